Source: an optimization exercise on an open RTL-to-GDS flow (aim: small area). Production flows keep margins and buffers that such runs may drop. Where RTL was checked, it was by simulation tests only, not by an equivalence proof against the original. The runs stand in the order in which they began. Some may have run side by side, so a run need not build on the results above it, and the first need not be the original design. Some runs may be left out. An edit can pass the tests and still lose a function that they never use. The RTL of run 15 was laid out without a check of its function. The flow treats the clock pin as an ideal source, which a real chip does not have. Power figures rest on the tool's default switching activity, not on a simulated workload.

$ cat flow/run.sh
#!/bin/bash
# synth_recipe.tcl (not shown) runs the flow's synth.tcl, then flattens the netlist and writes it again
# the make line also repeats each setting of config.mk as NAME=value (left out here)
make -C /OpenROAD-flow-scripts/flow DESIGN_CONFIG=/design/flow/config.mk WORK_HOME=/design/flow/orfs CLKGATE_MAP_FILE= SYNTH_SCRIPT=/design/flow/synth_recipe.tcl finish
$ cat flow/config.mk
export PLATFORM = sky130hd
export DESIGN_NAME = project2
export DESIGN_NICKNAME = project2
export VERILOG_FILES = /design/flow/design.v
export SDC_FILE = /design/flow/constraint.sdc
export NUM_CORES = 4
export LEC_CHECK = 0
export CAP_MARGIN = 20
export CORE_MARGIN = 2
export CORE_UTILIZATION = 40
export PLACE_DENSITY = 0.6
export SLEW_MARGIN = 20
$ cat flow/constraint.sdc
create_clock -name core_clock -period 12.0 [get_ports {clk}]
set_input_delay 2.4000 -clock core_clock [delete_from_list [all_inputs] [get_ports {clk}]]
set_output_delay 2.4000 -clock core_clock [all_outputs]
set_load 0.01 [all_outputs]
$ cat flow/design.v
`timescale 1ns / 1ps
module project2(dip,btn,clk,rst,anodes,cathodes,leds);
input [4:0] dip;
input [3:0] btn;
input clk;
input rst;
output [3:0] anodes;
output [6:0] cathodes;
output [7:0] leds;
reg [3:0] anodes;
reg [6:0] cathodes;
reg [7:0] leds;
reg slow_clk1,slow_clk2;
reg tick1,tick2;  
integer d0,d1,d2,d3;  
integer pushcount, clk_count1, clk_count2;
integer segment, delay;  
reg [1:0] status;  
reg[3:0] flag;  
reg firstpress;  
integer entrycount;  
always @(posedge clk)
begin
	tick1 = 0;
	tick2 = 0;
	if(rst)
	begin
		d0 = 0; d1 = 0; d2 = 0; d3 = 0;
		pushcount = 0; clk_count1 = 0; clk_count2 = 0;
		segment = 0; delay = 0;
		status = 2'b00;
		flag = 0;
		firstpress = 0;
		entrycount = 0;
		slow_clk1 = 0;
		slow_clk2 = 0;
		leds = 0;
		anodes = 4'b1111;
		cathodes = 7'b1111111;
	end
	else
	begin
	if(clk_count1 > 8000)
	begin
		clk_count1 = 0;
		slow_clk1 = ~slow_clk1;  
		tick1 = slow_clk1;
	end
	else clk_count1 = clk_count1 + 1;
	if(clk_count2 > 100)
	begin
		clk_count2 = 0;
		slow_clk2 = ~slow_clk2;  
		tick2 = slow_clk2;
	end
	else clk_count2 = clk_count2 + 1;
if(tick1)
begin
	if(status == 2'b01)
		leds = ~leds;
	else
		leds = 0;
end
if(tick2)
begin
	segment = (segment + 1)%4;
	if(status == 2'b00)  
	begin
		if(entrycount <= 5000)
		begin
			if(dip[3:0]==4'b0001)  
			begin
				if(btn[0] == 1 && flag[0] == 0)
					begin 
						d0 = d0 + 1;
						flag[0] = 1; 
						pushcount = pushcount + 1;
						if(firstpress == 0)	firstpress = 1;
					end
				else if(btn[0] == 0)	flag[0] = 0;
				if(btn[1] == 1 && flag[1] == 0)
					begin 
						d0 = d0 + 2;
						flag[1] = 1; 
						pushcount = pushcount + 1;
						if(firstpress == 0)	firstpress = 1;
					end
				else if(btn[1] == 0)	flag[1] = 0;
				if(btn[2] == 1 && flag[2] == 0)
					begin 
						d0 = d0 + 4;
						flag[2] = 1; 
						pushcount = pushcount + 1;
						if(firstpress == 0)	firstpress = 1;
					end
				else if(btn[2] == 0)	flag[2] = 0;
				if(btn[3] == 1 && flag[3] == 0)
					begin 
						d0 = d0 + 8;
						flag[3] = 1; 
						pushcount = pushcount + 1;
						if(firstpress == 0)	firstpress = 1;
					end
				else if(btn[3] == 0)	flag[3] = 0;
			end
			else if(dip[3:0]==4'b0010)  
			begin
				if(btn[0] == 1 && flag[0] == 0)
					begin 
						d1 = d1 + 1;
						flag[0] = 1; 
						pushcount = pushcount + 1;
						if(firstpress == 0)	firstpress = 1;
					end
				else if(btn[0] == 0)	flag[0] = 0;
				if(btn[1] == 1 && flag[1] == 0)
					begin 
						d1 = d1 + 2;
						flag[1] = 1; 
						pushcount = pushcount + 1;
						if(firstpress == 0)	firstpress = 1;
					end
				else if(btn[1] == 0)	flag[1] = 0;
				if(btn[2] == 1 && flag[2] == 0)
					begin 
						d1 = d1 + 4;
						flag[2] = 1; 
						pushcount = pushcount + 1;
						if(firstpress == 0)	firstpress = 1;
					end
				else if(btn[2] == 0)	flag[2] = 0;
				if(btn[3] == 1 && flag[3] == 0)
					begin 
						d1 = d1 + 8;
						flag[3] = 1; 
						pushcount = pushcount + 1;
						if(firstpress == 0)	firstpress = 1;
					end
				else if(btn[3] == 0)	flag[3] = 0;
			end
			else if(dip[3:0]==4'b0100)  
			begin
				if(btn[0] == 1 && flag[0] == 0)
					begin 
						d2 = d2 + 1;
						flag[0] = 1; 
						pushcount = pushcount + 1;
						if(firstpress == 0)	firstpress = 1;  
					end
				else if(btn[0] == 0)	flag[0] = 0;
				if(btn[1] == 1 && flag[1] == 0)
					begin 
						d2 = d2 + 2;
						flag[1] = 1; 
						pushcount = pushcount + 1;
						if(firstpress == 0)	firstpress = 1;
					end
				else if(btn[1] == 0)	flag[1] = 0;
				if(btn[2] == 1 && flag[2] == 0)
					begin 
						d2 = d2 + 4;
						flag[2] = 1; 
						pushcount = pushcount + 1;
						if(firstpress == 0)	firstpress = 1;
					end
				else if(btn[2] == 0)	flag[2] = 0;
				if(btn[3] == 1 && flag[3] == 0)
					begin 
						d2 = d2 + 8;
						flag[3] = 1; 
						pushcount = pushcount + 1;
						if(firstpress == 0)	firstpress = 1;
					end
				else if(btn[3] == 0)	flag[3] = 0;
			end
			else if(dip[3:0]==4'b1000)  
			begin
				if(btn[0] == 1 && flag[0] == 0)
					begin
						d3 = d3 + 1;
						flag[0] = 1; 
						pushcount = pushcount + 1;
						if(firstpress == 0)	firstpress = 1;
					end
				else if(btn[0] == 0)	flag[0] = 0;
				if(btn[1] == 1 && flag[1] == 0)
					begin 
						d3 = d3 + 2;
						flag[1] = 1; 
						pushcount = pushcount + 1;
						if(firstpress == 0)	firstpress = 1;
					end
				else if(btn[1] == 0)	flag[1] = 0;
				if(btn[2] == 1 && flag[2] == 0)
					begin 
						d3 = d3 + 4;
						flag[2] = 1; 
						pushcount = pushcount + 1;
						if(firstpress == 0)	firstpress = 1;
					end
				else if(btn[2] == 0)	flag[2] = 0;
				if(btn[3] == 1 && flag[3] == 0)
					begin 
						d3 = d3 + 8;
						flag[3] = 1; 
						pushcount = pushcount + 1;
						if(firstpress == 0)	firstpress = 1;
					end
				else if(btn[3] == 0)	flag[3] = 0;
			end
			if(pushcount > 20)  
			begin
				status = 2'b10;
				pushcount = 0;
				firstpress = 0;
				entrycount = 0;
			end
			else if(d0 == 9 && d1 == 8 && d2 == 8 && d3 == 3)  
			begin
				status = 2'b01;  
				pushcount = 0;
				firstpress = 0;
				entrycount = 0;
				flag = 0;
				d0 = 0;d1 = 0;d2 = 0;d3 = 0;
			end
			else
			begin
				case(segment)
					0: begin anodes = 4'b1111; cathodes = 7'b1111111; end 
					1: begin anodes = 4'b1101; cathodes = 7'b1000110; end	 
					2: begin anodes = 4'b1011; cathodes = 7'b1000000; end	 
					3: begin anodes = 4'b0111; cathodes = 7'b1000111; end	 
				endcase
			end
			if(firstpress == 1)
				entrycount = entrycount + 1;  
		end
		else
		begin
			status = 2'b10;  
			entrycount = 0;
			pushcount = 0;
			firstpress = 0;
		end
	end
	else if(status == 2'b01)  
	begin
		if(dip[4] == 1)  
		begin
			status = 2'b00;  
			pushcount = 0;
			flag = 0;
			d0 = 0;d1 = 0;d2 = 0;d3 = 0;
		end
		else
		begin
			case(segment)
				0: begin anodes = 4'b1110; cathodes = 7'b1000110; end  
				1: begin anodes = 4'b1101; cathodes = 7'b1000111; end  
				2: begin anodes = 4'b1011; cathodes = 7'b0101011; end  
				3: begin anodes = 4'b0111; cathodes = 7'b1000001; end  
			endcase
		end
	end
	else if(status == 2'b10)  
	begin
		if(delay > 2500)  
		begin
			delay = 0;
			status = 2'b00;
			pushcount = 0;
			flag = 0;
			d0 = 0;d1 = 0;d2 = 0;d3 = 0;
		end
		else
			delay = delay + 1;
		case(segment)
			0: begin anodes = 4'b1110; cathodes = 7'b0010010;end  
			1: begin anodes = 4'b1101; cathodes = 7'b1000001;end  
			2: begin anodes = 4'b1011; cathodes = 7'b0001000;end  
			3: begin anodes = 4'b0111; cathodes = 7'b0001100;end  
		endcase
	end
end
	end
end
endmodule
==> run notes, run 1 <==
outcome=no timing/DRC/antenna violations; post-synthesis simple-gate area fraction=0.358; critical path's largest stage delay=roughly 0.72 ns; TNS Setup=0 ns; most frequent cells in the layout=nand2_1, nor2_1, xnor2_1; endpoints failing hold=0; Slew HR=0.233; Clock Latency Late Sink=0.60 ns; Yosys top cell area share=0.181; Starting DRT DRC Count=3778; clock skew=roughly 0.033 ns; Tcrit/Tclk final=0.956; Multi-input gate area=27400 um2; clock period minus worst slack=~11 ns; Least-Margin Pin Slew=1.15 ns; fmax=approximately 0.087 GHz; Starting Density=0.402; R2R depth=38; CTS sink cnt=about 320; ys flop type=dfxtp_1; cell taking the most area after synthesis=dfxtp_1; most frequent CP cell=and3_1; row cnt=~110; most common cell after layout, fill and taps aside=nand2_1; register area share after synthesis=0.181; H-Tree Depth=2; first-pass GRT wire length=around 200 mm; Startpoint Class=input pin; unrepaired setup endpoints after global routing=no; routed len/inst=approximately 21 um; Die X=301 um; GRT Util Overall=0.273; I/O Pins=30; Adder-Cell Fraction of Synth Area=0.0113; mean post-synth cell area=approximately 7.2 um2; final setup fails=0; Hold Path Class=flop to flop; vias in the first global route=35347; largest family of logic cells by synthesized area=simple AND/OR/NAND/NOR gates; clk buf depth=3; Worst Hold Depth=2; area grow syn2layout=9.07%; R2R Path End=entrycount[28]; first-pass detailed-route iteration total=6; Core Region=slightly below 90000 um2; root cell of the clock tree=clkbuf_16; R2R Path Start=d2[0]; Post-CTS Setup Bufs=0; Core Util, Final=0.438; Pwr Density=around 66 nW/um2; Reg area=~6400 um2; PortBufs=29; final WL=128 mm; Reg2Reg Setup Slack=about 2.1 ns; drt drc=0; gpl congestion=approximately 1.0; via count=~38000; complex-gate fraction of the synthesized area=0.239; post-synthesis mux area share=0.0191; CTS Hold Buffers Added=0; Final HPWL DP=98.5 mm; HP Start=slow_clk1; Post-Synthesis Cells=4912; peak supply drop=0.0888 mV; Leak=around 0.012 uW; nets@finish=4874; Distinct cells, synth=113; XOR/XNOR Fraction of Synth Area=0.145; die area=between 90000 and 100000 um2; Worst EP arrival=approximately 12 ns; Worst Hold End=slow_clk1; Post-Syn Area=~35000 um2; EDFF count, synth=0; Detail Route Antenna Nets=0; initial antenna violation count=1; Crit. End Element=flop; share of cells above drive strength 1=0.0782; Reg clk slew, reported paths=around 0.06 ns; Max Slew Vio Count=0; Seq cells post-synth=about 320; Worst EP required=between 10 and 15 ns; hold slack final=~0.47 ns; CTS Buf Count=40; Crit Path Max Fanout=18; Chip Height=about 300 um; pin count of the biggest net entering global routing=between 50 and 60; Synthesized Nets=about 5000; Synth Warn #=1; maxcap violations=0; crit path kind=input pin to flop; synth top area cells=dfxtp_1, xnor2_1, nand2_1; drt via density=roughly 6.3; CTS tree=done; fraction of registers with async set/reset=0; CP max-delay cell=or4b_2; Congestion Overflow GR=0; filler instances=9083
cell families after synthesis:
| group | after synthesis |
|---|---|
| XOR/XNOR | 576 |
| AO/OA/AOI/OAI | 1178 |
| flip-flops | 319 |
| AND/OR/NAND/NOR | 2335 |
| multiplexers | 66 |
| adder cells (fa/ha/maj) | 32 |
| buffers and inverters | 406 |
cells in the mapped netlist, types with 26 or more instances:
master and number:
xnor2_1 383, a21oi_1 183, nand2b_1 32, o21ai_0 199, nand4_1 161, o2111ai_1 29, nand3b_1 36, a22o_1 64
nor4b_1 29, or4_1 51, xor2_1 186, or2_2 38, buf_2 41, buf_1 31, a2111oi_0 27, clkbuf_1 219
nor3b_1 33, nor2b_1 48, nand4b_1 26, nor2_1 445, ha_1 32, nand3_1 242, a21o_1 38, a32o_1 27
dfxtp_1 319, and2_1 67, o31a_1 26, nor3_1 197, o31ai_1 43, o22ai_1 34, nor4_1 162, a22oi_1 36
a31oi_1 54, nand2_1 447, and4_1 50, or3_1 69, mux2i_1 55, inv_1 97, a211oi_1 44, o2bb2ai_1 29
o211ai_1 65, and3_1 102
registers in the layout, summed over array words and instances (netlist names), 32 cells and up:
| name | cells |
|---|---|
| clk_count1 | 32 |
| clk_count2 | 32 |
| d0 | 32 |
| d1 | 32 |
| d2 | 32 |
| d3 | 32 |
| delay | 32 |
| entrycount | 32 |
| pushcount | 32 |
critical path: cells and delay by family:
family	cells	cell delay, ns
AND/OR/NAND/NOR	24	6.24
buffers and inverters	4	1.22
XOR/XNOR	2	0.61
AO/OA/AOI/OAI	5	1.25
adder cells (fa/ha/maj)	1	0.22
layer usage:
metal  track usage  share of wire
met1         0.366           0.44
met2         0.451           0.46
met3        0.0302          0.066
met4        0.0959          0.037
met5             0        0.00010
area by class of cell:
| class | count | area share |
|---|---|---|
| clock inverter | 18 | 0.00769 |
| multi-input combinational | 4187 | 0.712 |
| clock buffer | 52 | 0.0295 |
| inverter | 99 | 0.00964 |
| antenna | 2 | 0.000130 |
| tap | 1165 | 0.0378 |
| sequential | 319 | 0.166 |
| timing repair buffer | 184 | 0.0379 |
where the power goes:
| group | internal [uW] | switching, uW |
|---|---|---|
| Sequential | 1060 | 2.11 |
| Combinational | 35.7 | 96.6 |
| Clock | 803 | 527 |
per-stage QoR:
| stage | instance area, um2 | setup WS (ns) | power (uW) | std cells |
|---|---|---|---|---|
| 6_report | 38500 | 0.525 | 2530 | 6026 |
| 5_1_grt | 38500 | 0.0170 | 2600 | 6024 |
| 4_1_cts | 38500 | 0.834 | 2550 | 6024 |
| 3_5_place_dp | 37100 | 0.220 | 1220 | 5954 |
| 3_3_place_gp | 37100 | 0.237 | 1220 | 5954 |
| 2_1_floorplan | 35300 | 0.813 | 1170 | 4912 |
worst max-delay path by stage:
stage	slack [ns]	startpoint	to	cells after the start
after floorplan	0.81	btn[0]	entrycount[28]	41
after global routing	0.02	btn[0]	entrycount[28]	40
after CTS	0.83	btn[0]	entrycount[28]	36
final	0.53	btn[0]	entrycount[28]	36
after detailed placement	0.22	btn[0]	entrycount[28]	36
after global placement	0.24	btn[0]	entrycount[28]	36
what timing repair did:
action                                 4_1_cts  5_1_grt
setup endpoints to repair                    0        2
resized for setup                            0        2
endpoints found under the hold margin        0        0
==> run 2, diff against run 1 <==
==> flow/design.v (replaced) <==
module project2(dip,btn,clk,rst,anodes,cathodes,leds);
input [4:0] dip;
input [3:0] btn;
input clk;
input rst;
output [3:0] anodes;
output [6:0] cathodes;
output [7:0] leds;
reg [1:0] p;
reg [11:0] x;
reg [5:0] y;
wire xt = x[11] & x[10] & x[9] & x[8] & x[7] & x[5];   
wire yt = y[5] & y[4] & y[1];                           
wire ph1 = ~p[1] & p[0];
wire ph3 = p[1] & p[0];
wire tick1 = ph1 & xt;    
wire tick2 = ph1 & yt;    
always @(posedge clk) begin
	if (rst) begin
		p <= 2'd0;
		x <= 12'd2000;
		y <= 6'd25;
	end else begin
		p <= p + 2'd1;
		if (ph3) begin
			x <= xt ? 12'd0 : x + 12'd1;
			y <= yt ? 6'd0 : y + 6'd1;
		end
	end
end
reg unl, pau;
reg [1:0] seg;          
reg [3:0] d0, d1, d2;   
reg [1:0] d3;
reg dead;               
reg [3:0] flag;         
reg [4:0] pc;           
reg [12:0] t;           
reg led;
reg [1:0] dm;           
reg [1:0] ds;           
wire loc = ~unl & ~pau;
wire [1:0] segn = seg + 2'd1;
wire texp = t[12] & t[9] & t[8] & t[7] & t[3] & t[0];    
wire pexp = t[11] & t[8] & t[7] & t[6] & t[2] & t[0];    
wire valid = (dip[3:0] == 4'b0001) | (dip[3:0] == 4'b0010) |
             (dip[3:0] == 4'b0100) | (dip[3:0] == 4'b1000);
wire [3:0] nw = valid ? (btn & ~flag) : 4'd0;
wire [4:0] pcn = pc + nw[0] + nw[1] + nw[2] + nw[3];
wire over = pcn > 5'd20;
wire [4:0] s0 = d0 + nw;
wire [4:0] s1 = d1 + nw;
wire [4:0] s2 = d2 + nw;
wire [4:0] s3 = d3 + nw;
wire [3:0] d0n = dip[0] ? s0[3:0] : d0;
wire [3:0] d1n = dip[1] ? s1[3:0] : d1;
wire [3:0] d2n = dip[2] ? s2[3:0] : d2;
wire [1:0] d3n = dip[3] ? s3[1:0] : d3;
wire deadn = dead | (dip[0] & (s0 > 5'd9)) | (dip[1] & (s1 > 5'd8)) |
                    (dip[2] & (s2 > 5'd8)) | (dip[3] & (s3 > 5'd3));
wire unlock = ~deadn & (d0n == 4'd9) & (d1n == 4'd8) & (d2n == 4'd8) & (d3n == 2'd3);
wire fpn = (t != 13'd0) | (nw != 4'd0);
wire clr = rst | ~loc;
always @(posedge clk) begin
	if (clr) begin
		d0 <= 4'd0; d1 <= 4'd0; d2 <= 4'd0; d3 <= 2'd0;
		dead <= 1'b0;
		flag <= 4'd0;
		pc <= 5'd0;
	end else if (tick2) begin
		if (valid) begin
			d0 <= d0n; d1 <= d1n; d2 <= d2n; d3 <= d3n;
			dead <= deadn;
			flag <= btn;
			pc <= pcn;
		end
	end
end
always @(posedge clk) begin
	if (rst) begin
		unl <= 1'b0; pau <= 1'b0;
		seg <= 2'd0;
		t <= 13'd0;
		led <= 1'b0;
		dm <= 2'd0; ds <= 2'd0;
	end else begin
		if (tick1)
			led <= unl & ~led;
		if (tick2) begin
			seg <= segn;
			if (loc) begin
				if (texp) begin
					pau <= 1'b1; t <= 13'd0;
				end else if (over) begin
					pau <= 1'b1; t <= 13'd0;
				end else if (unlock) begin
					unl <= 1'b1; t <= 13'd0;
				end else begin
					dm <= 2'd0; ds <= segn;
					if (fpn) t <= t + 13'd1;
				end
			end else if (unl) begin
				if (dip[4]) unl <= 1'b0;
				else begin dm <= 2'd1; ds <= segn; end
			end else begin
				dm <= 2'd2; ds <= segn;
				if (pexp) begin
					pau <= 1'b0; t <= 13'd0;
				end else
					t <= t + 13'd1;
			end
		end
	end
end
reg [3:0] an;
reg [6:0] ca;
always @* begin
	case ({dm, ds})
	4'b00_00: begin an = 4'b1111; ca = 7'b1111111; end
	4'b00_01: begin an = 4'b1101; ca = 7'b1000110; end  
	4'b00_10: begin an = 4'b1011; ca = 7'b1000000; end  
	4'b00_11: begin an = 4'b0111; ca = 7'b1000111; end  
	4'b01_00: begin an = 4'b1110; ca = 7'b1000110; end  
	4'b01_01: begin an = 4'b1101; ca = 7'b1000111; end  
	4'b01_10: begin an = 4'b1011; ca = 7'b0101011; end  
	4'b01_11: begin an = 4'b0111; ca = 7'b1000001; end  
	4'b10_00: begin an = 4'b1110; ca = 7'b0010010; end  
	4'b10_01: begin an = 4'b1101; ca = 7'b1000001; end  
	4'b10_10: begin an = 4'b1011; ca = 7'b0001000; end  
	4'b10_11: begin an = 4'b0111; ca = 7'b0001100; end  
	default:  begin an = 4'b1111; ca = 7'b1111111; end
	endcase
end
assign anodes = an;
assign cathodes = ca;
assign leds = {8{led}};
endmodule
--- a/flow/config.mk
+++ b/flow/config.mk
@@ -8,5 +8,5 @@
 export CAP_MARGIN = 20
 export CORE_MARGIN = 2
-export CORE_UTILIZATION = 40
-export PLACE_DENSITY = 0.6
+export CORE_UTILIZATION = 70
+export PLACE_DENSITY = 0.8
 export SLEW_MARGIN = 20
==> run 2 against run 1 <==
Effect of this change:
- still clean
- via count is 89% lower
- global-route usage up 2.4 points
- power decreased by 81%
- clock power decreased by 87%
- cell area is 86% lower
- non-clock buffer count is 152 lower
- fmax up 31%
- critical path type unchanged
- critical endpoint is now cathodes[2]
- highest routed layer is now met4
==> run notes, run 2 <==
outcome=no timing/DRC/antenna violations; Detail Route Antenna Nets=0 (unchanged); post-synthesis mux area share=0.0159 (-0.00319); Tcrit/Tclk final=0.729 (-0.227); Worst EP arrival=9.01 ns (-2.96 ns); initial antenna violation count=0 (-1); Biggest register=t; Yosys top cell area share=0.316 (+0.135); Distinct cells, synth=73 (-35%); switching power=129 uW (-79%); Multi-input gate area=3010 um2 (-89%); pin count of the biggest net entering global routing=28 (-46%); Core Util, Final=0.780 (+0.342); Adder-Cell Fraction of Synth Area=0.0851 (+0.0738); Clock Latency Late Sink=0.35 ns (-0.25 ns); unrepaired setup endpoints after global routing=no; Top Family by Delay on Critical Path=compound AO/OA/AOI/OAI gates; post-synthesis simple-gate area fraction=0.276 (-0.0821); most frequent CP cell=inv_1; Worst EP required=12.25 ns (-0.25 ns); Startpoint Class=input pin; CP max-delay cell=clkdlybuf4s50_1; maxcap violations=0 (unchanged); most common cell after layout, fill and taps aside=dfxtp_1; CTS Buf Count=9 (-78%); Ant. Diodes=0 (-2); Crit. End Element=flop; fraction of registers with async set/reset=0 (unchanged); cells along the critical path=clkdlybuf4s50_1, xor2_1, a22oi_4, nor3b_1, inv_1, fa_1, inv_1, fa_1, inv_1, fa_1, nand2b_1, a21oi_1, o221ai_1, a22oi_1, o21ai_0, a221o_1, a21oi_2, mux2i_1, and2_1, inv_1, ha_1, nor3b_1, a221oi_1; die area=7660 um2 (-92%); Sequential Power Share=0.533 (+0.112); via count=4296 (-89%); hold slack final=0.445 ns (-0.0240 ns); TNS Setup=0 ns (unchanged); area grow syn2layout=7.92%; PortBufs=29 (unchanged); Max Slew Vio Count=0 (unchanged); Buf+Inv Stages, Crit Path=5 (+1); ys flop type=dfxtp_1; Post-Syn Area=4880 um2 (-86%); Switching Share=0.266 (+0.0185); crit path kind=input pin to flop; Seq cells post-synth=77 (-76%); clk buf depth=2 (-1); endpoints failing hold=0 (unchanged); H-Tree Depth=3 (+1); GRT Util Overall=0.296 (+0.0239); Internal=355 uW (-81%); largest family of logic cells by synthesized area=simple AND/OR/NAND/NOR gates; register area share after synthesis=0.316 (+0.135); Reg area=1540 um2 (-76%); first-pass detailed-route iteration total=5 (-1); clock period minus worst slack=8.75 ns (-2.72 ns); Post-CTS Setup Bufs=0 (unchanged); Reg clk slew, reported paths=0.08 ns (+0.02 ns); critical path's largest stage delay=0.84 ns (+0.12 ns); vias in the first global route=4009 (-89%); post-CTS resize count=0 (unchanged); Core Region=6760 um2 (-92%); most frequent cells in the layout=dfxtp_1, nor2_1, nand2_1; drt via density=6.23 (-1.9%); Hold Path Class=flop to flop; mean post-synth cell area=8.14 um2 (+13%); routed len/inst=15.6 um (-27%); final setup fails=0 (unchanged); most numerous cell in the Yosys netlist=dfxtp_1; CTS Hold Buffers Added=0 (unchanged); Starting DRT DRC Count=423 (-89%); share of cells above drive strength 1=0.0590 (-0.0192); gpl congestion=0.929 (-7.0%); Congestion Overflow GR=0 (unchanged); Leak=0.00192 uW (-84%); Final HPWL DP=7.81 mm (-92%); clock skew=0.00997 ns (-0.0234 ns); Least-Margin Pin Slew=0.899 ns (-0.248 ns); root cell of the clock tree=clkbuf_8; most frequent cells after synthesis=dfxtp_1, nor2_1, nand2_1; Starting Density=0.723 (+0.321); Largest register FFs=13; drt drc=0 (unchanged); row cnt=30 (-72%); complex-gate fraction of the synthesized area=0.174 (-0.0653); Slew HR=0.399 (+0.166); Post-Synthesis Cells=600 (-88%); final WL=10.8 mm (-92%); filler instances=498 (-95%); first-pass GRT wire length=18.2 mm (-91%); Crit Path Max Fanout=18 (unchanged); cell taking the most area after synthesis=dfxtp_1; fmax=0.114 GHz (+31%); Die X=87.5 um (-71%); Synthesized Nets=640 (-87%); CTS sink cnt=77 (-76%); I/O Pins=30 (unchanged); Synth Warn #=1 (unchanged); Chip Height=87.5 um (-71%); CTS tree=done; Comb pwr share=0.104 (+0.052); peak supply drop=0.0725 mV (-18%); XOR/XNOR Fraction of Synth Area=0.0661 (-0.0792); Pwr Density=91.7 nW/um2 (+40%); Clock Power Share=0.363 (-0.164); EDFF count, synth=0 (unchanged); nets@finish=646 (-87%); synth top area cells=dfxtp_1, ha_1, nor2_1
-- run 2: cell types whose count changed in the layout (fill, tap and decap cells not counted), moves of 171 or more --
cell     delta
nor2_1    -385
xor2_1    -172
nand3_1   -214
o21ai_0   -171
dfxtp_1   -241
nand2_1   -392
nor3_1    -185
xnor2_1   -362
-- run 2: logic make-up after synthesis --
kind of cell | Yosys count
AOI/OAI and AO/OA | 128
xor gates and xnor gates | 36
adders and majority gates | 29
buffers and inverters | 71
DFF | 77
muxes | 7
and+or+nand+nor | 252
-- run 2: path summary, 6_finish.rpt --
| kind | from | cells after the start | slack [ns] | endpoint |
|---|---|---|---|---|
| max | dip[1] | 23 | 3.25 | cathodes[2] |
| min | p[0] | 1 | 0.44 | p[0] |
| max reg2reg | flag[2] | 21 | 6.38 | cathodes[2] |
| min reg2reg | p[0] | 1 | 0.44 | p[0] |
-- run 2: final cells by class --
| type | count | share of cell area |
|---|---|---|
| multi-input combinational | 452 | 0.572 |
| clock inverter | 5 | 0.00665 |
| tap | 80 | 0.0190 |
| clock buffer | 10 | 0.0261 |
| inverter | 34 | 0.0245 |
| sequential | 77 | 0.293 |
| timing repair buffer | 32 | 0.0594 |
-- run 2: metrics by stage --
step | instances | power (uW) | setup WS (ns) | cell area [um2]
after global placement | 675 | 311 | 3.33 | 5100
after detailed placement | 675 | 312 | 2.97 | 5100
final | 690 | 483 | 3.25 | 5270
after global routing | 690 | 503 | 2.70 | 5270
after floorplan | 600 | 301 | 4.60 | 4880
after CTS | 690 | 486 | 3.28 | 5270
-- run 2: layer usage --
metal | track usage | wire length (um) | vias up
li1 | - | - | 2125
met1 | 0.395 | 4720 | 2007
met2 | 0.490 | 5250 | 131
met3 | 0.0398 | 561 | 33
met4 | 0.113 | 227 | 0
met5 | 0 | 0 | -
-- run 2: power groups by stage --
stage	Clock (uW)	Combinational (uW)	Sequential, uW
global route	191	55.0	258
CTS	179	49.1	258
detailed placement	0	48.5	264
global placement	0	47.2	264
floorplan	0	37.4	263
finish	176	50.1	258
==> run 3, diff against run 2 <==
==> flow/design.v (replaced) <==
module project2(dip,btn,clk,rst,anodes,cathodes,leds);
input [4:0] dip;
input [3:0] btn;
input clk;
input rst;
output [3:0] anodes;
output [6:0] cathodes;
output [7:0] leds;
reg [12:0] c1;
reg [6:0] c2;
reg sc1, sc2;
wire w1 = (c1 == 13'd1354);
wire w2 = (c2 == 7'd45);
wire tick1 = w1 & ~sc1;   
wire tick2 = w2 & ~sc2;   
always @(posedge clk) begin
	if (rst | w1) c1 <= 13'd0;
	else c1 <= {c1[11:0], ~(c1[12] ^ c1[11] ^ c1[10])};
	if (rst | w2) c2 <= 7'd0;
	else c2 <= {c2[5:0], ~(c2[6] ^ c2[5])};
	if (rst) begin
		sc1 <= 1'b0; sc2 <= 1'b0;
	end else begin
		if (w1) sc1 <= ~sc1;
		if (w2) sc2 <= ~sc2;
	end
end
reg unl, pau;
reg [1:0] seg;               
reg [3:0] r0, r1, r2;        
reg [1:0] r3;
reg dead;                    
reg [3:0] flag;              
reg [4:0] rem;               
reg [12:0] t;                
reg led;
reg [1:0] dm;                
reg [1:0] ds;                
wire loc = ~unl & ~pau;
wire [1:0] segn = seg + 2'd1;
wire texp = t[12] & t[9] & t[8] & t[7] & t[3] & t[0];    
wire pexp = t[11] & t[8] & t[7] & t[6] & t[2] & t[0];    
wire valid = (dip[3:0] == 4'b0001) | (dip[3:0] == 4'b0010) |
             (dip[3:0] == 4'b0100) | (dip[3:0] == 4'b1000);
wire [3:0] nw = valid ? (btn & ~flag) : 4'd0;
wire [2:0] np = nw[0] + nw[1] + nw[2] + nw[3];
wire [5:0] remd = {1'b0, rem} - {3'b000, np};
wire over = remd[5];
wire [3:0] rsel = ({4{dip[0]}} & r0) | ({4{dip[1]}} & r1) |
                  ({4{dip[2]}} & r2) | ({4{dip[3]}} & {2'b00, r3});
wire [4:0] diff = {1'b0, rsel} - {1'b0, nw};
wire deadn = dead | diff[4];
wire unlock = ~deadn & (diff[3:0] == 4'd0) &
              (dip[0] | (r0 == 4'd0)) & (dip[1] | (r1 == 4'd0)) &
              (dip[2] | (r2 == 4'd0)) & (dip[3] | (r3 == 2'd0));
wire fpn = (t != 13'd0) | (nw != 4'd0);
always @(posedge clk) begin
	if (rst | ~loc) begin
		r0 <= 4'd9; r1 <= 4'd8; r2 <= 4'd8; r3 <= 2'd3;
		dead <= 1'b0;
		flag <= 4'd0;
		rem <= 5'd20;
	end else if (tick2 & valid) begin
		if (dip[0]) r0 <= diff[3:0];
		if (dip[1]) r1 <= diff[3:0];
		if (dip[2]) r2 <= diff[3:0];
		if (dip[3]) r3 <= diff[1:0];
		dead <= deadn;
		flag <= btn;
		rem <= remd[4:0];
	end
end
always @(posedge clk) begin
	if (rst) begin
		unl <= 1'b0; pau <= 1'b0;
		seg <= 2'd0;
		t <= 13'd0;
		led <= 1'b0;
		dm <= 2'd0; ds <= 2'd0;
	end else begin
		if (tick1)
			led <= unl & ~led;
		if (tick2) begin
			seg <= segn;
			if (loc) begin
				if (texp | over) begin
					pau <= 1'b1; t <= 13'd0;
				end else if (unlock) begin
					unl <= 1'b1; t <= 13'd0;
				end else begin
					dm <= 2'd0; ds <= segn;
					if (fpn) t <= t + 13'd1;
				end
			end else if (unl) begin
				if (dip[4]) unl <= 1'b0;
				else begin dm <= 2'd1; ds <= segn; end
			end else begin
				dm <= 2'd2; ds <= segn;
				if (pexp) begin
					pau <= 1'b0; t <= 13'd0;
				end else
					t <= t + 13'd1;
			end
		end
	end
end
wire [3:0] dc = {dm, ds};
wire [10:0] disp =
	(dc == 4'b00_01) ? {4'b1101, 7'b1000110} :  
	(dc == 4'b00_10) ? {4'b1011, 7'b1000000} :  
	(dc == 4'b00_11) ? {4'b0111, 7'b1000111} :  
	(dc == 4'b01_00) ? {4'b1110, 7'b1000110} :  
	(dc == 4'b01_01) ? {4'b1101, 7'b1000111} :  
	(dc == 4'b01_10) ? {4'b1011, 7'b0101011} :  
	(dc == 4'b01_11) ? {4'b0111, 7'b1000001} :  
	(dc == 4'b10_00) ? {4'b1110, 7'b0010010} :  
	(dc == 4'b10_01) ? {4'b1101, 7'b1000001} :  
	(dc == 4'b10_10) ? {4'b1011, 7'b0001000} :  
	(dc == 4'b10_11) ? {4'b0111, 7'b0001100} :  
	                   {4'b1111, 7'b1111111};   
assign anodes = disp[10:7];
assign cathodes = disp[6:0];
assign leds = {8{led}};
endmodule
==> run 3 against run 2 <==
Effect of this change:
- largest cell class unchanged
- highest routed layer unchanged
- worst hold slack improved by 0.017 ns
- area after synthesis is 25% lower
- core utilization up 3.4 points
- critical path type unchanged
- routed wire length decreased by 25%
- fmax increased by 25%
- die area shrank 24%
==> run notes, run 3 <==
outcome=no timing/DRC/antenna violations; Least-Margin Pin Slew=0.839 ns (-0.0606 ns); maxcap violations=0 (unchanged); Clock Power Share=0.409 (+0.046); fmax=0.143 GHz (+25%); Post-Synthesis Cells=428 (-29%); Finished Cell Area=4130 um2 (-22%); Starting DRT DRC Count=191 (-55%); Reg clk slew, reported paths=0.08 ns (about the same); Clock Latency Late Sink=0.36 ns (about the same); ys flop type=dfxtp_1; fraction of registers with async set/reset=0 (unchanged); TNS Setup=0 ns (unchanged); Reg2Reg Setup Slack=7.98 ns (+1.60 ns); Crit Path Max Fanout=12 (-6); Slew HR=0.436 (+0.0374); Seq cells post-synth=68 (-12%); Distinct cells, synth=62 (-15%); Starting Density=0.724 (+0.00152); share of cells above drive strength 1=0.0850 (+0.0260); Post-Syn Area=3670 um2 (-25%); CTS Buf Count=9 (unchanged); EDFF count, synth=0 (unchanged); critical path's largest stage delay=0.72 ns (-0.12 ns); Synth Warn #=1 (unchanged); first-pass detailed-route iteration total=6 (+1); nets@finish=466 (-28%); CTS Hold Buffers Added=0 (unchanged); drt via density=6.03 (-3.2%); vias in the first global route=2983 (-26%); Adder-Cell Fraction of Synth Area=0.0565 (-0.0286); clock period minus worst slack=6.98 ns (-1.77 ns); filler instances=367 (-26%); synth top area cells=dfxtp_1, nand2_1, nor2_1; Core Util, Final=0.814 (+0.0340); root cell of the clock tree=clkbuf_8; I/O Pins=30 (unchanged); Max Slew Vio Count=0 (unchanged); Final Worst Setup Slack=5.02 ns (+1.77 ns); Pwr Density=125 nW/um2 (+36%); Hold Path Class=flop to flop; Tcrit/Tclk final=0.582 (-0.147); drt drc=0 (unchanged); final setup fails=0 (unchanged); unrepaired setup endpoints after global routing=no; initial antenna violation count=0 (unchanged); number of placed instances, taps included=501 (-26%); post-synthesis mux area share=0.0191 (+0.00318); XOR/XNOR Fraction of Synth Area=0.0334 (-0.0328); Chip Height=76.5 um (-13%); gpl congestion=0.895 (-3.7%); register area share after synthesis=0.370 (+0.0547); clock skew=0.00589 ns (-0.00408 ns); cell taking the most area after synthesis=dfxtp_1; clk buf depth=2 (unchanged); Congestion Overflow GR=0 (unchanged); Leak=0.00158 uW (-17%); largest family of logic cells by synthesized area=simple AND/OR/NAND/NOR gates; Startpoint Class=input pin; most frequent cells after synthesis=dfxtp_1, nand2_1, nor2_1; most frequent cells in the layout=dfxtp_1, nand2_1, nor2_1; mean post-synth cell area=8.59 um2 (+5.5%); cells along the critical path=clkdlybuf4s50_1, o31ai_1, nand3_1, inv_1, fa_1, fa_1, fa_1, inv_1, ha_1, nand2_1, and4b_1, o21ai_0, o2111a_1, nand4_1, o211ai_2; Internal=377 uW (+6.2%); most frequent CP cell=fa_1; Yosys top cell area share=0.370 (+0.0547); dpl cell area=3910 um2 (-23%); Post-CTS Setup Bufs=0 (unchanged); Worst EP arrival=7.27 ns (-1.74 ns); Ant. Diodes=0 (unchanged); routed len/inst=15.6 um (about the same); most common cell after layout, fill and taps aside=dfxtp_1; CTS sink cnt=68 (-12%); Finished Layout Cells=517 (-25%); peak supply drop=0.137 mV (+89%); complex-gate fraction of the synthesized area=0.156 (-0.0178); Crit. End Element=flop; pre-CTS setup slack=4.66 ns (+1.70 ns); Worst EP required=12.29 ns (+0.04 ns); post-synthesis simple-gate area fraction=0.287 (+0.0108); GRT Util Overall=0.300 (+0.00329); most numerous cell in the Yosys netlist=dfxtp_1; Sequential Power Share=0.475 (-0.058); CP max-delay cell=o31ai_1; final WL=8.06 mm (-25%); Comb pwr share=0.116 (+0.012); endpoints failing hold=0 (unchanged); switching power=138 uW (+7.1%); Switching Share=0.268 (+0.00169); H-Tree Depth=3 (unchanged); area grow syn2layout=12.4%; Detail Route Antenna Nets=0 (unchanged); Die X=76.5 um (-13%); pin count of the biggest net entering global routing=30 (+7.1%); first-pass GRT wire length=14.1 mm (-22%); post-CTS resize count=0 (unchanged); die area=5850 um2 (-24%); CTS tree=done; via count=3117 (-27%); row cnt=26 (-13%); Core Region=5070 um2 (-25%); crit path kind=input pin to flop; Synthesized Nets=452 (-29%); Final HPWL DP=5.62 mm (-28%); PortBufs=29 (unchanged)
==> run 3: cell count changes after synthesis, moves of 10 or more <==
cell	before	now
xor2_1	14	4
o211ai_2	0	10
nor2_1	58	36
a21oi_1	37	19
xnor2_1	21	10
o21ai_0	28	7
nand2b_1	13	2
ha_1	22	7
==> run 3: path summary, 6_finish.rpt <==
path                              start  endpoint  depth (start not counted)
worst max-delay path             dip[2]      t[9]                         15
worst min-delay path              c1[2]     c1[3]                          1
worst max register to register  flag[1]      t[9]                         14
worst min register to register    c1[2]     c1[3]                          1
==> run 3: stage by stage <==
stage          hold slack (ns)  power, uW
4_1_cts                  0.461        516
3_3_place_gp             0.435        305
6_report                 0.461        515
3_5_place_dp             0.441        308
5_1_grt                  0.482        534
2_1_floorplan            0.421        293
==> run 3: worst max-delay path, delay by kind of cell <==
family / cells / cell delay, ns
AOI/OAI and AO/OA: 4 / 1.73
adders and majority gates: 4 / 1.66
buffers and inverters: 3 / 0.80
and+or+nand+nor: 4 / 0.67
==> run 3: final cells by class <==
class,count,area [um2],area share
Clock inverter,7,98.8,0.0239
Tap cell,70,87.6,0.0212
Clock buffer,9,124,0.0300
Multi-Input combinational cell,300,2030,0.492
Inverter,32,120,0.0291
Sequential cell,68,1360,0.330
Timing Repair Buffer,31,305,0.0739
==> run 3: cells by family after synthesis <==
| logic type | after synthesis |
|---|---|
| DFF | 68 |
| and+or+nand+nor | 195 |
| adders and majority gates | 13 |
| xor gates and xnor gates | 14 |
| buffers and inverters | 60 |
| AOI/OAI and AO/OA | 71 |
| muxes | 7 |
==> run 3: layer usage <==
layer,wire length (um),vias up,global-route usage
li1,-,1537,-
met1,3460,1461,0.372
met2,3990,103,0.499
met3,426,16,0.0640
met4,182,0,0.138
met5,0,-,0
==> run 3: power by group through the flow <==
stage,Clock [uW],Sequential [uW],Combinational (uW)
after floorplan,0,246,46.8
after global placement,0,249,56.5
after detailed placement,0,249,59.0
after CTS,213,244,59.5
after global routing,221,246,66.8
final,211,244,59.6
==> run 4, diff against run 3 <==
==> flow/flow/run.sh (new file) <==
#!/bin/bash
# Own layout flow: the standard ORFS flow (standard.sh) with
#  - an area-oriented ABC script in synthesis (flow/area.abc) and no
#    separate full/half-adder cell mapping; registers are mapped by the
#    standard synthesis exactly as before, only the logic between them changes;
#  - minimum-size buffers on the input and output ports;
#  - a clock tree without dummy balancing loads.
# Each tool's output goes to the ORFS logs under orfs/logs; make's own output
# goes to flow_make.log here.
set -euo pipefail
here=$(pwd)
flowdir=$here/flow
cat > "$here/own_synth.tcl" <<EOT
proc abc {args} {
  set i [lsearch \$args -script]
  if {\$i >= 0} { set args [lreplace \$args \$i [expr {\$i+1}] -script $flowdir/area.abc] }
  set j [lsearch \$args -D]
  if {\$j >= 0} { set args [lreplace \$args \$j [expr {\$j+1}]] }
  yosys abc {*}\$args
}
source $here/synth_recipe.tcl
EOT
sed "s#SYNTH_SCRIPT=[^ ]*#SYNTH_SCRIPT=$here/own_synth.tcl#" standard.sh > own_standard.sh
bash own_standard.sh ADDER_MAP_FILE= \
  "BUFFER_PORTS_ARGS=-buffer_cell sky130_fd_sc_hd__buf_1" \
  "CTS_ARGS=-sink_clustering_enable -repair_clock_nets -dont_use_dummy_load -buf_list {sky130_fd_sc_hd__clkbuf_4 sky130_fd_sc_hd__clkbuf_8}" \
  finish > flow_make.log 2>&1
mkdir -p logs_copy
cp -r orfs/logs/* logs_copy/ 2>/dev/null || true
==> flow/flow/area.abc (new file) <==
strash
dc2
dch -f
amap
topo
==> flow/standard.sh (new file) <==
#!/bin/bash
# synth_recipe.tcl (not shown) runs the flow's synth.tcl, then flattens the netlist and writes it again
# the make line also repeats each setting of config.mk as NAME=value (left out here)
make -C /OpenROAD-flow-scripts/flow DESIGN_CONFIG=/design/flow/config.mk WORK_HOME=/design/flow/orfs CLKGATE_MAP_FILE= SYNTH_SCRIPT=/design/flow/synth_recipe.tcl "${@:-finish}"
removed: flow/run.sh
==> run 4 against run 3 <==
Effect of this change:
- largest power group unchanged
- combinational power fell by 46%
- critical path depth rose by 18
- synthesized cell count fell by 9.1%
- final cell count fell by 9.1%
- critical path type unchanged
==> run notes, run 4 <==
outcome=no timing/DRC/antenna violations; peak supply drop=0.0831 mV (-39%); most numerous cell in the Yosys netlist=nor2_1; Clock Latency Late Sink=0.34 ns (-0.02 ns); Final HPWL DP=4.64 mm (-17%); Switching Share=0.236 (-0.0316); Congestion Overflow GR=0 (unchanged); filler instances=309 (-16%); Startpoint Class=input pin; PortBufs=29 (unchanged); Crit Path Max Fanout=8 (-4); Synthesized Nets=400 (-12%); Worst EP arrival=7.87 ns (+0.60 ns); root cell of the clock tree=clkbuf_8; GRT Util Overall=0.287 (-0.0127); Crit. End Element=flop; via count=2810 (-9.8%); Die X=69.5 um (-9.1%); most frequent cells after synthesis=nor2_1, dfxtp_1, clkinv_1; drt via density=5.98 (-0.83%); Yosys top cell area share=0.453 (+0.0827); CTS tree=done; mean post-synth cell area=7.72 um2 (-10%); Distinct cells, synth=31 (-50%); die area=4830 um2 (-17%); register area share after synthesis=0.453 (+0.0827); row cnt=23 (-12%); area grow syn2layout=8.08%; post-CTS resize count=0 (unchanged); CTS Hold Buffers Added=0 (unchanged); first-pass detailed-route iteration total=6 (unchanged); unrepaired setup endpoints after global routing=no; CTS Buf Count=9 (unchanged); Leak=0.00116 uW (-27%); Worst EP required=12.25 ns (-0.04 ns); first-pass GRT wire length=11.2 mm (-20%); most common cell after layout, fill and taps aside=nor2_1; nets@finish=433 (-7.1%); endpoints failing hold=0 (unchanged); Hold Path Class=flop to flop; H-Tree Depth=3 (unchanged); Slew HR=0.485 (+0.0483); pre-CTS setup slack=4.30 ns (-0.363 ns); clock skew=0.0207 ns (+0.0148 ns); most frequent cells in the layout=nor2_1, dfxtp_1, clkinv_1; crit path kind=input pin to flop; drt drc=0 (unchanged); Chip Height=69.5 um (-9.1%); Reg clk slew, reported paths=0.06 ns (-0.02 ns); Reg2Reg Setup Slack=6.84 ns (-1.14 ns); maxcap violations=0 (unchanged); Post-Synthesis Cells=389 (-9.1%); Seq cells post-synth=68 (unchanged); hold slack final=0.424 ns (-0.0376 ns); CP max-delay cell=nor3b_1; gpl congestion=0.922 (+3.0%); Internal=303 uW (-20%); Post-CTS Setup Bufs=0 (unchanged); share of cells above drive strength 1=0.0238 (-0.0612); clk buf depth=2 (unchanged); final setup fails=0 (unchanged); Core Region=4060 um2 (-20%); overall power=397 uW (-23%); Comb pwr share=0.081 (-0.035); initial antenna violation count=0 (unchanged); EDFF count, synth=0 (unchanged); cell taking the most area after synthesis=dfxtp_1; switching power=93.8 uW (-32%); Sequential Power Share=0.574 (+0.099); fraction of registers with async set/reset=0 (unchanged); Final Worst Setup Slack=4.38 ns (-0.642 ns); Tcrit/Tclk final=0.635 (+0.0535); Synth Warn #=1 (unchanged); fmax=0.131 GHz (-8.4%); Ant. Diodes=0 (unchanged); CTS sink cnt=68 (unchanged); clock period minus worst slack=7.62 ns (+0.642 ns); I/O Pins=30 (unchanged); Clock Power Share=0.345 (-0.064); critical path's largest stage delay=0.49 ns (-0.23 ns); vias in the first global route=2599 (-13%); Post-Syn Area=3000 um2 (-18%); routed len/inst=13.9 um (-11%); TNS Setup=0 ns (unchanged); Starting Density=0.740 (+0.0163); final WL=6.52 mm (-19%); ys flop type=dfxtp_1; Pwr Density=122 nW/um2 (-1.9%); Max Slew Vio Count=0 (unchanged); Detail Route Antenna Nets=0 (unchanged); Starting DRT DRC Count=257 (+35%); pin count of the biggest net entering global routing=18 (-40%); synth top area cells=dfxtp_1, nor2_1, clkinv_1; Least-Margin Pin Slew=0.770 ns (-0.0688 ns)
-- run 4: cell types whose count changed after synthesis, sizes merged, moves of 12 or more --
cell and delta:
nand3 -15, o21ai +15, and2 -12, clkinv +56, nand2 -21, clkbuf -13
nor2 +43, o211ai -15, inv -32, nor2b -13, a21oi +12
-- run 4: per-stage QoR --
| step | area [um2] | utilization | instances |
|---|---|---|---|
| 2_1_floorplan | 3000 | - | 389 |
| 3_3_place_gp | 3120 | 0.770 | 461 |
| 3_5_place_dp | 3120 | 0.770 | 461 |
| 4_1_cts | 3250 | 0.800 | 470 |
| 5_1_grt | 3250 | 0.800 | 470 |
| 6_report | 3250 | 0.800 | 470 |
-- run 4: logic make-up after synthesis --
logic type	count (synthesis)	share of synthesized area
DFF	68	0.453
and+or+nand+nor	154	0.228
buffers and inverters	64	0.0900
AOI/OAI and AO/OA	103	0.229
-- run 4: layout make-up --
type / instances / area [um2] / share of cell area
clock buffers: 9 / 124 / 0.0382
flip-flops and latches: 68 / 1360 / 0.419
multi-input cells: 257 / 1370 / 0.423
inverters: 56 / 210 / 0.0647
well taps: 50 / 62.6 / 0.0193
repair buffers: 30 / 116 / 0.0358
-- run 4: power groups by stage --
| stage | registers [uW] | clock network [uW] | logic (uW) |
|---|---|---|---|
| global route | 228 | 149 | 35.1 |
| floorplan | 233 | 0 | 21.4 |
| CTS | 228 | 139 | 31.1 |
| detailed placement | 233 | 0 | 30.4 |
| global placement | 233 | 0 | 29.5 |
| finish | 228 | 137 | 32.0 |
-- run 4: worst max-delay path: cells and delay by family --
family	cells	cell delay [ns]
and+or+nand+nor	18	2.83
buffers and inverters	2	0.45
AOI/OAI and AO/OA	13	2.17
-- run 4: worst paths after layout --
path,start,endpoint,cells past startpoint
setup / recovery,dip[2],t[11],33
hold / removal,c1[8],c1[9],2
setup reg to reg,flag[1],t[11],29
hold reg to reg,c1[8],c1[9],2
-- run 4: layer usage --
| metal | global-route usage | up-vias | share of wire |
|---|---|---|---|
| met1 | 0.376 | 1261 | 0.45 |
| met3 | 0.0741 | 20 | 0.058 |
| met4 | 0.107 | 0 | 0.019 |
| li1 | - | 1431 | - |
| met5 | 0 | - | 0 |
| met2 | 0.457 | 98 | 0.47 |
==> run 5, diff against run 4 <==
--- a/flow/flow/run.sh
+++ b/flow/flow/run.sh
@@ -24,5 +24,5 @@
 bash own_standard.sh ADDER_MAP_FILE= \
   "BUFFER_PORTS_ARGS=-buffer_cell sky130_fd_sc_hd__buf_1" \
-  "CTS_ARGS=-sink_clustering_enable -repair_clock_nets -dont_use_dummy_load -buf_list {sky130_fd_sc_hd__clkbuf_4 sky130_fd_sc_hd__clkbuf_8}" \
+  "CTS_ARGS=-sink_clustering_enable -repair_clock_nets -dont_use_dummy_load -buf_list {sky130_fd_sc_hd__clkbuf_4}" \
   finish > flow_make.log 2>&1
 mkdir -p logs_copy
==> run 5 against run 4 <==
Effect of this change:
- final cell count unchanged
- routed wire length down 3.2%
- area after synthesis unchanged
- sequential cell count unchanged
- register-to-register slack better by 0.05 ns
- sequential share of layout area up 0.74 points
- clock power down 26%
- combinational power down 2%
- power down 9.2%
- core utilization down 1.4 points
- non-clock buffer count unchanged
- critical path depth unchanged
- largest cell class unchanged
- largest power group unchanged
==> run notes, run 5 <==
pre-CTS setup slack=4.30 ns (unchanged); root cell of the clock tree=clkbuf_4; row cnt=23 (unchanged); post-CTS resize count=0 (unchanged); die area=4830 um2 (unchanged); highest routed layer=met4; Ant. Diodes=0 (unchanged); register area share after synthesis=0.453 (unchanged); Crit. End Element=flop; crit path kind=input pin to flop; most frequent cells in the layout=nor2_1, dfxtp_1, clkinv_1; drt via density=5.95 (-0.50%); CTS sink cnt=68 (unchanged); Chip Height=69.5 um (unchanged); R2R Path Start=flag[1]; Post-Syn Area=3000 um2 (unchanged); clock period minus worst slack=7.44 ns (-0.180 ns); Clock Latency Late Sink=0.41 ns (+0.07 ns); CTS Hold Buffers Added=0 (unchanged); Least-Margin Pin Slew=0.760 ns (-0.0104 ns); Distinct cells, synth=31 (unchanged); GRT Util Overall=0.281 (-0.00617); CTS Buf Count=9 (unchanged); CP startpoint=dip[2]; outcome=no timing/DRC/antenna violations; area grow syn2layout=6.21%; final WL=6.31 mm (-3.2%); Seq cells post-synth=68 (unchanged); clk buf depth=2 (unchanged); Worst EP arrival=7.78 ns (-0.09 ns); most frequent CP cell=nor2_1; Final Worst Setup Slack=4.56 ns (+0.180 ns); initial antenna violation count=0 (unchanged); Reg clk slew, reported paths=0.10 ns (+0.04 ns); Synth Warn #=1 (unchanged); maxcap violations=0 (unchanged); routed len/inst=13.4 um (-3.2%); ys flop type=dfxtp_1; drt drc=0 (unchanged); first-pass GRT wire length=11.0 mm (-2.0%); pin count of the biggest net entering global routing=18 (unchanged); peak supply drop=0.0688 mV (-17%); CP max-delay cell=nor3b_1; Final HPWL DP=4.64 mm (unchanged); Congestion Overflow GR=0 (unchanged); I/O Pins=30 (unchanged); Synthesized Nets=400 (unchanged); gpl congestion=0.922 (unchanged); unrepaired setup endpoints after global routing=no; Hold Path Class=flop to flop; Yosys top cell area share=0.453 (unchanged); metal2 WL=2.89 mm (-5.9%); overall power=360 uW (-9.2%); Detail Route Antenna Nets=0 (unchanged); filler instances=329 (+6.5%); Reg2Reg Setup Slack=6.89 ns (+0.05 ns); EDFF count, synth=0 (unchanged); met3 WL=382 um (+1.9%); most common cell after layout, fill and taps aside=nor2_1; Die X=69.5 um (unchanged); synth top area cells=dfxtp_1, nor2_1, clkinv_1; Post-Synthesis Cells=389 (unchanged); Worst EP required=12.34 ns (+0.09 ns); Pwr Density=113 nW/um2 (-7.6%); final setup fails=0 (unchanged); Core Util, Final=0.786 (-0.0139); most frequent cells after synthesis=nor2_1, dfxtp_1, clkinv_1; Tcrit/Tclk final=0.620 (-0.0150); CTS tree=done; Multi-input gate area=1370 um2 (unchanged); H-Tree Depth=3 (unchanged); nets@finish=433 (unchanged); Core Region=4060 um2 (unchanged); TNS Setup=0 ns (unchanged); met1 wire length=2.93 mm (-0.51%); critical path's largest stage delay=0.47 ns (-0.02 ns); Starting DRT DRC Count=241 (-6.2%); PortBufs=29 (unchanged); Slew HR=0.492 (+0.00699); vias in the first global route=2560 (-1.5%); fraction of registers with async set/reset=0 (unchanged); HP Start=c2[1]; Post-CTS Setup Bufs=0 (unchanged); cell taking the most area after synthesis=dfxtp_1; endpoints failing hold=0 (unchanged); Leak=0.00114 uW (-2.0%); Crit Path Max Fanout=8 (unchanged); mean post-synth cell area=7.72 um2 (unchanged); most numerous cell in the Yosys netlist=nor2_1; Starting Density=0.740 (unchanged); clock skew=0.0355 ns (+0.0147 ns); via count=2796 (-0.50%); Max Slew Vio Count=0 (unchanged); fmax=0.134 GHz (+2.4%); Reg area=1360 um2 (unchanged); first-pass detailed-route iteration total=4 (-2); share of cells above drive strength 1=0.0238 (unchanged); Startpoint Class=input pin
[run 5: cell counts after synthesis]
Identical to the previous run, type by type.
[run 5: cells by family after synthesis]
logic type      synth area share
simple gates               0.228
buf+inv                   0.0900
compound gates             0.229
flops                      0.453
[run 5: stage by stage]
stage	hold slack [ns]	instances	instance area, um2
after floorplan	0.400	389	3000
after global placement	0.411	461	3120
after detailed placement	0.418	461	3120
after CTS	0.418	470	3190
after global routing	0.442	470	3190
final	0.415	470	3190
[run 5: worst paths after layout]
path	to	cells after the start
max	t[12]	33
min	c2[2]	2
max reg2reg	t[12]	29
min reg2reg	c2[2]	2
[run 5: layout make-up]
type                    instances  share of cell area
clock buffers                   9              0.0212
multi-input cells             257               0.430
well taps                      50              0.0196
repair buffers                 30              0.0365
flip-flops and latches         68               0.427
inverters                      56              0.0659
[run 5: metal layers]
metal	vias up	track usage
met2	80	0.443
met1	1271	0.375
li1	1434	-
met5	-	0
met3	11	0.0669
met4	0	0.105
[run 5: critical path: cells and delay by family]
| family | cells | cell delay (ns) |
|---|---|---|
| simple gates | 19 | 2.87 |
| buf+inv | 2 | 0.45 |
| compound gates | 12 | 2.05 |
[run 5: power by group]
part / leakage, uW / total (uW) / internal [uW] / switching, uW
combinational: 0.000546 / 31.3 / 9.40 / 21.9
sequential: 0.000550 / 227 / 227 / 0.562
clock: 0.0000414 / 102 / 34.8 / 66.8
total: 0.00114 / 360 / 271 / 89.2
==> run 6, diff against run 5 <==
--- a/flow/design.v
+++ b/flow/design.v
@@ -10,13 +10,13 @@
 reg [6:0] c2;
 reg sc1, sc2;
-wire w1 = (c1 == 13'd1354);
-wire w2 = (c2 == 7'd45);
+wire w1 = ((c1 & 13'b1111011111111) == (13'd3083 & 13'b1111011111111));
+wire w2 = ((c2 & 7'b1011110) == (7'd116 & 7'b1011110));
 wire tick1 = w1 & ~sc1;   
 wire tick2 = w2 & ~sc2;   
+wire clr1 = rst | w1;
+wire clr2 = rst | w2;
 always @(posedge clk) begin
-	if (rst | w1) c1 <= 13'd0;
-	else c1 <= {c1[11:0], ~(c1[12] ^ c1[11] ^ c1[10])};
-	if (rst | w2) c2 <= 7'd0;
-	else c2 <= {c2[5:0], ~(c2[6] ^ c2[5])};
+	c1 <= ~({13{clr1}} | {c1[11:0], ~(c1[12] ^ c1[7] ^ c1[6])});
+	c2 <= ~({7{clr2}} | {c2[5:0], c2[6] ^ c2[0]});
 	if (rst) begin
 		sc1 <= 1'b0; sc2 <= 1'b0;
==> flow/flow/area.abc (replaced) <==
strash
&get -n
&deepsyn -T 60
&put
dc2
dch -f
amap
topo
==> run 6 against run 5 <==
Effect of this change:
- fmax rose by 33%
- highest routed layer unchanged
- count of clock-buffer cells in the layout did not move
- still clean
- register-to-register slack improved by 1.1 ns
- synthesized cell count fell by 2.8%
- clock skew fell by 0.0078 ns
- final cell count fell by 2.3%
- largest cell class is now flip-flops and latches
- worst hold slack got worse by 0.033 ns
==> run notes, run 6 <==
outcome=no timing/DRC/antenna violations; Ant. Diodes=0 (unchanged); Core Region=3970 um2 (-2.1%); CTS sink cnt=68 (unchanged); most numerous cell in the Yosys netlist=nor2_1; TNS Setup=0 ns (unchanged); root cell of the clock tree=clkbuf_4; synth top area cells=dfxtp_1, nor2_1, clkinv_1; area grow syn2layout=6.50%; Detail Route Antenna Nets=0 (unchanged); filler instances=307 (-6.7%); Core Util, Final=0.769 (-0.0169); most frequent cells in the layout=nor2_1, dfxtp_1, clkinv_1; Finished Layout Cells=459 (-2.3%); Crit Path Max Fanout=13 (+5); number of placed instances, taps included=450 (-2.4%); fmax=0.178 GHz (+33%); drt drc=0 (unchanged); Reg clk slew, reported paths=0.10 ns (about the same); fraction of registers with async set/reset=0 (unchanged); CTS Buf Count=9 (unchanged); maxcap violations=0 (unchanged); Die X=68.0 um (-2.1%); most frequent cells after synthesis=nor2_1, dfxtp_1, clkinv_1; Yosys top cell area share=0.474 (+0.0213); Starting Density=0.722 (-0.0179); CTS tree=done; Worst EP required=12.27 ns (-0.07 ns); Distinct cells, synth=35 (+13%); endpoints failing hold=0 (unchanged); Least-Margin Pin Slew=0.754 ns (-0.00559 ns); Tcrit/Tclk final=0.468 (-0.152); peak supply drop=0.107 mV (+55%); final WL=5.98 mm (-5.2%); Chip Height=68.0 um (-2.1%); mean post-synth cell area=7.59 um2 (-1.7%); GRT Util Overall=0.286 (+0.00494); pin count of the biggest net entering global routing=18 (unchanged); Clock Latency Late Sink=0.42 ns (about the same); initial antenna violation count=0 (unchanged); die area=4630 um2 (-4.2%); ys flop type=dfxtp_1; Crit. End Element=flop; clock period minus worst slack=5.62 ns (-1.83 ns); crit path kind=input pin to flop; share of cells above drive strength 1=0.0244 (+0.000640); clk buf depth=2 (unchanged); most common cell after layout, fill and taps aside=nor2_1; I/O Pins=30 (unchanged); first-pass GRT wire length=9.72 mm (-12%); row cnt=23 (unchanged); nets@finish=422 (-2.5%); Startpoint Class=input pin; vias in the first global route=2285 (-11%); first-pass detailed-route iteration total=5 (+1); Final HPWL DP=4.44 mm (-4.3%); EDFF count, synth=0 (unchanged); Synth Warn #=1 (unchanged); clock skew=0.0277 ns (-0.00778 ns); CTS Hold Buffers Added=0 (unchanged); Slew HR=0.495 (+0.00374); Seq cells post-synth=68 (unchanged); dpl cell area=2990 um2 (-4.3%); Worst EP arrival=5.89 ns (-1.89 ns); Post-CTS Setup Bufs=0 (unchanged); unrepaired setup endpoints after global routing=no; routed len/inst=13.0 um (-2.9%); register area share after synthesis=0.474 (+0.0213); gpl congestion=0.964 (+4.6%); Leak=0.00112 uW (-1.7%); Synthesized Nets=389 (-2.8%); Max Slew Vio Count=0 (unchanged); Finished Cell Area=3060 um2 (-4.2%); post-CTS resize count=0 (unchanged); Post-Synthesis Cells=378 (-2.8%); via count=2577 (-7.8%); Pwr Density=120 nW/um2 (+6.5%); Congestion Overflow GR=0 (unchanged); hold slack final=0.382 ns (-0.0331 ns); PortBufs=29 (unchanged); drt via density=5.61 (-5.6%); cell taking the most area after synthesis=dfxtp_1; final setup fails=0 (unchanged); Post-Syn Area=2870 um2 (-4.5%); H-Tree Depth=3 (unchanged); Hold Path Class=flop to flop; Starting DRT DRC Count=156 (-35%)
run 6: power breakdown:
part	internal [uW]	switching, uW	total (uW)
clock network	34.8	68.6	103
registers	231	3.19	235
logic	9.08	20.3	29.4
total	275	92.2	367
run 6: per-stage QoR:
stage	power (uW)	worst slack, ns
2_1_floorplan	259	6.85
3_3_place_gp	267	6.32
3_5_place_dp	269	6.05
4_1_cts	368	6.46
5_1_grt	381	5.81
6_report	367	6.38
run 6: cell type report:
cell class	instances	area, um2	area share
clock buffer	9	67.6	0.0221
inverter	61	229	0.0749
multi-input combinational	241	1220	0.399
sequential	68	1360	0.446
tap	50	62.6	0.0205
timing repair buffer	30	116	0.0381
run 6: metal layers:
layer	up-vias	global-route usage	wire, um
met5	-	0	0
met1	1140	0.349	2780
met3	16	0.0740	263
li1	1350	-	-
met2	71	0.470	2800
met4	0	0.135	131
run 6: cells by family after synthesis:
logic type | count (synthesis) | synth area share
flip-flops | 68 | 0.474
AND/OR/NAND/NOR | 150 | 0.218
AO/OA/AOI/OAI | 91 | 0.206
buffers and inverters | 69 | 0.101
run 6: path summary, 6_finish.rpt:
check	slack (ns)	depth (start not counted)	to	startpoint
worst min register to register	0.38	1	c2[6]	c2[5]
worst max-delay path	6.38	22	t[3]	dip[0]
worst min-delay path	0.38	1	c2[6]	c2[5]
worst max register to register	8.02	25	t[11]	c2[3]
run 6: critical path: stages:
cell	delay, ns
buf_1	0.18
clkinv_1	0.18
o21ai_0	0.19
nor2_1	0.05
a21oi_1	0.39
nor3_1	0.14
nor2_1	0.14
a21oi_1	0.08
nand2_1	0.11
o21ai_0	0.11
nand2_1	0.12
o21ai_0	0.11
nand2_1	0.12
o21ai_0	0.12
nor2_1	0.16
a21oi_1	0.10
nor3_1	0.26
nor2_1	0.10
a31oi_1	0.24
o21ai_0	0.14
nand2_1	0.37
a211oi_1	0.10
==> run 7, diff against run 6 <==
==> flow/design.v (replaced) <==
module project2(dip,btn,clk,rst,anodes,cathodes,leds);
input [4:0] dip;
input [3:0] btn;
input clk;
input rst;
output [3:0] anodes;
output [6:0] cathodes;
output [7:0] leds;
localparam [12:0] P_C1 = 13'd0;
reg [12:0] s_c1;
wire [12:0] c1 = s_c1 ^ P_C1;
wire [12:0] c1_d;
localparam [6:0] P_C2 = 7'd0;
reg [6:0] s_c2;
wire [6:0] c2 = s_c2 ^ P_C2;
wire [6:0] c2_d;
localparam [0:0] P_SC1 = 1'd0;
reg [0:0] s_sc1;
wire [0:0] sc1 = s_sc1 ^ P_SC1;
wire [0:0] sc1_d;
localparam [0:0] P_SC2 = 1'd0;
reg [0:0] s_sc2;
wire [0:0] sc2 = s_sc2 ^ P_SC2;
wire [0:0] sc2_d;
localparam [0:0] P_UNL = 1'd0;
reg [0:0] s_unl;
wire [0:0] unl = s_unl ^ P_UNL;
wire [0:0] unl_d;
localparam [0:0] P_PAU = 1'd0;
reg [0:0] s_pau;
wire [0:0] pau = s_pau ^ P_PAU;
wire [0:0] pau_d;
localparam [1:0] P_SEG = 2'd0;
reg [1:0] s_seg;
wire [1:0] seg = s_seg ^ P_SEG;
wire [1:0] seg_d;
localparam [3:0] P_R0 = 4'd0;
reg [3:0] s_r0;
wire [3:0] r0 = s_r0 ^ P_R0;
wire [3:0] r0_d;
localparam [3:0] P_R1 = 4'd0;
reg [3:0] s_r1;
wire [3:0] r1 = s_r1 ^ P_R1;
wire [3:0] r1_d;
localparam [3:0] P_R2 = 4'd0;
reg [3:0] s_r2;
wire [3:0] r2 = s_r2 ^ P_R2;
wire [3:0] r2_d;
localparam [1:0] P_R3 = 2'd0;
reg [1:0] s_r3;
wire [1:0] r3 = s_r3 ^ P_R3;
wire [1:0] r3_d;
localparam [0:0] P_DEAD = 1'd0;
reg [0:0] s_dead;
wire [0:0] dead = s_dead ^ P_DEAD;
wire [0:0] dead_d;
localparam [3:0] P_FLAG = 4'd0;
reg [3:0] s_flag;
wire [3:0] flag = s_flag ^ P_FLAG;
wire [3:0] flag_d;
localparam [4:0] P_REM = 5'd0;
reg [4:0] s_rem;
wire [4:0] rem = s_rem ^ P_REM;
wire [4:0] rem_d;
localparam [12:0] P_T = 13'd0;
reg [12:0] s_t;
wire [12:0] t = s_t ^ P_T;
wire [12:0] t_d;
localparam [0:0] P_LED = 1'd0;
reg [0:0] s_led;
wire [0:0] led = s_led ^ P_LED;
wire [0:0] led_d;
localparam [1:0] P_DM = 2'd0;
reg [1:0] s_dm;
wire [1:0] dm = s_dm ^ P_DM;
wire [1:0] dm_d;
localparam [1:0] P_DS = 2'd0;
reg [1:0] s_ds;
wire [1:0] ds = s_ds ^ P_DS;
wire [1:0] ds_d;
always @(posedge clk) begin
	s_c1 <= c1_d ^ P_C1;
	s_c2 <= c2_d ^ P_C2;
	s_sc1 <= sc1_d ^ P_SC1;
	s_sc2 <= sc2_d ^ P_SC2;
	s_unl <= unl_d ^ P_UNL;
	s_pau <= pau_d ^ P_PAU;
	s_seg <= seg_d ^ P_SEG;
	s_r0 <= r0_d ^ P_R0;
	s_r1 <= r1_d ^ P_R1;
	s_r2 <= r2_d ^ P_R2;
	s_r3 <= r3_d ^ P_R3;
	s_dead <= dead_d ^ P_DEAD;
	s_flag <= flag_d ^ P_FLAG;
	s_rem <= rem_d ^ P_REM;
	s_t <= t_d ^ P_T;
	s_led <= led_d ^ P_LED;
	s_dm <= dm_d ^ P_DM;
	s_ds <= ds_d ^ P_DS;
end
wire w1 = ((c1 & 13'b1111011111111) == (13'd3083 & 13'b1111011111111));
wire w2 = ((c2 & 7'b1011110) == (7'd116 & 7'b1011110));
wire tick1 = w1 & ~sc1;   
wire tick2 = w2 & ~sc2;   
wire clr1 = rst | w1;
wire clr2 = rst | w2;
assign c1_d = ~({13{clr1}} | {c1[11:0], ~(c1[12] ^ c1[7] ^ c1[6])});
assign c2_d = ~({7{clr2}} | {c2[5:0], c2[6] ^ c2[0]});
assign sc1_d = ~rst & (sc1 ^ w1);
assign sc2_d = ~rst & (sc2 ^ w2);
wire loc = ~unl & ~pau;
wire [1:0] segn = seg + 2'd1;
wire texp = t[12] & t[9] & t[8] & t[7] & t[3] & t[0];    
wire pexp = t[11] & t[8] & t[7] & t[6] & t[2] & t[0];    
wire valid = (dip[3:0] == 4'b0001) | (dip[3:0] == 4'b0010) |
             (dip[3:0] == 4'b0100) | (dip[3:0] == 4'b1000);
wire [3:0] nw = valid ? (btn & ~flag) : 4'd0;
wire [2:0] np = nw[0] + nw[1] + nw[2] + nw[3];
wire [5:0] remd = {1'b0, rem} - {3'b000, np};
wire over = remd[5];
wire [3:0] rsel = ({4{dip[0]}} & r0) | ({4{dip[1]}} & r1) |
                  ({4{dip[2]}} & r2) | ({4{dip[3]}} & {2'b00, r3});
wire [4:0] diff = {1'b0, rsel} - {1'b0, nw};
wire deadn = dead | diff[4];
wire unlock = ~deadn & (diff[3:0] == 4'd0) &
              (dip[0] | (r0 == 4'd0)) & (dip[1] | (r1 == 4'd0)) &
              (dip[2] | (r2 == 4'd0)) & (dip[3] | (r3 == 2'd0));
wire fpn = (t != 13'd0) | (nw != 4'd0);
wire lt = tick2 & loc;
wire lstay = lt & ~texp & ~over & ~unlock;
wire uu = tick2 & unl;
wire pt = tick2 & pau;
wire clrd = rst | ~loc;
wire upd = tick2 & valid;
assign r0_d = clrd ? 4'd9 : (upd & dip[0]) ? diff[3:0] : r0;
assign r1_d = clrd ? 4'd8 : (upd & dip[1]) ? diff[3:0] : r1;
assign r2_d = clrd ? 4'd8 : (upd & dip[2]) ? diff[3:0] : r2;
assign r3_d = clrd ? 2'd3 : (upd & dip[3]) ? diff[1:0] : r3;
assign dead_d = clrd ? 1'b0 : upd ? deadn : dead;
assign flag_d = clrd ? 4'd0 : upd ? btn : flag;
assign rem_d = clrd ? 5'd20 : upd ? remd[4:0] : rem;
assign unl_d = ~rst & ((unl & ~(uu & dip[4])) | (lt & ~texp & ~over & unlock));
assign pau_d = ~rst & ((pau & ~(pt & pexp)) | (lt & (texp | over)));
assign seg_d = rst ? 2'd0 : tick2 ? segn : seg;
assign t_d = rst ? 13'd0 :
             lt ? ((texp | over | unlock) ? 13'd0 : fpn ? t + 13'd1 : t) :
             pt ? (pexp ? 13'd0 : t + 13'd1) : t;
assign led_d = rst ? 1'b0 : tick1 ? (unl & ~led) : led;
assign dm_d = rst ? 2'd0 : lstay ? 2'd0 : (uu & ~dip[4]) ? 2'd1 : pt ? 2'd2 : dm;
assign ds_d = rst ? 2'd0 : (lstay | (uu & ~dip[4]) | pt) ? segn : ds;
wire [10:0] dl = (ds == 2'd0) ? {4'b1111, 7'b1111111} :   
                 (ds == 2'd1) ? {4'b1101, 7'b1000110} :   
                 (ds == 2'd2) ? {4'b1011, 7'b1000000} :   
                                {4'b0111, 7'b1000111};    
wire [10:0] du = (ds == 2'd0) ? {4'b1110, 7'b1000110} :   
                 (ds == 2'd1) ? {4'b1101, 7'b1000111} :   
                 (ds == 2'd2) ? {4'b1011, 7'b0101011} :   
                                {4'b0111, 7'b1000001};    
wire [10:0] dp = (ds == 2'd0) ? {4'b1110, 7'b0010010} :   
                 (ds == 2'd1) ? {4'b1101, 7'b1000001} :   
                 (ds == 2'd2) ? {4'b1011, 7'b0001000} :   
                                {4'b0111, 7'b0001100};    
wire [10:0] disp = dm[1] ? dp : dm[0] ? du : dl;
assign anodes = disp[10:7];
assign cathodes = disp[6:0];
assign leds = {8{led}};
endmodule
==> flow/flow/run.sh (replaced) <==
#!/bin/bash
# Own layout flow: the standard ORFS flow (standard.sh) with
#  - the logic between the registers mapped by area-oriented ABC scripts
#    (flow/area*.abc, the smallest result kept, flow/own_abc.tcl) and no
#    separate full/half-adder cell mapping; the registers come out of the
#    standard synthesis unchanged;
#  - minimum-size buffers on the input and output ports;
#  - a clock tree of clkbuf_4 cells without dummy balancing loads, with any
#    leaf that drives its flip-flops too slowly made a clkbuf_8
#    (flow/post_cts.tcl).
# The ORFS logs stay under orfs/logs; make's own output goes to flow_make.log.
set -euo pipefail
here=$(pwd)
flowdir=$here/flow
export OWN_ABC_SCRIPTS="$(ls "$flowdir"/area*.abc | tr '\n' ' ')"
export OWN_LOG_DIR="$here"
cat > "$here/own_synth.tcl" <<EOT
source $flowdir/own_abc.tcl
source $here/synth_recipe.tcl
EOT
sed "s#SYNTH_SCRIPT=[^ ]*#SYNTH_SCRIPT=$here/own_synth.tcl#" standard.sh > own_standard.sh
bash own_standard.sh ADDER_MAP_FILE= \
  "BUFFER_PORTS_ARGS=-buffer_cell sky130_fd_sc_hd__buf_1" \
  "CTS_ARGS=-sink_clustering_enable -repair_clock_nets -dont_use_dummy_load -buf_list {sky130_fd_sc_hd__clkbuf_4}" \
  "POST_CTS_TCL=$flowdir/post_cts.tcl" \
  finish > flow_make.log 2>&1
==> flow/flow/area0.abc (new file) <==
strash
&get -n
&deepsyn -T 60 -S 0
&put
dc2
dch -f
amap
topo
==> flow/flow/area1.abc (new file) <==
strash
&get -n
&deepsyn -T 60 -S 1
&put
dc2
dch -f
amap
topo
==> flow/flow/area2.abc (new file) <==
strash
&get -n
&deepsyn -T 60 -S 2
&put
dc2
dch -f
amap
topo
==> flow/flow/area3.abc (new file) <==
strash
&get -n
&deepsyn -T 60 -S 3
&put
dc2
dch -f
amap
topo
==> flow/flow/area4.abc (new file) <==
strash
&get -n
&deepsyn -T 60 -S 4
&put
dc2
dch -f
amap
topo
==> flow/flow/area5.abc (new file) <==
strash
&get -n
&deepsyn -T 60 -S 5
&put
dc2
dch -f
amap
topo
==> flow/flow/own_abc.tcl (new file) <==
# Loaded before synth_recipe.tcl: replaces Yosys's abc command so that the
# logic between the registers (which synthesis has already mapped) is mapped
# by each of the area-oriented ABC scripts in OWN_ABC_SCRIPTS, keeping the
# result with the smallest cell area.
proc abc {args} {
  set rest {}
  set skip 0
  foreach a $args {
    if {$skip} { set skip 0; continue }
    if {$a eq "-script" || $a eq "-D"} { set skip 1; continue }
    lappend rest $a
  }
  set lib [lindex $args [expr {[lsearch $args -liberty] + 1}]]
  yosys design -save own_abc_in
  set best_area 1e18
  set best ""
  set k 0
  foreach s $::env(OWN_ABC_SCRIPTS) {
    yosys design -load own_abc_in
    yosys abc -script $s {*}$rest
    set f $::env(OWN_LOG_DIR)/own_abc_stat_$k.txt
    yosys tee -q -o $f stat -liberty $lib
    set fh [open $f r]; set txt [read $fh]; close $fh
    if {[regexp {Chip area for module[^:]*:\s*([0-9.]+)} $txt -> a]} {
      puts "own abc: $s area $a"
      if {$a < $best_area} {
        set best_area $a
        set best $s
        yosys design -save own_abc_best
      }
    }
    incr k
  }
  yosys design -load own_abc_best
  puts "own abc: kept $best area $best_area"
}
==> flow/flow/post_cts.tcl (new file) <==
# POST_CTS_TCL hook: clkbuf_4 leaves of the clock tree that drive their
# flip-flops too slowly become clkbuf_8.
source [file dirname [info script]]/upsize_clk.tcl
own_upsize_clock_buffers 0.095
==> flow/flow/upsize_clk.tcl (new file) <==
# Upsize any clock tree buffer whose flip-flop clock pins see a slew above
# OWN_CLK_SLEW (ns, placement parasitics) to clkbuf_8, then re-legalize.
proc own_upsize_clock_buffers { limit } {
  set_propagated_clock [all_clocks]
  estimate_parasitics -placement
  set worst [dict create]
  foreach p [get_pins -hierarchical */CLK] {
    set s [get_property $p slew_max]
    set net [get_nets -of_objects $p]
    foreach d [get_pins -of_objects $net -filter "direction == output"] {
      set inst [get_cells -of_objects $d]
      set n [get_full_name $inst]
      if {![dict exists $worst $n] || [dict get $worst $n] < $s} { dict set worst $n $s }
    }
  }
  set changed 0
  dict for {n s} $worst {
    set inst [get_cells $n]
    set m [get_property $inst ref_name]
    puts "clock driver $n ($m): worst clock pin slew $s"
    if {$s > $limit && $m eq "sky130_fd_sc_hd__clkbuf_4"} {
      replace_cell $inst sky130_fd_sc_hd__clkbuf_8
      puts "  upsized to clkbuf_8"
      incr changed
    }
  }
  if {$changed} { detailed_placement }
  estimate_parasitics -placement
}
removed: flow/flow/area.abc
==> run 7 against run 6 <==
Effect of this change:
- synthesized cell count down 9.3%
- clock skew down 0.011 ns
- worst hold slack better by 0.0082 ns
- largest power group unchanged
- routed wire length up 2.9%
- first-iteration DRC count up 39%
- clock power up 5%
- sequential cell count unchanged
- still clean
- global-route usage up 2.0 points
- sequential power about the same
- area after synthesis down 3.5%
==> run notes, run 7 <==
Startpoint Class=input pin; Reg clk slew, reported paths=0.09 ns (about the same); Slew HR=0.530 (+0.0343); most frequent cells in the layout=nor2_1, dfxtp_1, clkinv_1; crit path kind=input pin to flop; Clock Latency Late Sink=0.41 ns (about the same); Post-Synthesis Cells=343 (-9.3%); Worst EP required=12.29 ns (+0.02 ns); row cnt=22 (-4.3%); mean post-synth cell area=8.07 um2 (+6.4%); Worst EP arrival=6.60 ns (+0.71 ns); unrepaired setup endpoints after global routing=no; initial antenna violation count=0 (unchanged); cell taking the most area after synthesis=dfxtp_1; R2R depth=21 (-16%); Top Family by Delay on Critical Path=simple AND/OR/NAND/NOR gates; Crit. End Element=flop; nets@finish=388 (-8.1%); Core Region=3740 um2 (-5.7%); GRT Util Overall=0.306 (+0.0201); share of cells above drive strength 1=0.0293 (+0.00488); Hold Path Class=flop to flop; HP Start=s_c1[8]; Least-Margin Pin Slew=0.705 ns (-0.0486 ns); first-pass GRT wire length=10.1 mm (+3.5%); via count=2533 (-1.7%); CTS tree=done; peak supply drop=0.105 mV (-1.1%); Congestion Overflow GR=0 (unchanged); Tcrit/Tclk final=0.525 (+0.0574); CTS sink cnt=68 (unchanged); PortBufs=29 (unchanged); Seq cells post-synth=68 (unchanged); Starting Density=0.740 (+0.0172); fmax=0.159 GHz (-11%); Reg2Reg Setup Slack=8.09 ns (+0.07 ns); Chip Height=66.9 um (-1.7%); Leak=0.00104 uW (-7.3%); vias in the first global route=2302 (+0.74%); gpl congestion=0.881 (-8.6%); Worst Hold Depth=1 (unchanged); CP startpoint=dip[1]; critical path's largest stage delay=0.55 ns (+0.16 ns); Max Slew Vio Count=0 (unchanged); Die X=66.9 um (-1.7%); most frequent CP cell=nor2_1; final WL=6.15 mm (+2.9%); most common cell after layout, fill and taps aside=nor2_1; pre-CTS setup slack=5.43 ns (-0.618 ns); Synthesized Nets=354 (-9.0%); ys flop type=dfxtp_1; overall power=375 uW (+2.0%); Ant. Diodes=0 (unchanged); Final HPWL DP=4.42 mm (-0.56%); TNS Setup=0 ns (unchanged); Crit Path Max Fanout=8 (-5); routed len/inst=14.5 um (+12%); area grow syn2layout=7.14%; Detail Route Antenna Nets=0 (unchanged); Post-Syn Area=2770 um2 (-3.5%); EDFF count, synth=0 (unchanged); synth top area cells=dfxtp_1, nor2_1, clkinv_1; die area=4470 um2 (-3.3%); drt drc=0 (unchanged); Final Worst Setup Slack=5.69 ns (-0.688 ns); clock period minus worst slack=6.31 ns (+0.688 ns); clock skew=0.0171 ns (-0.0106 ns); first-pass detailed-route iteration total=5 (unchanged); CP max-delay cell=nor3b_1; fraction of registers with async set/reset=0 (unchanged); outcome=no timing/DRC/antenna violations; most numerous cell in the Yosys netlist=nor2_1; hold slack final=0.390 ns (+0.00816 ns); register area share after synthesis=0.492 (+0.0172); endpoints failing hold=0 (unchanged); Buf+Inv Stages, Crit Path=1 (-1); final setup fails=0 (unchanged); drt via density=5.99 (+6.7%); Worst Hold End=s_c1[9]; Synth Warn #=1 (unchanged); I/O Pins=30 (unchanged); Pwr Density=126 nW/um2 (+5.0%); pin count of the biggest net entering global routing=17 (-1); Distinct cells, synth=32 (-8.6%); R2R Path Start=s_flag[1]; Starting DRT DRC Count=217 (+39%); maxcap violations=0 (unchanged); Yosys top cell area share=0.492 (+0.0172); most frequent cells after synthesis=nor2_1, dfxtp_1, clkinv_1; R2R Path End=s_t[12]
==> run 7: worst max-delay path by stage <==
stage / endpoint / slack (ns) / cells after the start
finish: s_t[12] / 5.69 / 25
global route: s_t[12] / 5.16 / 25
detailed placement: s_t[12] / 5.43 / 25
global placement: s_t[12] / 5.83 / 25
floorplan: s_t[1] / 6.31 / 20
==> run 7: kinds of logic after synthesis <==
family                 share of synthesized area
buffers and inverters                     0.0718
flip-flops                                 0.492
AND/OR/NAND/NOR                            0.228
AO/OA/AOI/OAI                              0.206
XOR/XNOR                                 0.00316
==> run 7: stage by stage <==
step                instances  instance area (um2)   util
floorplan                 343                 2770      -
global placement          414                 2890  0.773
detailed placement        414                 2890  0.773
global route              423                 2970  0.792
finish                    423                 2970  0.792
==> run 7: routing by layer <==
metal  up-vias  track usage  wire [um]
met1      1162        0.358       2640
met4         0        0.153        181
li1       1270            -          -
met2        80        0.498       2980
met5         -            0          0
met3        21        0.103        351
==> run 7: area by class of cell <==
cell class	count	area (um2)
well taps	48	60.1
inverters	37	139
repair buffers	31	124
flip-flops and latches	68	1360
clock buffers	9	73.8
fillers	274	777
multi-input cells	230	1210
==> run 7: where the power goes <==
part / switching (uW) / total (uW) / internal, uW
combinational: 21.6 / 31.5 / 9.84
clock: 69.9 / 108 / 38.4
sequential: 3.53 / 235 / 231
==> run 8, diff against run 7 <==
==> flow/design.v (replaced) <==
module project2(dip,btn,clk,rst,anodes,cathodes,leds);
input [4:0] dip;
input [3:0] btn;
input clk;
input rst;
output [3:0] anodes;
output [6:0] cathodes;
output [7:0] leds;
reg [12:0] c1;     
reg [6:0] c2;      
reg sc1, sc2;      
reg unl, pau;      
reg [1:0] seg;     
reg [3:0] r0, r1, r2;   
reg [1:0] r3;
reg [3:0] flag;    
reg [4:0] rem;     
reg [12:0] t;      
reg led;           
reg [1:0] dm;      
reg [1:0] ds;      
wire [12:0] c1_d, t_d;
wire [6:0] c2_d;
wire sc1_d, sc2_d, unl_d, pau_d, led_d;
wire [1:0] seg_d, r3_d, dm_d, ds_d;
wire [3:0] r0_d, r1_d, r2_d, flag_d;
wire [4:0] rem_d;
always @(posedge clk) begin
	c1 <= c1_d;
	c2 <= c2_d;
	sc1 <= sc1_d;
	sc2 <= sc2_d;
	unl <= unl_d;
	pau <= pau_d;
	seg <= seg_d;
	r0 <= r0_d;
	r1 <= r1_d;
	r2 <= r2_d;
	r3 <= r3_d;
	flag <= flag_d;
	rem <= rem_d;
	t <= t_d;
	led <= led_d;
	dm <= dm_d;
	ds <= ds_d;
end
wire w1 = ((c1 & 13'b1111011111111) == (13'd3083 & 13'b1111011111111));
wire w2 = ((c2 & 7'b1011110) == (7'd116 & 7'b1011110));
wire tick1 = w1 & ~sc1;   
wire tick2 = w2 & ~sc2;   
wire clr1 = rst | w1;
wire clr2 = rst | w2;
assign c1_d = ~({13{clr1}} | {c1[11:0], ~(c1[12] ^ c1[7] ^ c1[6])});
assign c2_d = ~({7{clr2}} | {c2[5:0], c2[6] ^ c2[0]});
assign sc1_d = ~rst & (sc1 ^ w1);
assign sc2_d = ~rst & (sc2 ^ w2);
wire loc = ~unl & ~pau;
wire [1:0] segn = seg + 2'd1;
wire texp = ((t & 13'b1101111011101) == (13'd2528 & 13'b1101111011101));
wire pexp = ((t & 13'b0001101111111) == (13'd3764 & 13'b0001101111111));
wire [12:0] tstep = ~{t[11:0], t[12] ^ t[5]};
wire valid = (dip[3:0] == 4'b0001) | (dip[3:0] == 4'b0010) |
             (dip[3:0] == 4'b0100) | (dip[3:0] == 4'b1000);
wire [3:0] nw = valid ? (btn & ~flag) : 4'd0;
wire [2:0] np = nw[0] + nw[1] + nw[2] + nw[3];
wire [5:0] remd = {1'b0, rem} - {3'b000, np};
wire over = remd[5];
wire [3:0] rsel = ({4{dip[0]}} & r0) | ({4{dip[1]}} & r1) |
                  ({4{dip[2]}} & r2) | ({4{dip[3]}} & {2'b00, r3});
wire [4:0] diff = {1'b0, rsel} - {1'b0, nw};
wire dead = r0[3] & (r0[2] | r0[1]);
wire deadn = dead | diff[4];
wire unlock = ~deadn & (diff[3:0] == 4'd0) &
              (dip[0] | (r0 == 4'd0)) & (dip[1] | (r1 == 4'd0)) &
              (dip[2] | (r2 == 4'd0)) & (dip[3] | (r3 == 2'd0));
wire fpn = (t != 13'd0) | (nw != 4'd0);
wire lt = tick2 & loc;
wire lstay = lt & ~texp & ~over & ~unlock;
wire uu = tick2 & unl;
wire pt = tick2 & pau;
wire clrd = rst | ~loc;
wire upd = tick2 & valid;
assign r0_d = clrd ? 4'd9 : (upd & deadn) ? 4'd15 : (upd & dip[0]) ? diff[3:0] : r0;
assign r1_d = clrd ? 4'd8 : (upd & dip[1]) ? diff[3:0] : r1;
assign r2_d = clrd ? 4'd8 : (upd & dip[2]) ? diff[3:0] : r2;
assign r3_d = clrd ? 2'd3 : (upd & dip[3]) ? diff[1:0] : r3;
assign flag_d = clrd ? 4'd0 : upd ? btn : flag;
assign rem_d = clrd ? 5'd20 : upd ? remd[4:0] : rem;
assign unl_d = ~rst & ((unl & ~(uu & dip[4])) | (lt & ~texp & ~over & unlock));
assign pau_d = ~rst & ((pau & ~(pt & pexp)) | (lt & (texp | over)));
assign seg_d = rst ? 2'd0 : tick2 ? segn : seg;
assign t_d = rst ? 13'd0 :
             lt ? ((texp | over | unlock) ? 13'd0 : fpn ? tstep : t) :
             pt ? (pexp ? 13'd0 : tstep) : t;
assign led_d = rst ? 1'b0 : tick1 ? (unl & ~led) : led;
assign dm_d = rst ? 2'd0 : lstay ? 2'd0 : (uu & ~dip[4]) ? 2'd1 : pt ? 2'd2 : dm;
assign ds_d = rst ? 2'd0 : (lstay | (uu & ~dip[4]) | pt) ? segn : ds;
wire [10:0] dl = (ds == 2'd0) ? {4'b1111, 7'b1111111} :   
                 (ds == 2'd1) ? {4'b1101, 7'b1000110} :   
                 (ds == 2'd2) ? {4'b1011, 7'b1000000} :   
                                {4'b0111, 7'b1000111};    
wire [10:0] du = (ds == 2'd0) ? {4'b1110, 7'b1000110} :   
                 (ds == 2'd1) ? {4'b1101, 7'b1000111} :   
                 (ds == 2'd2) ? {4'b1011, 7'b0101011} :   
                                {4'b0111, 7'b1000001};    
wire [10:0] dp = (ds == 2'd0) ? {4'b1110, 7'b0010010} :   
                 (ds == 2'd1) ? {4'b1101, 7'b1000001} :   
                 (ds == 2'd2) ? {4'b1011, 7'b0001000} :   
                                {4'b0111, 7'b0001100};    
wire [10:0] disp = dm[1] ? dp : dm[0] ? du : dl;
assign anodes = disp[10:7];
assign cathodes = disp[6:0];
assign leds = {8{led}};
endmodule
==> flow/flow/area6.abc (new file) <==
strash
&get -n
&deepsyn -T 60
&dch -f
&nf -a -R 1000
&put
topo
==> flow/flow/area7.abc (new file) <==
strash
&get -n
&deepsyn -T 60
&put
dc2
dch -f
amap
mfs -a -W 4
strash
dch -f
amap
topo
--- a/flow/flow/upsize_clk.tcl
+++ b/flow/flow/upsize_clk.tcl
@@ -1,4 +1,4 @@
 # Upsize any clock tree buffer whose flip-flop clock pins see a slew above
-# OWN_CLK_SLEW (ns, placement parasitics) to clkbuf_8, then re-legalize.
+# limit (ns, with placement parasitics) to clkbuf_8, then re-legalize.
 proc own_upsize_clock_buffers { limit } {
   set_propagated_clock [all_clocks]
==> run 8 against run 7 <==
Effect of this change:
- via count rose by 0.79%
- synthesized cell count increased by 2.9%
- still clean on timing, DRC and antenna
- core utilization up 0.12 points
- worst hold slack worse by 0.0025 ns
- area after synthesis fell by 0.59%
- register-to-register slack improved by 0.47 ns
- sequential power is essentially flat
- critical endpoint is now ds[1]
- cell area is 0.59% lower
- count of clock-buffer cells in the layout unchanged
- largest cell class unchanged
- clock power is essentially flat
==> run notes, run 8 <==
clock period minus worst slack=5.67 ns (-0.637 ns); Worst EP required=12.32 ns (+0.03 ns); first-pass GRT wire length=10.4 mm (+3.0%); drt drc=0 (unchanged); Synthesized Nets=364 (+2.8%); Detail Route Antenna Nets=0 (unchanged); CTS sink cnt=67 (-1.5%); nets@finish=397 (+2.3%); Comb pwr share=0.091 (+0.007); Hold Path Class=flop to flop; gpl congestion=0.982 (+11%); PortBufs=29 (unchanged); maxcap violations=0 (unchanged); Slew HR=0.538 (+0.00807); Post-Syn Area=2750 um2 (-0.59%); endpoints failing hold=0 (unchanged); switching power=95.1 uW (about the same); Final HPWL DP=4.46 mm (+0.91%); Core Region=3720 um2 (-0.74%); Clock Power Share=0.291 (+0.002); die area=4450 um2 (-0.55%); most frequent CP cell=nor2_1; Distinct cells, synth=32 (unchanged); Pwr Density=128 nW/um2 (+1.0%); GRT Util Overall=0.309 (+0.00279); crit path kind=input pin to flop; dpl cell area=2870 um2 (-0.82%); drt via density=5.91 (-1.3%); register area share after synthesis=0.487 (-0.00437); fraction of registers with async set/reset=0 (unchanged); unrepaired setup endpoints after global routing=no; Crit Path Max Fanout=9 (+1); Finished Cell Area=2950 um2 (-0.59%); Sequential Power Share=0.618 (-0.009); Switching Share=0.253 (-0.00127); clock skew=0.0309 ns (+0.0138 ns); vias in the first global route=2423 (+5.3%); Reg clk slew, reported paths=0.07 ns (-0.02 ns); Post-Synthesis Cells=353 (+2.9%); Yosys top cell area share=0.487 (-0.00437); ys flop type=dfxtp_1; Least-Margin Pin Slew=0.693 ns (-0.0121 ns); Buf+Inv Stages, Crit Path=1 (unchanged); critical path's largest stage delay=0.52 ns (-0.03 ns); outcome=no timing/DRC/antenna violations; Starting Density=0.741 (+0.00110); Multi-input gate area=1160 um2 (-4.3%); Synth Warn #=1 (unchanged); initial antenna violation count=0 (unchanged); final setup fails=0 (unchanged); mean post-synth cell area=7.80 um2 (-3.4%); most numerous cell in the Yosys netlist=nor2_1; hold slack final=0.387 ns (-0.00252 ns); peak supply drop=0.0952 mV (-9.7%); CTS tree=done; Tcrit/Tclk final=0.472 (-0.0531); share of cells above drive strength 1=0.0260 (-0.00329); Top Family by Delay on Critical Path=compound AO/OA/AOI/OAI gates; Final Worst Setup Slack=6.33 ns (+0.637 ns); Congestion Overflow GR=0 (unchanged); Max Slew Vio Count=0 (unchanged); synth top area cells=dfxtp_1, nor2_1, clkinv_1; Die X=66.7 um (-0.28%); routed len/inst=14.1 um (-2.9%); most frequent cells in the layout=nor2_1, dfxtp_1, clkinv_1; area grow syn2layout=7.14% (about the same); most common cell after layout, fill and taps aside=nor2_1; Chip Height=66.7 um (-0.28%); fmax=0.176 GHz (+11%); cells along the critical path=buf_1, nor2_1, o21ai_0, nor2_1, nand2_1, o21ai_0, o21ai_0, nor2_1, a21oi_1, nand2_1, o21ai_0, nor2_1, a21oi_1, a31oi_1, or2_0, a211oi_1, nor2_1, a21oi_1; EDFF count, synth=0 (unchanged); first-pass detailed-route iteration total=5 (unchanged); Crit. End Element=flop; Internal=281 uW (+0.62%); TNS Setup=0 ns (unchanged); pre-CTS setup slack=6.02 ns (+0.583 ns); Startpoint Class=input pin; Leak=0.00106 uW (+2.2%); via count=2553 (+0.79%); row cnt=22 (unchanged); Ant. Diodes=0 (unchanged); pin count of the biggest net entering global routing=17 (unchanged); final WL=6.10 mm (-0.81%); most frequent cells after synthesis=nor2_1, dfxtp_1, clkinv_1; Starting DRT DRC Count=305 (+41%); CP max-delay cell=o21ai_0; filler instances=288 (+5.1%); Clock Latency Late Sink=0.41 ns (about the same); cell taking the most area after synthesis=dfxtp_1; Worst EP arrival=5.99 ns (-0.61 ns); I/O Pins=30 (unchanged); Reg area=1340 um2 (-1.5%); Seq cells post-synth=67 (-1.5%)
==> run 8: changes by cell type after synthesis, sizes merged, moves of 3 or more <==
cell	previous run	this run
nand3	2	5
nor3	15	8
o22a	5	0
clkinv	37	52
a211oi	12	8
nand4	5	2
nor3b	5	0
a21oi	20	25
or2	1	4
o22ai	15	25
o21ai	13	18
and2	5	1
==> run 8: logic make-up (layout without fill, tap and decap cells) <==
logic type,after synthesis,after routing,synth area share
flip-flops,67,67,0.487
AO/OA/AOI/OAI,96,96,0.217
AND/OR/NAND/NOR,130,130,0.203
buffers and inverters,60,91,0.0927
==> run 8: metal layers <==
metal | wire [um] | up-vias | track usage
li1 | - | 1285 | -
met1 | 2640 | 1162 | 0.372
met2 | 3000 | 97 | 0.538
met3 | 395 | 9 | 0.0608
met4 | 70 | 0 | 0.122
met5 | 0 | - | 0
==> run 8: power groups by stage <==
stage	registers [uW]	logic, uW	clock network (uW)
after global placement	238	32.1	0
after global routing	233	38.7	118
final	233	34.2	109
after floorplan	237	23.0	0
after detailed placement	238	33.5	0
==> run 8: cell type report <==
cell class	count	share of cell area
Inverter	52	0.0662
Clock buffer	9	0.0272
Sequential cell	67	0.455
Multi-Input combinational cell	226	0.392
Tap cell	48	0.0204
Timing Repair Buffer	30	0.0395
==> run 8: per-stage QoR <==
stage	total power (uW)	utilization	instances
6_report	376	0.794	432
5_1_grt	390	0.794	432
3_5_place_dp	271	0.772	423
3_3_place_gp	270	0.772	423
2_1_floorplan	260	-	353
==> run 8: worst register-to-register path, delay by kind of cell (launching register included) <==
kind	cells	cell delay (ns)
AOI/OAI and AO/OA	10	2.28
DFF	1	0.33
and+or+nand+nor	6	0.77
==> run 8: path summary, 6_finish.rpt <==
path | slack, ns | endpoint | from | cells past startpoint
max reg2reg | 8.56 | ds[1] | r0[1] | 16
min reg2reg | 0.39 | c1[9] | c1[8] | 1
min | 0.39 | c1[9] | c1[8] | 1
max | 6.33 | ds[1] | dip[0] | 18
==> run 9, diff against run 8 <==
==> flow/flow/run.sh (replaced) <==
#!/bin/bash
# Own layout flow: the standard ORFS flow (standard.sh) with
#  - the logic between the registers mapped by area-oriented ABC scripts
#    (flow/area*.abc): four synthesis runs in parallel, each trying its share
#    of the scripts and keeping its smallest result (flow/own_abc.tcl); the
#    smallest of the four goes on to the layout. No separate full/half-adder
#    cell mapping. The registers come out of the standard synthesis unchanged;
#  - minimum-size buffers on the input and output ports;
#  - a clock tree of clkbuf_4 cells without dummy balancing loads, with any
#    leaf that drives its flip-flops too slowly made a clkbuf_8
#    (flow/post_cts.tcl).
# The ORFS logs stay under orfs/logs (and orfs_N/logs for the synthesis
# runs); make's own output goes to synth_N.log and flow_make.log.
set -euo pipefail
here=$(pwd)
flowdir=$here/flow
cat > "$here/own_synth.tcl" <<EOT
source $flowdir/own_abc.tcl
source $here/synth_recipe.tcl
EOT
sed "s#SYNTH_SCRIPT=[^ ]*#SYNTH_SCRIPT=$here/own_synth.tcl#" standard.sh > own_standard.sh
args=(ADDER_MAP_FILE=
  "BUFFER_PORTS_ARGS=-buffer_cell sky130_fd_sc_hd__buf_1"
  "CTS_ARGS=-sink_clustering_enable -repair_clock_nets -dont_use_dummy_load -buf_list {sky130_fd_sc_hd__clkbuf_4}"
  "POST_CTS_TCL=$flowdir/post_cts.tcl")
scripts=("$flowdir"/area*.abc)
pids=()
for k in 0 1 2 3; do
  mine=""
  for i in "${!scripts[@]}"; do
    if (( i % 4 == k )); then mine="$mine ${scripts[$i]}"; fi
  done
  mkdir -p "$here/synth_$k"
  sed "s#WORK_HOME=[^ ]*#WORK_HOME=$here/orfs_$k#" own_standard.sh > "own_standard_$k.sh"
  OWN_ABC_SCRIPTS="$mine" OWN_LOG_DIR="$here/synth_$k" \
    bash "own_standard_$k.sh" "${args[@]}" synth > "synth_$k.log" 2>&1 &
  pids+=($!)
done
for p in "${pids[@]}"; do wait "$p" || true; done
best=""; best_area=""
for k in 0 1 2 3; do
  f="$here/orfs_$k/reports/sky130hd/project2/base/synth_stat.txt"
  [[ -f $f ]] || continue
  a=$(sed -n 's/.*Chip area for module[^:]*: *\([0-9.]*\).*/\1/p' "$f" | head -1)
  echo "synthesis run $k: area $a"
  if [[ -z $best ]] || awk -v a="$a" -v b="$best_area" 'BEGIN{exit !(a < b)}'; then
    best=$k; best_area=$a
  fi
done
echo "using synthesis run $best (area $best_area)"
if [[ -n $best ]]; then
  mkdir -p orfs
  cp -a "orfs_$best"/. orfs/
fi
export OWN_ABC_SCRIPTS="${scripts[*]}"
export OWN_LOG_DIR="$here"
bash own_standard.sh "${args[@]}" finish > flow_make.log 2>&1
==> flow/flow/area10.abc (new file) <==
strash
&get -n
&deepsyn -T 60 -S 10
&put
dc2
dch -f
amap
topo
==> flow/flow/area11.abc (new file) <==
strash
&get -n
&deepsyn -T 60 -S 11
&put
dc2
dch -f
amap
topo
==> flow/flow/area12.abc (new file) <==
strash
&get -n
&deepsyn -T 60 -S 2
&dch -f
&nf -a -R 1000
&put
topo
==> flow/flow/area13.abc (new file) <==
strash
&get -n
&deepsyn -T 60 -S 2
&put
dc2
dch -f
amap
mfs -a -W 4
strash
dch -f
amap
topo
==> flow/flow/area6.abc (replaced) <==
strash
&get -n
&deepsyn -T 60 -S 6
&put
dc2
dch -f
amap
topo
==> flow/flow/area7.abc (replaced) <==
strash
&get -n
&deepsyn -T 60 -S 7
&put
dc2
dch -f
amap
topo
==> flow/flow/area8.abc (new file) <==
strash
&get -n
&deepsyn -T 60 -S 8
&put
dc2
dch -f
amap
topo
==> flow/flow/area9.abc (new file) <==
strash
&get -n
&deepsyn -T 60 -S 9
&put
dc2
dch -f
amap
topo
==> run 9 against run 8 <==
Effect of this change:
- fmax unchanged
- sequential power hardly changed
- clock skew is the same
- first-iteration DRC count unchanged
- synthesized cell count unchanged
- non-clock buffer count unchanged
- worst hold slack stayed put
==> run notes, run 9 <==
area grow syn2layout=7.14% (unchanged); peak supply drop=0.0952 mV (unchanged); vias in the first global route=2423 (unchanged); Pwr Density=128 nW/um2 (unchanged); Starting DRT DRC Count=305 (unchanged); CTS sink cnt=67 (unchanged); register area share after synthesis=0.487 (unchanged); Synthesized Nets=364 (unchanged); Congestion Overflow GR=0 (unchanged); Chip Height=66.7 um (unchanged); Worst EP required=12.32 ns (about the same); TNS Setup=0 ns (unchanged); maxcap violations=0 (unchanged); HP Start=c1[8]; Post-Syn Area=2750 um2 (unchanged); fraction of registers with async set/reset=0 (unchanged); highest routed layer=met4; GRT Util Overall=0.309 (unchanged); Synth Warn #=1 (unchanged); Tcrit/Tclk final=0.472 (unchanged); crit path kind=input pin to flop; Yosys top cell area share=0.487 (unchanged); mean post-synth cell area=7.80 um2 (unchanged); initial antenna violation count=0 (unchanged); fmax=0.176 GHz (unchanged); Crit Path Max Fanout=9 (unchanged); Hold Path Class=flop to flop; row cnt=22 (unchanged); Seq cells post-synth=67 (unchanged); first-pass detailed-route iteration total=5 (unchanged); pre-CTS setup slack=6.02 ns (unchanged); Die X=66.7 um (unchanged); critical path's largest stage delay=0.52 ns (about the same); number of placed instances, taps included=423 (unchanged); synth top area cells=dfxtp_1, nor2_1, clkinv_1; dpl cell area=2870 um2 (unchanged); outcome=no timing/DRC/antenna violations; met1 wire length=2.64 mm (unchanged); Buf+Inv Stages, Crit Path=1 (unchanged); Slew HR=0.538 (unchanged); cell taking the most area after synthesis=dfxtp_1; CP max-delay cell=o21ai_0; final setup fails=0 (unchanged); drt drc=0 (unchanged); Final HPWL DP=4.46 mm (unchanged); filler instances=288 (unchanged); Ant. Diodes=0 (unchanged); Leak=0.00106 uW (unchanged); Detail Route Antenna Nets=0 (unchanged); EDFF count, synth=0 (unchanged); metal2 WL=3.00 mm (unchanged); Max Slew Vio Count=0 (unchanged); via count=2553 (unchanged); Least-Margin Pin Slew=0.693 ns (unchanged); R2R Path End=ds[1]; Starting Density=0.741 (unchanged); Worst EP arrival=5.99 ns (about the same); share of cells above drive strength 1=0.0260 (unchanged); Worst Hold Depth=1 (unchanged); Reg clk slew, reported paths=0.07 ns (about the same); most frequent cells after synthesis=nor2_1, dfxtp_1, clkinv_1; R2R depth=16 (unchanged); final WL=6.10 mm (unchanged); Final Worst Setup Slack=6.33 ns (unchanged); most common cell after layout, fill and taps aside=nor2_1; die area=4450 um2 (unchanged); most frequent CP cell=nor2_1; Finished Cell Area=2950 um2 (unchanged); drt via density=5.91 (unchanged); unrepaired setup endpoints after global routing=no; most frequent cells in the layout=nor2_1, dfxtp_1, clkinv_1; Reg2Reg Setup Slack=8.56 ns (about the same); Crit. End Element=flop; Clock Latency Late Sink=0.41 ns (about the same); Distinct cells, synth=32 (unchanged); first-pass GRT wire length=10.4 mm (unchanged); nets@finish=397 (unchanged); clock period minus worst slack=5.67 ns (unchanged); endpoints failing hold=0 (unchanged); routed len/inst=14.1 um (unchanged); clock skew=0.0309 ns (unchanged); Top Family by Delay on Critical Path=compound AO/OA/AOI/OAI gates; cells along the critical path=buf_1, nor2_1, o21ai_0, nor2_1, nand2_1, o21ai_0, o21ai_0, nor2_1, a21oi_1, nand2_1, o21ai_0, nor2_1, a21oi_1, a31oi_1, or2_0, a211oi_1, nor2_1, a21oi_1; Worst Hold End=c1[9]; gpl congestion=0.982 (unchanged); Post-Synthesis Cells=353 (unchanged); overall power=376 uW (unchanged); Startpoint Class=input pin; Core Region=3720 um2 (unchanged); R2R Path Start=r0[1]; ys flop type=dfxtp_1; Finished Layout Cells=432 (unchanged); PortBufs=29 (unchanged); pin count of the biggest net entering global routing=17 (unchanged); CTS tree=done; met3 WL=395 um (unchanged); I/O Pins=30 (unchanged); most numerous cell in the Yosys netlist=nor2_1
==> run 9: cell counts after synthesis <==
Identical to the previous run, type by type.
==> run 9: worst max-delay path by stage <==
stage                       from    end  slack [ns]  depth (start not counted)
after detailed placement  dip[0]  ds[0]        6.02                         18
final                     dip[0]  ds[1]        6.33                         18
after floorplan           dip[2]  ds[0]        6.92                         17
after global placement    dip[0]  ds[0]        6.29                         18
after global routing      dip[0]  ds[1]        5.92                         18
==> run 9: layout make-up <==
class,instances,area (um2),share of cell area
clock buffers,9,80.1,0.0272
inverters,52,195,0.0662
multi-input cells,226,1160,0.392
flip-flops and latches,67,1340,0.455
well taps,48,60.1,0.0204
repair buffers,30,116,0.0395
==> run 9: routing by layer <==
layer | vias up | track usage
li1 | 1285 | -
met1 | 1162 | 0.372
met2 | 97 | 0.538
met3 | 9 | 0.0608
met4 | 0 | 0.122
met5 | - | 0
==> run 9: worst register-to-register path, delay by kind of cell (launching register included) <==
| family | cells | cell delay (ns) |
|---|---|---|
| simple gates | 6 | 0.77 |
| compound gates | 10 | 2.28 |
| flops | 1 | 0.33 |
==> run 9: power by group <==
group          switching [uW]  internal, uW
combinational            23.3          10.9
sequential               4.18           229
clock                    67.5          41.8
total                    95.1           281
==> run 9: cells by family (layout without fill, tap and decap cells) <==
group | Yosys count | in the layout | synth area share
buffers and inverters | 60 | 91 | 0.0927
flip-flops | 67 | 67 | 0.487
AO/OA/AOI/OAI | 96 | 96 | 0.217
AND/OR/NAND/NOR | 130 | 130 | 0.203
==> run 9: through the flow <==
stage / hold slack, ns / util
after global routing: 0.406 / 0.794
after floorplan: 0.368 / -
final: 0.387 / 0.794
after detailed placement: 0.383 / 0.772
after global placement: 0.369 / 0.772
==> run 10, diff against run 9 <==
--- a/flow/design.v
+++ b/flow/design.v
@@ -14,5 +14,5 @@
 reg [3:0] r0, r1, r2;   
 reg [1:0] r3;
-reg [3:0] flag;    
+reg [3:0] rel;     
 reg [4:0] rem;     
 reg [12:0] t;      
@@ -24,5 +24,5 @@
 wire sc1_d, sc2_d, unl_d, pau_d, led_d;
 wire [1:0] seg_d, r3_d, dm_d, ds_d;
-wire [3:0] r0_d, r1_d, r2_d, flag_d;
+wire [3:0] r0_d, r1_d, r2_d, rel_d;
 wire [4:0] rem_d;
 always @(posedge clk) begin
@@ -38,5 +38,5 @@
 	r2 <= r2_d;
 	r3 <= r3_d;
-	flag <= flag_d;
+	rel <= rel_d;
 	rem <= rem_d;
 	t <= t_d;
@@ -57,10 +57,10 @@
 wire loc = ~unl & ~pau;
 wire [1:0] segn = seg + 2'd1;
-wire texp = ((t & 13'b1101111011101) == (13'd2528 & 13'b1101111011101));
-wire pexp = ((t & 13'b0001101111111) == (13'd3764 & 13'b0001101111111));
-wire [12:0] tstep = ~{t[11:0], t[12] ^ t[5]};
+wire texp = ((t & 13'b1110111111001) == (13'd2367 & 13'b1110111111001));
+wire pexp = ((t & 13'b0011101101111) == (13'd1824 & 13'b0011101101111));
+wire [12:0] tstep = {t[11:0], ~(t[12] ^ t[8])};
 wire valid = (dip[3:0] == 4'b0001) | (dip[3:0] == 4'b0010) |
              (dip[3:0] == 4'b0100) | (dip[3:0] == 4'b1000);
-wire [3:0] nw = valid ? (btn & ~flag) : 4'd0;
+wire [3:0] nw = valid ? (btn & rel) : 4'd0;
 wire [2:0] np = nw[0] + nw[1] + nw[2] + nw[3];
 wire [5:0] remd = {1'b0, rem} - {3'b000, np};
@@ -85,5 +85,5 @@
 assign r2_d = clrd ? 4'd8 : (upd & dip[2]) ? diff[3:0] : r2;
 assign r3_d = clrd ? 2'd3 : (upd & dip[3]) ? diff[1:0] : r3;
-assign flag_d = clrd ? 4'd0 : upd ? btn : flag;
+assign rel_d = clrd ? 4'b1111 : upd ? ~btn : rel;
 assign rem_d = clrd ? 5'd20 : upd ? remd[4:0] : rem;
 assign unl_d = ~rst & ((unl & ~(uu & dip[4])) | (lt & ~texp & ~over & unlock));
--- a/flow/config.mk
+++ b/flow/config.mk
@@ -8,5 +8,5 @@
 export CAP_MARGIN = 20
 export CORE_MARGIN = 2
-export CORE_UTILIZATION = 70
-export PLACE_DENSITY = 0.8
+export CORE_UTILIZATION = 85
+export PLACE_DENSITY = 0.9
 export SLEW_MARGIN = 20
==> run 10 against run 9 <==
Effect of this change:
- synthesized cell count is 0.85% lower
- area after synthesis down 0.59%
- the run now fails in global placement without I/O
==> run notes, run 10 <==
register area share after synthesis=0.490 (+0.00290); EDFF count, synth=0 (unchanged); Post-Synthesis Cells=350 (-0.85%); Yosys top cell area share=0.490 (+0.00290); outcome=stopped before the end; cell taking the most area after synthesis=dfxtp_1; ys flop type=dfxtp_1; Distinct cells, synth=30 (-6.3%); Synth Warn #=1 (unchanged); Stop stage=global placement without I/O; Die X=60.7 um (-8.9%); stop err=[ERROR GPL-0301] Utilization 103.341 % exceeds 100%.; most frequent cells after synthesis=nor2_1, dfxtp_1, clkinv_1; synth top area cells=dfxtp_1, nor2_1, clkinv_1; Synthesized Nets=361 (-0.82%); Chip Height=60.7 um (-8.9%); Seq cells post-synth=67 (unchanged); row cnt=20 (-9.1%); mean post-synth cell area=7.82 um2 (+0.26%); most numerous cell in the Yosys netlist=nor2_1; Post-Syn Area=2740 um2 (-0.59%); Starting Density=0.896 (+0.156); fraction of registers with async set/reset=0 (unchanged)
## run 10: changes by cell type after synthesis, moves of 2 or more
cell,delta
nand2_1,+10
a21oi_1,-7
clkinv_1,-6
nor3_1,-6
nand4_1,+4
o21ai_0,+3
a221oi_1,+2
a32o_1,-2
o22a_1,+2
o22ai_1,-2
or2_0,-2
or3_1,+2
## run 10: cells by family after synthesis
| family | after synthesis | synth area share |
|---|---|---|
| flip-flops | 67 | 0.490 |
| AND/OR/NAND/NOR | 135 | 0.209 |
| buffers and inverters | 54 | 0.0851 |
| AO/OA/AOI/OAI | 94 | 0.216 |
==> run 11, diff against run 10 <==
--- a/flow/config.mk
+++ b/flow/config.mk
@@ -8,5 +8,5 @@
 export CAP_MARGIN = 20
 export CORE_MARGIN = 2
-export CORE_UTILIZATION = 85
-export PLACE_DENSITY = 0.9
+export CORE_UTILIZATION = 70
+export PLACE_DENSITY = 0.8
 export SLEW_MARGIN = 20
==> run 11 against run 10 <==
Effect of this change:
- the run now finishes clean
- area after synthesis unchanged
- synthesized cell count unchanged
==> run notes, run 11 <==
HP Start=c2[5]; CTS tree=done; gpl congestion=approximately 0.96; Distinct cells, synth=30 (unchanged); filler instances=approximately 280; Core Util, Final=0.789; register area share after synthesis=0.490 (unchanged); highest routed layer=met4; met1 wire length=between 2 and 3 mm; Die X=66.5 um (+9.5%); clock period minus worst slack=roughly 6.0 ns; Finished Layout Cells=~430; crit path kind=input pin to flop; most common cell after layout, fill and taps aside=nor2_1; Chip Height=66.5 um (+9.5%); ys flop type=dfxtp_1; R2R Path Start=rel[2]; cell taking the most area after synthesis=dfxtp_1; Ant. Diodes=0; Clock Latency Late Sink=around 0.4 ns; met3 WL=a little over 300 um; Detail Route Antenna Nets=0; I/O Pins=30; nets@finish=about 400; Pwr Density=126 nW/um2; Leak=between 0.001 and 0.0015 uW; Worst EP required=between 10 and 15 ns; fraction of registers with async set/reset=0 (unchanged); initial antenna violation count=0; hold slack final=0.388 ns; Synthesized Nets=361 (unchanged); routed len/inst=12.9 um; Synth Warn #=1 (unchanged); final WL=around 5.5 mm; Reg area=approximately 1300 um2; Starting Density=0.736 (-0.160); share of cells above drive strength 1=0.0237; TNS Setup=0 ns; Hold Path Class=flop to flop; Seq cells post-synth=67 (unchanged); number of placed instances, taps included=419; Reg clk slew, reported paths=approximately 0.080 ns; unrepaired setup endpoints after global routing=no; area grow syn2layout=7.13%; synth top area cells=dfxtp_1, nor2_1, clkinv_1; peak supply drop=0.124 mV; metal2 WL=roughly 2.6 mm; first-pass detailed-route iteration total=4; fmax=between 0.15 and 0.2 GHz; EDFF count, synth=0 (unchanged); row cnt=22 (+10%); R2R Path End=t[0]; drt via density=approximately 5.6; Final HPWL DP=slightly above 4 mm; Post-Synthesis Cells=350 (unchanged); die area=about 4400 um2; CTS sink cnt=67; Worst Hold End=c2[6]; Starting DRT DRC Count=roughly 270; final setup fails=0; Least-Margin Pin Slew=between 0.8 and 0.9 ns; most numerous cell in the Yosys netlist=nor2_1; most frequent cells after synthesis=nor2_1, dfxtp_1, clkinv_1; Worst Hold Depth=1; pin count of the biggest net entering global routing=17; most frequent cells in the layout=nor2_1, dfxtp_1, clkinv_1; Crit Path Max Fanout=13; Crit. End Element=flop; Tcrit/Tclk final=0.504; first-pass GRT wire length=~9.2 mm; GRT Util Overall=0.280; Post-Syn Area=2740 um2 (unchanged); endpoints failing hold=0; Multi-input gate area=1160 um2; outcome=no timing/DRC/antenna violations; PortBufs=29; drt drc=0; R2R depth=16; Slew HR=0.420; Yosys top cell area share=0.490 (unchanged); Max Slew Vio Count=0; clock skew=approximately 0.023 ns; Core Region=between 3000 and 4000 um2; Startpoint Class=input pin; mean post-synth cell area=7.82 um2 (unchanged); overall power=between 300 and 400 uW; Congestion Overflow GR=0; Reg2Reg Setup Slack=8.44 ns; vias in the first global route=around 2100; Worst EP arrival=6.27 ns; via count=between 2000 and 2500; maxcap violations=0
==> run 11: cell counts after synthesis <==
Identical to the previous run, type by type.
==> run 11: worst max path at each step <==
stage,start,to,cells after the start
final,dip[0],t[0],19
after global routing,dip[0],t[0],19
after detailed placement,dip[0],t[4],19
after global placement,dip[0],t[0],19
after floorplan,dip[0],t[0],18
==> run 11: layout make-up <==
class / count / share of cell area
Sequential cell: 67 / 0.458
Multi-Input combinational cell: 229 / 0.396
Inverter: 46 / 0.0589
Timing Repair Buffer: 29 / 0.0371
Clock buffer: 9 / 0.0294
Tap cell: 48 / 0.0205
==> run 11: metrics by stage <==
step	setup slack (ns)	area (um2)
floorplan	6.46	2740
global placement	5.86	2850
finish	5.96	2930
global route	5.63	2930
detailed placement	5.64	2850
==> run 11: where the power goes <==
part           internal [uW]  total (uW)  switching [uW]
clock network           45.2         111            65.5
logic                   8.57        27.7            19.1
registers                228         231            3.19
==> run 11: kinds of logic after synthesis <==
logic type / Yosys count / share of synthesized area
AO/OA/AOI/OAI: 94 / 0.216
AND/OR/NAND/NOR: 135 / 0.209
flip-flops: 67 / 0.490
buffers and inverters: 54 / 0.0851
==> run 11: metal layers <==
layer | track usage | vias to the layer above
met1 | 0.345 | 1041
met2 | 0.441 | 65
met3 | 0.0963 | 11
met5 | 0 | -
li1 | - | 1278
met4 | 0.125 | 0
==> run 11: critical path, cell delays in order <==
cell      delay, ns
buf_1          0.19
clkinv_1       0.16
o21ai_0        0.19
nor2_1         0.06
a21oi_1        0.33
nor2_1         0.17
nor2_1         0.17
a31oi_1        0.07
o21ai_0        0.28
and2_0         0.19
o22ai_1        0.09
nand2_1        0.10
nand2_1        0.09
or4_1          0.53
o21ai_0        0.13
or4_1          0.16
a21oi_1        0.06
o21bai_1       0.71
o22ai_1        0.18
==> run 12, diff against run 11 <==
--- a/flow/design.v
+++ b/flow/design.v
@@ -74,5 +74,5 @@
               (dip[0] | (r0 == 4'd0)) & (dip[1] | (r1 == 4'd0)) &
               (dip[2] | (r2 == 4'd0)) & (dip[3] | (r3 == 2'd0));
-wire fpn = (t != 13'd0) | (nw != 4'd0);
+wire fpn = ~(rem[4] & rem[2]) | (nw != 4'd0);
 wire lt = tick2 & loc;
 wire lstay = lt & ~texp & ~over & ~unlock;
==> flow/flow/post_cts.tcl (replaced) <==
# POST_CTS_TCL hook: clkbuf_4 leaves of the clock tree that drive their
# flip-flops too slowly become clkbuf_8.
source [file dirname [info script]]/upsize_clk.tcl
own_upsize_clock_buffers 0.11
==> run 12 against run 11 <==
Effect of this change:
- die area decreased by 0.51%
- largest power group unchanged
- worst setup slack improved by 0.18 ns
- power decreased by 2.1%
- critical endpoint is now t[11]
==> run notes, run 12 <==
Synth Warn #=1 (unchanged); Hold Path Class=flop to flop; first-pass detailed-route iteration total=5 (+1); share of cells above drive strength 1=0.0267 (+0.00298); maxcap violations=0 (unchanged); HP Start=c1[8]; die area=4400 um2 (-0.51%); register area share after synthesis=0.493 (+0.00270); Worst Hold Depth=1 (unchanged); first-pass GRT wire length=9.43 mm (+2.7%); Leak=0.00105 uW (-1.3%); Slew HR=0.571 (+0.152); CP startpoint=dip[2]; TNS Setup=0 ns (unchanged); row cnt=22 (unchanged); Post-Synthesis Cells=344 (-1.7%); I/O Pins=30 (unchanged); CTS sink cnt=67 (unchanged); pin count of the biggest net entering global routing=14 (-3); Worst EP required=12.29 ns (+0.07 ns); clock skew=0.0254 ns (+0.00209 ns); hold slack final=0.389 ns (+0.00119 ns); EDFF count, synth=0 (unchanged); Worst EP arrival=6.15 ns (-0.12 ns); Tcrit/Tclk final=0.488 (-0.0153); Detail Route Antenna Nets=0 (unchanged); cell taking the most area after synthesis=dfxtp_1; pre-CTS setup slack=5.86 ns (+0.222 ns); Finished Layout Cells=423 (-1.2%); drt drc=0 (unchanged); unrepaired setup endpoints after global routing=no; Die X=66.4 um (-0.26%); PortBufs=29 (unchanged); GRT Util Overall=0.284 (+0.00474); fraction of registers with async set/reset=0 (unchanged); endpoints failing hold=0 (unchanged); most frequent cells after synthesis=nor2_1, dfxtp_1, clkinv_1; mean post-synth cell area=7.91 um2 (+1.2%); Seq cells post-synth=67 (unchanged); routed len/inst=13.0 um (+0.76%); Starting Density=0.738 (+0.00142); final setup fails=0 (unchanged); Yosys top cell area share=0.493 (+0.00270); Startpoint Class=input pin; Final Worst Setup Slack=6.14 ns (+0.184 ns); via count=2443 (+2.0%); Final HPWL DP=4.17 mm (+1.6%); outcome=no timing/DRC/antenna violations; Least-Margin Pin Slew=0.635 ns (-0.234 ns); R2R Path Start=r2[1]; Reg clk slew, reported paths=0.10 ns (+0.02 ns); most frequent cells in the layout=nor2_1, dfxtp_1, clkinv_1; Pwr Density=125 nW/um2 (-1.2%); number of placed instances, taps included=414 (-1.2%); peak supply drop=0.120 mV (-3.5%); Ant. Diodes=0 (unchanged); area grow syn2layout=6.76%; ys flop type=dfxtp_1; gpl congestion=0.933 (-3.3%); most numerous cell in the Yosys netlist=nor2_1; R2R depth=15 (-1); Core Region=3690 um2 (-0.74%); Clock Latency Late Sink=0.39 ns (about the same); drt via density=5.78 (+3.2%); Congestion Overflow GR=0 (unchanged); crit path kind=input pin to flop; Chip Height=66.4 um (-0.26%); CTS tree=done; Synthesized Nets=355 (-1.7%); Distinct cells, synth=35 (+17%); clock period minus worst slack=5.86 ns (-0.184 ns); most common cell after layout, fill and taps aside=nor2_1; Crit Path Max Fanout=13 (unchanged); initial antenna violation count=0 (unchanged); Core Util, Final=0.788 (-0.00124); nets@finish=388 (-1.3%); Crit. End Element=flop; Starting DRT DRC Count=174 (-35%); vias in the first global route=2134 (+0.094%); synth top area cells=dfxtp_1, nor2_1, clkinv_1; fmax=0.171 GHz (+3.1%); final WL=5.49 mm (-0.42%); Post-Syn Area=2720 um2 (-0.55%); Max Slew Vio Count=0 (unchanged)
[run 12: cell types whose count changed after synthesis, moves of 3 or more]
cell      change
o21ai_0       -9
a21oi_1       -3
nor2_1        +6
nand2_1       -6
nor3_1        +4
clkinv_1      -3
[run 12: cell type report]
class	count	area [um2]
Sequential cell	67	1340
Multi-Input combinational cell	226	1160
Fill cell	275	783
Inverter	43	161
Timing Repair Buffer	30	116
Clock buffer	9	67.6
Tap cell	48	60.1
[run 12: report_power, final]
part	switching (uW)	total [uW]	internal, uW
Combinational	21.9	32.5	10.5
Sequential	4.21	233	228
Clock	62.0	96.8	34.8
Total	88.1	362	274
[run 12: metal layers]
| layer | up-vias | track usage | part of all wire |
|---|---|---|---|
| met5 | - | 0 | 0 |
| met1 | 1081 | 0.376 | 0.46 |
| li1 | 1269 | - | - |
| met3 | 9 | 0.0545 | 0.067 |
| met2 | 84 | 0.446 | 0.45 |
| met4 | 0 | 0.135 | 0.016 |
[run 12: worst paths after layout]
| check | endpoint | slack (ns) |
|---|---|---|
| min reg2reg | c1[9] | 0.39 |
| max reg2reg | t[11] | 8.57 |
| min | c1[9] | 0.39 |
| max | t[11] | 6.14 |
[run 12: logic make-up after synthesis]
family                 synth area share
AND/OR/NAND/NOR                   0.215
flip-flops                        0.493
buffers and inverters            0.0814
AO/OA/AOI/OAI                     0.211
[run 12: worst max-delay path, cell delays in order]
cell      delay [ns]
buf_1           0.22
clkinv_1        0.14
o21ai_0         0.18
nor2_1          0.05
a21oi_1         0.37
nor2_1          0.13
o21ai_0         0.34
o21ai_0         0.19
nor2_1          0.16
nor2_1          0.07
nand2_1         0.08
o21ai_0         0.19
o41ai_1         0.58
or4_1           0.20
o21ai_0         0.11
or3_1           0.53
o22ai_1         0.19
[run 12: through the flow]
step / area [um2] / power [uW]
5_1_grt: 2910 / 379
2_1_floorplan: 2720 / 259
3_5_place_dp: 2840 / 270
6_report: 2910 / 362
3_3_place_gp: 2840 / 268
==> run 13, diff against run 12 <==
--- a/flow/design.v
+++ b/flow/design.v
@@ -62,5 +62,6 @@
 wire valid = (dip[3:0] == 4'b0001) | (dip[3:0] == 4'b0010) |
              (dip[3:0] == 4'b0100) | (dip[3:0] == 4'b1000);
-wire [3:0] nw = valid ? (btn & rel) : 4'd0;
+wire upd = tick2 & valid;
+wire [3:0] nw = upd ? (btn & rel) : 4'd0;
 wire [2:0] np = nw[0] + nw[1] + nw[2] + nw[3];
 wire [5:0] remd = {1'b0, rem} - {3'b000, np};
@@ -80,11 +81,10 @@
 wire pt = tick2 & pau;
 wire clrd = rst | ~loc;
-wire upd = tick2 & valid;
-assign r0_d = clrd ? 4'd9 : (upd & deadn) ? 4'd15 : (upd & dip[0]) ? diff[3:0] : r0;
-assign r1_d = clrd ? 4'd8 : (upd & dip[1]) ? diff[3:0] : r1;
-assign r2_d = clrd ? 4'd8 : (upd & dip[2]) ? diff[3:0] : r2;
-assign r3_d = clrd ? 2'd3 : (upd & dip[3]) ? diff[1:0] : r3;
+assign r0_d = clrd ? 4'd9 : (valid & deadn) ? 4'd15 : (valid & dip[0]) ? diff[3:0] : r0;
+assign r1_d = clrd ? 4'd8 : (valid & dip[1]) ? diff[3:0] : r1;
+assign r2_d = clrd ? 4'd8 : (valid & dip[2]) ? diff[3:0] : r2;
+assign r3_d = clrd ? 2'd3 : (valid & dip[3]) ? diff[1:0] : r3;
 assign rel_d = clrd ? 4'b1111 : upd ? ~btn : rel;
-assign rem_d = clrd ? 5'd20 : upd ? remd[4:0] : rem;
+assign rem_d = clrd ? 5'd20 : remd[4:0];
 assign unl_d = ~rst & ((unl & ~(uu & dip[4])) | (lt & ~texp & ~over & unlock));
 assign pau_d = ~rst & ((pau & ~(pt & pexp)) | (lt & (texp | over)));
==> run 13 against run 12 <==
Effect of this change:
- critical endpoint is now t[0]
- count of clock-buffer cells in the layout is the same
- area after synthesis fell by 0.28%
- clock power up 7%
- worst setup slack got worse by 0.55 ns
- worst hold slack better by 0.013 ns
- sequential power about the same
- first-iteration DRC count stayed put
- largest cell class unchanged
- global-route usage fell by 0.94 points
- sequential share of layout area up 0.14 points
- die area down 0.26%
==> run notes, run 13 <==
Leak=0.00102 uW (-3.1%); routed len/inst=12.9 um (-0.95%); first-pass GRT wire length=9.07 mm (-3.8%); Post-Syn Area=2710 um2 (-0.28%); filler instances=286 (+4.0%); GRT Util Overall=0.275 (-0.00935); I/O Pins=30 (unchanged); vias in the first global route=2140 (+0.28%); number of placed instances, taps included=414 (unchanged); Max Slew Vio Count=0 (unchanged); die area=4390 um2 (-0.26%); share of cells above drive strength 1=0.0240 (-0.00267); ys flop type=dfxtp_1; Final HPWL DP=4.12 mm (-1.2%); initial antenna violation count=0 (unchanged); Congestion Overflow GR=0 (unchanged); Synth Warn #=1 (unchanged); row cnt=22 (unchanged); switching power=90.5 uW (+2.7%); Chip Height=66.3 um (-0.13%); most common cell after layout, fill and taps aside=nor2_1; Adder-Cell Fraction of Synth Area=0 (unchanged); CTS tree=done; Least-Margin Pin Slew=0.920 ns (+0.285 ns); register area share after synthesis=0.494 (+0.00136); Seq cells post-synth=67 (unchanged); PortBufs=29 (unchanged); XOR/XNOR Fraction of Synth Area=0 (unchanged); complex-gate fraction of the synthesized area=0.200 (-0.0114); CP max-delay cell=nor4_1; Crit. End Element=flop; fmax=0.156 GHz (-8.6%); Finished Layout Cells=423 (unchanged); clock skew=0.0200 ns (-0.00538 ns); Slew HR=0.384 (-0.187); Startpoint Class=input pin; Crit Path Max Fanout=13 (unchanged); Core Region=3690 um2 (unchanged); cell taking the most area after synthesis=dfxtp_1; drt drc=0 (unchanged); most frequent CP cell=nor2_1; nets@finish=388 (unchanged); final WL=5.44 mm (-0.95%); peak supply drop=0.0988 mV (-18%); Starting DRT DRC Count=174 (unchanged); area grow syn2layout=6.73% (about the same); Hold Path Class=flop to flop; critical path's largest stage delay=0.47 ns (-0.11 ns); hold slack final=0.402 ns (+0.0126 ns); unrepaired setup endpoints after global routing=no; Comb pwr share=0.083 (-0.007); Worst EP required=12.33 ns (+0.04 ns); post-synthesis simple-gate area fraction=0.219 (+0.00428); Die X=66.3 um (-0.13%); overall power=369 uW (+1.9%); most frequent cells in the layout=nor2_1, dfxtp_1, clkinv_1; outcome=no timing/DRC/antenna violations; fraction of registers with async set/reset=0 (unchanged); maxcap violations=0 (unchanged); clock period minus worst slack=6.41 ns (+0.549 ns); Clock Power Share=0.281 (+0.013); Pwr Density=127 nW/um2 (+2.2%); Post-Synthesis Cells=345 (+0.29%); Reg clk slew, reported paths=0.09 ns (about the same); Synthesized Nets=356 (+0.28%); Detail Route Antenna Nets=0 (unchanged); synth top area cells=dfxtp_1, nor2_1, clkinv_1; endpoints failing hold=0 (unchanged); mean post-synth cell area=7.87 um2 (-0.56%); TNS Setup=0 ns (unchanged); CTS sink cnt=67 (unchanged); post-synthesis mux area share=0 (unchanged); most frequent cells after synthesis=nor2_1, dfxtp_1, clkinv_1; crit path kind=input pin to flop; Sequential Power Share=0.636 (-0.007); Internal=278 uW (+1.6%); gpl congestion=1.00 (+7.3%); Starting Density=0.736 (-0.00204); drt via density=5.70 (-1.3%); Worst EP arrival=6.74 ns (+0.59 ns); most numerous cell in the Yosys netlist=nor2_1; Ant. Diodes=0 (unchanged); largest family of logic cells by synthesized area=simple AND/OR/NAND/NOR gates; Distinct cells, synth=30 (-14%); final setup fails=0 (unchanged); cells along the critical path=buf_1, clkinv_1, nand2_1, nor3_1, nor4_1, nor2_1, clkinv_1, nor2_1, o21ai_0, o21ai_0, nor2_1, a21oi_1, a21oi_1, nand2_1, o21a_1, o21ai_0, nor2_1, nor2_1, clkinv_1, o32a_1, or2_0, o22ai_1; Core Util, Final=0.785 (-0.00238); via count=2411 (-1.3%); Clock Latency Late Sink=0.41 ns (+0.02 ns); Yosys top cell area share=0.494 (+0.00136); pin count of the biggest net entering global routing=17 (+3); Switching Share=0.245 (+0.00195); first-pass detailed-route iteration total=4 (-1); Tcrit/Tclk final=0.534 (+0.0458); EDFF count, synth=0 (unchanged)
==> run 13: power by group through the flow <==
stage	clock network [uW]	logic (uW)	registers, uW
2_1_floorplan	0	20.9	238
3_3_place_gp	0	29.2	239
3_5_place_dp	0	30.1	239
5_1_grt	113	34.1	235
6_report	104	30.5	234
==> run 13: final timing paths <==
kind | startpoint | end | slack (ns) | cells after the start
setup / recovery | dip[0] | t[0] | 5.59 | 22
hold / removal | c2[4] | c2[5] | 0.40 | 1
setup reg to reg | c2[1] | t[0] | 7.36 | 22
hold reg to reg | c2[4] | c2[5] | 0.40 | 1
==> run 13: final cells by class <==
type	count	area [um2]	share of cell area
multi-input cells	223	1140	0.392
well taps	48	60.1	0.0207
flip-flops and latches	67	1340	0.463
inverters	47	176	0.0609
clock buffers	9	73.8	0.0255
repair buffers	29	109	0.0376
==> run 13: stage by stage <==
stage | area (um2) | setup slack (ns)
floorplan | 2710 | 6.16
global placement | 2820 | 5.46
detailed placement | 2820 | 5.31
global route | 2900 | 4.94
finish | 2900 | 5.59
==> run 13: kinds of logic (layout without fill, tap and decap cells) <==
family / count (synthesis) / after routing
AND/OR/NAND/NOR: 137 / 137
AO/OA/AOI/OAI: 86 / 86
flip-flops: 67 / 67
buffers and inverters: 55 / 85
==> run 13: layer usage <==
metal  GRT usage  wire length (um)  vias up
li1            -                 -     1250
met1       0.362              2530     1064
met2       0.414              2420       83
met3      0.0801               369       14
met4       0.133               126        0
met5           0                 0        -
==> run 13: critical path, delay by kind of cell <==
family,cells,cell delay (ns)
AOI/OAI and AO/OA,8,1.91
and+or+nand+nor,10,1.82
buffers and inverters,4,0.62
==> run 14, diff against run 13 <==
==> flow/flow/area14.abc (new file) <==
strash
&get -n
&deepsyn -T 60 -S 14
&put
dc2
dch -f
amap
topo
==> flow/flow/area15.abc (new file) <==
strash
&get -n
&deepsyn -T 60 -S 15
&put
dc2
dch -f
amap
topo
==> flow/flow/area16.abc (new file) <==
strash
&get -n
&deepsyn -T 60 -S 16
&put
dc2
dch -f
amap
topo
==> flow/flow/area17.abc (new file) <==
strash
&get -n
&deepsyn -T 60 -S 17
&put
dc2
dch -f
amap
topo
==> flow/flow/area18.abc (new file) <==
strash
&get -n
&deepsyn -T 60 -S 18
&put
dc2
dch -f
amap
topo
==> flow/flow/area19.abc (new file) <==
strash
&get -n
&deepsyn -T 60 -S 19
&put
dc2
dch -f
amap
topo
==> run 14 against run 13 <==
Effect of this change:
- largest cell class unchanged
- critical endpoint is now t[4]
- still clean
- first-iteration DRC count increased by 4.0%
- sequential cell count unchanged
- largest power group unchanged
- clock skew decreased by 0.0056 ns
==> run notes, run 14 <==
outcome=no timing/DRC/antenna violations; filler instances=272 (-4.9%); nets@finish=387 (-0.26%); fmax=0.157 GHz (+0.76%); most numerous cell in the Yosys netlist=nor2_1; critical path's largest stage delay=0.53 ns (+0.06 ns); Comb pwr share=0.084 (about the same); cells along the critical path=buf_1, clkinv_1, nor3_1, nor4_1, nor2_1, clkinv_1, nor3_1, nand2_1, o21ai_0, and2_0, nor2_1, or3_1, o22ai_1, clkinv_1, nand2_1, nor2_1, clkinv_1, o32ai_1, or3_1, o22ai_1; synth top area cells=dfxtp_1, nor2_1, clkinv_1; Final HPWL DP=4.00 mm (-2.9%); share of cells above drive strength 1=0.0267 (+0.00274); CTS sink cnt=67 (unchanged); Tcrit/Tclk final=0.530 (-0.00404); pin count of the biggest net entering global routing=15 (-2); Slew HR=0.602 (+0.218); Distinct cells, synth=30 (unchanged); Chip Height=66.1 um (-0.20%); first-pass detailed-route iteration total=4 (unchanged); Die X=66.1 um (-0.20%); GRT Util Overall=0.271 (-0.00388); Crit Path Max Fanout=13 (unchanged); Worst EP arrival=6.67 ns (-0.07 ns); number of placed instances, taps included=413 (-0.24%); vias in the first global route=2130 (-0.47%); I/O Pins=30 (unchanged); Yosys top cell area share=0.496 (+0.00206); most frequent cells in the layout=nor2_1, dfxtp_1, clkinv_1; cell taking the most area after synthesis=dfxtp_1; pre-CTS setup slack=5.29 ns (-0.0183 ns); endpoints failing hold=0 (unchanged); Reg clk slew, reported paths=0.09 ns (about the same); final setup fails=0 (unchanged); Synthesized Nets=354 (-0.56%); Multi-input gate area=1130 um2 (-0.33%); clock skew=0.0144 ns (-0.00563 ns); fraction of registers with async set/reset=0 (unchanged); Detail Route Antenna Nets=0 (unchanged); routed len/inst=12.7 um (-1.4%); register area share after synthesis=0.496 (+0.00206); Sequential Power Share=0.642 (+0.006); Starting Density=0.733 (-0.00305); via count=2397 (-0.58%); Finished Layout Cells=422 (-0.24%); EDFF count, synth=0 (unchanged); Starting DRT DRC Count=181 (+4.0%); Least-Margin Pin Slew=0.590 ns (-0.330 ns); peak supply drop=0.0980 mV (-0.81%); CP max-delay cell=or3_1; Buf+Inv Stages, Crit Path=5 (+1); initial antenna violation count=0 (unchanged); Seq cells post-synth=67 (unchanged); final WL=5.35 mm (-1.6%); unrepaired setup endpoints after global routing=no; clock period minus worst slack=6.36 ns (-0.0485 ns); Final Worst Setup Slack=5.64 ns (+0.0485 ns); gpl congestion=0.954 (-4.7%); Leak=0.00101 uW (-0.67%); most frequent cells after synthesis=nor2_1, dfxtp_1, clkinv_1; Post-Syn Area=2700 um2 (-0.41%); Max Slew Vio Count=0 (unchanged); crit path kind=input pin to flop; overall power=365 uW (-0.93%); Synth Warn #=1 (unchanged); Reg area=1340 um2 (unchanged); drt via density=5.68 (-0.35%); mean post-synth cell area=7.88 um2 (+0.17%); drt drc=0 (unchanged); most common cell after layout, fill and taps aside=nor2_1; Startpoint Class=input pin; ys flop type=dfxtp_1; most frequent CP cell=clkinv_1; Worst EP required=12.31 ns (-0.02 ns); CTS tree=done; switching power=90.4 uW (about the same); TNS Setup=0 ns (unchanged); area grow syn2layout=6.81% (about the same); Crit. End Element=flop; hold slack final=0.393 ns (-0.00894 ns); die area=4370 um2 (-0.39%); Clock Power Share=0.274 (-0.007); first-pass GRT wire length=9.00 mm (-0.76%); Post-Synthesis Cells=343 (-0.58%); Core Region=3690 um2 (unchanged); Congestion Overflow GR=0 (unchanged); Clock Latency Late Sink=0.39 ns (-0.02 ns); Hold Path Class=flop to flop; PortBufs=29 (unchanged); Pwr Density=127 nW/um2 (-0.59%); Top Family by Delay on Critical Path=simple AND/OR/NAND/NOR gates; maxcap violations=0 (unchanged); Ant. Diodes=0 (unchanged); row cnt=22 (unchanged); Switching Share=0.248 (+0.00210); Internal=275 uW (-1.2%)
[run 14: metal layers]
layer  global-route usage  share of wire  vias up
met5                    0              0        -
met2                0.425           0.44       70
li1                     -              -     1256
met1                0.344           0.48     1057
met4                0.153          0.026        0
met3               0.0613          0.060       14
[run 14: cells by family after synthesis]
group	after synthesis	share of synthesized area
AO/OA/AOI/OAI	81	0.190
AND/OR/NAND/NOR	142	0.229
buffers and inverters	53	0.0847
flip-flops	67	0.496
[run 14: worst register-to-register path, cell delays in order, from the launching register on]
cell	delay (ns)
dfxtp_1	0.32
nor2_1	0.09
nand4_1	0.14
nor2_1	0.25
clkinv_1	0.25
nor2_1	0.41
clkinv_1	0.22
nor3_1	0.35
nand2_1	0.11
o21ai_0	0.12
and2_0	0.19
nor2_1	0.08
or3_1	0.41
o22ai_1	0.24
clkinv_1	0.12
nand2_1	0.08
nor2_1	0.06
clkinv_1	0.08
o32ai_1	0.08
or3_1	0.53
o22ai_1	0.25
[run 14: worst paths after layout]
kind	startpoint	end	slack, ns	depth (start not counted)
max	dip[0]	t[4]	5.64	20
max reg2reg	c2[1]	t[4]	7.53	20
min	c1[3]	c1[4]	0.39	1
min reg2reg	c1[3]	c1[4]	0.39	1
[run 14: cell type report]
cell class                 count  share of cell area
timing repair buffer          30              0.0403
tap                           48              0.0208
inverter                      45              0.0585
clock buffer                   9              0.0234
sequential                    67               0.465
multi-input combinational    223               0.392
[run 14: per-stage QoR]
stage,utilization,instance area (um2)
floorplan,-,2700
global placement,0.764,2820
detailed placement,0.764,2820
global route,0.783,2890
finish,0.783,2890
[run 14: power by group through the flow]
stage | Combinational [uW] | Clock (uW) | Sequential, uW
2_1_floorplan | 20.8 | 0 | 238
3_3_place_gp | 29.3 | 0 | 239
3_5_place_dp | 30.1 | 0 | 240
5_1_grt | 34.5 | 109 | 235
6_report | 30.5 | 100 | 234
==> run 15, diff against run 14 <==
--- a/flow/design.v
+++ b/flow/design.v
@@ -57,7 +57,6 @@
 wire loc = ~unl & ~pau;
 wire [1:0] segn = seg + 2'd1;
-wire texp = ((t & 13'b1110111111001) == (13'd2367 & 13'b1110111111001));
-wire pexp = ((t & 13'b0011101101111) == (13'd1824 & 13'b0011101101111));
-wire [12:0] tstep = {t[11:0], ~(t[12] ^ t[8])};
+wire texp = t[12] & t[9] & t[8] & t[7] & t[3] & t[0];    
+wire pexp = t[11] & t[8] & t[7] & t[6] & t[2] & t[0];    
 wire valid = (dip[3:0] == 4'b0001) | (dip[3:0] == 4'b0010) |
              (dip[3:0] == 4'b0100) | (dip[3:0] == 4'b1000);
@@ -90,7 +89,7 @@
 assign pau_d = ~rst & ((pau & ~(pt & pexp)) | (lt & (texp | over)));
 assign seg_d = rst ? 2'd0 : tick2 ? segn : seg;
-assign t_d = rst ? 13'd0 :
-             lt ? ((texp | over | unlock) ? 13'd0 : fpn ? tstep : t) :
-             pt ? (pexp ? 13'd0 : tstep) : t;
+wire tclr = rst | (lt & (texp | over | unlock)) | (pt & pexp);
+wire tinc = (lt & fpn) | pt;
+assign t_d = tclr ? 13'd0 : t + {12'd0, tinc};
 assign led_d = rst ? 1'b0 : tick1 ? (unl & ~led) : led;
 assign dm_d = rst ? 2'd0 : lstay ? 2'd0 : (uu & ~dip[4]) ? 2'd1 : pt ? 2'd2 : dm;
==> run 15 against run 14 <==
Effect of this change:
- final cell count is 0.71% higher
- via count is 3.8% higher
- clock skew is 0.015 ns higher
- power is 1.9% higher
- critical path type unchanged
- critical endpoint is now ds[0]
==> run notes, run 15 <==
Reg2Reg Setup Slack=7.08 ns (-0.45 ns); register area share after synthesis=0.493 (-0.00365); R2R Path End=ds[0]; gr busiest metal=met2; filler instances=272 (unchanged); Seq cells post-synth=67 (unchanged); routed len/inst=13.7 um (+7.7%); clock period minus worst slack=6.59 ns (+0.231 ns); GR Util met2=0.498 (+0.0725); overall power=372 uW (+1.9%); Ant. Diodes=0 (unchanged); Chip Height=66.4 um (+0.35%); Yosys top cell area share=0.493 (-0.00365); pin count of the biggest net entering global routing=14 (-1); most frequent cells after synthesis=nor2_1, dfxtp_1, clkinv_1; mean post-synth cell area=7.85 um2 (-0.42%); largest family of logic cells by synthesized area=simple AND/OR/NAND/NOR gates; initial antenna violation count=0 (unchanged); R2R depth=24 (+20%); XOR/XNOR Fraction of Synth Area=0 (unchanged); cell taking the most area after synthesis=dfxtp_1; final WL=5.80 mm (+8.5%); Synthesized Nets=358 (+1.1%); EDFF count, synth=0 (unchanged); Starting DRT DRC Count=161 (-11%); first-pass detailed-route iteration total=7 (+3); Pwr Density=128 nW/um2 (+1.5%); Core Region=3690 um2 (unchanged); most frequent cells in the layout=nor2_1, dfxtp_1, clkinv_1; CTS tree=done; synth top area cells=dfxtp_1, nor2_1, clkinv_1; Post-Syn Area=2720 um2 (+0.74%); peak supply drop=0.0814 mV (-17%); PortBufs=29 (unchanged); I/O Pins=30 (unchanged); Max Slew Vio Count=0 (unchanged); final setup fails=0 (unchanged); nets@finish=390 (+0.78%); Final HPWL DP=4.34 mm (+8.4%); row cnt=22 (unchanged); gpl congestion=0.983 (+3.1%); clock skew=0.0294 ns (+0.0150 ns); Startpoint Class=input pin; complex-gate fraction of the synthesized area=0.187 (-0.00277); Reg clk slew, reported paths=0.09 ns (about the same); Tcrit/Tclk final=0.549 (+0.0193); Distinct cells, synth=33 (+10%); post-synthesis mux area share=0 (unchanged); met3 usage in global routing=0.0733 (+0.0119); GRT Util Overall=0.297 (+0.0254); Least-Margin Pin Slew=0.856 ns (+0.266 ns); Worst EP required=12.33 ns (+0.02 ns); die area=4400 um2 (+0.70%); Worst Hold Depth=1 (unchanged); maxcap violations=0 (unchanged); outcome=no timing/DRC/antenna violations; Detail Route Antenna Nets=0 (unchanged); Leak=0.00103 uW (+1.3%); ys flop type=dfxtp_1; most common cell after layout, fill and taps aside=nor2_1; endpoints failing hold=0 (unchanged); area grow syn2layout=6.48%; Worst Hold End=c1[9]; Adder-Cell Fraction of Synth Area=0 (unchanged); fmax=0.152 GHz (-3.5%); Worst EP arrival=6.92 ns (+0.25 ns); Crit Path Max Fanout=8 (-5); CTS sink cnt=67 (unchanged); drt via density=5.85 (+3.1%); vias in the first global route=2292 (+7.6%); crit path kind=input pin to flop; Hold Path Class=flop to flop; Congestion Overflow GR=0 (unchanged); first-pass GRT wire length=9.69 mm (+7.7%); unrepaired setup endpoints after global routing=no; post-synthesis simple-gate area fraction=0.246 (+0.0167); Starting Density=0.738 (+0.00543); share of cells above drive strength 1=0.0239 (-0.00287); Die X=66.4 um (+0.35%); R2R Path Start=c2[6]; drt drc=0 (unchanged); most numerous cell in the Yosys netlist=nor2_1; TNS Setup=0 ns (unchanged); Slew HR=0.425 (-0.177); fraction of registers with async set/reset=0 (unchanged); HP Start=c1[8]; GRT met1 Usage=0.343 (about the same); Post-Synthesis Cells=347 (+1.2%); Clock Latency Late Sink=0.41 ns (+0.02 ns); via count=2488 (+3.8%); Crit. End Element=flop; Synth Warn #=1 (unchanged)
[run 15: cell count changes after synthesis, sizes merged, moves of 4 or more]
cell | previous run | this run
o22ai | 24 | 9
nand2 | 32 | 28
nor2 | 69 | 86
a21oi | 17 | 21
a211oi | 4 | 11
nand4 | 5 | 1
clkinv | 45 | 38
[run 15: where the power goes]
group	internal [uW]	leakage (uW)	total (uW)	switching (uW)
Sequential	230	0.000548	236	5.64
Combinational	11.6	0.000438	35.3	23.7
Clock	34.8	0.0000414	101	66.2
[run 15: cell type report]
type                    count  area (um2)  share of cell area
clock buffers               9        67.6              0.0233
flip-flops and latches     67        1340               0.463
multi-input cells         234        1180               0.407
repair buffers             29         109              0.0375
inverters                  38         143              0.0492
well taps                  48        60.1              0.0207
[run 15: metrics by stage]
step / hold slack, ns / utilization / std cells / setup slack [ns] / area [um2]
2_1_floorplan: 0.368 / - / 347 / 6.18 / 2720
3_3_place_gp: 0.370 / 0.768 / 416 / 5.43 / 2830
3_5_place_dp: 0.377 / 0.768 / 416 / 5.17 / 2830
5_1_grt: 0.372 / 0.786 / 425 / 4.88 / 2900
6_report: 0.383 / 0.786 / 425 / 5.41 / 2900
[run 15: cell families (layout without fill, tap and decap cells)]
logic type,count (synthesis),in the layout
and+or+nand+nor,155,155
AOI/OAI and AO/OA,79,79
DFF,67,67
buffers and inverters,46,76
[run 15: worst max path at each step]
stage | from | endpoint | cells past startpoint
final | dip[0] | ds[0] | 23
after global placement | dip[0] | ds[1] | 23
after floorplan | dip[3] | ds[0] | 23
after global routing | dip[0] | ds[1] | 23
after detailed placement | dip[0] | ds[0] | 23
[run 15: critical path: stages]
cell and delay (ns):
buf_1 0.23, clkinv_1 0.18, nor3_1 0.49, nor4_1 0.15
nor2_1 0.41, clkinv_1 0.27, nor2_1 0.17, nand2_1 0.08
o21ai_0 0.17, o21ai_0 0.19, nor2_1 0.16, a21oi_1 0.09
a21oi_1 0.22, nor2_1 0.08, a21o_1 0.18, nor2_1 0.13
o22a_1 0.17, nand2_1 0.09, nor3_1 0.30, o31ai_1 0.18
nor3_1 0.37, nor2_1 0.10, a21oi_1 0.11
[run 15: routing by layer]
layer / wire length, um / vias up
met5: 0 / -
met4: 164 / 0
met3: 331 / 20
met2: 2790 / 92
met1: 2520 / 1123
li1: - / 1253

## afterwards: timing with drivers on the ports
How much do the figures lean on ideal ports? The routed layouts below were timed once more, with nothing changed but the port constraints. Step 1 assumes that a clkbuf_16 drives the clock port and a buf_2 every other input. Step 2 times the ports against the registers' clock, not the clock port: input delays grow and output delays shrink by t, the midpoint of the rising clock arrivals with the driver on. Slacks: ideal / step 1 / step 2; pairs: ideal / step 1.
| run | t, ns | setup slack, ns | cell pins on the clock port's net |
|---|---|---|---|
| run 1 | 0.646 | 0.525 / 0.477 / -0.169 | 1 |
| run 2 | 0.379 | 3.250 / 3.255 / 2.876 | 1 |
| run 3 | 0.384 | 5.019 / 5.024 / 4.640 | 1 |
| run 4 | 0.358 | 4.377 / 4.382 / 4.023 | 1 |
| run 5 | 0.422 | 4.557 / 4.564 / 4.142 | 1 |
| run 6 | 0.428 | 6.382 / 6.381 / 5.953 | 1 |
| run 7 | 0.427 | 5.694 / 5.701 / 5.273 | 1 |
| run 8 | 0.421 | 6.331 / 6.334 / 5.913 | 1 |
| run 9 | 0.421 | 6.331 / 6.334 / 5.913 | 1 |
| run 11 | 0.415 | 5.955 / 5.957 / 5.541 | 1 |
| run 12 | 0.401 | 6.139 / 6.141 / 5.739 | 1 |
| run 13 | 0.423 | 5.589 / 5.595 / 5.172 | 1 |
| run 14 | 0.415 | 5.638 / 5.642 / 5.227 | 1 |
| run 15 | 0.416 | 5.407 / 5.410 / 4.994 | 1 |
With both steps, setup timing fails in run 1, where it was met with ideal ports. The setup slack of run 1, which loses most, moves by -0.048 ns with the drivers and by -0.694 ns with both steps.
